Background: an optimization exercise with open tools, aiming at small area. Do not read the settings as production practice. Where RTL was checked, it was by simulation tests only, not by an equivalence proof against the original. The runs stand in the order in which they began. Some may have run side by side, so a run need not build on the results above it, and the first need not be the original design. Not every run is shown, and edits may drop behaviour that the tests do not exercise. Only the layout flow was run in run 6; the RTL was not checked for function there. In runs 13 to 19 the design's own scripts or RTL, not TritonCTS, make the clock network. No driver is modelled on the clock port, so clock power and skew are understated where the tree is cut down; a real chip needs a root buffer or a tree. Power and IR drop assume default switching activity.

===== flow/run.sh =====
#!/bin/bash
# synth_recipe.tcl (not shown) runs the flow's synth.tcl, then flattens the netlist and writes it again
# the make line also repeats each setting of config.mk as NAME=value (left out here)
make -C /OpenROAD-flow-scripts/flow DESIGN_CONFIG=/design/flow/config.mk WORK_HOME=/design/flow/orfs CLKGATE_MAP_FILE= SYNTH_SCRIPT=/design/flow/synth_recipe.tcl finish

===== flow/config.mk =====
export PLATFORM = sky130hd
export DESIGN_NAME = cordic
export DESIGN_NICKNAME = cordic
export VERILOG_FILES = /design/flow/design.v
export SDC_FILE = /design/flow/constraint.sdc
export NUM_CORES = 4
export LEC_CHECK = 0
export CAP_MARGIN = 20
export CORE_MARGIN = 2
export CORE_UTILIZATION = 40
export SLEW_MARGIN = 20

===== flow/constraint.sdc =====
create_clock -name core_clock -period 11.0 [get_ports {i_clk}]
set_input_delay 2.2000 -clock core_clock [delete_from_list [all_inputs] [get_ports {i_clk}]]
set_output_delay 2.2000 -clock core_clock [all_outputs]
set_load 0.01 [all_outputs]

===== flow/design.v =====
module cordic(
    input signed [29:0] i_angle,
    input i_clk,
    input i_rst,
    input i_start,
    output signed [29:0] o_sin,
    output signed [29:0] o_cos,
    output o_done
);
localparam WD_EXT = 28;
localparam WD_INT = 62;
localparam START_VAL = 64'h26dd3b6a10d79a00;
localparam max_i = 8'd62;
reg signed [WD_INT+1:0] x;
reg signed [WD_INT+1:0] y; 
reg signed [WD_INT+1:0] z; 
reg signed [WD_INT+1:0] angle;
reg done;
assign o_done = done;
assign o_sin = y[(WD_INT+1):(WD_INT-WD_EXT)];
assign o_cos = x[(WD_INT+1):(WD_INT-WD_EXT)];
reg [7:0] i;
reg [7:0] state;
localparam 
    s_rst = 8'b0,
    s_work = 8'b1;
wire [WD_INT+1:0] atan [WD_INT:0];
assign atan[0] = 	63'h3243f6a8885a3000;
assign atan[1] = 	63'h1dac670561bb4f00;
assign atan[2] = 	63'hfadbafc96406e80;
assign atan[3] = 	63'h7f56ea6ab0bdb80;
assign atan[4] = 	63'h3feab76e59fbd40;
assign atan[5] = 	63'h1ffd55bba976250;
assign atan[6] = 	63'hfffaaadddb94d8;
assign atan[7] = 	63'h7fff5556eeea5c;
assign atan[8] = 	63'h3fffeaaab7776e;
assign atan[9] = 	63'h1ffffd5555bbbc;
assign atan[10] = 	63'hfffffaaaaadde;
assign atan[11] = 	63'h7fffff555556e;
assign atan[12] = 	63'h3fffffeaaaaaa;
assign atan[13] = 	63'h1ffffffd55554;
assign atan[14] = 	63'hfffffffaaaaa;
assign atan[15] = 	63'h7fffffff5554;
assign atan[16] = 	63'h3fffffffeaaa;
assign atan[17] = 	63'h1ffffffffd54;
assign atan[18] = 	63'hfffffffffaa;
assign atan[19] = 	63'h7fffffffff4;
assign atan[20] = 	63'h3fffffffffe;
assign atan[21] = 	63'h1fffffffffe;
assign atan[22] = 	63'hfffffffffe;
assign atan[23] = 	63'h7ffffffffe;
assign atan[24] = 	63'h3ffffffffe;
assign atan[25] = 	63'h1ffffffffe;
assign atan[26] = 	63'hffffffffe;
assign atan[27] = 	63'h800000000;
assign atan[28] = 	63'h400000000;
assign atan[29] = 	63'h200000000;
assign atan[30] = 	63'h100000000;
assign atan[31] = 	63'h80000000;
assign atan[32] = 	63'h40000000;
assign atan[33] = 	63'h20000000;
assign atan[34] = 	63'h10000000;
assign atan[35] = 	63'h8000000;
assign atan[36] = 	63'h4000000;
assign atan[37] = 	63'h2000000;
assign atan[38] = 	63'h1000000;
assign atan[39] = 	63'h800000;
assign atan[40] = 	63'h400000;
assign atan[41] = 	63'h200000;
assign atan[42] = 	63'h100000;
assign atan[43] = 	63'h80000;
assign atan[44] = 	63'h40000;
assign atan[45] = 	63'h20000;
assign atan[46] = 	63'h10000;
assign atan[47] = 	63'h8000;
assign atan[48] = 	63'h4000;
assign atan[49] = 	63'h2000;
assign atan[50] = 	63'h1000;
assign atan[51] = 	63'h800;
assign atan[52] = 	63'h400;
assign atan[53] = 	63'h200;
assign atan[54] = 	63'h100;
assign atan[55] = 	63'h80;
assign atan[56] = 	63'h40;
assign atan[57] = 	63'h20;
assign atan[58] = 	63'h10;
assign atan[59] = 	63'h8;
assign atan[60] = 	63'h4;
assign atan[61] = 	63'h2;
assign atan[62] = 	63'h1;
always @(posedge i_clk) begin
    if(i_rst) begin
        x <= 0;
        y <= 0;
        done <= 0;
        i <= 0;
        state <= s_rst;
    end
    else begin
        case (state)
            s_rst: begin
                if(i_start) begin
                    angle <= i_angle <<< (WD_INT-WD_EXT);
                    state <= s_work;
                    i <= 0;
                    x <= START_VAL;
                    y <= 0;
                    z <= 0;
                    done <= 0;
                end
            end
            s_work: begin
                if (z<=angle) begin
                    z <= z + atan[i];
                    x <= x - (y>>>i);
                    y <= y + (x>>>i);
                end
                else begin
                    z <= z - atan[i];
                    x <= x + (y>>>i);
                    y <= y - (x>>>i);
                end
                i <= i+1;
                if(i == max_i) begin
                    done <= 1'b1;
                    state <= s_rst;
                end
            end
        endcase
    end
end
endmodule

==> results.yml, run 1 <==
clock_tree:
  post_cts_buffers: 0
  clockBufferDepth: 3
  cts-resized-gates: 0
  holdBufCountCts: 0
  clock-root-buffer: "clkbuf_16"
  cts-buffers-inserted: 34
  cts_max_level: 2
  cts_tree: "built"
  clk_pin_slew_ns: 0.06
  clk_latency_ns: 0.62
  numClockSinks: 232
placement:
  pre_cts_slack_ns: 1.67
  io_buffers: 93
  dp_hpwl_um: 133000
  dp_cells: 5805
  place_area_um2: 36800
  gp_congestion: 1.10
final_layout:
  area_growth_pct: 7.03
  drive_gt1_share_pct: 7.57
  fin_cells: 5872
  fin_area_um2: 37900
  nNetsFinal: 4946
floorplan:
  die_y_um: 301
  die_x_um: 301
  initial_utilization_pct: 40.2
  core_area_um2: 88000
  row_count: 109
  die-area_um2: 90800
  io-pin-count: 94
worst_setup_path:
  crit_top_cell: "nand2_1"
  critPathLaunchType: "flip-flop"
  cpLargestDelayFamily: "simple AND/OR/NAND/NOR gates"
  required_ns: 11.35
  setup.worst_path.class: "flip-flop to flip-flop"
  crit_arrival_ns: 9.83
  crit_path_max_incr_delay_ns: 1.01
  path_max_fanout: 74
  crit_buf_inv: 2
  worstSetupEndpointType: "flip-flop"
  cp_slowest_cell: "dfxtp_4"
yosys:
  synth.yosys.seq_area_share_pct: 15.8
  synth_edf_count: 94
  synth.most_common_cell: "nor2_1"
  yosysTopAreaCell: "ha_1"
  synth_top_area_share_pct: 8.20
  synth_ff_type: "dfxtp_1"
  ys_async_sr_fraction_pct: 0
  yosys-top-cells-area: "ha_1, edfxtp_1, dfxtp_1"
  ys_warn_count: 1
  synth_commonest_cells: "nor2_1, nand2_1, a21oi_1, o21ai_0, ha_1"
  synth_nets: 5083
  synth-seq-cells: 232
  syn_area_um2: 35400
  avgSynthCellArea_um2: 7.35
  synth_cell_type_count: 120
  synthCells: 4815
route:
  drt_pass1_iterations: 9
  wirelength_um: 174000
  ant_nets: 0
  drt_iter0_drc: 4897
  vias: 39600
  wire_per_inst_um: 29.6
  vias_per_cell: 6.75
  drc: 0
timing:
  fmax_mhz: 106
  drv_slew: 0
  rsz0062_at_grt: "no"
  relSlewSlack_pct: 17.6
  skew_ns: 0.0185
  hold_viol_final: 0
  tns_ns: 0
  setup_violations: 0
  worst_slack_ns: 1.52
  period_minus_slack_ns: 9.48
  tightestPinTransition_ns: 1.24
  min_period_over_period_pct: 86.2
global_route:
  antenna_found_initial: 7
  grt_overflow: 0
  first_global_vias: 37000
  grt_use_total_pct: 37.0
  grt_first_pass_wirelength_um: 252000
  grt_start_max_net_pins: 82
power_and_ir_drop:
  powerDensity_nw_per_um2: 309
  leakage_nw: 15.4
  design_power_total_w: 0.0117
  irDropWorstVdd_v: 0.000208
run:
  max_cap_viol_count: 0
worst_hold_path:
  hp-class: "flip-flop to flip-flop"
outcome:
  status: "no timing/DRC/antenna violations"
-- report_power, final --
group | switching (W) | internal (W) | leakage [nW]
Clock | 0.000478 | 0.000616 | 0.529
Sequential | 0.000470 | 0.00116 | 2.05
Combinational | 0.00546 | 0.00351 | 12.8
Total | 0.00641 | 0.00528 | 15.4
-- tightest hold or removal path: stages (launching register included) --
cell and delay [ns]:
dfxtp_1 0.32, nand2_1 0.06, a21oi_1 0.05
-- per-layer routing --
| layer | part of all wire, % | vias up | GRT usage, % |
|---|---|---|---|
| met1 | 39 | 19000 | 45.3 |
| met3 | 9.5 | 652 | 8.22 |
| met2 | 44 | 2255 | 58.9 |
| li1 | - | 17700 | - |
| met5 | 0.037 | - | 0 |
| met4 | 7.4 | 10 | 23.0 |
-- cell usage in the layout, fill, tap and decap left out, types with 66 or more instances in the layout --
master and n:
o22ai_1 67, clkdlybuf4s50_1 92, nand2_1 443, nor2_1 516
xnor2_1 190, nand3_1 138, a211oi_1 75, a31oi_1 66
a21o_1 138, xor2_1 146, nand4_1 70, dfxtp_1 129
nor3_1 104, edfxtp_1 94, mux2i_1 109, ha_1 232
a21oi_1 364, o21ai_0 308, buf_4 103, inv_1 115
a22oi_1 114
-- sequential cells by signal (all words and copies together), names as in the netlist --
name / count
angle: 30
done: 1
i: 8
state: 1
x: 64
y: 64
z: 64
-- through the flow --
stage                     hold WS, ns  util (%)
after global routing            0.499      43.0
after detailed placement        0.476      41.8
after CTS                       0.486      43.0
after floorplan                 0.461         -
final                           0.481      43.0
after global placement          0.459      41.8
-- final timing paths --
| check | slack, ns | cells after the start | start | end |
|---|---|---|---|---|
| max | 1.52 | 30 | i[0] | z[63] |
| min | 0.48 | 2 | done | done |
| max reg2reg | 1.52 | 30 | i[0] | z[63] |
| min reg2reg | 0.48 | 2 | done | done |
-- final cells by class --
class | count | area [um2]
multi-input combinational | 4088 | 27500
clock inverter | 14 | 104
tap | 1165 | 1460
inverter | 121 | 454
antenna | 4 | 10.0
clock buffer | 47 | 961
fill | 9240 | 50100
sequential | 232 | 5610
timing repair buffer | 201 | 1780
-- logic make-up (layout without fill, tap and decap cells) --
family          after synthesis  count (layout)  synth area share (%)
fa+ha+maj                   235             235                  8.37
mux                         192             192                  6.58
other cells                   0               4                     0
simple gates               1697            1697                  23.3
compound gates             1627            1627                  30.8
flops                       232             232                  15.8
buf+inv                     495             383                  6.78
xor+xnor                    337             337                  8.38
==> run 2: changes to the inputs <==
==> flow/design.v (replaced) <==
module cordic(
    input signed [29:0] i_angle,
    input i_clk,
    input i_rst,
    input i_start,
    output signed [29:0] o_sin,
    output signed [29:0] o_cos,
    output o_done
);
localparam W = 36;
localparam D = 18;
reg [W-1:0] x;
reg [W-1:0] y;
reg [W-1:0] z;
reg [4:0] i;
reg c;           
reg busy;
reg done;
reg cx, cy, cz;  
assign o_done = done;
assign o_cos = x[W-1:W-30];
assign o_sin = y[W-1:W-30];
wire last = (i == 5'd30);
wire d = c ? ~z[D-1] : ~z[W-1];
wire sub_x = d;
wire sub_y = ~d;
reg [W-1:0] atan;
always @(*) begin
    case (i)
            5'd0: atan = 36'h3243f6a89;
            5'd1: atan = 36'h1dac67056;
            5'd2: atan = 36'h0fadbafc9;
            5'd3: atan = 36'h07f56ea6b;
            5'd4: atan = 36'h03feab76e;
            5'd5: atan = 36'h01ffd55bc;
            5'd6: atan = 36'h00fffaaae;
            5'd7: atan = 36'h007fff555;
            5'd8: atan = 36'h003fffeab;
            5'd9: atan = 36'h001ffffd5;
            5'd10: atan = 36'h000fffffb;
            5'd11: atan = 36'h0007fffff;
            5'd12: atan = 36'h000400000;
            5'd13: atan = 36'h000200000;
            5'd14: atan = 36'h000100000;
            5'd15: atan = 36'h000080000;
            5'd16: atan = 36'h000040000;
            5'd17: atan = 36'h000020000;
            5'd18: atan = 36'h000010000;
            5'd19: atan = 36'h000008000;
            5'd20: atan = 36'h000004000;
            5'd21: atan = 36'h000002000;
            5'd22: atan = 36'h000001000;
            5'd23: atan = 36'h000000800;
            5'd24: atan = 36'h000000400;
            5'd25: atan = 36'h000000200;
            5'd26: atan = 36'h000000100;
            5'd27: atan = 36'h000000080;
            5'd28: atan = 36'h000000040;
            5'd29: atan = 36'h000000020;
            5'd30: atan = 36'h000000010;
        default: atan = {W{1'b0}};
    endcase
end
wire fill_y = last ? sub_x : (c ? y[D-1] : y[W-1]);
wire fill_x = last ? sub_y : (c ? x[D-1] : x[W-1]);
wire [W+32:0] src_y = c ? {{(D+32){fill_y}}, y[D-1:0], 1'b0}
                        : {{32{fill_y}}, y[W-1] ^ last, y[W-2:0], 1'b0};
wire [W+32:0] src_x = c ? {{(D+32){fill_x}}, x[D-1:0], 1'b0}
                        : {{32{fill_x}}, x[W-1] ^ last, x[W-2:0], 1'b0};
wire [W+32:0] sh_y = src_y >> i;
wire [W+32:0] sh_x = src_x >> i;
wire [D-1:0] op_x = sh_y[D:1] ^ {D{sub_x}};
wire [D-1:0] op_y = sh_x[D:1] ^ {D{sub_y}};
wire [D-1:0] op_z = (c ? atan[W-1:D] : atan[D-1:0]) ^ {D{d}};
wire ci_x = c ? cx : sh_y[0] ^ sub_x;
wire ci_y = c ? cy : sh_x[0] ^ sub_y;
wire ci_z = c ? cz : d;
wire [D:0] sum_x = {1'b0, x[D-1:0]} + {1'b0, op_x} + {{D{1'b0}}, ci_x};
wire [D:0] sum_y = {1'b0, y[D-1:0]} + {1'b0, op_y} + {{D{1'b0}}, ci_y};
wire [D:0] sum_z = {1'b0, z[D-1:0]} + {1'b0, op_z} + {{D{1'b0}}, ci_z};
always @(posedge i_clk) begin
    if (i_rst) begin
        busy <= 1'b0;
        done <= 1'b0;
    end else if (i_start) begin
        busy <= 1'b1;
        done <= 1'b0;
        i <= 5'd0;
        c <= 1'b0;
        x <= 36'h26dd3b6a1;
        y <= {W{1'b0}};
        z <= {i_angle, 6'b0};
    end else if (busy) begin
        x <= {sum_x[D-1:0], x[W-1:D]};
        y <= {sum_y[D-1:0], y[W-1:D]};
        z <= {sum_z[D-1:0], z[W-1:D]};
        cx <= sum_x[D];
        cy <= sum_y[D];
        cz <= sum_z[D];
        c <= ~c;
        if (c) begin
            i <= i + 5'd1;
            if (last) begin
                busy <= 1'b0;
                done <= 1'b1;
            end
        end
    end
end
endmodule
==> run 2 against run 1 <==
Compared with the run above: total power decreased by 78%; global-route usage decreased by 11 points; register-to-register slack improved by 3.1 ns; combinational power decreased by 87%; synthesized area decreased by 61%; fmax increased by 48%; synthesized cell count decreased by 69%; sequential share of layout area increased by 13 points; still clean; design area decreased by 59%; first-iteration DRC count decreased by 75%; sequential cell count decreased by 79.
==> results.yml, run 2 <==
yosys:
  synth_top_area_share_pct: 25.2
  synth.yosys.seq_area_share_pct: 30.4
  yosys-top-cells-area: "edfxtp_1, mux4_2, ha_1"
  ys_warn_count: 1
  synth.most_common_cell: "nor2_1"
  synth_cell_type_count: 98
  syn_area_um2: 13900
  synthCells: 1496
  synth_ff_type: "edfxtp_1"
  yosysTopAreaCell: "edfxtp_1"
  avgSynthCellArea_um2: 9.32
  ys_async_sr_fraction_pct: 0
  synth_commonest_cells: "nor2_1, edfxtp_1, nand2_1, a21oi_1, o21ai_0"
  synth_nets: 1596
  synth_edf_count: 117
  synth-seq-cells: 153
power_and_ir_drop:
  combPwrFrac_pct: 45.2
  clkPwrFrac_pct: 23.1
  leakage_nw: 5.72
  design_power_total_w: 0.00256
  p_sw_share_pct: 39.5
  p_seq_share_pct: 31.7
  power.switching_w: 0.00101
  powerDensity_nw_per_um2: 165
  irDropWorstVdd_v: 0.000122
  internal_power_w: 0.00155
worst_setup_path:
  setup.worst_path.class: "flip-flop to flip-flop"
  crit_path_max_incr_delay_ns: 0.89
  cp_slowest_cell: "edfxtp_1"
  crit_arrival_ns: 6.60
  crit_buf_inv: 2
  rr_endpoint: "y[34]"
  crit_chain: "buf_4 -> nor2b_1 -> mux2i_1 -> buf_4 -> a2111oi_0 -> o31a_1 -> o211ai_2 -> xnor2_1 -> o21ai_1 -> fa_1 -> fa_1 -> a211o_1 -> a21oi_1 -> o21ai_0 -> a221oi_1 -> o2bb2ai_1 -> xor2_1 -> nor2_1"
  required_ns: 11.18
  rr_startpoint: "c"
  worstSetupEndpointType: "flip-flop"
  critPathLaunchType: "flip-flop"
  r2r_setup_slack_ns: 4.58
  rr_worst_depth: 18
  cpLargestDelayFamily: "compound AO/OA/AOI/OAI gates"
  path_max_fanout: 69
final_layout:
  final_common_cell: "nor2_1"
  multi_input_area_um2: 8870
  layout_common_cells: "nor2_1, nand2_1, edfxtp_1"
  ff_latch_area_um2: 4230
  top_regs: "x (36), y (36), z (36)"
  drive_gt1_share_pct: 12.1
  nNetsFinal: 1600
  diodes: 0
  area_growth_pct: 11.0
  nFillCells: 3392
clock_tree:
  clk_latency_ns: 0.47
  cts_tree: "built"
  cts_max_level: 4
  clk_pin_slew_ns: 0.07
  clock-root-buffer: "clkbuf_16"
  clockBufferDepth: 2
  cts-resized-gates: 0
  post_cts_buffers: 0
  numClockSinks: 153
  holdBufCountCts: 0
  cts-buffers-inserted: 17
floorplan:
  row_count: 68
  io-pin-count: 94
  initial_utilization_pct: 40.5
  core_area_um2: 34500
  die-area_um2: 36400
  die_y_um: 191
  die_x_um: 191
timing:
  skew_ns: 0.0176
  tightestPinTransition_ns: 1.01
  rsz0062_at_grt: "no"
  hold_viol_final: 0
  min_period_over_period_pct: 58.3
  period_minus_slack_ns: 6.42
  setup_violations: 0
  worst_slack_ns: 4.58
  tns_ns: 0
  fmax_mhz: 156
  relSlewSlack_pct: 32.5
  drv_slew: 0
route:
  drt_pass1_iterations: 6
  ant_nets: 0
  drt_iter0_drc: 1234
  drc: 0
  wire_per_inst_um: 24.0
  vias_per_cell: 6.17
  vias: 12100
  wirelength_um: 47200
placement:
  gp_congestion: 0.964
  pre_cts_slack_ns: 4.66
  io_buffers: 93
  dp_hpwl_um: 34100
global_route:
  antenna_found_initial: 1
  first_global_vias: 11400
  grt_start_max_net_pins: 83
  grt_overflow: 0
  grt_use_total_pct: 26.2
  grt_first_pass_wirelength_um: 72100
worst_hold_path:
  hp-class: "flip-flop to flip-flop"
  holdPathEnd: "z[3]"
  hp-start: "z[21]"
  min_path_cells: 1
outcome:
  status: "no timing/DRC/antenna violations"
run:
  max_cap_viol_count: 0
[run 2: changes by cell type after synthesis, moves of 128 or more]
cell	before	now
a21oi_1	364	94
clkbuf_1	187	44
ha_1	232	61
nand2_1	443	117
nor2_1	522	122
o21ai_0	309	87
xor2_1	146	18
[run 2: layer usage]
layer / wire length [um] / GRT usage [%] / vias to the layer above
li1: - / - / 5612
met1: 22100 / 38.3 / 5970
met2: 20900 / 39.6 / 472
met3: 2860 / 4.12 / 85
met4: 1350 / 8.41 / 0
met5: 0 / 0 / -
[run 2: worst reg2reg max path: cells and delay by family (launching register included)]
| family | cells | cell delay, ns |
|---|---|---|
| xor gates and xnor gates | 2 | 0.34 |
| adders and majority gates | 2 | 1.00 |
| buffers and inverters | 2 | 0.97 |
| and+or+nand+nor | 2 | 0.38 |
| AOI/OAI and AO/OA | 9 | 2.49 |
| DFF | 1 | 0.89 |
| muxes | 1 | 0.10 |
[run 2: kinds of logic (layout without fill, tap and decap cells)]
logic type                 Yosys count  in the layout  synth area share [%]
xor gates and xnor gates            94             94                  5.96
buffers and inverters              160            177                  6.20
adders and majority gates           67             67                  6.33
DFF                                153            153                  30.4
AOI/OAI and AO/OA                  413            413                  19.9
and+or+nand+nor                    460            460                  16.4
muxes                              149            149                  14.8
[run 2: final cells by class]
| class | instances | area share, % |
|---|---|---|
| Multi-Input combinational cell | 1183 | 57.3 |
| Sequential cell | 153 | 27.3 |
| Timing Repair Buffer | 119 | 7.34 |
| Tap cell | 455 | 3.68 |
| Clock buffer | 22 | 3.22 |
| Inverter | 26 | 0.630 |
| Clock inverter | 10 | 0.517 |
[run 2: how the worst max path moves through the flow]
stage	startpoint	to	depth (start not counted)
after global placement	i[1]	x[34]	18
after global routing	c	y[28]	18
after floorplan	i_start	c	5
after detailed placement	c	y[34]	18
final	c	y[34]	18
after CTS	c	y[34]	18
[run 2: through the flow]
step / hold WS (ns) / instance area [um2] / cells / util (%)
after global placement: 0.516 / 14900 / 1935 / 43.2
after floorplan: 0.509 / 13900 / 1496 / -
final: 0.539 / 15500 / 1968 / 44.9
after CTS: 0.541 / 15500 / 1968 / 44.9
after detailed placement: 0.525 / 14900 / 1936 / 43.3
after global routing: 0.552 / 15500 / 1968 / 44.9
[run 2: power by group through the flow]
stage,sequential (W),clock (W),combinational (W)
floorplan,0.000789,0,0.000826
finish,0.000812,0.000592,0.00116
global route,0.000818,0.000624,0.00127
global placement,0.000821,0,0.00113
CTS,0.000810,0.000604,0.00115
detailed placement,0.000822,0,0.00113
==> run 3: changes to the inputs <==
==> flow/design.v (replaced) <==
module cordic(
    input signed [29:0] i_angle,
    input i_clk,
    input i_rst,
    input i_start,
    output signed [29:0] o_sin,
    output signed [29:0] o_cos,
    output o_done
);
localparam W = 36;
localparam D = 18;
reg [W-1:0] x;
reg [W-1:0] y;
reg [W-1:0] z;
reg [4:0] i;
reg c;           
reg busy;
reg done;
reg cx, cy, cz;  
assign o_done = done;
assign o_cos = x[W-1:W-30];
assign o_sin = y[W-1:W-30];
wire last = (i == 5'd30);
wire d = c ? ~z[D-1] : ~z[W-1];
wire sub_x = d;
wire sub_y = ~d;
localparam [31*W-1:0] ATAN = {
    36'h000000010,
    36'h000000020,
    36'h000000040,
    36'h000000080,
    36'h000000100,
    36'h000000200,
    36'h000000400,
    36'h000000800,
    36'h000001000,
    36'h000002000,
    36'h000004000,
    36'h000008000,
    36'h000010000,
    36'h000020000,
    36'h000040000,
    36'h000080000,
    36'h000100000,
    36'h000200000,
    36'h000400000,
    36'h0007fffff,
    36'h000fffffb,
    36'h001ffffd5,
    36'h003fffeab,
    36'h007fff555,
    36'h00fffaaae,
    36'h01ffd55bc,
    36'h03feab76e,
    36'h07f56ea6b,
    36'h0fadbafc9,
    36'h1dac67056,
    36'h3243f6a89
};
wire [W-1:0] atan = ATAN[W*i +: W];
wire fill_y = last ? sub_x : (c ? y[D-1] : y[W-1]);
wire fill_x = last ? sub_y : (c ? x[D-1] : x[W-1]);
wire [W+32:0] src_y = c ? {{(D+32){fill_y}}, y[D-1:0], 1'b0}
                        : {{32{fill_y}}, y[W-1] ^ last, y[W-2:0], 1'b0};
wire [W+32:0] src_x = c ? {{(D+32){fill_x}}, x[D-1:0], 1'b0}
                        : {{32{fill_x}}, x[W-1] ^ last, x[W-2:0], 1'b0};
wire [W+32:0] sh_y = src_y >> i;
wire [W+32:0] sh_x = src_x >> i;
wire [D-1:0] op_x = sh_y[D:1] ^ {D{sub_x}};
wire [D-1:0] op_y = sh_x[D:1] ^ {D{sub_y}};
wire [D-1:0] op_z = (c ? atan[W-1:D] : atan[D-1:0]) ^ {D{d}};
wire ci_x = c ? cx : sh_y[0] ^ sub_x;
wire ci_y = c ? cy : sh_x[0] ^ sub_y;
wire ci_z = c ? cz : d;
wire [D:0] k_x, k_y, k_z;
wire [D-1:0] sum_x, sum_y, sum_z;
assign k_x[0] = ci_x;
assign k_y[0] = ci_y;
assign k_z[0] = ci_z;
genvar g;
generate
    for (g = 0; g < D; g = g + 1) begin : rca
        assign sum_x[g] = x[g] ^ op_x[g] ^ k_x[g];
        assign k_x[g+1] = (x[g] & op_x[g]) | (k_x[g] & (x[g] ^ op_x[g]));
        assign sum_y[g] = y[g] ^ op_y[g] ^ k_y[g];
        assign k_y[g+1] = (y[g] & op_y[g]) | (k_y[g] & (y[g] ^ op_y[g]));
        assign sum_z[g] = z[g] ^ op_z[g] ^ k_z[g];
        assign k_z[g+1] = (z[g] & op_z[g]) | (k_z[g] & (z[g] ^ op_z[g]));
    end
endgenerate
always @(posedge i_clk) begin
    if (i_start) begin
        z <= {i_angle, 6'b0};
        i <= 5'd0;
        c <= 1'b0;
    end else begin
        z <= {sum_z, z[W-1:D]};
        c <= ~c;
        if (c)
            i <= i + 5'd1;
    end
    cx <= k_x[D];
    cy <= k_y[D];
    cz <= k_z[D];
end
always @(posedge i_clk) begin
    if (i_start) begin
        x <= 36'h26dd3b6a1;
        y <= {W{1'b0}};
    end else if (busy) begin
        x <= {sum_x, x[W-1:D]};
        y <= {sum_y, y[W-1:D]};
    end
end
always @(posedge i_clk) begin
    if (i_rst) begin
        busy <= 1'b0;
        done <= 1'b0;
    end else if (i_start) begin
        busy <= 1'b1;
        done <= 1'b0;
    end else if (busy && c && last) begin
        busy <= 1'b0;
        done <= 1'b1;
    end
end
endmodule
--- a/flow/config.mk
+++ b/flow/config.mk
@@ -7,2 +7,3 @@
 export LEC_CHECK = 0
+export ABC_AREA = 1
 export CAP_MARGIN = 20
==> run 3 against run 2 <==
Compared with the run above: sequential share of layout area shrank 7.5 points; global-route usage grew 3.7 points; critical endpoint is now x[35]; design area shrank 22%; clock-buffer cell count shrank 4; critical path depth grew 17; still clean on timing, DRC and antenna; die area shrank 25%.
==> results.yml, run 3 <==
yosys:
  synth_edf_count: 0
  synth.yosys.seq_area_share_pct: 22.8
  synth_ff_type: "dfxtp_1"
  synthCells: 1620
  ys_warn_count: 1
  ys_async_sr_fraction_pct: 0
  yosys-top-cells-area: "dfxtp_1, nand3_1, nand2_1"
  syn_area_um2: 10500
  synth-seq-cells: 119
  avgSynthCellArea_um2: 6.46
  yosysTopAreaCell: "dfxtp_1"
  synth_nets: 1717
  synth_top_area_share_pct: 22.8
  synth.most_common_cell: "nand2_1"
  synth_cell_type_count: 46
  synth_commonest_cells: "nand2_1, nand3_1, o21ai_0, dfxtp_1, inv_1"
final_layout:
  top_regs: "x (36), y (36), z (36)"
  nFillCells: 2699
  area_growth_pct: 15.5
  final_common_cell: "nand2_1"
  diodes: 0
  drive_gt1_share_pct: 8.39
  nNetsFinal: 1729
  layout_common_cells: "nand2_1, nand3_1, o21ai_0"
clock_tree:
  cts_max_level: 4
  clk_pin_slew_ns: 0.07
  clockBufferDepth: 2
  cts-resized-gates: 0
  numClockSinks: 119
  cts_tree: "built"
  clock-root-buffer: "clkbuf_16"
  post_cts_buffers: 0
  clk_latency_ns: 0.45
  cts-buffers-inserted: 17
  holdBufCountCts: 0
power_and_ir_drop:
  irDropWorstVdd_v: 0.0000878
  powerDensity_nw_per_um2: 195
  design_power_total_w: 0.00235
  leakage_nw: 5.37
  clkPwrFrac_pct: 26.6
  internal_power_w: 0.00132
  combPwrFrac_pct: 47.9
  p_sw_share_pct: 43.9
  power.switching_w: 0.00103
  p_seq_share_pct: 25.5
placement:
  gp_congestion: 0.977
  io_buffers: 93
  dp_hpwl_um: 30400
timing:
  tns_ns: 0
  min_period_over_period_pct: 95.6
  drv_slew: 0
  period_minus_slack_ns: 10.51
  rsz0062_at_grt: "no"
  hold_slack_ns: 0.400
  fmax_mhz: 95.1
  hold_viol_final: 0
  relSlewSlack_pct: 39.6
  skew_ns: 0.0169
  setup_violations: 0
  tightestPinTransition_ns: 0.906
floorplan:
  die-area_um2: 27500
  io-pin-count: 94
  die_x_um: 166
  initial_utilization_pct: 40.5
  core_area_um2: 25800
  row_count: 59
  die_y_um: 166
outcome:
  status: "no timing/DRC/antenna violations"
global_route:
  grt_use_total_pct: 30.0
  grt_overflow: 0
  first_global_vias: 10700
  antenna_found_initial: 1
  grt_first_pass_wirelength_um: 64100
  grt_start_max_net_pins: 111
route:
  drc: 0
  vias_per_cell: 5.76
  vias: 11400
  drt_iter0_drc: 1310
  wirelength_um: 41400
  drt_pass1_iterations: 5
  ant_nets: 0
  wire_per_inst_um: 20.9
worst_setup_path:
  crit_top_cell: "fa_1"
  cp_slowest_cell: "o21ai_0"
  crit_arrival_ns: 10.81
  critPathLaunchType: "flip-flop"
  required_ns: 11.29
  crit_path_max_incr_delay_ns: 0.58
  setup.worst_path.class: "flip-flop to flip-flop"
  path_max_fanout: 28
  r2r_setup_slack_ns: 0.49
  worstSetupEndpointType: "flip-flop"
worst_hold_path:
  hp-class: "flip-flop to flip-flop"
run:
  max_cap_viol_count: 0
-- run 3: cell count changes after synthesis, sizes merged, moves of 48 or more --
cell,delta
edfxtp,-117
mux2i,-66
ha,-51
nor2b,-50
fa,+48
nor2,-59
nand2,+258
xnor2,-76
inv,+82
nand3,+297
dfxtp,+83
o21ai,+96
-- run 3: layer usage --
layer	vias up	global-route usage, %	share of wire [%]
met2	569	48.2	46
li1	5425	-	-
met3	75	4.80	7.0
met1	5339	40.7	43
met5	-	0	0
met4	0	11.0	3.4
-- run 3: final cells by class --
cell class,instances,area [um2],area share (%)
clock inverter,14,188,1.55
clock buffer,18,439,3.63
sequential,119,2390,19.8
timing repair buffer,134,1260,10.4
inverter,113,427,3.53
multi-input combinational,1247,6960,57.6
tap,335,419,3.47
-- run 3: kinds of logic (layout without fill, tap and decap cells) --
family | count (synthesis) | in the layout | synth area share (%)
flops | 119 | 119 | 22.8
fa+ha+maj | 64 | 64 | 11.5
compound gates | 341 | 341 | 17.6
xor+xnor | 25 | 25 | 2.09
mux | 4 | 4 | 0.383
buf+inv | 254 | 279 | 10.8
simple gates | 813 | 813 | 34.9
-- run 3: final timing paths --
path | start | endpoint | cells past startpoint
min reg2reg | z[23] | z[5] | 2
max | c | x[35] | 35
max reg2reg | c | x[35] | 35
min | z[23] | z[5] | 2
-- run 3: critical path: cells and delay by family, from the launching register on --
family | cells | cell delay, ns
buffers and inverters | 3 | 0.22
flip-flops | 1 | 0.46
AND/OR/NAND/NOR | 10 | 1.20
adder cells (fa/ha/maj) | 18 | 7.51
AO/OA/AOI/OAI | 4 | 0.93
-- run 3: per-stage QoR --
stage	utilization [%]	worst slack, ns	instance area, um2	instances
floorplan	-	0.814	10500	1620
global placement	44.3	0.621	11500	1948
detailed placement	44.3	0.506	11500	1948
CTS	46.8	0.487	12100	1980
global route	46.8	0.0251	12100	1980
finish	46.8	0.486	12100	1980
-- run 3: power by group through the flow --
stage	Combinational, W	Clock, W	Sequential, W
after floorplan	0.000738	0	0.000587
after global placement	0.00112	0	0.000605
after detailed placement	0.00113	0	0.000606
after CTS	0.00114	0.000631	0.000598
after global routing	0.00127	0.000652	0.000610
final	0.00113	0.000625	0.000599
==> run 4: changes to the inputs <==
==> flow/flow/run.sh (new file) <==
#!/bin/bash
# The standard layout, with the smallest buffer cell for the port buffers.
set -euo pipefail
bash standard.sh "BUFFER_PORTS_ARGS=-buffer_cell sky130_fd_sc_hd__buf_1" finish > standard.log 2>&1
==> flow/standard.sh (new file) <==
#!/bin/bash
# synth_recipe.tcl (not shown) runs the flow's synth.tcl, then flattens the netlist and writes it again
# the make line also repeats each setting of config.mk as NAME=value (left out here)
make -C /OpenROAD-flow-scripts/flow DESIGN_CONFIG=/design/flow/config.mk WORK_HOME=/design/flow/orfs CLKGATE_MAP_FILE= SYNTH_SCRIPT=/design/flow/synth_recipe.tcl "${@:-finish}"
removed: flow/run.sh
==> run 4 against run 3 <==
Compared with the run above: highest routed layer unchanged; critical path type unchanged; fmax up 0.44%; worst hold slack better by 0.0036 ns; synthesized area unchanged; critical endpoint unchanged; sequential power down 0.7%; clock power down 3%; final cell count down 0.25%; total power down 2.8%; synthesized cell count unchanged; still clean on timing, DRC and antenna.
==> results.yml, run 4 <==
final_layout:
  nNetsFinal: 1724
  diodes: 0
  area_growth_pct: 9.63
  layout_common_cells: "nand2_1, nand3_1, o21ai_0"
  final_common_cell: "nand2_1"
  post-route-util_pct: 44.4
  drive_gt1_share_pct: 8.17
  top_regs: "x (36), y (36), z (36)"
clock_tree:
  cts-buffers-inserted: 17
  clock-root-buffer: "clkbuf_16"
  cts_max_level: 4
  cts_tree: "built"
  clk_pin_slew_ns: 0.06
  holdBufCountCts: 0
  post_cts_buffers: 0
  numClockSinks: 119
  cts-resized-gates: 0
  clockBufferDepth: 2
  clk_latency_ns: 0.44
timing:
  setup_violations: 0
  skew_ns: 0.0118
  min_period_over_period_pct: 95.2
  rsz0062_at_grt: "no"
  relSlewSlack_pct: 34.7
  drv_slew: 0
  hold_viol_final: 0
  worst_slack_ns: 0.533
  hold_slack_ns: 0.404
  period_minus_slack_ns: 10.47
  fmax_mhz: 95.5
  tns_ns: 0
  tightestPinTransition_ns: 0.979
route:
  drc: 0
  drt_pass1_iterations: 9
  drt_iter0_drc: 1423
  vias_per_cell: 5.76
  vias: 11400
  ant_nets: 0
  wire_per_inst_um: 20.3
  wirelength_um: 40100
global_route:
  antenna_found_initial: 0
  grt_use_total_pct: 29.0
  first_global_vias: 10500
  grt_start_max_net_pins: 111
  grt_overflow: 0
  grt_first_pass_wirelength_um: 62300
worst_setup_path:
  path_max_fanout: 36
  critPathLaunchType: "flip-flop"
  crit_path_max_incr_delay_ns: 0.47
  rr_startpoint: "i[0]"
  rr_endpoint: "x[35]"
  critPathLaunch: "i[0]"
  setup.worst_path.class: "flip-flop to flip-flop"
  cp_slowest_cell: "fa_1"
  crit_top_cell: "fa_1"
  crit_arrival_ns: 10.75
  r2r_setup_slack_ns: 0.53
  worstSetupEndpointType: "flip-flop"
  required_ns: 11.28
  rr_worst_depth: 39
floorplan:
  core_area_um2: 25800
  io-pin-count: 94
  die_y_um: 166
  die-area_um2: 27500
  die_x_um: 166
  row_count: 59
  initial_utilization_pct: 40.5
power_and_ir_drop:
  design_power_total_w: 0.00229
  leakage_nw: 5.08
  powerDensity_nw_per_um2: 199
  irDropWorstVdd_v: 0.0000910
run:
  max_cap_viol_count: 0
yosys:
  synthCells: 1620
  avgSynthCellArea_um2: 6.46
  ys_async_sr_fraction_pct: 0
  syn_area_um2: 10500
  synth-seq-cells: 119
  synth_nets: 1717
  synth.yosys.seq_area_share_pct: 22.8
  synth_top_area_share_pct: 22.8
  synth_commonest_cells: "nand2_1, nand3_1, o21ai_0, dfxtp_1, inv_1"
  synth_cell_type_count: 46
  yosysTopAreaCell: "dfxtp_1"
  ys_warn_count: 1
  synth.most_common_cell: "nand2_1"
  synth_ff_type: "dfxtp_1"
  yosys-top-cells-area: "dfxtp_1, nand3_1, nand2_1"
  synth_edf_count: 0
placement:
  io_buffers: 93
  gp_congestion: 0.947
  dp_hpwl_um: 29500
  pre_cts_slack_ns: 0.459
worst_hold_path:
  hp-class: "flip-flop to flip-flop"
  holdPathEnd: "z[1]"
  hp-start: "z[19]"
  min_path_cells: 2
outcome:
  status: "no timing/DRC/antenna violations"
-- run 4: cell counts after synthesis --
Identical to the previous run, type by type.
-- run 4: how the worst max path moves through the flow --
| stage | end | slack (ns) |
|---|---|---|
| floorplan | x[35] | 0.81 |
| global placement | x[35] | 0.61 |
| detailed placement | x[35] | 0.46 |
| CTS | x[35] | 0.45 |
| global route | y[35] | 0.0003 |
| finish | x[35] | 0.53 |
-- run 4: stage by stage --
step | std cells | cell area [um2]
3_5_place_dp | 1943 | 10800
6_report | 1975 | 11500
5_1_grt | 1975 | 11500
2_1_floorplan | 1620 | 10500
3_3_place_gp | 1943 | 10800
4_1_cts | 1975 | 11400
-- run 4: report_power, final --
part | switching, W | total [W] | leakage (nW) | internal, W
Sequential | 0.0000655 | 0.000595 | 0.992 | 0.000529
Combinational | 0.000709 | 0.00108 | 3.79 | 0.000374
Clock | 0.000242 | 0.000607 | 0.291 | 0.000365
-- run 4: layout make-up --
cell class	instances	area [um2]
inverters	113	428
well taps	335	419
clock inverters	13	170
multi-input cells	1247	6980
flip-flops and latches	119	2390
fillers	2768	14400
repair buffers	129	633
clock buffers	19	443
-- run 4: cells by family after synthesis --
logic type / count (synthesis) / share of synthesized area [%]
multiplexers: 4 / 0.383
XOR/XNOR: 25 / 2.09
adder cells (fa/ha/maj): 64 / 11.5
flip-flops: 119 / 22.8
buffers and inverters: 254 / 10.8
AO/OA/AOI/OAI: 341 / 17.6
AND/OR/NAND/NOR: 813 / 34.9
-- run 4: critical path: cells and delay by family, from the launching register on --
family / cells / cell delay (ns)
DFF: 1 / 0.36
AOI/OAI and AO/OA: 3 / 0.37
and+or+nand+nor: 12 / 1.43
adders and majority gates: 19 / 7.74
buffers and inverters: 5 / 0.39
-- run 4: layer usage --
| layer | GRT usage (%) | vias up | wire (um) |
|---|---|---|---|
| li1 | - | 5408 | - |
| met1 | 39.9 | 5317 | 17500 |
| met2 | 45.9 | 555 | 18300 |
| met3 | 4.73 | 94 | 3010 |
| met4 | 10.4 | 0 | 1340 |
| met5 | 0 | - | 0 |
==> run 5: changes to the inputs <==
--- a/flow/config.mk
+++ b/flow/config.mk
@@ -11,2 +11,3 @@
 export CORE_UTILIZATION = 40
+export CTS_BUF_LIST = sky130_fd_sc_hd__clkbuf_8
 export SLEW_MARGIN = 20
==> run 5 against run 4 <==
Compared with the run above: critical path depth is 2 lower; global-route usage hardly changed; synthesized area stayed put; clock power is 25% lower; worst hold slack better by 0.0042 ns; fmax is 0.24% lower; setup slack worse by 0.025 ns; still clean on timing, DRC and antenna; largest cell class unchanged; utilization is 0.76 points lower.
==> results.yml, run 5 <==
power_and_ir_drop:
  combPwrFrac_pct: 50.8
  clkPwrFrac_pct: 21.3
  powerDensity_nw_per_um2: 189
  leakage_nw: 4.99
  internal_power_w: 0.00114
  p_sw_share_pct: 46.8
  p_seq_share_pct: 27.9
  irDropWorstVdd_v: 0.0000854
  power.switching_w: 0.000999
yosys:
  synth_cell_type_count: 46
  ys_async_sr_fraction_pct: 0
  synth-seq-cells: 119
  yosys-top-cells-area: "dfxtp_1, nand3_1, nand2_1"
  syn_area_um2: 10500
  synth_commonest_cells: "nand2_1, nand3_1, o21ai_0, dfxtp_1, inv_1"
  synth_edf_count: 0
  yosysTopAreaCell: "dfxtp_1"
  avgSynthCellArea_um2: 6.46
  synth_ff_type: "dfxtp_1"
  synthCells: 1620
  synth_nets: 1717
  ys_warn_count: 1
  synth_top_area_share_pct: 22.8
  synth.yosys.seq_area_share_pct: 22.8
  synth.most_common_cell: "nand2_1"
final_layout:
  nFillCells: 2787
  nNetsFinal: 1724
  diodes: 0
  post-route-util_pct: 43.6
  top_regs: "x (36), y (36), z (36)"
  area_growth_pct: 7.75
  layout_common_cells: "nand2_1, nand3_1, o21ai_0"
  final_common_cell: "nand2_1"
  drive_gt1_share_pct: 8.11
clock_tree:
  clk_pin_slew_ns: 0.09
  numClockSinks: 119
  post_cts_buffers: 0
  clock-root-buffer: "clkbuf_8"
  clockBufferDepth: 2
  cts-buffers-inserted: 17
  holdBufCountCts: 0
  cts_max_level: 4
  clk_latency_ns: 0.48
  cts-resized-gates: 0
  cts_tree: "built"
floorplan:
  die_y_um: 166
  die_x_um: 166
  die-area_um2: 27500
  core_area_um2: 25800
  initial_utilization_pct: 40.5
  row_count: 59
  io-pin-count: 94
worst_setup_path:
  cpLargestDelayFamily: "adder cells"
  crit_arrival_ns: 10.81
  rr_startpoint: "i[1]"
  crit_path_max_incr_delay_ns: 0.47
  worstSetupEndpointType: "flip-flop"
  path_max_fanout: 36
  required_ns: 11.32
  r2r_setup_slack_ns: 0.51
  critPathLaunchType: "flip-flop"
  crit_buf_inv: 4
  crit_top_cell: "fa_1"
  cp_slowest_cell: "dfxtp_2"
  setup.worst_path.class: "flip-flop to flip-flop"
  critPathLaunch: "i[1]"
placement:
  io_buffers: 93
  gp_congestion: 0.947
  dp_hpwl_um: 29500
timing:
  min_period_over_period_pct: 95.4
  relSlewSlack_pct: 33.9
  period_minus_slack_ns: 10.49
  tightestPinTransition_ns: 0.991
  skew_ns: 0.0203
  setup_violations: 0
  drv_slew: 0
  hold_slack_ns: 0.408
  fmax_mhz: 95.3
  hold_viol_final: 0
route:
  vias_per_cell: 5.77
  drt_pass1_iterations: 5
  drc: 0
  wirelength_um: 40200
  vias: 11400
  wire_per_inst_um: 20.3
  drt_iter0_drc: 1336
  ant_nets: 0
outcome:
  status: "no timing/DRC/antenna violations"
global_route:
  antenna_found_initial: 0
  first_global_vias: 10500
  grt_use_total_pct: 28.9
  grt_first_pass_wirelength_um: 62400
  grt_start_max_net_pins: 111
  grt_overflow: 0
worst_hold_path:
  hp-class: "flip-flop to flip-flop"
  hp-start: "z[19]"
run:
  max_cap_viol_count: 0
[run 5: cell counts after synthesis]
Identical to the previous run, type by type.
[run 5: per-stage QoR]
| step | setup TNS (ns) | cells | setup WS (ns) | total power (W) | cell area [um2] |
|---|---|---|---|---|---|
| after floorplan | 0 | 1620 | 0.814 | 0.00132 | 10500 |
| after global routing | -0.000209 | 1975 | -0.000209 | 0.00230 | 11300 |
| after detailed placement | 0 | 1943 | 0.459 | 0.00168 | 10800 |
| after CTS | 0 | 1975 | 0.445 | 0.00214 | 11300 |
| final | 0 | 1975 | 0.508 | 0.00213 | 11300 |
| after global placement | 0 | 1943 | 0.613 | 0.00166 | 10800 |
[run 5: power groups by stage]
stage          Sequential (W)  Combinational (W)  Clock (W)
2_1_floorplan        0.000587           0.000738          0
3_3_place_gp         0.000601            0.00106          0
3_5_place_dp         0.000602            0.00108          0
6_report             0.000595            0.00108   0.000455
5_1_grt              0.000604            0.00122   0.000479
4_1_cts              0.000593            0.00108   0.000464
[run 5: layout make-up]
type | count | area (um2) | share of cell area (%)
clock buffers | 18 | 248 | 2.20
clock inverters | 14 | 174 | 1.54
inverters | 113 | 428 | 3.80
flip-flops and latches | 119 | 2390 | 21.2
multi-input cells | 1247 | 6980 | 61.9
well taps | 335 | 419 | 3.72
repair buffers | 129 | 633 | 5.62
[run 5: cells by family (layout without fill, tap and decap cells)]
group           count (synthesis)  count (layout)  share of synthesized area [%]
xor+xnor                       25              25                           2.09
buf+inv                       254             274                           10.8
flops                         119             119                           22.8
mux                             4               4                          0.383
compound gates                341             341                           17.6
fa+ha+maj                      64              64                           11.5
simple gates                  813             813                           34.9
[run 5: path summary, 6_finish.rpt]
| check | to | cells after the start |
|---|---|---|
| min reg2reg | z[1] | 2 |
| max | x[35] | 37 |
| min | z[1] | 2 |
| max reg2reg | x[35] | 37 |
[run 5: tightest hold or removal path, delay by kind of cell (launching register included)]
family,cells,cell delay [ns]
simple gates,1,0.03
buf+inv,1,0.04
flops,1,0.31
[run 5: per-layer routing]
metal  part of all wire [%]  track usage (%)  vias up
met2                     46             46.0      569
met4                    3.2             10.0        0
li1                       -                -     5408
met1                     43             40.2     5326
met5                      0                0        -
met3                    8.3             4.21       85
==> run 6: changes to the inputs <==
--- a/flow/design.v
+++ b/flow/design.v
@@ -9,7 +9,9 @@
 );
-localparam W = 36;
+localparam W = 36;    
 localparam D = 18;
+localparam WA = 34;   
+localparam DA = 17;
 reg [W-1:0] x;
 reg [W-1:0] y;
-reg [W-1:0] z;
+reg [WA-1:0] w;
 reg [4:0] i;
@@ -18,3 +20,4 @@
 reg done;
-reg cx, cy, cz;  
+reg cx, cy, cw;  
+reg mw;          
 assign o_done = done;
@@ -23,39 +26,39 @@
 wire last = (i == 5'd30);
-wire d = c ? ~z[D-1] : ~z[W-1];
+wire d = c ? ~w[DA-1] : ~w[WA-1];
 wire sub_x = d;
 wire sub_y = ~d;
-localparam [31*W-1:0] ATAN = {
-    36'h000000010,
-    36'h000000020,
-    36'h000000040,
-    36'h000000080,
-    36'h000000100,
-    36'h000000200,
-    36'h000000400,
-    36'h000000800,
-    36'h000001000,
-    36'h000002000,
-    36'h000004000,
-    36'h000008000,
-    36'h000010000,
-    36'h000020000,
-    36'h000040000,
-    36'h000080000,
-    36'h000100000,
-    36'h000200000,
-    36'h000400000,
-    36'h0007fffff,
-    36'h000fffffb,
-    36'h001ffffd5,
-    36'h003fffeab,
-    36'h007fff555,
-    36'h00fffaaae,
-    36'h01ffd55bc,
-    36'h03feab76e,
-    36'h07f56ea6b,
-    36'h0fadbafc9,
-    36'h1dac67056,
-    36'h3243f6a89
+localparam [31*WA-1:0] ATAN = {
+    34'h100000000,
+    34'h100000000,
+    34'h100000000,
+    34'h100000000,
+    34'h100000000,
+    34'h100000000,
+    34'h100000000,
+    34'h100000000,
+    34'h100000000,
+    34'h100000000,
+    34'h100000000,
+    34'h100000000,
+    34'h100000000,
+    34'h100000000,
+    34'h100000000,
+    34'h0ffffffff,
+    34'h0fffffffb,
+    34'h0ffffffeb,
+    34'h0ffffffab,
+    34'h0fffffeab,
+    34'h0fffffaab,
+    34'h0ffffeaab,
+    34'h0ffffaaab,
+    34'h0fffeaaae,
+    34'h0fffaaade,
+    34'h0ffeaaddd,
+    34'h0ffaaddb9,
+    34'h0feadd4d5,
+    34'h0fadbafc9,
+    34'h0ed63382b,
+    34'h0c90fdaa2
 };
-wire [W-1:0] atan = ATAN[W*i +: W];
+wire [WA-1:0] atan = ATAN[WA*i +: WA];
 wire fill_y = last ? sub_x : (c ? y[D-1] : y[W-1]);
@@ -70,11 +73,13 @@
 wire [D-1:0] op_y = sh_x[D:1] ^ {D{sub_y}};
-wire [D-1:0] op_z = (c ? atan[W-1:D] : atan[D-1:0]) ^ {D{d}};
+wire [DA-1:0] op_w = (c ? atan[WA-1:DA] : atan[DA-1:0]) ^ {DA{d}};
 wire ci_x = c ? cx : sh_y[0] ^ sub_x;
 wire ci_y = c ? cy : sh_x[0] ^ sub_y;
-wire ci_z = c ? cz : d;
-wire [D:0] k_x, k_y, k_z;
-wire [D-1:0] sum_x, sum_y, sum_z;
+wire ci_w = c ? cw : d;
+wire [D:0] k_x, k_y;
+wire [DA:0] k_w;
+wire [D-1:0] sum_x, sum_y;
+wire [DA-1:0] sum_w;
 assign k_x[0] = ci_x;
 assign k_y[0] = ci_y;
-assign k_z[0] = ci_z;
+assign k_w[0] = ci_w;
 genvar g;
@@ -86,4 +91,6 @@
         assign k_y[g+1] = (y[g] & op_y[g]) | (k_y[g] & (y[g] ^ op_y[g]));
-        assign sum_z[g] = z[g] ^ op_z[g] ^ k_z[g];
-        assign k_z[g+1] = (z[g] & op_z[g]) | (k_z[g] & (z[g] ^ op_z[g]));
+    end
+    for (g = 0; g < DA; g = g + 1) begin : rcaw
+        assign sum_w[g] = w[g] ^ op_w[g] ^ k_w[g];
+        assign k_w[g+1] = (w[g] & op_w[g]) | (k_w[g] & (w[g] ^ op_w[g]));
     end
@@ -92,3 +99,3 @@
     if (i_start) begin
-        z <= {i_angle, 6'b0};
+        w <= {i_angle, 4'b0};
         i <= 5'd0;
@@ -96,3 +103,3 @@
     end else begin
-        z <= {sum_z, z[W-1:D]};
+        w <= {sum_w[DA-2:0], c ? mw : 1'b0, w[WA-1:DA]};
         c <= ~c;
@@ -103,3 +110,4 @@
     cy <= k_y[D];
-    cz <= k_z[D];
+    cw <= k_w[DA];
+    mw <= sum_w[DA-1];
 end
==> flow/flow/run.sh (replaced) <==
#!/bin/bash
# The standard layout with two changes:
#  - synthesis is the standard flow's own script (synth_recipe.tcl), except that the final ABC
#    mapping uses flow/area.abc, an area-only standard-cell mapping (amap); every
#    step before it, and so every register, is the standard synthesis's;
#  - the port buffers use the smallest buffer cell.
set -euo pipefail
here=$(pwd)
cat > "$here/own_synth.tcl" <<EOT
proc abc {args} {
  set i [lsearch -exact \$args -script]
  if { \$i >= 0 } { lset args [expr {\$i + 1}] $here/flow/area.abc }
  yosys abc {*}\$args
}
source $here/synth_recipe.tcl
EOT
bash standard.sh "SYNTH_SCRIPT=$here/own_synth.tcl" \
  "BUFFER_PORTS_ARGS=-buffer_cell sky130_fd_sc_hd__buf_1" finish > standard.log 2>&1
==> flow/flow/area.abc (new file) <==
strash
dch -f
amap
==> run 6 against run 5 <==
Compared with the run above: via count is 21% lower; total power is 8.4% lower; utilization is 3.8 points higher; worst hold slack better by 0.034 ns; clock-buffer cell count is 1 lower; synthesized area is 18% lower; sequential share of layout area is 2.6 points higher; setup slack worse by 0.13 ns; critical path type unchanged; largest cell class unchanged.
==> results.yml, run 6 <==
timing:
  min_period_over_period_pct: 96.6
  setup_violations: 0
  relSlewSlack_pct: 45.1
  drv_slew: 0
  fmax_mhz: 94.1
  rsz0062_at_grt: "no"
  period_minus_slack_ns: 10.63
  tns_ns: 0
  skew_ns: 0.0120
  tightestPinTransition_ns: 0.824
  hold_viol_final: 0
worst_setup_path:
  crit_buf_inv: 5
  crit_arrival_ns: 10.97
  worstSetupEndpointType: "flip-flop"
  path_max_fanout: 10
  critPathLaunchType: "flip-flop"
  cp_slowest_cell: "fa_1"
  required_ns: 11.34
  setup.worst_path.class: "flip-flop to flip-flop"
  crit_top_cell: "fa_1"
  cpLargestDelayFamily: "adder cells"
  crit_path_max_incr_delay_ns: 0.44
yosys:
  synth_commonest_cells: "o21ai_0, o22ai_1, a21oi_1, dfxtp_1, o22a_1"
  ys_async_sr_fraction_pct: 0
  synth_top_area_share_pct: 27.5
  synth.most_common_cell: "o21ai_0"
  muxShareOfSynthArea_pct: 0
  yosysTopAreaCell: "dfxtp_1"
  synth_adder_area_share_pct: 13.9
  synth_cell_type_count: 33
  synthSimpleGateAreaFrac_pct: 9.37
  synth.yosys.seq_area_share_pct: 27.5
  synth_xor_area_share_pct: 0
  syn_area_um2: 8600
  synth_edf_count: 0
  synth_ff_type: "dfxtp_1"
  synthCells: 1085
  synth-seq-cells: 118
  ys_warn_count: 1
  synth-compound-area-share_pct: 43.9
  synth_nets: 1182
  avgSynthCellArea_um2: 7.93
  yosys-top-cells-area: "dfxtp_1, fa_1, o22a_1"
  synth_top_family_by_area: "compound AO/OA/AOI/OAI gates"
floorplan:
  io-pin-count: 94
  die_y_um: 151
  core_area_um2: 21100
  row_count: 53
  initial_utilization_pct: 40.8
  die_x_um: 151
  die-area_um2: 22700
final_layout:
  nNetsFinal: 1307
  diodes: 0
  multi_input_area_um2: 5910
  layout_common_cells: "o21ai_0, o22ai_1, a21oi_1"
  area_growth_pct: 16.2
  drive_gt1_share_pct: 8.50
  fin_cells: 1498
  final_common_cell: "o21ai_0"
  post-route-util_pct: 47.4
  ff_latch_area_um2: 2380
  top_regs: "x (36), y (36), w (34)"
  nFillCells: 2162
clock_tree:
  holdBufCountCts: 0
  cts-buffers-inserted: 17
  cts_max_level: 4
  clock-root-buffer: "clkbuf_8"
  clk_pin_slew_ns: 0.08
  clockBufferDepth: 2
  cts_tree: "built"
  clk_latency_ns: 0.46
  numClockSinks: 118
global_route:
  grt_overflow: 0
  top_usage_layer: "met1"
  grt_start_max_net_pins: 80
  grt_util_met3_pct: 5.24
  grt_use_total_pct: 26.3
  met1_usage_pct: 39.2
  antenna_found_initial: 0
  first_global_vias: 8004
  grtUsageMet2_pct: 39.0
  grt_first_pass_wirelength_um: 46100
route:
  drt_iter0_drc: 808
  vias_per_cell: 6.04
  wirelength_um: 29500
  ant_nets: 0
  vias: 9045
  wire_per_inst_um: 19.7
  drt_pass1_iterations: 6
  drc: 0
power_and_ir_drop:
  irDropWorstVdd_v: 0.000103
  leakage_nw: 3.48
  design_power_total_w: 0.00196
  powerDensity_nw_per_um2: 196
worst_hold_path:
  hp-class: "flip-flop to flip-flop"
placement:
  dp_hpwl_um: 21000
  io_buffers: 93
  gp_congestion: 0.946
  dp_cells: 1461
run:
  max_cap_viol_count: 0
outcome:
  status: "no timing/DRC/antenna violations"
run 6: area by class of cell:
class                           count  share of cell area [%]
Clock buffer                       17                    2.34
Sequential cell                   118                    23.8
Clock inverter                     15                    1.53
Timing Repair Buffer              127                    6.35
Inverter                           74                    3.34
Tap cell                          275                    3.44
Multi-Input combinational cell    872                    59.2
run 6: per-stage QoR:
step	instance area (um2)	worst slack, ns	hold WS [ns]
2_1_floorplan	8710	0.00405	0.414
3_3_place_gp	9490	0.145	0.418
3_5_place_dp	9490	0.0420	0.424
4_1_cts	9900	0.0161	0.443
5_1_grt	9990	0.0294	0.461
6_report	9990	0.375	0.442
run 6: logic make-up (layout without fill, tap and decap cells):
family                     count (synthesis)  after routing
DFF                                      118            118
and+or+nand+nor                          205            208
AOI/OAI and AO/OA                        600            600
adders and majority gates                 64             64
buffers and inverters                     98            233
run 6: worst paths after layout:
path	cells after the start	slack (ns)	startpoint	to
setup / recovery	36	0.37	c	x[35]
hold reg to reg	1	0.44	w[19]	w[2]
setup reg to reg	36	0.37	c	x[35]
hold / removal	1	0.44	w[19]	w[2]
run 6: what timing repair did:
action	4_1_cts	5_1_grt
resized for setup	3	21
setup buffers	0	2
gates cloned	2	1
pin swaps	2	3
setup endpoints to repair	1	2
run 6: power breakdown:
part / total (W) / leakage [nW] / internal, W / switching (W)
clock network: 0.000409 / 0.193 / 0.000202 / 0.000208
registers: 0.000584 / 0.986 / 0.000519 / 0.0000651
logic: 0.000963 / 2.30 / 0.000379 / 0.000583
run 6: metal layers:
metal  part of all wire [%]  vias up
met4                    1.5        0
met1                     48     4241
li1                       -     4412
met3                    7.5       34
met5                      0        -
met2                     43      358
==> run 7: changes to the inputs <==
--- a/flow/design.v
+++ b/flow/design.v
@@ -63,15 +63,49 @@
 wire [WA-1:0] atan = ATAN[WA*i +: WA];
-wire fill_y = last ? sub_x : (c ? y[D-1] : y[W-1]);
-wire fill_x = last ? sub_y : (c ? x[D-1] : x[W-1]);
-wire [W+32:0] src_y = c ? {{(D+32){fill_y}}, y[D-1:0], 1'b0}
-                        : {{32{fill_y}}, y[W-1] ^ last, y[W-2:0], 1'b0};
-wire [W+32:0] src_x = c ? {{(D+32){fill_x}}, x[D-1:0], 1'b0}
-                        : {{32{fill_x}}, x[W-1] ^ last, x[W-2:0], 1'b0};
-wire [W+32:0] sh_y = src_y >> i;
-wire [W+32:0] sh_x = src_x >> i;
-wire [D-1:0] op_x = sh_y[D:1] ^ {D{sub_x}};
-wire [D-1:0] op_y = sh_x[D:1] ^ {D{sub_y}};
+wire [W-1:0] src [0:1];
+wire [1:0] sub;
+assign src[0] = y;
+assign src[1] = x;
+assign sub[0] = sub_x;
+assign sub[1] = sub_y;
+wire [D:0] sh [0:1];
+genvar g, k;
+generate
+    for (g = 0; g < 2; g = g + 1) begin : lane
+        wire fill = last ? sub[g] : (c ? src[g][D-1] : src[g][W-1]);
+        wire [W:0] p = {src[g][W-1] ^ last, src[g][W-2:0], 1'b0};
+        wire [D+15:0] s1;
+        wire [D+7:0] s2;
+        wire [D+3:0] s3;
+        wire [D+1:0] s4;
+        wire [D:0] s5;
+        for (k = 0; k < D + 16; k = k + 1) begin : st16
+            if (k + 16 <= D)
+                assign s1[k] = i[4] ? p[k+16] : p[k];
+            else if (k <= D)
+                assign s1[k] = i[4] ? (c ? fill : p[k+16]) : p[k];
+            else if (k + 16 <= W)
+                assign s1[k] = c ? fill : (i[4] ? p[k+16] : p[k]);
+            else
+                assign s1[k] = (c | i[4]) ? fill : p[k];
+        end
+        for (k = 0; k < D + 8; k = k + 1) begin : st8
+            assign s2[k] = i[3] ? (k + 8 < D + 16 ? s1[k+8] : fill) : s1[k];
+        end
+        for (k = 0; k < D + 4; k = k + 1) begin : st4
+            assign s3[k] = i[2] ? s2[k+4] : s2[k];
+        end
+        for (k = 0; k < D + 2; k = k + 1) begin : st2
+            assign s4[k] = i[1] ? s3[k+2] : s3[k];
+        end
+        for (k = 0; k < D + 1; k = k + 1) begin : st1
+            assign s5[k] = i[0] ? s4[k+1] : s4[k];
+        end
+        assign sh[g] = s5;
+    end
+endgenerate
+wire [D-1:0] op_x = sh[0][D:1] ^ {D{sub_x}};
+wire [D-1:0] op_y = sh[1][D:1] ^ {D{sub_y}};
 wire [DA-1:0] op_w = (c ? atan[WA-1:DA] : atan[DA-1:0]) ^ {DA{d}};
-wire ci_x = c ? cx : sh_y[0] ^ sub_x;
-wire ci_y = c ? cy : sh_x[0] ^ sub_y;
+wire ci_x = c ? cx : sh[0][0] ^ sub_x;
+wire ci_y = c ? cy : sh[1][0] ^ sub_y;
 wire ci_w = c ? cw : d;
@@ -84,3 +118,2 @@
 assign k_w[0] = ci_w;
-genvar g;
 generate
==> run 7 against run 6 <==
Compared with the run above: still clean on timing, DRC and antenna; sequential power about the same; sequential share of layout area increased by 1.8 points; routed wire length decreased by 11%; clock-buffer cell count increased by 2; global-route usage decreased by 1.5 points; largest power group unchanged; critical endpoint is now y[35]; critical path type unchanged; non-clock buffer count increased by 8.
==> results.yml, run 7 <==
clock_tree:
  clk_latency_ns: 0.46
  cts_max_level: 4
  cts_tree: "built"
  clk_pin_slew_ns: 0.08
  clock-root-buffer: "clkbuf_8"
  clockBufferDepth: 2
  numClockSinks: 118
  holdBufCountCts: 0
  cts-buffers-inserted: 17
route:
  vias_per_cell: 5.77
  vias: 8055
  wire_per_inst_um: 18.8
  drc: 0
  drt_pass1_iterations: 5
  drt_iter0_drc: 888
  wirelength_um: 26200
  ant_nets: 0
power_and_ir_drop:
  internal_power_w: 0.00104
  powerDensity_nw_per_um2: 192
  design_power_total_w: 0.00177
  p_sw_share_pct: 41.4
  leakage_nw: 3.23
  p_seq_share_pct: 33.0
  irDropWorstVdd_v: 0.0000774
  combPwrFrac_pct: 43.3
  power.switching_w: 0.000734
  clkPwrFrac_pct: 23.7
placement:
  gp_congestion: 0.899
  dp_hpwl_um: 18800
  pre_cts_slack_ns: 0.0333
  io_buffers: 93
  place_area_um2: 8710
  dp_cells: 1358
worst_setup_path:
  crit_top_cell: "fa_1"
  worstSetupEndpointType: "flip-flop"
  cpLargestDelayFamily: "adder cells"
  setup.worst_path.class: "flip-flop to flip-flop"
  cp_slowest_cell: "fa_1"
  crit_path_max_incr_delay_ns: 0.42
  crit_arrival_ns: 10.86
  required_ns: 11.35
  crit_buf_inv: 9
  path_max_fanout: 8
  r2r_setup_slack_ns: 0.49
  critPathLaunchType: "flip-flop"
yosys:
  synth_nets: 1114
  yosysTopAreaCell: "dfxtp_1"
  synth-seq-cells: 118
  synth_top_area_share_pct: 28.9
  synth.yosys.seq_area_share_pct: 28.9
  syn_area_um2: 8160
  synthCells: 1017
  synth_cell_type_count: 31
  synth_edf_count: 0
  yosys-top-cells-area: "dfxtp_1, fa_1, a21oi_1"
  avgSynthCellArea_um2: 8.03
  ys_async_sr_fraction_pct: 0
  synth_ff_type: "dfxtp_1"
  synth_commonest_cells: "nor2_1, a21oi_1, o21ai_0, dfxtp_1, clkinv_1"
  ys_warn_count: 1
  synth.most_common_cell: "nor2_1"
worst_hold_path:
  hp-class: "flip-flop to flip-flop"
floorplan:
  die-area_um2: 21600
  io-pin-count: 94
  die_y_um: 147
  row_count: 52
  die_x_um: 147
  core_area_um2: 20100
  initial_utilization_pct: 40.6
global_route:
  grt_overflow: 0
  grt_first_pass_wirelength_um: 42000
  first_global_vias: 7460
  grt_use_total_pct: 24.7
  antenna_found_initial: 0
  grt_start_max_net_pins: 73
timing:
  setup_violations: 0
  hold_viol_final: 0
  worst_slack_ns: 0.492
  tns_ns: 0
  period_minus_slack_ns: 10.51
  skew_ns: 0.0128
  fmax_mhz: 95.2
  drv_slew: 0
  relSlewSlack_pct: 51.9
  min_period_over_period_pct: 95.5
  tightestPinTransition_ns: 0.721
final_layout:
  nNetsFinal: 1210
  final_common_cell: "nor2_1"
  layout_common_cells: "nor2_1, o21ai_0, a21oi_1"
  fin_cells: 1396
  top_regs: "x (36), y (36), w (34)"
  nFillCells: 2057
  drive_gt1_share_pct: 9.68
  fin_area_um2: 9240
  area_growth_pct: 13.2
  diodes: 0
outcome:
  status: "no timing/DRC/antenna violations"
run:
  max_cap_viol_count: 0
==> run 7: changes by cell type after synthesis, moves of 8 or more <==
cell / before / now
nor2_1: 109 / 132
o221ai_1: 7 / 25
buf_4: 24 / 58
o32a_1: 0 / 8
o22a_1: 111 / 67
clkinv_1: 74 / 82
o21ai_0: 171 / 127
o22ai_1: 135 / 78
==> run 7: layout make-up <==
type | count | area (um2) | share of cell area, %
clock buffer | 19 | 262 | 2.83
clock inverter | 13 | 146 | 1.58
inverter | 82 | 322 | 3.48
multi-input combinational | 759 | 5130 | 55.5
sequential | 118 | 2370 | 25.7
tap | 270 | 338 | 3.66
timing repair buffer | 135 | 666 | 7.21
==> run 7: metal layers <==
layer	track usage (%)	wire length, um	vias up
li1	-	-	3933
met3	4.53	1890	56
met2	35.7	11100	334
met1	36.8	12400	3732
met5	0	0	-
met4	9.03	801	0
==> run 7: path summary, 6_finish.rpt <==
path / start / cells after the start / end
max reg2reg: i[0] / 42 / y[35]
max: i[0] / 42 / y[35]
min reg2reg: w[18] / 1 / w[1]
min: w[18] / 1 / w[1]
==> run 7: per-stage QoR <==
step	hold WS (ns)	utilization, %
6_report	0.440	45.9
5_1_grt	0.460	45.9
4_1_cts	0.443	45.4
3_5_place_dp	0.424	43.3
3_3_place_gp	0.416	43.3
2_1_floorplan	0.414	-
==> run 7: kinds of logic after synthesis <==
family          Yosys count  share of synthesized area, %
compound gates          476                          36.9
flops                   118                          28.9
simple gates            219                          10.4
fa+ha+maj                64                          14.7
buf+inv                 140                          9.10
==> run 7: timing repair <==
item                                    4_1_cts  5_1_grt
setup buffers                                 0        6
gates resized for setup                       0       24
endpoints found under the setup margin        0        5
==> run 7: worst reg2reg max path, delay by kind of cell (launching register included) <==
family	cells	cell delay, ns
fa+ha+maj	19	7.12
flops	1	0.36
simple gates	6	0.60
buf+inv	9	0.91
compound gates	8	1.44
==> run 7: power by group through the flow <==
stage / Sequential, W / Combinational [W] / Clock [W]
floorplan: 0.000581 / 0.000563 / 0
global placement: 0.000593 / 0.000751 / 0
detailed placement: 0.000594 / 0.000752 / 0
CTS: 0.000584 / 0.000760 / 0.000428
global route: 0.000597 / 0.000883 / 0.000449
finish: 0.000586 / 0.000768 / 0.000421
==> run 8: changes to the inputs <==
--- a/flow/config.mk
+++ b/flow/config.mk
@@ -11,3 +11,3 @@
 export CORE_UTILIZATION = 40
-export CTS_BUF_LIST = sky130_fd_sc_hd__clkbuf_8
+export CTS_BUF_LIST = sky130_fd_sc_hd__clkbuf_4 sky130_fd_sc_hd__clkbuf_8
 export SLEW_MARGIN = 20
==> run 8 against run 7 <==
Compared with the run above: global-route usage is the same; combinational power is essentially flat; setup slack unchanged; sequential power is essentially flat.
==> results.yml, run 8 <==
global_route:
  grt_overflow: 0
  first_global_vias: 7460
  antenna_found_initial: 0
  grt_start_max_net_pins: 73
  grt_use_total_pct: 24.7
  grt_first_pass_wirelength_um: 42000
power_and_ir_drop:
  p_seq_share_pct: 33.0
  internal_power_w: 0.00104
  design_power_total_w: 0.00177
  p_sw_share_pct: 41.4
  powerDensity_nw_per_um2: 192
  leakage_nw: 3.23
  clkPwrFrac_pct: 23.7
  power.switching_w: 0.000734
  combPwrFrac_pct: 43.3
  irDropWorstVdd_v: 0.0000774
floorplan:
  die_y_um: 147
  die-area_um2: 21600
  row_count: 52
  initial_utilization_pct: 40.6
  die_x_um: 147
  core_area_um2: 20100
  io-pin-count: 94
timing:
  relSlewSlack_pct: 51.9
  fmax_mhz: 95.2
  period_minus_slack_ns: 10.51
  min_period_over_period_pct: 95.5
  hold_viol_final: 0
  skew_ns: 0.0128
  tightestPinTransition_ns: 0.721
  worst_slack_ns: 0.492
  drv_slew: 0
  setup_violations: 0
placement:
  io_buffers: 93
  pre_cts_slack_ns: 0.0333
  dp_hpwl_um: 18800
  dp_cells: 1358
  gp_congestion: 0.899
yosys:
  ys_async_sr_fraction_pct: 0
  synth_ff_type: "dfxtp_1"
  synth_edf_count: 0
  synth_top_area_share_pct: 28.9
  synth_adder_area_share_pct: 14.7
  synth_commonest_cells: "nor2_1, a21oi_1, o21ai_0, dfxtp_1, clkinv_1"
  yosys-top-cells-area: "dfxtp_1, fa_1, a21oi_1"
  synth_top_family_by_area: "compound AO/OA/AOI/OAI gates"
  yosysTopAreaCell: "dfxtp_1"
  synthCells: 1017
  ys_warn_count: 1
  synth-compound-area-share_pct: 36.9
  synth_cell_type_count: 31
  muxShareOfSynthArea_pct: 0
  avgSynthCellArea_um2: 8.03
  synth-seq-cells: 118
  synth_nets: 1114
  synth.most_common_cell: "nor2_1"
  synthSimpleGateAreaFrac_pct: 10.4
  synth_xor_area_share_pct: 0
  syn_area_um2: 8160
  synth.yosys.seq_area_share_pct: 28.9
worst_setup_path:
  rr_startpoint: "i[0]"
  crit_arrival_ns: 10.86
  worstSetupEndpointType: "flip-flop"
  r2r_setup_slack_ns: 0.49
  setup.worst_path.class: "flip-flop to flip-flop"
  rr_endpoint: "y[35]"
  path_max_fanout: 8
  critPathLaunchType: "flip-flop"
  crit_path_max_incr_delay_ns: 0.42
  crit_top_cell: "fa_1"
  cp_slowest_cell: "fa_1"
  required_ns: 11.35
  rr_worst_depth: 42
final_layout:
  drive_gt1_share_pct: 9.68
  fin_cells: 1396
  diodes: 0
  ff_latch_area_um2: 2370
  nNetsFinal: 1210
  top_regs: "x (36), y (36), w (34)"
  area_growth_pct: 13.2
  final_common_cell: "nor2_1"
  nFillCells: 2057
  multi_input_area_um2: 5130
  layout_common_cells: "nor2_1, o21ai_0, a21oi_1"
clock_tree:
  clk_pin_slew_ns: 0.08
  clock-root-buffer: "clkbuf_8"
  cts_tree: "built"
  cts_max_level: 4
  numClockSinks: 118
  clk_latency_ns: 0.46
  holdBufCountCts: 0
  cts-buffers-inserted: 17
  clockBufferDepth: 2
outcome:
  status: "no timing/DRC/antenna violations"
worst_hold_path:
  hp-start: "w[18]"
  hp-class: "flip-flop to flip-flop"
  holdPathEnd: "w[1]"
  min_path_cells: 1
route:
  drt_pass1_iterations: 5
  wire_per_inst_um: 18.8
  ant_nets: 0
  wirelength_um: 26200
  vias_per_cell: 5.77
  drc: 0
  drt_iter0_drc: 888
  vias: 8055
run:
  max_cap_viol_count: 0
[run 8: power groups by stage]
stage	Sequential (W)	Clock, W	Combinational [W]
2_1_floorplan	0.000581	0	0.000563
5_1_grt	0.000597	0.000449	0.000883
3_5_place_dp	0.000594	0	0.000752
6_report	0.000586	0.000421	0.000768
3_3_place_gp	0.000593	0	0.000751
4_1_cts	0.000584	0.000428	0.000760
[run 8: worst max-delay path: cells and delay by family (launching register included)]
kind | cells | cell delay, ns
DFF | 1 | 0.36
and+or+nand+nor | 6 | 0.59
buffers and inverters | 9 | 0.91
AOI/OAI and AO/OA | 8 | 1.44
adders and majority gates | 19 | 7.11
[run 8: kinds of logic after synthesis]
group,count (synthesis)
buffers and inverters,140
adders and majority gates,64
AOI/OAI and AO/OA,476
and+or+nand+nor,219
DFF,118
[run 8: layout make-up]
class | count | area share (%)
clock buffers | 19 | 2.83
multi-input cells | 759 | 55.5
clock inverters | 13 | 1.58
flip-flops and latches | 118 | 25.7
inverters | 82 | 3.48
repair buffers | 135 | 7.21
well taps | 270 | 3.66
[run 8: through the flow]
step | util (%) | hold WS [ns] | cell area (um2) | TNS (ns)
2_1_floorplan | - | 0.414 | 8190 | 0
3_3_place_gp | 43.3 | 0.416 | 8710 | 0
3_5_place_dp | 43.3 | 0.424 | 8710 | 0
4_1_cts | 45.4 | 0.443 | 9120 | 0
5_1_grt | 45.9 | 0.460 | 9240 | -0.0171
6_report | 45.9 | 0.440 | 9240 | 0
[run 8: repair_timing]
item	4_1_cts	5_1_grt
setup buffers	0	6
setup endpoints to repair	0	5
gates resized for setup	0	24
hold endpoints to repair	0	0
[run 8: metal layers]
metal,share of wire [%],wire length (um),GRT usage (%)
met5,0,0,0
met4,3.1,801,9.03
met3,7.2,1890,4.53
met2,42,11100,35.7
met1,47,12400,36.8
[run 8: worst max path at each step]
stage	cells after the start	from	slack [ns]	endpoint
after floorplan	38	i[3]	0.05	x[35]
after global placement	40	i[0]	0.10	x[35]
after detailed placement	42	i[0]	0.03	x[35]
after CTS	42	i[0]	0.01	x[35]
after global routing	43	i[0]	-0.02	y[35]
final	42	i[0]	0.49	y[35]
==> run 9: changes to the inputs <==
--- a/flow/config.mk
+++ b/flow/config.mk
@@ -11,3 +11,5 @@
 export CORE_UTILIZATION = 40
-export CTS_BUF_LIST = sky130_fd_sc_hd__clkbuf_4 sky130_fd_sc_hd__clkbuf_8
+export CTS_BUF_LIST = sky130_fd_sc_hd__clkbuf_8
+export CTS_CLUSTER_DIAMETER = 100
+export CTS_CLUSTER_SIZE = 30
 export SLEW_MARGIN = 20
==> run 9 against run 8 <==
Compared with the run above: still clean; final cell count is the same; clock-buffer cell count is the same; worst hold slack is the same; non-clock buffer count is the same; critical path type unchanged.
==> results.yml, run 9 <==
outcome:
  status: "no timing/DRC/antenna violations"
final_layout:
  layout_common_cells: "nor2_1, o21ai_0, a21oi_1"
  nFillCells: 2057
  drive_gt1_share_pct: 9.68
  nNetsFinal: 1210
  area_growth_pct: 13.2
  final_common_cell: "nor2_1"
  fin_area_um2: 9240
  post-route-util_pct: 45.9
  top_regs: "x (36), y (36), w (34)"
  diodes: 0
power_and_ir_drop:
  irDropWorstVdd_v: 0.0000774
  leakage_nw: 3.23
  powerDensity_nw_per_um2: 192
placement:
  place_area_um2: 8710
  gp_congestion: 0.899
  dp_hpwl_um: 18800
  io_buffers: 93
  pre_cts_slack_ns: 0.0333
worst_setup_path:
  crit_path_max_incr_delay_ns: 0.42
  rr_endpoint: "y[35]"
  crit_top_cell: "fa_1"
  rr_worst_depth: 42
  crit_arrival_ns: 10.86
  worstSetupEndpointType: "flip-flop"
  critPathLaunchType: "flip-flop"
  rr_startpoint: "i[0]"
  critPathCapture: "y[35]"
  cp_slowest_cell: "fa_1"
  required_ns: 11.35
  path_max_fanout: 8
  critPathLaunch: "i[0]"
  r2r_setup_slack_ns: 0.49
  setup.worst_path.class: "flip-flop to flip-flop"
timing:
  worst_slack_ns: 0.492
  skew_ns: 0.0128
  hold_viol_final: 0
  min_period_over_period_pct: 95.5
  tightestPinTransition_ns: 0.721
  setup_violations: 0
  fmax_mhz: 95.2
  relSlewSlack_pct: 51.9
  period_minus_slack_ns: 10.51
  drv_slew: 0
yosys:
  avgSynthCellArea_um2: 8.03
  synth.most_common_cell: "nor2_1"
  yosys-top-cells-area: "dfxtp_1, fa_1, a21oi_1"
  synth-seq-cells: 118
  synthCells: 1017
  synthSimpleGateAreaFrac_pct: 10.4
  synth_top_family_by_area: "compound AO/OA/AOI/OAI gates"
  synth_cell_type_count: 31
  synth.yosys.seq_area_share_pct: 28.9
  synth_edf_count: 0
  yosysTopAreaCell: "dfxtp_1"
  synth_adder_area_share_pct: 14.7
  ys_async_sr_fraction_pct: 0
  muxShareOfSynthArea_pct: 0
  synth_xor_area_share_pct: 0
  synth_top_area_share_pct: 28.9
  syn_area_um2: 8160
  ys_warn_count: 1
  synth-compound-area-share_pct: 36.9
  synth_ff_type: "dfxtp_1"
  synth_nets: 1114
  synth_commonest_cells: "nor2_1, a21oi_1, o21ai_0, dfxtp_1, clkinv_1"
worst_hold_path:
  hp-class: "flip-flop to flip-flop"
floorplan:
  initial_utilization_pct: 40.6
  die_x_um: 147
  row_count: 52
  die-area_um2: 21600
  core_area_um2: 20100
  io-pin-count: 94
  die_y_um: 147
route:
  vias: 8055
  wirelength_um: 26200
  vias_per_cell: 5.77
  ant_nets: 0
  met3_length_um: 1890
  wire_per_inst_um: 18.8
  wl_met1_um: 12400
  highest_layer: "met4"
  met2WireLength_um: 11100
  drt_pass1_iterations: 5
  drt_iter0_drc: 888
  drc: 0
clock_tree:
  holdBufCountCts: 0
  clockBufferDepth: 2
  clk_latency_ns: 0.46
  clk_pin_slew_ns: 0.08
  cts_tree: "built"
  cts_max_level: 4
  clock-root-buffer: "clkbuf_8"
  cts-buffers-inserted: 17
  numClockSinks: 118
global_route:
  grt_overflow: 0
  grt_first_pass_wirelength_um: 42000
  antenna_found_initial: 0
  grt_start_max_net_pins: 73
  first_global_vias: 7460
  grt_use_total_pct: 24.7
run:
  max_cap_viol_count: 0
==> run 9: cell type report <==
type	instances	area (um2)	share of cell area, %
repair buffers	135	666	7.21
clock inverters	13	146	1.58
inverters	82	322	3.48
clock buffers	19	262	2.83
well taps	270	338	3.66
multi-input cells	759	5130	55.5
flip-flops and latches	118	2370	25.7
==> run 9: per-stage QoR <==
| stage | hold WS (ns) | total power (W) | instances | TNS, ns |
|---|---|---|---|---|
| 2_1_floorplan | 0.414 | 0.00114 | 1017 | 0 |
| 3_3_place_gp | 0.416 | 0.00134 | 1358 | 0 |
| 3_5_place_dp | 0.424 | 0.00135 | 1358 | 0 |
| 4_1_cts | 0.443 | 0.00177 | 1390 | 0 |
| 5_1_grt | 0.460 | 0.00193 | 1396 | -0.0171 |
| 6_report | 0.440 | 0.00177 | 1396 | 0 |
==> run 9: what timing repair did <==
action | in CTS | in global routing
resized for setup | 0 | 24
buffers inserted | 0 | 6
endpoints found under the setup margin | 0 | 5
==> run 9: how the worst min path moves through the flow <==
stage | startpoint | endpoint | slack (ns) | cells past startpoint
after floorplan | w[17] | w[0] | 0.41 | 1
after global placement | w[18] | w[1] | 0.42 | 1
after detailed placement | w[18] | w[1] | 0.42 | 1
after CTS | w[18] | w[1] | 0.44 | 1
after global routing | w[18] | w[1] | 0.46 | 1
final | w[18] | w[1] | 0.44 | 1
==> run 9: cells by family after synthesis <==
logic type / Yosys count
AO/OA/AOI/OAI: 476
adder cells (fa/ha/maj): 64
buffers and inverters: 140
flip-flops: 118
AND/OR/NAND/NOR: 219
==> run 9: critical path: cells and delay by family (launching register included) <==
| kind | cells | cell delay [ns] |
|---|---|---|
| adder cells (fa/ha/maj) | 19 | 7.11 |
| flip-flops | 1 | 0.36 |
| AO/OA/AOI/OAI | 8 | 1.44 |
| buffers and inverters | 9 | 0.91 |
| AND/OR/NAND/NOR | 6 | 0.59 |
==> run 9: report_power, final <==
part | internal [W] | switching, W
Combinational | 0.000306 | 0.000462
Sequential | 0.000519 | 0.0000672
Clock | 0.000216 | 0.000205
Total | 0.00104 | 0.000734
==> run 9: metal layers <==
| metal | GRT usage, % | vias up |
|---|---|---|
| met5 | 0 | - |
| met4 | 9.03 | 0 |
| met3 | 4.53 | 56 |
| met2 | 35.7 | 334 |
| met1 | 36.8 | 3732 |
| li1 | - | 3933 |
==> run 10: changes to the inputs <==
--- a/flow/config.mk
+++ b/flow/config.mk
@@ -8,3 +8,3 @@
 export ABC_AREA = 1
-export CAP_MARGIN = 20
+export CAP_MARGIN = 0
 export CORE_MARGIN = 2
@@ -12,4 +12,3 @@
 export CTS_BUF_LIST = sky130_fd_sc_hd__clkbuf_8
-export CTS_CLUSTER_DIAMETER = 100
-export CTS_CLUSTER_SIZE = 30
-export SLEW_MARGIN = 20
+export GPL_TIMING_DRIVEN = 0
+export SLEW_MARGIN = 0
==> run 10 against run 9 <==
Compared with the run above: combinational power rose by 5.9%; synthesized cell count did not move; clock-buffer cell count fell by 1; worst hold slack got worse by 0.0017 ns; global-route usage rose by 0.31 points; sequential power rose by 1%; critical endpoint is now x[35]; largest cell class unchanged.
==> results.yml, run 10 <==
outcome:
  status: "no timing/DRC/antenna violations"
global_route:
  first_global_vias: 7544
  grt_start_max_net_pins: 76
  grt_util_met3_pct: 4.91
  grt_overflow: 0
  grtUsageMet2_pct: 37.4
  top_usage_layer: "met2"
  met1_usage_pct: 36.1
  grt_use_total_pct: 25.0
  antenna_found_initial: 0
  grt_first_pass_wirelength_um: 42000
route:
  wire_per_inst_um: 18.9
  vias_per_cell: 5.77
  wirelength_um: 27200
  drt_pass1_iterations: 5
  drc: 0
  ant_nets: 0
  vias: 8303
  drt_iter0_drc: 816
final_layout:
  ff_latch_area_um2: 2390
  layout_common_cells: "nor2_1, o21ai_0, a21oi_1"
  multi_input_area_um2: 5250
  fin_cells: 1439
  diodes: 0
  top_regs: "x (36), y (36), w (34)"
  area_growth_pct: 20.5
  drive_gt1_share_pct: 14.7
  post-route-util_pct: 48.9
  nNetsFinal: 1253
  final_common_cell: "nor2_1"
  nFillCells: 2023
placement:
  gp_congestion: 0.910
  io_buffers: 93
  dp_hpwl_um: 17800
  dp_cells: 1383
clock_tree:
  clockBufferDepth: 2
  clk_latency_ns: 0.46
  numClockSinks: 118
  clock-root-buffer: "clkbuf_8"
  cts_tree: "built"
  clk_pin_slew_ns: 0.08
  cts-buffers-inserted: 17
  cts_max_level: 4
  holdBufCountCts: 0
yosys:
  synth_commonest_cells: "nor2_1, a21oi_1, o21ai_0, dfxtp_1, clkinv_1"
  synth_edf_count: 0
  synth_nets: 1114
  yosys-top-cells-area: "dfxtp_1, fa_1, a21oi_1"
  synth.most_common_cell: "nor2_1"
  ys_warn_count: 1
  synth_top_area_share_pct: 28.9
  syn_area_um2: 8160
  synth_ff_type: "dfxtp_1"
  synth-seq-cells: 118
  synth_cell_type_count: 31
  avgSynthCellArea_um2: 8.03
  synth.yosys.seq_area_share_pct: 28.9
  yosysTopAreaCell: "dfxtp_1"
  synthCells: 1017
  ys_async_sr_fraction_pct: 0
worst_setup_path:
  crit_top_cell: "fa_1"
  critPathLaunchType: "flip-flop"
  path_max_fanout: 22
  crit_path_max_incr_delay_ns: 0.43
  worstSetupEndpointType: "flip-flop"
  crit_arrival_ns: 10.95
  setup.worst_path.class: "flip-flop to flip-flop"
  required_ns: 11.31
  cp_slowest_cell: "fa_1"
run:
  max_cap_viol_count: 0
timing:
  period_minus_slack_ns: 10.64
  skew_ns: 0.0122
  tightestPinTransition_ns: 1.20
  min_period_over_period_pct: 96.8
  drv_slew: 0
  relSlewSlack_pct: 19.5
  fmax_mhz: 94.0
  hold_viol_final: 0
  setup_violations: 0
power_and_ir_drop:
  p_sw_share_pct: 40.5
  power.switching_w: 0.000739
  clkPwrFrac_pct: 23.0
  irDropWorstVdd_v: 0.0000794
  leakage_nw: 3.51
  combPwrFrac_pct: 44.6
  p_seq_share_pct: 32.5
  internal_power_w: 0.00109
  powerDensity_nw_per_um2: 185
worst_hold_path:
  hp-class: "flip-flop to flip-flop"
floorplan:
  die_y_um: 147
  row_count: 52
  initial_utilization_pct: 40.6
  io-pin-count: 94
  die-area_um2: 21600
  core_area_um2: 20100
  die_x_um: 147
[run 10: area by class of cell]
type / instances / area share, %
sequential: 118 / 24.3
buffer: 58 / 4.43
multi-input combinational: 761 / 53.4
inverter: 82 / 3.74
clock inverter: 14 / 1.64
clock buffer: 18 / 2.52
timing repair inverter: 1 / 0.0890
timing repair buffer: 117 / 6.49
tap: 270 / 3.43
[run 10: worst paths after layout]
kind | start | end | slack, ns | cells after the start
max | i[0] | x[35] | 0.36 | 41
max reg2reg | i[0] | x[35] | 0.36 | 41
min | w[20] | w[3] | 0.44 | 1
min reg2reg | w[20] | w[3] | 0.44 | 1
[run 10: metal layers]
metal,wire [um],vias to the layer above
met2,11800,387
li1,-,4036
met5,0,-
met1,12500,3829
met3,2190,51
met4,765,0
[run 10: power by group through the flow]
stage / sequential, W / clock (W) / combinational, W
2_1_floorplan: 0.000581 / 0 / 0.000563
3_3_place_gp: 0.000610 / 0 / 0.000739
3_5_place_dp: 0.000607 / 0 / 0.000753
4_1_cts: 0.000591 / 0.000428 / 0.000801
5_1_grt: 0.000604 / 0.000445 / 0.000920
6_report: 0.000593 / 0.000419 / 0.000813
[run 10: kinds of logic (layout without fill, tap and decap cells)]
| group | after synthesis | after routing | synth area share, % |
|---|---|---|---|
| AOI/OAI and AO/OA | 476 | 476 | 36.9 |
| adders and majority gates | 64 | 64 | 14.7 |
| and+or+nand+nor | 219 | 221 | 10.4 |
| buffers and inverters | 140 | 290 | 9.10 |
| DFF | 118 | 118 | 28.9 |
[run 10: per-stage QoR]
stage               setup WS [ns]  hold WS, ns  instance area [um2]  TNS [ns]  total power [W]
floorplan                  0.0534        0.414                 8190         0          0.00114
global placement            -1.82        0.416                 8870    -11.53          0.00135
detailed placement          -1.82        0.422                 8950    -11.08          0.00136
CTS                      -0.00333        0.440                 9690  -0.00333          0.00182
global route              -0.0508        0.453                 9840   -0.0783          0.00197
finish                      0.357        0.438                 9840         0          0.00182
[run 10: timing repair]
item / in CTS / in global routing
pin swaps: 5 / 10
buffers inserted: 16 / 5
resized for setup: 33 / 31
setup endpoints to repair: 12 / 5
cloned: 3 / 0
[run 10: critical path: cells and delay by family (launching register included)]
family	cells	cell delay [ns]
AOI/OAI and AO/OA	9	1.33
DFF	1	0.39
buffers and inverters	7	0.80
and+or+nand+nor	6	0.73
adders and majority gates	19	7.24
==> run 11: changes to the inputs <==
--- a/flow/design.v
+++ b/flow/design.v
@@ -146,9 +146,20 @@
 end
+localparam G = W - 30;
+localparam [W-1:0] X0 = 36'h26dd3b6a1;
 always @(posedge i_clk) begin
     if (i_start) begin
-        x <= 36'h26dd3b6a1;
-        y <= {W{1'b0}};
+        x[G-1:0] <= X0[G-1:0];
+        y[G-1:0] <= {G{1'b0}};
+    end else begin
+        x[G-1:0] <= x[D+G-1:D];
+        y[G-1:0] <= y[D+G-1:D];
+    end
+end
+always @(posedge i_clk) begin
+    if (i_start) begin
+        x[W-1:G] <= X0[W-1:G];
+        y[W-1:G] <= {(W-G){1'b0}};
     end else if (busy) begin
-        x <= {sum_x, x[W-1:D]};
-        y <= {sum_y, y[W-1:D]};
+        x[W-1:G] <= {sum_x, x[W-1:D+G]};
+        y[W-1:G] <= {sum_y, y[W-1:D+G]};
     end
--- a/flow/flow/run.sh
+++ b/flow/flow/run.sh
@@ -3,3 +3,3 @@
 #  - synthesis is the standard flow's own script (synth_recipe.tcl), except that the final ABC
-#    mapping uses flow/area.abc, an area-only standard-cell mapping (amap); every
+#    mapping uses flow/area.abc, a deeper logic optimisation (&deepsyn) and an area-only standard-cell mapping (amap); every
 #    step before it, and so every register, is the standard synthesis's;
==> flow/flow/area.abc (replaced) <==
strash
&get -n
&st
&deepsyn -T 30
&put
dch -f
amap -F 3 -A 6
--- a/flow/config.mk
+++ b/flow/config.mk
@@ -8,3 +8,3 @@
 export ABC_AREA = 1
-export CAP_MARGIN = 0
+export CAP_MARGIN = 20
 export CORE_MARGIN = 2
@@ -12,3 +12,2 @@
 export CTS_BUF_LIST = sky130_fd_sc_hd__clkbuf_8
-export GPL_TIMING_DRIVEN = 0
-export SLEW_MARGIN = 0
+export SLEW_MARGIN = 20
==> run 11 against run 10 <==
Compared with the run above: first-iteration DRC count fell by 18%; clock power fell by 2%; utilization fell by 2.9 points; still clean on timing, DRC and antenna; total power barely moved; clock skew rose by 0.0030 ns; largest power group unchanged; critical path type unchanged.
==> results.yml, run 11 <==
outcome:
  status: "no timing/DRC/antenna violations"
final_layout:
  drive_gt1_share_pct: 10.1
  diodes: 0
  top_regs: "x (36), y (36), w (34)"
  post-route-util_pct: 46.0
  final_common_cell: "o22ai_1"
  nFillCells: 2035
  fin_area_um2: 8900
  nNetsFinal: 1147
  area_growth_pct: 13.4
  layout_common_cells: "o22ai_1, clkinv_1, nor2_1"
  fin_cells: 1327
yosys:
  synth_edf_count: 0
  synth.most_common_cell: "o22ai_1"
  synth_commonest_cells: "o22ai_1, clkinv_1, nor2_1, dfxtp_1, a21oi_1"
  synth_xor_area_share_pct: 0
  synthSimpleGateAreaFrac_pct: 9.04
  syn_area_um2: 7850
  synth_top_family_by_area: "compound AO/OA/AOI/OAI gates"
  synth.yosys.seq_area_share_pct: 30.1
  synth_adder_area_share_pct: 15.3
  synth_cell_type_count: 32
  muxShareOfSynthArea_pct: 0
  synth_ff_type: "dfxtp_1"
  synth_top_area_share_pct: 30.1
  ys_async_sr_fraction_pct: 0
  yosysTopAreaCell: "dfxtp_1"
  synth-seq-cells: 118
  synth-compound-area-share_pct: 33.9
  synth_nets: 1056
  synthCells: 959
  ys_warn_count: 1
  yosys-top-cells-area: "dfxtp_1, fa_1, o22ai_1"
  avgSynthCellArea_um2: 8.18
route:
  wirelength_um: 27000
  vias: 7717
  ant_nets: 0
  drt_pass1_iterations: 6
  vias_per_cell: 5.82
  wire_per_inst_um: 20.3
  drc: 0
  drt_iter0_drc: 666
floorplan:
  die_y_um: 144
  die_x_um: 144
  initial_utilization_pct: 40.6
  io-pin-count: 94
  core_area_um2: 19300
  row_count: 51
  die-area_um2: 20700
timing:
  skew_ns: 0.0152
  tns_ns: 0
  period_minus_slack_ns: 10.55
  min_period_over_period_pct: 95.9
  hold_slack_ns: 0.441
  tightestPinTransition_ns: 0.798
  fmax_mhz: 94.8
  hold_viol_final: 0
  drv_slew: 0
  relSlewSlack_pct: 46.3
  setup_violations: 0
worst_setup_path:
  critPathLaunch: "i[0]"
  worstSetupEndpointType: "flip-flop"
  crit_buf_inv: 9
  rr_startpoint: "i[0]"
  required_ns: 11.36
  path_max_fanout: 8
  crit_path_max_incr_delay_ns: 0.45
  cpLargestDelayFamily: "adder cells"
  cp_slowest_cell: "a222oi_1"
  crit_arrival_ns: 10.91
  setup.worst_path.class: "flip-flop to flip-flop"
  critPathLaunchType: "flip-flop"
  crit_top_cell: "fa_1"
power_and_ir_drop:
  combPwrFrac_pct: 44.0
  leakage_nw: 3.07
  irDropWorstVdd_v: 0.0000987
  p_sw_share_pct: 41.8
  p_seq_share_pct: 33.5
  clkPwrFrac_pct: 22.5
  powerDensity_nw_per_um2: 205
  power.switching_w: 0.000763
  internal_power_w: 0.00106
placement:
  dp_hpwl_um: 20200
  io_buffers: 93
  gp_congestion: 0.960
  place_area_um2: 8370
  dp_cells: 1294
global_route:
  grt_use_total_pct: 26.6
  first_global_vias: 7224
  grt_overflow: 0
  antenna_found_initial: 0
  grt_start_max_net_pins: 61
  grt_first_pass_wirelength_um: 41200
worst_hold_path:
  hp-start: "w[20]"
  hp-class: "flip-flop to flip-flop"
clock_tree:
  cts_tree: "built"
  cts-buffers-inserted: 17
  clockBufferDepth: 2
  clock-root-buffer: "clkbuf_8"
  cts_max_level: 4
  clk_pin_slew_ns: 0.08
  holdBufCountCts: 0
  numClockSinks: 118
  clk_latency_ns: 0.46
run:
  max_cap_viol_count: 0
[run 11: changes by cell type after synthesis, moves of 7 or more]
cell / before / now
nor2_1: 132 / 120
nand2_1: 72 / 45
o32a_1: 8 / 0
a21oi_1: 127 / 83
o211ai_1: 9 / 0
a221oi_1: 0 / 7
a22o_1: 1 / 14
clkinv_1: 82 / 128
o22a_1: 67 / 33
o21ai_0: 127 / 64
o22ai_1: 78 / 146
[run 11: final cells by class]
class | count | area (um2) | area share (%)
clock inverter | 11 | 125 | 1.41
multi-input combinational | 655 | 4690 | 52.7
tap | 265 | 332 | 3.73
sequential | 118 | 2370 | 26.6
clock buffer | 20 | 275 | 3.09
inverter | 128 | 484 | 5.44
timing repair buffer | 130 | 628 | 7.06
[run 11: stage by stage]
| step | setup WS [ns] | power [W] |
|---|---|---|
| 2_1_floorplan | -0.370 | 0.00119 |
| 3_3_place_gp | 0.182 | 0.00141 |
| 3_5_place_dp | -0.0334 | 0.00141 |
| 4_1_cts | 0.0143 | 0.00183 |
| 5_1_grt | -0.0565 | 0.00197 |
| 6_report | 0.451 | 0.00182 |
[run 11: cells by family (layout without fill, tap and decap cells)]
| group | count (synthesis) | after routing |
|---|---|---|
| and+or+nand+nor | 181 | 181 |
| adders and majority gates | 64 | 64 |
| buffers and inverters | 186 | 289 |
| DFF | 118 | 118 |
| AOI/OAI and AO/OA | 410 | 410 |
[run 11: power groups by stage]
stage	Clock, W	Sequential (W)	Combinational [W]
after detailed placement	0	0.000619	0.000793
final	0.000411	0.000611	0.000803
after CTS	0.000417	0.000611	0.000798
after global routing	0.000435	0.000621	0.000916
after global placement	0	0.000619	0.000788
after floorplan	0	0.000597	0.000598
[run 11: repair_timing]
action	CTS	global route
hold endpoints to repair	0	0
endpoints found under the setup margin	1	4
cloned	0	0
buffers inserted	0	2
pin swaps	0	9
gates resized for setup	1	33
[run 11: final timing paths]
kind | depth (start not counted) | slack, ns | end
worst max-delay path | 40 | 0.45 | x[35]
worst min-delay path | 1 | 0.44 | w[3]
worst max register to register | 40 | 0.45 | x[35]
worst min register to register | 1 | 0.44 | w[3]
[run 11: routing by layer]
metal / global-route usage, % / wire length (um) / vias to the layer above
met1: 34.6 / 11500 / 3603
met5: 0 / 0 / -
met2: 42.9 / 12500 / 372
li1: - / - / 3678
met4: 12.1 / 1050 / 0
met3: 5.10 / 1950 / 64
==> run 12: changes to the inputs <==
--- a/flow/config.mk
+++ b/flow/config.mk
@@ -10,3 +10,3 @@
 export CORE_MARGIN = 2
-export CORE_UTILIZATION = 40
+export CORE_UTILIZATION = 60
 export CTS_BUF_LIST = sky130_fd_sc_hd__clkbuf_8
==> run 12 against run 11 <==
Compared with the run above: synthesized cell count did not move; largest power group unchanged; largest cell class unchanged; critical path depth fell by 2; register-to-register slack got worse by 0.15 ns; routed wire length rose by 2.4%; global-route usage rose by 13 points; still clean on timing, DRC and antenna.
==> results.yml, run 12 <==
outcome:
  status: "no timing/DRC/antenna violations"
clock_tree:
  clockBufferDepth: 2
  holdBufCountCts: 0
  cts_max_level: 4
  clk_pin_slew_ns: 0.07
  cts_tree: "built"
  clk_latency_ns: 0.47
  cts-buffers-inserted: 17
  numClockSinks: 118
  clock-root-buffer: "clkbuf_8"
power_and_ir_drop:
  irDropWorstVdd_v: 0.000151
  power.switching_w: 0.000797
  combPwrFrac_pct: 44.3
  clkPwrFrac_pct: 23.1
  powerDensity_nw_per_um2: 214
  p_sw_share_pct: 42.1
  p_seq_share_pct: 32.6
  leakage_nw: 3.10
  internal_power_w: 0.00109
yosys:
  synth_top_area_share_pct: 30.1
  synth_nets: 1056
  avgSynthCellArea_um2: 8.18
  ys_async_sr_fraction_pct: 0
  synth_cell_type_count: 32
  synth.most_common_cell: "o22ai_1"
  synth_ff_type: "dfxtp_1"
  synth_edf_count: 0
  yosys-top-cells-area: "dfxtp_1, fa_1, o22ai_1"
  synth-seq-cells: 118
  synthCells: 959
  synth.yosys.seq_area_share_pct: 30.1
  syn_area_um2: 7850
  ys_warn_count: 1
  yosysTopAreaCell: "dfxtp_1"
  synth_commonest_cells: "o22ai_1, clkinv_1, nor2_1, dfxtp_1, a21oi_1"
global_route:
  first_global_vias: 7910
  grt_start_max_net_pins: 61
  grt_first_pass_wirelength_um: 42700
  grt_overflow: 0
  antenna_found_initial: 0
  grt_use_total_pct: 39.5
route:
  wire_per_inst_um: 22.4
  drt_iter0_drc: 1095
  wirelength_um: 27600
  drt_pass1_iterations: 7
  vias: 8212
  vias_per_cell: 6.64
  ant_nets: 0
  drc: 0
timing:
  worst_slack_ns: 0.303
  hold_viol_final: 0
  min_period_over_period_pct: 97.2
  relSlewSlack_pct: 43.7
  fmax_mhz: 93.5
  drv_slew: 0
  tightestPinTransition_ns: 0.843
  period_minus_slack_ns: 10.70
  skew_ns: 0.0139
  setup_violations: 0
worst_setup_path:
  critPathLaunchType: "flip-flop"
  crit_buf_inv: 7
  cp.depth: 38
  critPathLaunch: "i[0]"
  crit_top_cell: "fa_1"
  r2r_setup_slack_ns: 0.30
  rr_startpoint: "i[0]"
  path_max_fanout: 6
  cpLargestDelayFamily: "adder cells"
  setup.worst_path.class: "flip-flop to flip-flop"
  cp_slowest_cell: "fa_1"
  required_ns: 11.35
  worstSetupEndpointType: "flip-flop"
  critPathCapture: "x[35]"
  crit_path_max_incr_delay_ns: 0.45
  rr_worst_depth: 38
  rr_endpoint: "x[35]"
  crit_arrival_ns: 11.05
placement:
  io_buffers: 93
  pre_cts_slack_ns: -0.206
  dp_hpwl_um: 20200
  gp_congestion: 0.991
worst_hold_path:
  hp-class: "flip-flop to flip-flop"
  min_path_cells: 1
final_layout:
  nFillCells: 1048
  top_regs: "x (36), y (36), w (34)"
  layout_common_cells: "o22ai_1, clkinv_1, nor2_1"
  ff_latch_area_um2: 2370
  nNetsFinal: 1148
  final_common_cell: "o22ai_1"
  area_growth_pct: 12.8
  drive_gt1_share_pct: 10.3
  post-route-util_pct: 69.8
  diodes: 0
  multi_input_area_um2: 4710
floorplan:
  die_y_um: 118
  io-pin-count: 94
  die_x_um: 118
  die-area_um2: 14000
  initial_utilization_pct: 61.9
  core_area_um2: 12700
  row_count: 41
run:
  max_cap_viol_count: 0
run 12: area by class of cell:
type	count	share of cell area [%]
Clock buffer	19	2.96
Clock inverter	13	1.92
Inverter	128	5.49
Multi-Input combinational cell	655	53.2
Sequential cell	118	26.8
Tap cell	172	2.43
Timing Repair Buffer	131	7.20
run 12: power by group through the flow:
stage                     sequential [W]  combinational, W  clock (W)
after floorplan                 0.000597          0.000598          0
after global placement          0.000619          0.000764          0
after detailed placement        0.000621          0.000802          0
after CTS                       0.000613          0.000809   0.000438
after global routing            0.000624          0.000932   0.000456
final                           0.000617          0.000837   0.000438
run 12: through the flow:
step / TNS, ns / hold WS [ns] / instances / area (um2) / total power [W]
2_1_floorplan: -0.370 / 0.414 / 959 / 7860 / 0.00119
3_5_place_dp: -0.206 / 0.430 / 1200 / 8250 / 0.00142
3_3_place_gp: 0 / 0.417 / 1200 / 8250 / 0.00138
5_1_grt: -0.0870 / 0.457 / 1236 / 8850 / 0.00201
6_report: 0 / 0.448 / 1236 / 8850 / 0.00189
4_1_cts: 0 / 0.452 / 1234 / 8730 / 0.00186
run 12: what timing repair did:
| item | CTS | global route |
|---|---|---|
| gates resized for setup | 8 | 30 |
| buffers inserted | 2 | 1 |
| cloned | 0 | 1 |
| pin swaps | 3 | 8 |
| setup endpoints to repair | 1 | 5 |
run 12: how the worst min path moves through the flow:
stage	start	to
after detailed placement	w[17]	w[0]
after global placement	w[19]	w[2]
final	w[19]	w[2]
after global routing	w[29]	w[12]
after floorplan	w[17]	w[0]
after CTS	w[28]	w[11]
run 12: cell families after synthesis:
kind of cell	Yosys count	share of synthesized area, %
AND/OR/NAND/NOR	181	9.04
AO/OA/AOI/OAI	410	33.9
buffers and inverters	186	11.7
adder cells (fa/ha/maj)	64	15.3
flip-flops	118	30.1
run 12: per-layer routing:
metal / up-vias / share of wire [%] / GRT usage, %
li1: 3683 / - / -
met1: 3836 / 38 / 47.5
met2: 557 / 46 / 63.3
met3: 136 / 10 / 11.1
met4: 0 / 6.1 / 22.7
met5: - / 0 / 0
==> run 13: changes to the inputs <==
--- a/flow/flow/run.sh
+++ b/flow/flow/run.sh
@@ -1,3 +1,3 @@
 #!/bin/bash
-# The standard layout with two changes:
+# The standard layout with three changes:
 #  - synthesis is the standard flow's own script (synth_recipe.tcl), except that the final ABC
@@ -5,3 +5,5 @@
 #    step before it, and so every register, is the standard synthesis's;
-#  - the port buffers use the smallest buffer cell.
+#  - the port buffers use the smallest buffer cell;
+#  - the clock tree is one clkbuf_8 driving six clkbuf_16 cells, each driving
+#    a cluster of flip-flops, built by flow/mtree.tcl in place of TritonCTS.
 set -euo pipefail
@@ -17,2 +19,3 @@
 bash standard.sh "SYNTH_SCRIPT=$here/own_synth.tcl" \
-  "BUFFER_PORTS_ARGS=-buffer_cell sky130_fd_sc_hd__buf_1" finish > standard.log 2>&1
+  "BUFFER_PORTS_ARGS=-buffer_cell sky130_fd_sc_hd__buf_1" \
+  "PRE_CTS_TCL=$here/flow/mtree.tcl" finish > standard.log 2>&1
==> flow/flow/mtree.tcl (new file) <==
# Manual clock tree, sourced by the CTS step (PRE_CTS_TCL): the clock port
# drives a root buffer, which drives NLEAF leaf buffers, each driving a
# cluster of the clock sinks (k-means on sink locations).
proc manual_clock_tree { nleaf master_name root_name } {
  set block [ord::get_db_block]
  set db [ord::get_db]
  set master [$db findMaster $master_name]
  set clk [$block findNet i_clk]
  set sinks {}
  foreach it [$clk getITerms] {
    set inst [$it getInst]
    set loc [$inst getLocation]
    lappend sinks [list $it [lindex $loc 0] [lindex $loc 1]]
  }
  set n [llength $sinks]
  # initial centres: sinks spread through the list sorted by x then y
  set sorted [lsort -real -index 1 $sinks]
  set cx {}; set cy {}
  for {set k 0} {$k < $nleaf} {incr k} {
    set s [lindex $sorted [expr {int(($k + 0.5) * $n / $nleaf)}]]
    lappend cx [lindex $s 1]; lappend cy [lindex $s 2]
  }
  for {set iter 0} {$iter < 30} {incr iter} {
    set sx [lrepeat $nleaf 0.0]; set sy [lrepeat $nleaf 0.0]; set cnt [lrepeat $nleaf 0]
    set assign {}
    foreach s $sinks {
      set best 0; set bd 1e30
      for {set k 0} {$k < $nleaf} {incr k} {
        set dx [expr {[lindex $s 1] - [lindex $cx $k]}]
        set dy [expr {[lindex $s 2] - [lindex $cy $k]}]
        set dd [expr {abs($dx) + abs($dy)}]
        if {$dd < $bd} {set bd $dd; set best $k}
      }
      lappend assign $best
      lset sx $best [expr {[lindex $sx $best] + [lindex $s 1]}]
      lset sy $best [expr {[lindex $sy $best] + [lindex $s 2]}]
      lset cnt $best [expr {[lindex $cnt $best] + 1}]
    }
    for {set k 0} {$k < $nleaf} {incr k} {
      if {[lindex $cnt $k] > 0} {
        lset cx $k [expr {[lindex $sx $k] / [lindex $cnt $k]}]
        lset cy $k [expr {[lindex $sy $k] / [lindex $cnt $k]}]
      }
    }
  }
  puts "manual clock tree: cluster sizes $cnt"
  # root buffer between the clock port and the leaf buffers, at their centre
  set root [odb::dbInst_create $block [$db findMaster $root_name] "clkbuf_m_root"]
  set rnet [odb::dbNet_create $block "clknet_m_root"]
  $rnet setSigType CLOCK
  [$root findITerm A] connect $clk
  [$root findITerm X] connect $rnet
  set mx 0.0; set my 0.0
  for {set k 0} {$k < $nleaf} {incr k} {
    set mx [expr {$mx + [lindex $cx $k] / $nleaf}]
    set my [expr {$my + [lindex $cy $k] / $nleaf}]
  }
  $root setLocation [expr {int($mx)}] [expr {int($my)}]
  $root setPlacementStatus PLACED
  for {set k 0} {$k < $nleaf} {incr k} {
    set inst [odb::dbInst_create $block $master "clkbuf_m_$k"]
    set net [odb::dbNet_create $block "clknet_m_$k"]
    $net setSigType CLOCK
    [$inst findITerm A] connect $rnet
    [$inst findITerm X] connect $net
    $inst setLocation [expr {int([lindex $cx $k])}] [expr {int([lindex $cy $k])}]
    $inst setPlacementStatus PLACED
    lappend nets $net
  }
  set idx 0
  foreach s $sinks {
    set it [lindex $s 0]
    set k [lindex $assign $idx]
    $it disconnect
    $it connect [lindex $nets $k]
    incr idx
  }
}

# Build the tree here, in place of TritonCTS: the clock port drives one
# clkbuf_8, which drives six clkbuf_16, each driving one cluster of about 20
# flip-flops. The
# CTS step then goes on as usual (legalisation, timing repair).
manual_clock_tree 6 sky130_fd_sc_hd__clkbuf_16 sky130_fd_sc_hd__clkbuf_8
proc clock_tree_synthesis {args} {
  puts "clock tree built by flow/mtree.tcl; TritonCTS not run"
  set_propagated_clock [all_clocks]
}
--- a/flow/config.mk
+++ b/flow/config.mk
@@ -10,3 +10,3 @@
 export CORE_MARGIN = 2
-export CORE_UTILIZATION = 60
+export CORE_UTILIZATION = 40
 export CTS_BUF_LIST = sky130_fd_sc_hd__clkbuf_8
==> run 13 against run 12 <==
Compared with the run above: combinational power fell by 4.2%; still clean; global-route usage fell by 14 points; sequential power fell by 1%; largest cell class unchanged; sequential cell count did not move; setup slack improved by 0.17 ns; design area fell by 2.1%; sequential share of layout area rose by 0.57 points; utilization fell by 25 points; via count fell by 7.1%.
==> results.yml, run 13 <==
timing:
  fmax_mhz: 95.0
  relSlewSlack_pct: 46.3
  setup_violations: 0
  tightestPinTransition_ns: 0.797
  skew_ns: 0.0279
  period_minus_slack_ns: 10.53
  drv_slew: 0
  min_period_over_period_pct: 95.7
  hold_viol_final: 0
global_route:
  grt_first_pass_wirelength_um: 40800
  grt_overflow: 0
  first_global_vias: 7129
  grt_use_total_pct: 25.4
  antenna_found_initial: 0
  grt_start_max_net_pins: 61
  grt_util_met3_pct: 2.32
  met1_usage_pct: 34.6
  top_usage_layer: "met2"
  grtUsageMet2_pct: 42.0
worst_setup_path:
  cp_slowest_cell: "fa_2"
  critPathLaunchType: "flip-flop"
  worstSetupEndpointType: "flip-flop"
  setup.worst_path.class: "flip-flop to flip-flop"
  crit_path_max_incr_delay_ns: 0.46
  required_ns: 11.34
  path_max_fanout: 8
  crit_arrival_ns: 10.87
  crit_top_cell: "fa_1"
final_layout:
  layout_common_cells: "o22ai_1, clkinv_1, nor2_1"
  top_regs: "x (36), y (36), w (34)"
  drive_gt1_share_pct: 8.09
  nFillCells: 2048
  diodes: 0
  multi_input_area_um2: 4690
  ff_latch_area_um2: 2370
  area_growth_pct: 10.4
  final_common_cell: "o22ai_1"
  post-route-util_pct: 44.8
  nNetsFinal: 1137
yosys:
  avgSynthCellArea_um2: 8.18
  synth_top_area_share_pct: 30.1
  synth_edf_count: 0
  ys_warn_count: 1
  synth.most_common_cell: "o22ai_1"
  yosys-top-cells-area: "dfxtp_1, fa_1, o22ai_1"
  synth_commonest_cells: "o22ai_1, clkinv_1, nor2_1, dfxtp_1, a21oi_1"
  syn_area_um2: 7850
  synth_ff_type: "dfxtp_1"
  synth.yosys.seq_area_share_pct: 30.1
  synth_cell_type_count: 32
  synth-seq-cells: 118
  yosysTopAreaCell: "dfxtp_1"
  ys_async_sr_fraction_pct: 0
  synth_nets: 1056
  synthCells: 959
outcome:
  status: "no timing/DRC/antenna violations"
floorplan:
  row_count: 51
  die_y_um: 144
  initial_utilization_pct: 40.6
  io-pin-count: 94
  core_area_um2: 19300
  die-area_um2: 20700
  die_x_um: 144
placement:
  io_buffers: 93
  dp_hpwl_um: 20200
  gp_congestion: 0.960
route:
  vias_per_cell: 5.86
  ant_nets: 0
  wirelength_um: 26700
  drc: 0
  drt_pass1_iterations: 7
  wire_per_inst_um: 20.5
  drt_iter0_drc: 664
  vias: 7630
run:
  max_cap_viol_count: 0
worst_hold_path:
  hp-class: "flip-flop to flip-flop"
clock_tree:
  holdBufCountCts: 0
  clk_latency_ns: 0.44
  clk_pin_slew_ns: 0.10
power_and_ir_drop:
  powerDensity_nw_per_um2: 192
  design_power_total_w: 0.00166
  irDropWorstVdd_v: 0.000120
  leakage_nw: 2.96
run 13: area by class of cell:
cell class | count | area share (%)
Multi-Input combinational cell | 655 | 54.1
Timing Repair Buffer | 130 | 7.25
Inverter | 128 | 5.59
Sequential cell | 118 | 27.3
Tap cell | 265 | 3.83
Buffer | 7 | 1.89
run 13: final timing paths:
| kind | end | cells past startpoint | slack, ns | start |
|---|---|---|---|---|
| hold reg to reg | w[0] | 1 | 0.43 | w[17] |
| setup / recovery | x[35] | 40 | 0.47 | i[0] |
| hold / removal | w[0] | 1 | 0.43 | w[17] |
| setup reg to reg | x[35] | 40 | 0.47 | i[0] |
run 13: power breakdown:
group	switching, W	total [W]	internal [W]
combinational	0.000493	0.000802	0.000309
clock	0.000142	0.000247	0.000105
sequential	0.0000765	0.000611	0.000534
run 13: timing repair:
| item | in CTS | in global routing |
|---|---|---|
| endpoints found under the setup margin | 1 | 4 |
| setup buffers | 0 | 2 |
| gates resized for setup | 1 | 34 |
| pin swaps | 1 | 9 |
| endpoints found under the hold margin | 0 | 0 |
run 13: stage by stage:
stage / setup TNS, ns / area, um2 / instances / hold WS, ns / setup WS [ns]
floorplan: -0.370 / 7860 / 959 / 0.414 / -0.370
global placement: 0 / 8370 / 1294 / 0.417 / 0.182
detailed placement: -0.0334 / 8370 / 1294 / 0.427 / -0.0334
CTS: 0 / 8540 / 1301 / 0.436 / 0.0141
global route: -0.00284 / 8660 / 1303 / 0.462 / -0.00284
finish: 0 / 8660 / 1303 / 0.433 / 0.470
run 13: metal layers:
| metal | wire [um] | up-vias |
|---|---|---|
| met5 | 0 | - |
| met4 | 1270 | 0 |
| met3 | 1660 | 74 |
| met2 | 12200 | 335 |
| met1 | 11500 | 3572 |
| li1 | - | 3649 |
run 13: kinds of logic (layout without fill, tap and decap cells):
family                   after synthesis  in the layout  synth area share, %
AO/OA/AOI/OAI                        410            410                 33.9
adder cells (fa/ha/maj)               64             64                 15.3
buffers and inverters                186            265                 11.7
flip-flops                           118            118                 30.1
AND/OR/NAND/NOR                      181            181                 9.04
run 13: worst max-delay path, delay by kind of cell, from the launching register on:
family	cells	cell delay (ns)
fa+ha+maj	19	7.37
compound gates	8	1.38
buf+inv	9	0.97
simple gates	4	0.36
flops	1	0.35
==> run 14: changes to the inputs <==
--- a/flow/config.mk
+++ b/flow/config.mk
@@ -8,6 +8,5 @@
 export ABC_AREA = 1
-export CAP_MARGIN = 20
+export CAP_MARGIN = 0
 export CORE_MARGIN = 2
 export CORE_UTILIZATION = 40
-export CTS_BUF_LIST = sky130_fd_sc_hd__clkbuf_8
-export SLEW_MARGIN = 20
+export SLEW_MARGIN = 0
==> run 14 against run 13 <==
Compared with the run above: fmax up 0.24%; highest routed layer unchanged; design area up 0.85%; total power down 0.50%; register-to-register slack better by 0.03 ns; setup slack better by 0.026 ns; sequential cell count unchanged; first-iteration DRC count down 18%; worst hold slack better by 0.0070 ns.
==> results.yml, run 14 <==
outcome:
  status: "no timing/DRC/antenna violations"
worst_hold_path:
  min_path_cells: 1
  hp-class: "flip-flop to flip-flop"
  holdPathEnd: "w[3]"
  hp-start: "w[20]"
floorplan:
  initial_utilization_pct: 40.6
  die_y_um: 145
  row_count: 51
  io-pin-count: 94
  core_area_um2: 19500
  die-area_um2: 20900
  die_x_um: 145
route:
  wirelength_um: 26600
  ant_nets: 0
  vias: 7658
  drc: 0
  vias_per_cell: 5.71
  drt_pass1_iterations: 5
  wire_per_inst_um: 19.8
  drt_iter0_drc: 543
placement:
  pre_cts_slack_ns: 0.183
  gp_congestion: 0.963
  io_buffers: 93
  dp_hpwl_um: 20300
  dp_cells: 1335
timing:
  tightestPinTransition_ns: 0.930
  fmax_mhz: 95.2
  hold_viol_final: 0
  worst_slack_ns: 0.495
  period_minus_slack_ns: 10.50
  drv_slew: 0
  relSlewSlack_pct: 37.8
  setup_violations: 0
  tns_ns: 0
  min_period_over_period_pct: 95.5
  rsz0062_at_grt: "no"
  skew_ns: 0.0139
global_route:
  grt_start_max_net_pins: 60
  grt_first_pass_wirelength_um: 40700
  first_global_vias: 7062
  grt_overflow: 0
  antenna_found_initial: 0
  grt_use_total_pct: 25.2
worst_setup_path:
  worstSetupEndpointType: "flip-flop"
  cp_slowest_cell: "fa_1"
  path_max_fanout: 4
  crit_arrival_ns: 10.81
  rr_startpoint: "i[0]"
  r2r_setup_slack_ns: 0.50
  rr_endpoint: "y[35]"
  crit_path_max_incr_delay_ns: 0.42
  rr_worst_depth: 40
  critPathLaunchType: "flip-flop"
  critPathLaunch: "i[0]"
  setup.worst_path.class: "flip-flop to flip-flop"
  required_ns: 11.30
  crit_top_cell: "fa_1"
final_layout:
  top_regs: "x (36), y (36), w (34)"
  final_common_cell: "nor2_1"
  nNetsFinal: 1176
  layout_common_cells: "nor2_1, o22ai_1, clkinv_1"
  area_growth_pct: 10.5
  fin_cells: 1342
  drive_gt1_share_pct: 6.96
  post-route-util_pct: 44.9
  diodes: 0
clock_tree:
  clk_pin_slew_ns: 0.08
  holdBufCountCts: 0
  clk_latency_ns: 0.44
run:
  max_cap_viol_count: 0
yosys:
  avgSynthCellArea_um2: 7.99
  synth_top_area_share_pct: 29.9
  synth.most_common_cell: "nor2_1"
  yosysTopAreaCell: "dfxtp_1"
  synth_edf_count: 0
  synth_commonest_cells: "nor2_1, clkinv_1, o22ai_1, dfxtp_1, o21ai_0"
  synth_cell_type_count: 33
  synth_nets: 1087
  synth.yosys.seq_area_share_pct: 29.9
  syn_area_um2: 7910
  yosys-top-cells-area: "dfxtp_1, fa_1, o22ai_1"
  ys_warn_count: 1
  synth-seq-cells: 118
  ys_async_sr_fraction_pct: 0
  synth_ff_type: "dfxtp_1"
  synthCells: 990
power_and_ir_drop:
  design_power_total_w: 0.00165
  leakage_nw: 3.01
  irDropWorstVdd_v: 0.000152
  powerDensity_nw_per_um2: 189
==> run 14: power by group <==
part / switching [W] / internal, W
Combinational: 0.000485 / 0.000305
Sequential: 0.0000812 / 0.000534
Clock: 0.000141 / 0.000105
Total: 0.000707 / 0.000945
==> run 14: worst max path at each step <==
stage | end | slack [ns]
final | y[35] | 0.50
after global routing | x[35] | 0.02
after floorplan | x[35] | 0.006
after CTS | x[35] | 0.16
after global placement | x[35] | 0.31
after detailed placement | x[35] | 0.18
==> run 14: metal layers <==
metal	up-vias	track usage (%)	wire length [um]
met4	0	8.99	1150
met2	286	41.1	12200
met5	-	0	0
met3	67	2.95	1540
li1	3748	-	-
met1	3557	34.4	11700
==> run 14: cells by family after synthesis <==
family	after synthesis	share of synthesized area, %
compound gates	428	33.7
fa+ha+maj	64	15.2
buf+inv	178	11.2
flops	118	29.9
simple gates	202	10.1
==> run 14: area by class of cell <==
| class | instances | area (um2) |
|---|---|---|
| fillers | 2022 | 10700 |
| multi-input cells | 694 | 4720 |
| flip-flops and latches | 118 | 2370 |
| inverters | 120 | 465 |
| plain buffers | 7 | 164 |
| repair buffers | 138 | 688 |
| well taps | 265 | 332 |
==> run 14: what timing repair did <==
item / CTS / global route
resized for setup: 0 / 11
buffers inserted: 0 / 0
hold endpoints to repair: 0 / 0
endpoints found under the setup margin: 0 / 4
==> run 14: critical path: cells and delay by family, from the launching register on <==
kind                     cells  cell delay [ns]
AND/OR/NAND/NOR              6             0.84
buffers and inverters        7             0.80
flip-flops                   1             0.37
adder cells (fa/ha/maj)     19             7.04
AO/OA/AOI/OAI                8             1.32
==> run 14: per-stage QoR <==
step / hold slack, ns / area, um2
final: 0.440 / 8740
after global routing: 0.457 / 8740
after CTS: 0.442 / 8690
after detailed placement: 0.422 / 8520
after global placement: 0.420 / 8520
after floorplan: 0.414 / 7940
==> run 15: changes to the inputs <==
==> flow/flow/area.abc (replaced) <==
strash
&get -n
&st
&deepsyn -T 30
&put
dch -f
amap -F 3 -A 6 -m
--- a/flow/config.mk
+++ b/flow/config.mk
@@ -8,5 +8,6 @@
 export ABC_AREA = 1
-export CAP_MARGIN = 0
+export CAP_MARGIN = 20
 export CORE_MARGIN = 2
 export CORE_UTILIZATION = 40
-export SLEW_MARGIN = 0
+export CTS_BUF_LIST = sky130_fd_sc_hd__clkbuf_8
+export SLEW_MARGIN = 20
==> run 15 against run 14 <==
Compared with the run above: total power rose by 0.50%; worst hold slack got worse by 0.0099 ns; fmax fell by 0.91%; synthesized area fell by 0.87%; global-route usage rose by 0.43 points; sequential share of layout area barely moved; clock skew rose by 0.0014 ns; combinational power rose by 0.6%; clock power rose by 2%; critical path type unchanged.
==> results.yml, run 15 <==
global_route:
  first_global_vias: 7176
  grt_start_max_net_pins: 62
  grt_overflow: 0
  grt_first_pass_wirelength_um: 41200
  grt_use_total_pct: 25.6
  antenna_found_initial: 0
route:
  wirelength_um: 27300
  drc: 0
  drt_pass1_iterations: 8
  vias_per_cell: 5.87
  vias: 7701
  ant_nets: 0
  drt_iter0_drc: 737
  wire_per_inst_um: 20.8
placement:
  place_area_um2: 8420
  io_buffers: 93
  dp_hpwl_um: 20100
  dp_cells: 1299
  gp_congestion: 0.979
floorplan:
  die-area_um2: 20700
  row_count: 51
  initial_utilization_pct: 40.5
  die_y_um: 144
  die_x_um: 144
  core_area_um2: 19300
  io-pin-count: 94
timing:
  tightestPinTransition_ns: 0.834
  drv_slew: 0
  fmax_mhz: 94.3
  relSlewSlack_pct: 43.8
  min_period_over_period_pct: 96.4
  skew_ns: 0.0153
  period_minus_slack_ns: 10.60
  setup_violations: 0
  hold_viol_final: 0
power_and_ir_drop:
  clkPwrFrac_pct: 15.2
  powerDensity_nw_per_um2: 189
  leakage_nw: 3.01
  power.switching_w: 0.000714
  p_seq_share_pct: 37.0
  combPwrFrac_pct: 47.9
  internal_power_w: 0.000946
  irDropWorstVdd_v: 0.000145
  p_sw_share_pct: 43.0
clock_tree:
  holdBufCountCts: 0
  clk_pin_slew_ns: 0.09
  clk_latency_ns: 0.44
worst_setup_path:
  critPathLaunchType: "flip-flop"
  setup.worst_path.class: "flip-flop to flip-flop"
  crit_arrival_ns: 10.94
  path_max_fanout: 7
  required_ns: 11.34
  crit_top_cell: "fa_1"
  worstSetupEndpointType: "flip-flop"
  cp_slowest_cell: "fa_1"
  crit_path_max_incr_delay_ns: 0.42
final_layout:
  ff_latch_area_um2: 2380
  drive_gt1_share_pct: 9.09
  nNetsFinal: 1144
  fin_cells: 1311
  fin_area_um2: 8760
  multi_input_area_um2: 4720
  final_common_cell: "o22ai_1"
  area_growth_pct: 11.8
  layout_common_cells: "o22ai_1, nor2_1, clkinv_1"
  nFillCells: 2037
  top_regs: "x (36), y (36), w (34)"
yosys:
  synthCells: 961
  synth.most_common_cell: "o22ai_1"
  synth_top_area_share_pct: 30.1
  synth_edf_count: 0
  avgSynthCellArea_um2: 8.16
  synth_commonest_cells: "o22ai_1, clkinv_1, nor2_1, dfxtp_1, a21oi_1"
  ys_warn_count: 1
  synth-seq-cells: 118
  synth_cell_type_count: 30
  yosys-top-cells-area: "dfxtp_1, fa_1, o22ai_1"
  synth_nets: 1058
  ys_async_sr_fraction_pct: 0
  synth_ff_type: "dfxtp_1"
  syn_area_um2: 7840
  synth.yosys.seq_area_share_pct: 30.1
  yosysTopAreaCell: "dfxtp_1"
run:
  max_cap_viol_count: 0
worst_hold_path:
  hp-class: "flip-flop to flip-flop"
outcome:
  status: "no timing/DRC/antenna violations"
-- run 15: changes by cell type after synthesis, sizes merged, moves of 4 or more --
cell / previous run / this run
a21oi: 89 / 83
a31oi: 10 / 6
clkinv: 120 / 127
nand2: 51 / 47
nor2: 131 / 120
o21ai: 111 / 67
o221ai: 16 / 23
o22ai: 119 / 148
-- run 15: layout make-up --
class	instances	area share [%]
tap	265	3.78
antenna	1	0.0286
inverter	127	5.67
buffer	7	1.87
multi-input combinational	658	53.9
timing repair buffer	135	7.60
sequential	118	27.2
-- run 15: metal layers --
layer | GRT usage, % | vias up | wire length, um
li1 | - | 3667 | -
met1 | 35.2 | 3650 | 11600
met2 | 43.4 | 326 | 12800
met3 | 2.12 | 58 | 2000
met4 | 6.97 | 0 | 968
met5 | 0 | - | 0
-- run 15: what timing repair did --
item / 4_1_cts / 5_1_grt
buffers inserted: 0 / 4
endpoints found under the setup margin: 1 / 4
pin swaps: 1 / 5
gates resized for setup: 3 / 37
-- run 15: critical path: cells and delay by family, from the launching register on --
| family | cells | cell delay (ns) |
|---|---|---|
| compound gates | 7 | 1.29 |
| fa+ha+maj | 19 | 7.04 |
| buf+inv | 10 | 1.02 |
| flops | 1 | 0.36 |
| simple gates | 5 | 0.77 |
-- run 15: cells by family after synthesis --
group	after synthesis	synth area share (%)
AO/OA/AOI/OAI	410	33.7
buffers and inverters	185	11.6
AND/OR/NAND/NOR	183	9.11
flip-flops	118	30.1
adder cells (fa/ha/maj)	64	15.3
multiplexers	1	0.144
-- run 15: worst paths after layout --
| kind | from | to | slack (ns) | cells after the start |
|---|---|---|---|---|
| worst min register to register | w[27] | w[10] | 0.43 | 1 |
| worst max register to register | i[0] | y[35] | 0.40 | 41 |
| worst max-delay path | i[0] | y[35] | 0.40 | 41 |
| worst min-delay path | w[27] | w[10] | 0.43 | 1 |
-- run 15: per-stage QoR --
stage          total power [W]  util [%]  TNS [ns]  setup slack (ns)  hold slack, ns
2_1_floorplan          0.00119         -         0            0.0213           0.414
3_5_place_dp           0.00140      43.5   -0.0917           -0.0917           0.426
5_1_grt                0.00179      45.3   -0.0312           -0.0306           0.441
6_report               0.00166      45.3         0             0.399           0.431
4_1_cts                0.00165      44.4         0            0.0368           0.433
3_3_place_gp           0.00139      43.5         0             0.165           0.419
-- run 15: power by group through the flow --
stage	Combinational [W]	Clock, W	Sequential (W)
2_1_floorplan	0.000592	0	0.000597
3_3_place_gp	0.000767	0	0.000622
3_5_place_dp	0.000778	0	0.000621
4_1_cts	0.000783	0.000257	0.000612
5_1_grt	0.000902	0.000268	0.000623
6_report	0.000795	0.000252	0.000614
==> run 16: changes to the inputs <==
--- a/flow/design.v
+++ b/flow/design.v
@@ -25,3 +25,3 @@
 assign o_sin = y[W-1:W-30];
-wire last = (i == 5'd30);
+reg last;        
 wire d = c ? ~w[DA-1] : ~w[WA-1];
@@ -135,2 +135,3 @@
         c <= 1'b0;
+        last <= 1'b0;
     end else begin
@@ -138,4 +139,6 @@
         c <= ~c;
-        if (c)
+        if (c) begin
             i <= i + 5'd1;
+            last <= (i == 5'd29);
+        end
     end
==> flow/flow/area.abc (replaced) <==
strash
&get -n
&st
&deepsyn -T 30
&put
dch -f
amap -F 3 -A 6
==> run 16 against run 15 <==
Compared with the run above: clock skew increased by 0.016 ns; total power fell by 0.67%; worst hold slack is essentially flat; critical endpoint is now x[35].
==> results.yml, run 16 <==
worst_setup_path:
  r2r_setup_slack_ns: 0.58
  crit_buf_inv: 6
  rr_endpoint: "x[35]"
  cpLargestDelayFamily: "adder cells"
  cp.depth: 34
  rr_startpoint: "last"
  path_max_fanout: 10
  crit_path_max_incr_delay_ns: 0.44
  worstSetupEndpointType: "flip-flop"
  cp_slowest_cell: "fa_1"
  rr_worst_depth: 34
  critPathCapture: "x[35]"
  setup.worst_path.class: "flip-flop to flip-flop"
  crit_arrival_ns: 10.71
  crit_top_cell: "fa_1"
  critPathLaunchType: "flip-flop"
  required_ns: 11.30
  critPathLaunch: "last"
timing:
  min_period_over_period_pct: 94.7
  hold_slack_ns: 0.430
  fmax_mhz: 96.0
  skew_ns: 0.0311
  relSlewSlack_pct: 46.4
  setup_violations: 0
  worst_slack_ns: 0.585
  period_minus_slack_ns: 10.42
  tightestPinTransition_ns: 0.801
  hold_viol_final: 0
  drv_slew: 0
  tns_ns: 0
  rsz0062_at_grt: "no"
yosys:
  synth_commonest_cells: "clkinv_1, nor2_1, dfxtp_1, o22ai_1, o21ai_0"
  synthCells: 974
  ys_warn_count: 1
  synth.yosys.seq_area_share_pct: 29.9
  avgSynthCellArea_um2: 8.18
  synth.most_common_cell: "clkinv_1"
  synth-seq-cells: 119
  synth_ff_type: "dfxtp_1"
  synth_cell_type_count: 35
  ys_async_sr_fraction_pct: 0
  yosys-top-cells-area: "dfxtp_1, fa_1, o22ai_1"
  yosysTopAreaCell: "dfxtp_1"
  synth_edf_count: 0
  synth_nets: 1071
  syn_area_um2: 7970
  synth_top_area_share_pct: 29.9
power_and_ir_drop:
  leakage_nw: 2.92
  powerDensity_nw_per_um2: 192
  irDropWorstVdd_v: 0.000146
route:
  wire_per_inst_um: 20.8
  vias_per_cell: 5.79
  drt_iter0_drc: 716
  ant_nets: 0
  wirelength_um: 27200
  drt_pass1_iterations: 6
  vias: 7579
  drc: 0
floorplan:
  initial_utilization_pct: 40.8
  core_area_um2: 19500
  die_y_um: 145
  die_x_um: 145
  io-pin-count: 94
  die-area_um2: 21100
  row_count: 51
global_route:
  grt_use_total_pct: 25.0
  grt_start_max_net_pins: 48
  antenna_found_initial: 0
  first_global_vias: 7304
  grt_overflow: 0
  grt_first_pass_wirelength_um: 42400
final_layout:
  top_regs: "x (36), y (36), w (34)"
  ff_latch_area_um2: 2380
  final_common_cell: "clkinv_1"
  drive_gt1_share_pct: 4.02
  layout_common_cells: "clkinv_1, nor2_1, dfxtp_1"
  multi_input_area_um2: 4670
  fin_area_um2: 8600
  nFillCells: 2082
  diodes: 0
  area_growth_pct: 7.99
  nNetsFinal: 1144
outcome:
  status: "no timing/DRC/antenna violations"
clock_tree:
  clk_latency_ns: 0.45
  clk_pin_slew_ns: 0.10
  holdBufCountCts: 0
placement:
  io_buffers: 93
  dp_hpwl_um: 20800
  pre_cts_slack_ns: 0.657
  place_area_um2: 8440
  gp_congestion: 0.997
run:
  max_cap_viol_count: 0
worst_hold_path:
  hp-start: "w[26]"
  hp-class: "flip-flop to flip-flop"
[run 16: power breakdown]
part           internal (W)  switching, W  total [W]
Clock              0.000105      0.000145   0.000250
Sequential         0.000537     0.0000767   0.000614
Combinational      0.000300      0.000485   0.000785
[run 16: timing repair]
action	CTS	global route
resized for setup	0	1
buffers inserted	0	0
setup endpoints to repair	0	1
[run 16: worst reg2reg max path: cells and delay by family, from the launching register on]
family,cells,cell delay [ns]
flops,1,0.40
buf+inv,6,0.75
compound gates,8,1.62
simple gates,2,0.16
fa+ha+maj,18,7.31
[run 16: metal layers]
metal	up-vias	track usage (%)	wire length (um)
li1	3674	-	-
met1	3547	34.4	11800
met2	306	42.9	12900
met3	52	2.11	1690
met4	0	6.03	752
met5	-	0	0
[run 16: layout make-up]
type,instances,area share [%]
Multi-Input combinational cell,668,54.3
Sequential cell,119,27.7
Timing Repair Buffer,122,6.60
Inverter,129,5.69
Tap cell,265,3.85
Buffer,7,1.90
[run 16: worst min-delay path by stage]
stage | slack [ns] | to | cells past startpoint
after CTS | 0.44 | w[9] | 1
after global placement | 0.42 | w[6] | 1
after global routing | 0.45 | w[6] | 1
after floorplan | 0.41 | w[0] | 1
final | 0.43 | w[9] | 1
after detailed placement | 0.43 | w[14] | 1
[run 16: kinds of logic after synthesis]
family | count (synthesis) | share of synthesized area [%]
and+or+nand+nor | 201 | 9.86
AOI/OAI and AO/OA | 403 | 33.7
adders and majority gates | 64 | 15.0
buffers and inverters | 187 | 11.5
DFF | 119 | 29.9
[run 16: metrics by stage]
step,instances,util (%),total power (W)
after floorplan,974,-,0.00119
after global placement,1303,43.2,0.00141
after detailed placement,1303,43.2,0.00141
after CTS,1310,44.0,0.00166
after global routing,1310,44.1,0.00178
final,1310,44.1,0.00165
==> run 17: changes to the inputs <==
==> flow/flow/area.abc (replaced) <==
strash
&get -n
&st
&deepsyn -T 30
&put
dch -f
amap -F 3 -A 6 -m
==> run 17 against run 16 <==
Compared with the run above: total power rose by 0.56%; synthesized area decreased by 0.50%; register-to-register slack better by 0.02 ns; die area fell by 0.49%; combinational power grew 1%; global-route usage rose by 0.56 points; setup slack gained 0.024 ns; sequential share of layout area grew 0.12 points.
==> results.yml, run 17 <==
route:
  wl_met1_um: 11600
  drt_iter0_drc: 567
  highest_layer: "met4"
  met2WireLength_um: 12500
  drt_pass1_iterations: 5
  wire_per_inst_um: 20.8
  met3_length_um: 1720
  vias: 7577
  ant_nets: 0
  wirelength_um: 27100
  drc: 0
  vias_per_cell: 5.83
power_and_ir_drop:
  leakage_nw: 2.92
  p_seq_share_pct: 37.2
  design_power_total_w: 0.00166
  power.switching_w: 0.000710
  irDropWorstVdd_v: 0.000124
  combPwrFrac_pct: 47.9
  internal_power_w: 0.000948
  clkPwrFrac_pct: 15.0
  powerDensity_nw_per_um2: 194
  p_sw_share_pct: 42.8
floorplan:
  die_x_um: 145
  initial_utilization_pct: 40.7
  io-pin-count: 94
  die_y_um: 145
  core_area_um2: 19500
  die-area_um2: 21000
  row_count: 51
yosys:
  avgSynthCellArea_um2: 8.22
  ys_async_sr_fraction_pct: 0
  synth_commonest_cells: "clkinv_1, nor2_1, dfxtp_1, o22ai_1, a21oi_1"
  synth_ff_type: "dfxtp_1"
  yosys-top-cells-area: "dfxtp_1, fa_1, o22ai_1"
  synth-seq-cells: 119
  synthCells: 964
  synth_edf_count: 0
  synth.most_common_cell: "clkinv_1"
  yosysTopAreaCell: "dfxtp_1"
  ys_warn_count: 1
  synth.yosys.seq_area_share_pct: 30.1
  synth_top_area_share_pct: 30.1
  synth_nets: 1061
  syn_area_um2: 7930
  synth_cell_type_count: 34
placement:
  dp_hpwl_um: 20800
  io_buffers: 93
  gp_congestion: 0.967
  pre_cts_slack_ns: 0.549
  place_area_um2: 8400
worst_setup_path:
  required_ns: 11.27
  rr_endpoint: "x[35]"
  path_max_fanout: 10
  cp_slowest_cell: "fa_1"
  critPathCapture: "x[35]"
  setup.worst_path.class: "flip-flop to flip-flop"
  crit_path_max_incr_delay_ns: 0.45
  rr_startpoint: "last"
  crit_top_cell: "fa_1"
  r2r_setup_slack_ns: 0.61
  crit_arrival_ns: 10.67
  critPathLaunchType: "flip-flop"
  critPathLaunch: "last"
  rr_worst_depth: 34
  worstSetupEndpointType: "flip-flop"
final_layout:
  post-route-util_pct: 44.0
  fin_area_um2: 8570
  diodes: 0
  top_regs: "x (36), y (36), w (34)"
  drive_gt1_share_pct: 4.25
  final_common_cell: "nor2_1"
  area_growth_pct: 8.07
  layout_common_cells: "nor2_1, clkinv_1, dfxtp_1"
  nNetsFinal: 1134
worst_hold_path:
  hp-class: "flip-flop to flip-flop"
clock_tree:
  clk_pin_slew_ns: 0.10
  clk_latency_ns: 0.44
timing:
  drv_slew: 0
  worst_slack_ns: 0.609
  tns_ns: 0
  hold_viol_final: 0
  relSlewSlack_pct: 40.7
  fmax_mhz: 96.2
  setup_violations: 0
  skew_ns: 0.0487
  tightestPinTransition_ns: 0.878
  period_minus_slack_ns: 10.39
  min_period_over_period_pct: 94.5
  rsz0062_at_grt: "no"
global_route:
  grt_start_max_net_pins: 62
  antenna_found_initial: 0
  grt_use_total_pct: 25.6
  grt_first_pass_wirelength_um: 41500
  first_global_vias: 7237
  grt_overflow: 0
run:
  max_cap_viol_count: 0
outcome:
  status: "no timing/DRC/antenna violations"
-- run 17: cell count changes after synthesis, sizes merged, moves of 2 or more --
cell,previous run,this run
o2111ai,3,0
o211ai,5,3
o21ai,76,74
clkinv,129,122
o22ai,107,112
o311ai,0,2
or3,2,0
a21oi,75,78
a222oi,6,9
o22a,46,42
nor2,125,121
-- run 17: kinds of logic after synthesis --
kind of cell / synth area share (%)
simple gates: 9.69
compound gates: 33.9
buf+inv: 11.3
flops: 30.1
fa+ha+maj: 15.1
-- run 17: cell type report --
cell class / count / area, um2
fillers: 2029 / 10900
multi-input cells: 665 / 4660
flip-flops and latches: 119 / 2380
repair buffers: 122 / 568
inverters: 122 / 463
well taps: 265 / 332
plain buffers: 7 / 164
-- run 17: per-stage QoR --
stage,hold slack [ns],std cells
floorplan,0.414,964
global placement,0.415,1293
detailed placement,0.428,1293
CTS,0.445,1300
global route,0.463,1300
finish,0.442,1300
-- run 17: worst max-delay path: cells and delay by family, from the launching register on --
| kind | cells | cell delay, ns |
|---|---|---|
| adder cells (fa/ha/maj) | 18 | 7.34 |
| AO/OA/AOI/OAI | 8 | 1.56 |
| buffers and inverters | 6 | 0.77 |
| flip-flops | 1 | 0.39 |
| AND/OR/NAND/NOR | 2 | 0.17 |
-- run 17: worst min-delay path by stage --
stage | startpoint | to | slack (ns) | cells after the start
3_3_place_gp | w[20] | w[3] | 0.42 | 1
4_1_cts | w[19] | w[2] | 0.44 | 1
3_5_place_dp | w[17] | w[0] | 0.43 | 1
6_report | w[19] | w[2] | 0.44 | 1
2_1_floorplan | w[17] | w[0] | 0.41 | 1
5_1_grt | w[19] | w[2] | 0.46 | 1
-- run 17: timing repair --
action	CTS	global route
gates resized for setup	0	4
setup endpoints to repair	0	1
hold buffers	0	0
hold endpoints to repair	0	0
setup buffers	0	0
-- run 17: per-layer routing --
metal / vias up / GRT usage (%)
li1: 3665 / -
met1: 3570 / 34.2
met2: 286 / 42.4
met3: 56 / 3.26
met4: 0 / 9.66
met5: - / 0
-- run 17: power groups by stage --
stage	sequential (W)	combinational [W]	clock, W
finish	0.000616	0.000793	0.000248
detailed placement	0.000626	0.000792	0
global route	0.000629	0.000899	0.000272
global placement	0.000625	0.000783	0
floorplan	0.000600	0.000594	0
CTS	0.000616	0.000798	0.000257
==> run 18: changes to the inputs <==
--- a/flow/config.mk
+++ b/flow/config.mk
@@ -10,4 +10,3 @@
 export CORE_MARGIN = 2
-export CORE_UTILIZATION = 40
-export CTS_BUF_LIST = sky130_fd_sc_hd__clkbuf_8
+export CORE_UTILIZATION = 55
 export SLEW_MARGIN = 20
==> run 18 against run 17 <==
Compared with the run above: utilization rose by 17 points; synthesized area is the same; final cell count is 6.5% lower; worst hold slack got worse by 0.021 ns; total power increased by 0.12%; first-iteration DRC count is 65% higher; sequential power grew 0.8%.
==> results.yml, run 18 <==
final_layout:
  top_regs: "x (36), y (36), w (34)"
  nFillCells: 1310
  final_common_cell: "nor2_1"
  ff_latch_area_um2: 2380
  area_growth_pct: 7.04
  diodes: 0
  post-route-util_pct: 60.7
  multi_input_area_um2: 4670
  drive_gt1_share_pct: 4.73
  layout_common_cells: "nor2_1, dfxtp_1, clkinv_1"
  nNetsFinal: 1134
timing:
  skew_ns: 0.0370
  setup_violations: 0
  rsz0062_at_grt: "no"
  hold_viol_final: 0
  fmax_mhz: 95.2
  min_period_over_period_pct: 95.5
  worst_slack_ns: 0.494
  period_minus_slack_ns: 10.51
  drv_slew: 0
  hold_slack_ns: 0.421
  tns_ns: 0
  tightestPinTransition_ns: 0.882
  relSlewSlack_pct: 41.0
yosys:
  synth.yosys.seq_area_share_pct: 30.1
  yosysTopAreaCell: "dfxtp_1"
  synthCells: 964
  synth_edf_count: 0
  avgSynthCellArea_um2: 8.22
  synth.most_common_cell: "clkinv_1"
  synth-seq-cells: 119
  yosys-top-cells-area: "dfxtp_1, fa_1, o22ai_1"
  synth_ff_type: "dfxtp_1"
  synth_nets: 1061
  syn_area_um2: 7930
  ys_warn_count: 1
  synth_commonest_cells: "clkinv_1, nor2_1, dfxtp_1, o22ai_1, a21oi_1"
  ys_async_sr_fraction_pct: 0
  synth_cell_type_count: 34
  synth_top_area_share_pct: 30.1
worst_setup_path:
  worstSetupEndpointType: "flip-flop"
  crit_arrival_ns: 10.79
  required_ns: 11.29
  setup.worst_path.class: "flip-flop to flip-flop"
  path_max_fanout: 9
  cp_slowest_cell: "fa_1"
  rr_worst_depth: 34
  cp.depth: 34
  crit_top_cell: "fa_1"
  crit_path_max_incr_delay_ns: 0.45
  crit_buf_inv: 6
  r2r_setup_slack_ns: 0.49
  cpLargestDelayFamily: "adder cells"
  critPathLaunchType: "flip-flop"
global_route:
  first_global_vias: 7428
  grt_overflow: 0
  grt_start_max_net_pins: 51
  grt_first_pass_wirelength_um: 40500
  grt_use_total_pct: 34.0
  antenna_found_initial: 0
placement:
  pre_cts_slack_ns: 0.420
  io_buffers: 93
  dp_hpwl_um: 20400
  gp_congestion: 1.02
route:
  wire_per_inst_um: 22.0
  vias: 7833
  drt_pass1_iterations: 8
  drt_iter0_drc: 933
  wirelength_um: 26700
  ant_nets: 0
  drc: 0
  vias_per_cell: 6.45
power_and_ir_drop:
  powerDensity_nw_per_um2: 196
  leakage_nw: 2.92
  irDropWorstVdd_v: 0.000182
clock_tree:
  clk_latency_ns: 0.44
  clk_pin_slew_ns: 0.11
outcome:
  status: "no timing/DRC/antenna violations"
run:
  max_cap_viol_count: 0
floorplan:
  core_area_um2: 14000
  initial_utilization_pct: 56.7
  die_y_um: 124
  die-area_um2: 15400
  io-pin-count: 94
  row_count: 43
  die_x_um: 124
worst_hold_path:
  hp-class: "flip-flop to flip-flop"
  min_path_cells: 1
run 18: cell counts after synthesis:
Identical to the previous run, type by type.
run 18: metrics by stage:
step,instances,total power (W),instance area [um2]
after floorplan,964,0.00119,7930
after global placement,1204,0.00139,8260
after detailed placement,1204,0.00141,8260
after CTS,1211,0.00166,8420
after global routing,1215,0.00178,8490
final,1215,0.00166,8490
run 18: layout make-up:
class                   instances  share of cell area (%)
repair buffers                122                    6.69
inverters                     122                    5.59
multi-input cells             665                    55.0
well taps                     180                    2.65
plain buffers                   7                    1.93
flip-flops and latches        119                    28.1
run 18: what timing repair did:
action                     in CTS  in global routing
buffers inserted                0                  4
hold buffers                    0                  0
setup endpoints to repair       0                  1
gates resized for setup         0                  9
run 18: routing by layer:
layer	part of all wire [%]	vias up	track usage (%)
li1	-	3642	-
met1	40	3697	43.9
met2	47	408	57.9
met3	7.9	86	4.35
met4	4.8	0	13.5
met5	0	-	0
run 18: logic make-up after synthesis:
logic type / synth area share, %
buffers and inverters: 11.3
and+or+nand+nor: 9.69
AOI/OAI and AO/OA: 33.9
DFF: 30.1
adders and majority gates: 15.1
run 18: where the power goes:
group	total (W)	switching, W	internal [W]
Clock	0.000245	0.000140	0.000105
Combinational	0.000794	0.000490	0.000304
Sequential	0.000621	0.0000833	0.000538
Total	0.00166	0.000713	0.000947
run 18: final timing paths:
kind | end | start
worst max-delay path | x[35] | last
worst min-delay path | w[15] | w[32]
worst max register to register | x[35] | last
worst min register to register | w[15] | w[32]
run 18: worst reg2reg max path, delay by kind of cell, from the launching register on:
family / cells / cell delay [ns]
DFF: 1 / 0.40
AOI/OAI and AO/OA: 8 / 1.66
adders and majority gates: 18 / 7.43
buffers and inverters: 6 / 0.74
and+or+nand+nor: 2 / 0.17
==> run 19: changes to the inputs <==
--- a/flow/config.mk
+++ b/flow/config.mk
@@ -10,3 +10,4 @@
 export CORE_MARGIN = 2
-export CORE_UTILIZATION = 55
+export CORE_UTILIZATION = 40
+export PLACE_DENSITY = 0.8
 export SLEW_MARGIN = 20
==> run 19 against run 18 <==
Compared with the run above: largest cell class unchanged; total power shrank 0.61%; fmax is 0.65% higher; clock power barely moved; critical endpoint unchanged; global-route usage is 9.4 points lower; first-iteration DRC count shrank 15%; synthesized cell count did not move; via count down 1.2%; still clean; clock skew grew 0.0044 ns.
==> results.yml, run 19 <==
outcome:
  status: "no timing/DRC/antenna violations"
worst_setup_path:
  critPathCapture: "x[35]"
  critPathLaunchType: "flip-flop"
  rr_startpoint: "last"
  rr_worst_depth: 34
  worstSetupEndpointType: "flip-flop"
  crit_arrival_ns: 10.73
  path_max_fanout: 10
  crit_top_cell: "fa_1"
  critPathLaunch: "last"
  cp_slowest_cell: "fa_1"
  rr_endpoint: "x[35]"
  setup.worst_path.class: "flip-flop to flip-flop"
  crit_path_max_incr_delay_ns: 0.44
  r2r_setup_slack_ns: 0.56
  required_ns: 11.29
yosys:
  synth-seq-cells: 119
  synth.most_common_cell: "clkinv_1"
  synth_nets: 1061
  synthCells: 964
  ys_async_sr_fraction_pct: 0
  avgSynthCellArea_um2: 8.22
  yosys-top-cells-area: "dfxtp_1, fa_1, o22ai_1"
  synth.yosys.seq_area_share_pct: 30.1
  yosysTopAreaCell: "dfxtp_1"
  synth_ff_type: "dfxtp_1"
  synth_commonest_cells: "clkinv_1, nor2_1, dfxtp_1, o22ai_1, a21oi_1"
  synth_cell_type_count: 34
  ys_warn_count: 1
  synth_edf_count: 0
  synth_top_area_share_pct: 30.1
  syn_area_um2: 7930
timing:
  tns_ns: 0
  relSlewSlack_pct: 44.0
  hold_viol_final: 0
  drv_slew: 0
  fmax_mhz: 95.8
  min_period_over_period_pct: 94.9
  setup_violations: 0
  period_minus_slack_ns: 10.44
  skew_ns: 0.0414
  rsz0062_at_grt: "no"
  tightestPinTransition_ns: 0.836
power_and_ir_drop:
  leakage_nw: 2.90
  design_power_total_w: 0.00165
  p_seq_share_pct: 37.4
  powerDensity_nw_per_um2: 193
  irDropWorstVdd_v: 0.000125
  internal_power_w: 0.000946
  p_sw_share_pct: 42.6
  power.switching_w: 0.000704
  clkPwrFrac_pct: 14.9
  combPwrFrac_pct: 47.7
global_route:
  first_global_vias: 7185
  grt_use_total_pct: 24.7
  grt_start_max_net_pins: 63
  grt_first_pass_wirelength_um: 40600
  antenna_found_initial: 0
  grt_overflow: 0
final_layout:
  nFillCells: 1977
  diodes: 0
  fin_cells: 1297
  nNetsFinal: 1131
  final_common_cell: "nor2_1"
  top_regs: "x (36), y (36), w (34)"
  drive_gt1_share_pct: 4.26
  layout_common_cells: "nor2_1, clkinv_1, dfxtp_1"
  area_growth_pct: 7.92
floorplan:
  initial_utilization_pct: 40.7
  row_count: 51
  die_y_um: 145
  io-pin-count: 94
  die-area_um2: 21000
  core_area_um2: 19500
  die_x_um: 145
route:
  wl_met1_um: 11100
  drt_iter0_drc: 790
  vias_per_cell: 5.97
  drt_pass1_iterations: 5
  wirelength_um: 26200
  vias: 7742
  met3_length_um: 2160
  highest_layer: "met4"
  ant_nets: 0
  wire_per_inst_um: 20.2
  drc: 0
  met2WireLength_um: 11900
clock_tree:
  clk_latency_ns: 0.44
  holdBufCountCts: 0
  post_cts_buffers: 0
  clk_pin_slew_ns: 0.10
placement:
  gp_congestion: 0.986
  io_buffers: 93
  dp_cells: 1290
  dp_hpwl_um: 19900
run:
  max_cap_viol_count: 0
worst_hold_path:
  min_path_cells: 1
  hp-class: "flip-flop to flip-flop"
run 19: through the flow:
step / hold WS [ns] / utilization, % / setup WS [ns] / instance area (um2)
6_report: 0.394 / 44.0 / 0.562 / 8560
3_3_place_gp: 0.424 / 43.0 / 0.659 / 8370
5_1_grt: 0.407 / 44.0 / 0.0215 / 8560
4_1_cts: 0.398 / 43.9 / 0.513 / 8540
2_1_floorplan: 0.414 / - / 0.272 / 7930
3_5_place_dp: 0.428 / 43.0 / 0.556 / 8370
run 19: worst min-delay path by stage:
stage	start	to	slack [ns]
floorplan	w[17]	w[0]	0.41
global placement	w[22]	w[5]	0.42
detailed placement	w[22]	w[5]	0.43
CTS	w[22]	w[5]	0.40
global route	w[22]	w[5]	0.41
finish	w[22]	w[5]	0.39
run 19: cell families after synthesis:
kind of cell,synth area share [%]
AOI/OAI and AO/OA,33.9
buffers and inverters,11.3
adders and majority gates,15.1
and+or+nand+nor,9.69
DFF,30.1
run 19: per-layer routing:
layer  vias up  global-route usage (%)
met5         -                       0
met4         0                    7.36
met3        67                    2.14
met2       402                    41.2
met1      3619                    34.1
li1       3654                       -
run 19: cell type report:
| class | count | area [um2] | share of cell area (%) |
|---|---|---|---|
| well taps | 265 | 332 | 3.88 |
| inverters | 122 | 470 | 5.50 |
| plain buffers | 7 | 164 | 1.92 |
| flip-flops and latches | 119 | 2380 | 27.9 |
| multi-input cells | 665 | 4660 | 54.5 |
| repair buffers | 119 | 546 | 6.38 |
run 19: worst max-delay path, delay by kind of cell, from the launching register on:
| kind | cells | cell delay, ns |
|---|---|---|
| AND/OR/NAND/NOR | 2 | 0.15 |
| adder cells (fa/ha/maj) | 18 | 7.37 |
| buffers and inverters | 6 | 0.76 |
| flip-flops | 1 | 0.42 |
| AO/OA/AOI/OAI | 8 | 1.57 |
run 19: power groups by stage:
| stage | Clock [W] | Combinational, W | Sequential [W] |
|---|---|---|---|
| finish | 0.000246 | 0.000786 | 0.000617 |
| global route | 0.000270 | 0.000891 | 0.000628 |
| CTS | 0.000251 | 0.000790 | 0.000616 |
| detailed placement | 0 | 0.000786 | 0.000624 |
| global placement | 0 | 0.000763 | 0.000623 |
| floorplan | 0 | 0.000594 | 0.000600 |
run 19: repair_timing:
action	in CTS	in global routing
endpoints found under the setup margin	0	1
hold endpoints to repair	0	0
resized for setup	0	6

==> port drivers added, routing unchanged <==
The flow's constraints put no driver on any port. The routed layouts listed below were extracted and timed again, unchanged, in two steps.
Step 1 assumes that a clkbuf_16 drives the clock port and a buf_2 every other input.
Step 2 adds t to the input delays and takes it off the output delays; t is the mean of the earliest and latest rising clock arrival at the registers after step 1. Input paths then give back, and output paths get back, about the clock's delay inside the block.
a / b / c = no drivers / after step 1 / after step 2; a / b = the first two.
run | t (ns) | setup WS [ns] | latest minus earliest clock arrival (ns) | worst slew at a driven data input, ns | cell pins on the clock port's net
run 1 | 0.683 | 1.523 / 1.523 / 1.523 | 0.018 / 0.018 | 0.05 | 1
run 2 | 0.516 | 4.582 / 4.582 / 4.582 | 0.018 / 0.018 | 0.05 | 1
run 3 | 0.493 | 0.486 / 0.486 / 0.486 | 0.017 / 0.017 | 0.04 | 1
run 4 | 0.487 | 0.533 / 0.533 / 0.533 | 0.012 / 0.012 | 0.04 | 1
run 5 | 0.516 | 0.508 / 0.508 / 0.508 | 0.020 / 0.021 | 0.05 | 1
run 6 | 0.494 | 0.375 / 0.375 / 0.375 | 0.012 / 0.012 | 0.03 | 1
run 7 | 0.498 | 0.492 / 0.492 / 0.492 | 0.012 / 0.013 | 0.03 | 1
run 8 | 0.498 | 0.492 / 0.492 / 0.492 | 0.012 / 0.013 | 0.03 | 1
run 9 | 0.498 | 0.492 / 0.492 / 0.492 | 0.012 / 0.013 | 0.03 | 1
run 10 | 0.503 | 0.357 / 0.357 / 0.357 | 0.013 / 0.012 | 0.03 | 1
run 11 | 0.495 | 0.451 / 0.451 / 0.451 | 0.019 / 0.019 | 0.04 | 1
run 12 | 0.498 | 0.303 / 0.303 / 0.303 | 0.014 / 0.014 | 0.04 | 1
run 13 | 0.469 | 0.470 / 0.470 / 0.470 | 0.028 / 0.028 | 0.04 | 1
run 14 | 0.470 | 0.495 / 0.495 / 0.495 | 0.014 / 0.014 | 0.04 | 1
run 15 | 0.475 | 0.399 / 0.399 / 0.399 | 0.015 / 0.015 | 0.04 | 1
run 16 | 0.474 | 0.585 / 0.585 / 0.585 | 0.031 / 0.031 | 0.04 | 1
run 17 | 0.460 | 0.609 / 0.609 / 0.609 | 0.049 / 0.049 | 0.04 | 1
run 18 | 0.463 | 0.494 / 0.494 / 0.494 | 0.037 / 0.037 | 0.03 | 1
run 19 | 0.462 | 0.562 / 0.562 / 0.562 | 0.042 / 0.041 | 0.04 | 1
After both steps setup and hold are still met in every run listed.
